From an optimization exercise on the open Yosys and OpenROAD flow, aimed at small area, a short achievable clock period and few clock cycles; shortcuts taken in it are not production practice. At most, simulation tests tie the RTL to the original design; equivalence was not proved. The runs stand in the order in which they began. Some may have run side by side, so a run need not build on the results above it, and the first need not be the original design. The series may have gaps, and a smaller design here may also do less where the tests do not look. For runs 3 to 5, 13 and 15 to 17, only the layout was checked, not whether the RTL still works. Power and IR drop assume default switching activity.

==> design.v <==
module ALU(
    input [2:0] s,
    input [31:0] a,
    input [31:0] b,
    output reg [31:0] y,
    output reg zero
    );
    parameter ADD = 0, SUB = 1, AND = 2, OR = 3, XOR = 4, NOR = 5, SLT = 6;
    always @ (*)
    begin
      case (s)
        ADD:
        begin
            y = a + b;
            if (a + b == 0) 
                zero = 1;
            else
                zero = 0;
        end
        SUB:
        begin
            y = a + ~b + 32'd1;  
            if (a + ~b + 32'd1 == 0)
                zero = 1;  
            else
                zero = 0;  
        end
        AND:
        begin
            y = a & b;
            if (a & b == 0)
                zero = 1;
            else
                zero = 0;
        end
        OR:
        begin
            y = a | b;
            if (a | b == 0)
                zero = 1;
            else
                zero = 0;            
        end
        XOR:
        begin
            y = (~a & b) | (a & ~b);
            if (((a & b) | (~a & ~b)) == 0)
                zero = 1;
            else 
                zero = 0;
        end
        NOR:
        begin
            y = ~(a | b);
            if (~(a | b) == 0)
                zero = 1;
            else
                zero = 0;
        end
        SLT:
        begin
            if (a[31] == 0 && b[31] == 0) begin
                y = (a < b) ? 1 : 0;
                zero = (a < b) ? 0 : 1;
            end
            else if (a[31] == 1 && b[31] == 1) begin
                y = (a < b) ? 1 : 0;
                zero = (a < b) ? 0 : 1;
            end
            else if (a[31] == 0 && b[31] == 1) begin
                y = 0;
                zero = 1;
            end
            else begin
                y = 1;
                zero = 0;
            end
        end
        default: begin
            y = 0;
            zero = 0;
        end
      endcase
    end
endmodule
module ALUControl(
    input [1:0] ALUOp,
    input [5:0] OP,
    input [5:0] func,
    output reg [2:0] s
);
    always @ (*)
    begin
        if (ALUOp == 2'b00)
            s = 0;
        else if (ALUOp == 2'b01)
            s = 1;
        else if (ALUOp == 2'b10) begin
            if (func == 6'b100000)
                s = 0;
            else if (func == 6'b100010)
                s = 1;
            else if (func == 6'b100100)
                s = 2;
            else if (func == 6'b100101)
                s = 3;
            else if (func == 6'b100110)
                s = 4;
            else if (func == 6'b100111)
                s = 5;
            else if (func == 6'b101010)
                s = 6;
            else s = 0;
        end
        else begin
            if (OP == 6'b001000)
                s = 0;
            else if (OP == 6'b001100)
                s = 2;
            else if (OP == 6'b001101)
                s = 3;
            else if (OP == 6'b001110)
                s = 4;
            else if (OP == 6'b001010)
                s = 6;
            else s = 0;
        end
    end
endmodule  
module ControlUnit(
    input clk,
    input rst,
    input run,
    input [5:0] op,
    output reg PCWriteCond,
    output reg PCWrite,
    output reg IorD,
    output reg MemWrite,
    output reg MemtoReg,
    output reg IRWrite,
    output reg [1:0] PCSource,
    output reg [1:0] ALUOp,
    output reg [1:0] ALUSrcB,
    output reg ALUSrcA,
    output reg RegWrite,
    output reg RegDst,
    output reg EorN
);
    parameter Start = 0, InsFet = 1, InsDec = 2, MemAdrCom = 3, RExe = 4, IExe = 5, BeqCom = 6, 
    BneCom = 7, JumCom = 8, LwMemAcc = 9, SwMemAcc = 10, Rcom = 11, Icom = 12, WriBac = 13;
    reg [3:0] curr_state, next_state;
    always @ (posedge clk, posedge rst)
    begin
        if (rst)
            curr_state <= Start;
        else if (run)
            curr_state <= next_state;
        else curr_state <= curr_state;
    end
    always @ (*)
    begin
        case (curr_state)
            Start: begin
                next_state = InsFet;
            end
            InsFet: begin
                next_state = InsDec;
            end
            InsDec: begin
                if (op[5] == 1) begin
                        next_state = MemAdrCom;
                end
                else if (op == 6'b00_0000) begin
                        next_state = RExe;
                end
                else if (op[3] == 1) begin
                        next_state = IExe;
                end
                else if (op == 6'b00_0100) begin
                        next_state = BeqCom;
                end
                else if (op == 6'b00_0101) begin
                        next_state = BneCom;
                end
                else if (op == 6'b00_0010) begin
                        next_state = JumCom;
                end
                else next_state = InsFet;
            end
            MemAdrCom: begin
                if (op == 6'b10_0011) begin
                    next_state = LwMemAcc;
                end
                else if (op == 6'b10_1011) begin
                    next_state = SwMemAcc;
                end
                else next_state = InsFet;
            end
            RExe: begin
                next_state = Rcom;
            end
            IExe: begin
                next_state = Icom;
            end
            BeqCom: begin
                next_state = InsFet;
            end
            BneCom: begin
                next_state = InsFet;
            end
            JumCom: begin
                next_state = InsFet;
            end
            LwMemAcc: begin
                next_state = WriBac;
            end
            SwMemAcc: begin
                next_state = InsFet;
            end
            Rcom: begin
                next_state = InsFet;
            end
            Icom: begin
                next_state = InsFet;
            end
            WriBac: begin
                next_state = InsFet;
            end
            default: next_state = InsFet;
        endcase
    end
    always @ (curr_state)
    begin
        case (curr_state)
            Start: begin
                PCWriteCond = 1'b0;
                PCWrite = 1'b0;
                MemWrite = 1'b0;
                IRWrite = 1'b0;
                RegWrite = 1'b0;
                IorD = 1'b0;
                MemtoReg = 1'bx;
                PCSource = 2'bxx;
                ALUOp = 2'bxx;
                ALUSrcB = 2'bxx;
                ALUSrcA = 1'bx;
                RegDst = 1'bx;
                EorN = 1'bx;
            end
            InsFet: begin
                PCWriteCond = 1'b0;
                PCWrite = 1'b1;
                MemWrite = 1'b0;
                IRWrite = 1'b1;
                RegWrite = 1'b0;
                IorD = 1'b0;
                MemtoReg = 1'bx;
                PCSource = 2'b00;
                ALUOp = 2'b00;
                ALUSrcB = 2'b01;
                ALUSrcA = 1'b0;
                RegDst = 1'bx;
                EorN = 1'bx;
            end
            InsDec: begin
                PCWriteCond = 1'b0;
                PCWrite = 1'b0;
                MemWrite = 1'b0;
                IRWrite = 1'b0;
                RegWrite = 1'b0;
                IorD = 1'b0;
                MemtoReg = 1'bx;
                PCSource = 2'bxx;
                ALUOp = 2'b00;
                ALUSrcB = 2'b11;
                ALUSrcA = 1'b0;
                RegDst = 1'bx;
                EorN = 1'bx;
            end
            MemAdrCom: begin
                PCWriteCond = 1'b0;
                PCWrite = 1'b0;
                MemWrite = 1'b0;
                IRWrite = 1'b0;
                RegWrite = 1'b0;
                IorD = 1'b0;
                MemtoReg = 1'bx;
                PCSource = 2'bxx;
                ALUOp = 2'b00;
                ALUSrcB = 2'b10;
                ALUSrcA = 1'b1;
                RegDst = 1'bx;
                EorN = 1'bx;
            end 
            RExe: begin
                PCWriteCond = 1'b0;
                PCWrite = 1'b0;
                MemWrite = 1'b0;
                IRWrite = 1'b0;
                RegWrite = 1'b0;
                IorD = 1'b0;
                MemtoReg = 1'bx;
                PCSource = 2'bxx;
                ALUOp = 2'b10;
                ALUSrcB = 2'b00;
                ALUSrcA = 1'b1;
                RegDst = 1'bx;
                EorN = 1'bx;
            end
            IExe: begin
                PCWriteCond = 1'b0;
                PCWrite = 1'b0;
                MemWrite = 1'b0;
                IRWrite = 1'b0;
                RegWrite = 1'b0;
                IorD = 1'b0;
                MemtoReg = 1'bx;
                PCSource = 2'bxx;
                ALUOp = 2'b11;
                ALUSrcB = 2'b10;
                ALUSrcA = 1'b1;
                RegDst = 1'bx;
                EorN = 1'bx;
            end
            BeqCom: begin
                PCWriteCond = 1'b1;
                PCWrite = 1'b0;
                MemWrite = 1'b0;
                IRWrite = 1'b1;
                RegWrite = 1'b0;
                IorD = 1'b0;
                MemtoReg = 1'bx;
                PCSource = 2'b01;
                ALUOp = 2'b01;
                ALUSrcB = 2'b00;
                ALUSrcA = 1'b1;
                RegDst = 1'bX;
                EorN = 1'b1;
            end
            BneCom: begin
                PCWriteCond = 1'b1;
                PCWrite = 1'b0;
                MemWrite = 1'b0;
                IRWrite = 1'b0;
                RegWrite = 1'b0;
                IorD = 1'b0;
                MemtoReg = 1'bx;
                PCSource = 2'b01;
                ALUOp = 2'b01;
                ALUSrcB = 2'b00;
                ALUSrcA = 1'b1;
                RegDst = 1'bx;
                EorN = 1'b0;
            end
            JumCom: begin
                PCWriteCond = 1'b0;
                PCWrite = 1'b1;
                MemWrite = 1'b0;
                IRWrite = 1'b0;
                RegWrite = 1'b0;
                IorD = 1'b0;
                MemtoReg = 1'bx;
                PCSource = 2'b10;
                ALUOp = 2'bxx;
                ALUSrcB = 2'bxx;
                ALUSrcA = 1'bx;
                RegDst = 1'bx;
                EorN = 1'bx;
            end
            LwMemAcc: begin
                PCWriteCond = 1'b0;
                PCWrite = 1'b0;
                MemWrite = 1'b0;
                IRWrite = 1'b0;
                RegWrite = 1'b0;
                IorD = 1'b1;
                MemtoReg = 1'bx;
                PCSource = 2'bxx;
                ALUOp = 2'bxx;
                ALUSrcB = 2'bxx;
                ALUSrcA = 1'bx;
                RegDst = 1'bx;
                EorN = 1'bx;
            end
            SwMemAcc: begin
                PCWriteCond = 1'b0;
                PCWrite = 1'b0;
                MemWrite = 1'b1;
                IRWrite = 1'b0;
                RegWrite = 1'b0;
                IorD = 1'b1;
                MemtoReg = 1'bx;
                PCSource = 2'bxx;
                ALUOp = 2'bxx;
                ALUSrcB = 2'bxx;
                ALUSrcA = 1'bx;
                RegDst = 1'bx;
                EorN = 1'bx;
            end
            Rcom: begin
                PCWriteCond = 1'b0;
                PCWrite = 1'b0;
                MemWrite = 1'b0;
                IRWrite = 1'b0;
                RegWrite = 1'b1;
                IorD = 1'b0;
                MemtoReg = 1'b0;
                PCSource = 2'bxx;
                ALUOp = 2'bxx;
                ALUSrcB = 2'bxx;
                ALUSrcA = 1'bx;
                RegDst = 1'b1;
                EorN = 1'bx;
            end
            Icom: begin
                PCWriteCond = 1'b0;
                PCWrite = 1'b0;
                MemWrite = 1'b0;
                IRWrite = 1'b0;
                RegWrite = 1'b1;
                IorD = 1'b0;
                MemtoReg = 1'b0;
                PCSource = 2'bxx;
                ALUOp = 2'bxx;
                ALUSrcB = 2'bxx;
                ALUSrcA = 1'bx;
                RegDst = 1'b0;
                EorN = 1'bx;
            end
            WriBac: begin
                PCWriteCond = 1'b0;
                PCWrite = 1'b0;
                MemWrite = 1'b0;
                IRWrite = 1'b0;
                RegWrite = 1'b1;
                IorD = 1'b0;
                MemtoReg = 1'b1;
                PCSource = 2'bxx;
                ALUOp = 2'bxx;
                ALUSrcB = 2'bxx;
                ALUSrcA = 1'bx;
                RegDst = 1'b0;
                EorN = 1'bx;
            end
            default: begin
                PCWriteCond = 1'b0;
                PCWrite = 1'b0;
                MemWrite = 1'b0;
                IRWrite = 1'b0;
                RegWrite = 1'b0;
                IorD = 1'b0;
                MemtoReg = 1'bx;
                PCSource = 2'bxx;
                ALUOp = 2'bxx;
                ALUSrcB = 2'bxx;
                ALUSrcA = 1'bx;
                RegDst = 1'bx;
                EorN = 1'bx;
            end
        endcase
    end
endmodule  
module Registers #(parameter ADDR = 5, SIZE = 32, NUM = 1 << ADDR) (
    input [ADDR:1] ra1,
    input [ADDR:1] ra2,
    input [ADDR:1] wa,
    input [ADDR:1] addr,
    input [SIZE:1] wd,
    input we,
    input clk,
    input rst,
    output [SIZE:1] reg_data,
    output [SIZE:1] rd1,
    output [SIZE:1] rd2
);
    reg [SIZE:1] regs [NUM-1:0];
    integer i;
    always @ (posedge rst, posedge clk)
    begin
    if (rst)
        for (i = 0; i < NUM; i = i + 1) begin
            regs[i] <= 0;
        end
     else if (we) begin
        regs[wa] <= wd;
     end
    end
    assign reg_data = regs[addr];
    assign rd1 = regs[ra1];
    assign rd2 = regs[ra2];
endmodule 
module CPU(
    input clk,
    input rst,
    output [7:0] mem_addr,
    output [31:0] mem_wdata,
    output mem_we,
    input [31:0] mem_rdata
);
    wire run = 1'b1;
    wire [7:0] addr = 8'd0;
    wire [31:0] reg_data;
    reg [7:0] PC;
    reg [31:0] IR_q, A, B, ALUOut;
    reg IR_load;
    wire [31:0] IR, MDR;
    wire [1:0] PCSource, ALUOp, ALUSrcB;
    wire PCWriteCond, PCWrite, MemWrite, IRWrite, RegWrite;
    wire IorD, MemtoReg, ALUSrcA,  RegDst, EorN;
    wire zero, zero2, PCEnable;
    wire [7:0] AddrMux;
    wire [4:0] WriRegMux;
    wire [27:0] IRSL;
    wire [31:0] WriDatMux, AMux, BMux, MemData, SigExt, SigExtSL, PCMux, ALURes, rd1, rd2;
    wire [2:0] ALUChoice;
    assign mem_addr = AddrMux;
    assign mem_wdata = B;
    assign mem_we = run && MemWrite;
    assign MemData = mem_rdata;
    assign IR = IR_load ? MemData : IR_q;
    assign MDR = MemData;
    ALU ALU (.s(ALUChoice), .a(AMux), .b(BMux), .y(ALURes), .zero(zero));
    ControlUnit CU (.clk(clk), .rst(rst), .run(run), .op(IR[31:26]), .PCWriteCond(PCWriteCond), .PCWrite(PCWrite),
        .IorD(IorD), .MemWrite(MemWrite), .MemtoReg(MemtoReg), .IRWrite(IRWrite),
        .PCSource(PCSource), .ALUOp(ALUOp), .ALUSrcB(ALUSrcB), .ALUSrcA(ALUSrcA), .RegWrite(RegWrite),
        .RegDst(RegDst), .EorN(EorN));
    Registers Regs (.ra1(IR[25:21]), .ra2(IR[20:16]), .wa(WriRegMux), .addr(addr[4:0]),
        .wd(WriDatMux), .we(run && RegWrite), .clk(clk), .rst(rst), .reg_data(reg_data), .rd1(rd1), .rd2(rd2));               
    ALUControl ALUC (.ALUOp(ALUOp), .OP(IR[31:26]), .func(IR[5:0]), .s(ALUChoice));
    assign AddrMux = (IorD ? ALUOut : PC) / 4;
    assign WriRegMux = RegDst ? IR[15:11] : IR[20:16];
    assign WriDatMux = MemtoReg ? MDR : ALUOut;
    assign AMux = ALUSrcA ? A : PC;
    assign BMux = (ALUSrcB > 1) ? ((ALUSrcB == 2) ? SigExt : SigExtSL) : ((ALUSrcB == 0) ? B : 4);
    assign PCMux = (PCSource > 1) ? {4'b0000, IRSL} : ((PCSource == 0) ? ALURes : ALUOut);
    assign IRSL = {IR[25:0], 2'b00};
    assign SigExt = IR[15] ? {16'b1111_1111_1111_1111, IR[15:0]} : {16'b0000_0000_0000_0000, IR[15:0]};
    assign SigExtSL = SigExt << 2;
    assign PCEnable = PCWrite | (PCWriteCond & zero2);
    assign zero2 = EorN ? zero : ~zero;
    always @ (*)
    begin
        A = rd1;
        B = rd2;
    end
    always @ (posedge clk)
    begin
        if (run)
            ALUOut <= ALURes;
        else
            ALUOut <= ALUOut;
    end
    always @ (posedge clk, posedge rst)
    begin
        if (rst) begin
            PC <= 0;
        end
        else if (PCEnable && run) begin
            PC <= PCMux; 
        end      
        else PC <= PC; 
    end
    always @ (posedge clk, posedge rst)
    begin
        if (rst) begin
            IR_q <= 0;
            IR_load <= 0;
        end
        else begin
            IR_load <= IRWrite && run;
            if (IR_load)
                IR_q <= MemData;
        end
    end
endmodule  
==> run.sh <==
#!/bin/bash
# synth_recipe.tcl (not shown) runs the flow's synth.tcl, then flattens the netlist and writes it again
# the make line also repeats each setting of config.mk as NAME=value (left out here)
make -C /OpenROAD-flow-scripts/flow DESIGN_CONFIG=/design/flow/config.mk WORK_HOME=/design/flow/orfs CLKGATE_MAP_FILE= SYNTH_SCRIPT=/design/flow/synth_recipe.tcl finish
==> config.mk <==
export PLATFORM = sky130hd
export DESIGN_NAME = CPU
export DESIGN_NICKNAME = CPU
export VERILOG_FILES = /design/flow/design.v
export SDC_FILE = /design/flow/constraint.sdc
export NUM_CORES = 8
export LEC_CHECK = 0
export CAP_MARGIN = 20
export CORE_MARGIN = 2
export CORE_UTILIZATION = 30
export SLEW_MARGIN = 20
==> constraint.sdc <==
create_clock -name core_clock -period 12.0 [get_ports {clk}]
set_input_delay 2.4000 -clock core_clock [delete_from_list [all_inputs] [get_ports {clk}]]
set_output_delay 2.4000 -clock core_clock [all_outputs]
set_load 0.01 [all_outputs]
==> summary.md, run 1 <==
| Metric | Value |
|---|---|
| Status | `timing/DRC/antenna clean` |
| Pin count of the biggest net entering global routing | `173` |
| H-tree depth | `4` |
| DR vias | `71000` |
| HP Start | `IR_q[7]` |
| Leak | `31.4 nW` |
| Async set-reset flop share out of synthesis | `0.971` |
| Slew Viols, Final | `0` |
| First-pass GRT wire length | `576 mm` |
| Final worst-path cycle share | `0.961` |
| Routability cong. | `1.10` |
| Share of cells above drive strength 1 | `0.148` |
| Initial antenna violation count | `47` |
| R2R setup slack | `1880 ps` |
| Wire per inst | `42.8 µm` |
| R2r startpoint | `IR_load` |
| CTS root buf | `clkbuf_16` |
| Achievable Freq | `86.8 MHz` |
| Syn Nets | `7312` |
| Yosys warns | `6` |
| HP Class | `reg -> reg` |
| Rows | `167` |
| Post-cts repair resize count | `0` |
| CP max stage cell | `clkdlybuf4s50_1` |
| Port bufs | `74` |
| Worst clock skew | `46.6 ps` |
| Vias in the first global route | `64400` |
| Die Footprint | `211000 µm²` |
| Latest clock arrival within the worst-skew pair | `880 ps` |
| WHS | `494 ps` |
| Mapped cell area | `62100 µm²` |
| Max-cap violations | `0` |
| Least-Margin Pin Slew | `1320 ps` |
| Post-DP HPWL | `298 mm` |
| Clock slew at reported path FFs | `60 ps` |
| Sink Count | `1101` |
| Main flop type after synthesis | `dfrtp_1` |
| Post-CTS Hold Fix Bufs | `0` |
| I/O Pins | `75` |
| Synth Instances | `7173` |
| Synth Register Bits | `1101` |
| Final Util | `0.361` |
| Setup TNS | `0 ps` |
| Avg Cell Area, Syn | `8.66 µm²` |
| Synth top area cells | `dfrtp_1 (43%), a21oi_1 (9.7%), nor2_1 (7.7%)` |
| Arr. time, crit path | `12270 ps` |
| Top-count cell post-synth | `nor2_1` |
| Fill cells | `21100` |
| Core Area | `206000 µm²` |
| Final setup viols | `0` |
| Setup Buffers After CTS | `0` |
| Final nets | `7459` |
| Worst path top cell family by delay | `simple AND/OR/NAND/NOR gates` |
| Post-synth EDFFs | `0` |
| Critical Path Most Common Cell | `buf_4` |
| CP max stage delay | `870 ps` |
| Max IR drop VDD | `0.217 mV` |
| Top cells by count, synth | `nor2_1 (1271), a21oi_1 (1206), dfrtp_1 (1069)` |
| Die Ht | `459 µm` |
| Layout area overhead | `20.1%` |
| Worst endpoint required time | `12740 ps` |
| Setup CP Type | `in -> reg` |
| CTS tree | `done` |
| Final Critical Period | `11530 ps` |
| Drt pass-1 iters | `22` |
| Pwr Density | `324 nW/µm²` |
| RSZ-0062 raised after global routing | `no` |
| Chip width | `459 µm` |
| Detail Route Antenna Nets | `0` |
| Netlist cell types | `97` |
| Crit path max fanout | `14` |
| Starting DRT DRC Count | `13700` |
| Final Hold Viols | `0` |
| Initial Util | `0.301` |
| Top-area cell type share of the netlist area | `0.431` |
| Clock buffer depth | `3` |
| Total Wirelength | `435 mm` |
| WP buf/inv | `6` |
| # DRC | `0` |
| Sequential area share after synthesis | `0.441` |
| Total CTS buffers | `134` |
| Startpoint Class | `input pin` |
| Crit path launch | `mem_rdata[17]` |
| Total track usage | `0.399` |
| Via density | `6.98` |
| GRT Residual Overflow | `0` |
| Tot Pwr | `0.0241 W` |
| Area leader, netlist | `dfrtp_1` |
| Endpoint class of the critical path | `flop` |
| Rel. slew slack | `0.114` |
## stage by stage
stage	worst slack (ps)	cell area, µm²	std cells
3_3_place_gp	-60.3	69500	9874
2_1_floorplan	-5140	62100	7173
4_1_cts	852	74300	10100
5_1_grt	503	74500	10100
6_report	473	74600	10200
3_5_place_dp	14.5	69600	9879
## final timing paths
check | endpoint | depth (start not counted)
max reg2reg | PC[6] | 27
max | PC[6] | 27
min | IR_q[7] | 1
min reg2reg | IR_q[7] | 1
max in group asynchronous | Regs.regs[25][16] | 5
min in group asynchronous | Regs.regs[3][18] | 2
## sequential cells by signal, summed over array words and instances (netlist names)
| name | cells |
|---|---|
| Regs.regs | 1024 |
| IR_load | 1 |
| IR_q | 32 |
| CU.curr_state | 4 |
| ALUOut | 32 |
| PC | 8 |
## worst reg2reg max path: stages (launching register included)
cell and delay, ps:
dfrtp_4 730, buf_12 510, or3b_2 730, a22oi_2 1000
buf_4 520, a22oi_1 170, nand2_1 120, o32a_1 450
ha_1 330, inv_1 90, fa_1 570, nand2_1 70
a2111oi_0 800, o2111ai_1 300, nor2_1 260, nand4_1 140
nor4b_1 400, buf_4 200, nand4_1 160, nor4_1 500
buf_4 190, o2111ai_1 200, nor4_1 410, a211o_1 260
o31ai_2 100, nor3b_4 300, buf_12 170, mux2_2 330
## metal layers
| metal | GRT usage | routed length, µm | up-vias | part of all wire |
|---|---|---|---|---|
| met5 | 0.0218 | 1080 | - | 0.0025 |
| met4 | 0.321 | 46300 | 54 | 0.11 |
| met3 | 0.193 | 64500 | 2365 | 0.15 |
| met2 | 0.551 | 171000 | 6738 | 0.39 |
| met1 | 0.466 | 152000 | 34700 | 0.35 |
| li1 | - | - | 27200 | - |
## layout make-up
cell class	instances	area (µm²)	share of cell area
Timing Repair Buffer	658	5580	0.0748
Multi-Input combinational cell	5250	32800	0.439
Sequential cell	1101	27400	0.367
Clock buffer	189	3890	0.0522
Antenna cell	35	87.6	0.00117
Tap cell	2704	3380	0.0454
Clock inverter	57	807	0.0108
Inverter	175	661	0.00886
## logic make-up after synthesis
kind of cell / Yosys count / synth area share
AO/OA/AOI/OAI: 2852 / 0.302
XOR/XNOR: 39 / 0.00550
adder cells (fa/ha/maj): 105 / 0.0214
buffers and inverters: 822 / 0.0516
flip-flops: 1101 / 0.441
multiplexers: 102 / 0.0172
AND/OR/NAND/NOR: 2152 / 0.161
## cell usage in the layout, fill, tap and decap left out, drive strengths merged, types with 145 or more instances in the layout
| cell | instances |
|---|---|
| nor2 | 1272 |
| a21oi | 1206 |
| dfrtp | 1069 |
| buf | 582 |
| a22oi | 575 |
| nand2 | 261 |
| clkbuf | 191 |
| o21ai | 189 |
| inv | 176 |
| o221ai | 146 |
| a22o | 145 |
## report_power, final
group	internal [W]	total, W	leakage (nW)	switching [W]
registers	0.00502	0.00676	15.0	0.00174
logic	0.00399	0.0130	14.1	0.00899
clock network	0.00257	0.00441	2.29	0.00184
total	0.0116	0.0241	31.4	0.0126
Testbench counts, summed over its fixed seeds: cycles 71,110.
==> inputs of run 2 (changes only) <==
==> design.v (replaced) <==
module ALU(
    input [31:0] a,
    input [31:0] b,
    input sub,           
    input f_and,
    input f_or,
    input f_xor,
    input f_nor,
    input f_slt,
    output [31:0] y,
    output [31:0] sum
);
    wire [31:0] bx = sub ? ~b : b;
    assign sum = a + bx + {31'd0, sub};
    wire lt = (a[31] ^ b[31]) ? a[31] : sum[31];
    wire [31:0] lg = ({32{f_and}} & (a & b)) |
                     ({32{f_or}}  & (a | b)) |
                     ({32{f_xor}} & (a ^ b)) |
                     ({32{f_nor}} & ~(a | b));
    wire logic_op = f_and | f_or | f_xor | f_nor;
    assign y = f_slt ? {31'd0, lt} : (logic_op ? lg : sum);
endmodule
module Registers(
    input clk,
    input rst,
    input [4:0] ra1,
    input [4:0] ra2,
    input [4:0] wa,
    input [31:0] wd,
    input we,
    output reg [31:0] rd1,
    output reg [31:0] rd2
);
    reg [31:0] regs [0:31];
    reg [31:0] valid;
    integer k;
    genvar i;
    generate
        for (i = 0; i < 32; i = i + 1) begin : row
            always @(posedge clk)
                if (we && wa == i)
                    regs[i] <= wd;
        end
    endgenerate
    always @(posedge clk, posedge rst)
        if (rst)
            valid <= 32'd0;
        else if (we)
            valid[wa] <= 1'b1;
    wire [31:0] sel1 = valid & (32'd1 << ra1);
    wire [31:0] sel2 = valid & (32'd1 << ra2);
    always @(*) begin
        rd1 = 32'd0;
        rd2 = 32'd0;
        for (k = 0; k < 32; k = k + 1) begin
            rd1 = rd1 | ({32{sel1[k]}} & regs[k]);
            rd2 = rd2 | ({32{sel2[k]}} & regs[k]);
        end
    end
endmodule
module CPU(
    input clk,
    input rst,
    output [7:0] mem_addr,
    output [31:0] mem_wdata,
    output mem_we,
    input [31:0] mem_rdata
);
    reg  [5:0] nf_q;      
    reg        rv_q;      
    reg  [5:0] rpc_q;     
    reg        data_q;    
    reg  [7:0] daddr_q;   
    reg        dload_q;   
    reg  [4:0] lrd_d_q;   
    reg        lwb_q;     
    reg  [4:0] lrd_w_q;   
    reg        we_q;
    reg [31:0] wdata_q;
    reg        e_v;
    reg        e_wr;      
    reg        e_lw, e_sw, e_br, e_bne, e_j;
    reg  [4:0] e_rd, e_rs, e_rt;
    reg        e_urs, e_urt;
    reg        e_bimm, e_sub, e_and, e_or, e_xor, e_nor, e_slt;
    reg  [5:0] e_tgt;
    reg [15:0] e_imm;
    reg [31:0] e_a, e_b;
    wire [31:0] ins = mem_rdata;
    wire [5:0] op = ins[31:26];
    wire [5:0] fn = ins[5:0];
    wire [4:0] rs = ins[25:21];
    wire [4:0] rt = ins[20:16];
    wire d_r   = op == 6'b000000;
    wire d_i   = ~op[5] & op[3];
    wire d_lw  = op == 6'b100011;
    wire d_sw  = op == 6'b101011;
    wire d_beq = op == 6'b000100;
    wire d_bne = op == 6'b000101;
    wire d_j   = op == 6'b000010;
    wire d_br  = d_beq | d_bne;
    wire d_wr  = d_r | d_i;
    wire d_urs = d_r | d_i | d_lw | d_sw | d_br;
    wire d_urt = d_r | d_sw | d_br;
    wire [4:0] d_rd = d_r ? ins[15:11] : rt;
    wire d_sub = d_r & (fn == 6'b100010 || fn == 6'b101010) | (op == 6'b001010);
    wire d_and = d_r & (fn == 6'b100100) | (op == 6'b001100);
    wire d_or  = d_r & (fn == 6'b100101) | (op == 6'b001101);
    wire d_xor = d_r & (fn == 6'b100110) | (op == 6'b001110);
    wire d_nor = d_r & (fn == 6'b100111);
    wire d_slt = d_r & (fn == 6'b101010) | (op == 6'b001010);
    wire d_bimm = ~d_r;
    wire [5:0] d_tgt = d_j ? ins[5:0] : rpc_q + 6'd1 + ins[5:0];
    wire [31:0] res, sum;
    wire [31:0] bsel = e_bimm ? {{16{e_imm[15]}}, e_imm} : e_b;
    ALU alu (.a(e_a), .b(bsel), .sub(e_sub), .f_and(e_and), .f_or(e_or),
             .f_xor(e_xor), .f_nor(e_nor), .f_slt(e_slt), .y(res), .sum(sum));
    wire eq = e_a == e_b;
    wire lhaz = dload_q & ((e_urs & (e_rs == lrd_d_q)) |
                           (e_urt & (e_rt == lrd_d_q)) |
                           (e_wr  & (e_rd == lrd_d_q)));
    wire hold = lwb_q | (e_v & lhaz);
    wire ex = e_v & ~hold;
    wire redirect = ex & (e_j | (e_br & (eq ^ e_bne)));
    wire [5:0] fa = redirect ? e_tgt : nf_q;
    assign mem_addr  = data_q ? daddr_q : {2'b00, fa};
    assign mem_we    = we_q;
    assign mem_wdata = wdata_q;
    wire [31:0] rfa, rfb;
    wire        rf_we = lwb_q | (ex & e_wr);
    wire  [4:0] rf_wa = lwb_q ? lrd_w_q : e_rd;
    wire [31:0] rf_wd = lwb_q ? mem_rdata : res;
    Registers rf (.clk(clk), .rst(rst), .ra1(rs), .ra2(rt), .wa(rf_wa),
                  .wd(rf_wd), .we(rf_we), .rd1(rfa), .rd2(rfb));
    wire byp_a = e_v & e_wr & (e_rd == rs);
    wire byp_b = e_v & e_wr & (e_rd == rt);
    wire [31:0] d_a = byp_a ? res : rfa;
    wire [31:0] d_b = byp_b ? res : rfb;
    always @(posedge clk, posedge rst) begin
        if (rst) begin
            nf_q    <= 6'd0;
            rv_q    <= 1'b0;
            data_q  <= 1'b0;
            dload_q <= 1'b0;
            lwb_q   <= 1'b0;
            we_q    <= 1'b0;
            e_v     <= 1'b0;
        end else begin
            data_q  <= ex & (e_lw | e_sw);
            dload_q <= ex & e_lw;
            we_q    <= ex & e_sw;
            lwb_q   <= dload_q;
            rv_q    <= ~data_q;
            if (data_q)
                nf_q <= redirect ? e_tgt : ((rv_q & hold) ? rpc_q : nf_q);
            else
                nf_q <= fa + 6'd1;
            if (!hold)
                e_v <= rv_q & ~redirect;
        end
    end
    always @(posedge clk) begin
        rpc_q   <= fa;
        daddr_q <= sum[9:2];
        lrd_d_q <= e_rd;
        lrd_w_q <= lrd_d_q;
        wdata_q <= e_b;
        if (hold) begin
            if (lwb_q && e_rs == lrd_w_q) e_a <= mem_rdata;
            if (lwb_q && e_rt == lrd_w_q) e_b <= mem_rdata;
        end else begin
            e_a    <= d_a;
            e_b    <= d_b;
            e_imm  <= ins[15:0];
            e_rs   <= rs;
            e_rt   <= rt;
            e_rd   <= d_rd;
            e_urs  <= d_urs;
            e_urt  <= d_urt;
            e_wr   <= d_wr;
            e_lw   <= d_lw;
            e_sw   <= d_sw;
            e_br   <= d_br;
            e_bne  <= d_bne;
            e_j    <= d_j;
            e_bimm <= d_bimm;
            e_sub  <= d_sub;
            e_and  <= d_and;
            e_or   <= d_or;
            e_xor  <= d_xor;
            e_nor  <= d_nor;
            e_slt  <= d_slt;
            e_tgt  <= d_tgt;
        end
    end
endmodule
==> summary.md, run 2 <==
| Metric | Value |
|---|---|
| Detail Route Antenna Nets | `0` |
| Yosys warns | `3` |
| Final Util | `0.347` |
| Post-synthesis adder-cell area fraction | `0.0242` |
| Clock buffer depth | `3` |
| Top-count cell post-synth | `edfxtp_1` |
| Wire per inst | `38.9 µm` |
| Setup Buffers After CTS | `0` |
| Final Hold Viols | `0` |
| Final Critical Period | `7140 ps` |
| Pin count of the biggest net entering global routing | `49` |
| Main flop type after synthesis | `edfxtp_1` |
| Largest Register | `rf.regs` |
| Register share of total power | `0.449` |
| Avg Cell Area, Syn | `13.5 µm²` |
| Routability cong. | `0.981` |
| Syn Nets | `4311` |
| # DRC | `0` |
| Status | `timing/DRC/antenna clean` |
| Total CTS buffers | `132` |
| Clock slew at reported path FFs | `60 ps` |
| Least-Margin Pin Slew | `1340 ps` |
| Worst endpoint required time | `9600 ps` |
| Latest clock arrival within the worst-skew pair | `810 ps` |
| Endpoint class of the critical path | `output pin` |
| Die Ht | `438 µm` |
| Share of cells above drive strength 1 | `0.126` |
| Total track usage | `0.266` |
| Mux cell area share after synthesis | `0.0160` |
| Sink Count | `1240` |
| Most frequent cells in the layout | `edfxtp_1 (1140), a22oi_1 (549), a221oi_1 (186)` |
| CTS tree | `done` |
| Setup TNS | `0 ps` |
| Post-DP HPWL | `145 mm` |
| Synth Register Bits | `1240` |
| Arr. time, crit path | `4740 ps` |
| Top-area cell type share of the netlist area | `0.607` |
| Max reg flops | `1024` |
| Achievable Freq | `140 MHz` |
| Max IR drop VDD | `0.190 mV` |
| Gate power share | `0.292` |
| Crit path max fanout | `19` |
| Compound-Gate Fraction of Synth Area | `0.188` |
| Initial Util | `0.301` |
| Commonest non-fill, non-tap cell in the layout | `edfxtp_1` |
| P_sw | `0.00565 W` |
| Vias in the first global route | `43900` |
| Final nets | `4344` |
| Die Footprint | `192000 µm²` |
| Via density | `6.90` |
| Switching part of the total | `0.353` |
| Mapped cell area | `56400 µm²` |
| Rel. slew slack | `0.0988` |
| Chip width | `438 µm` |
| Worst clock skew | `48.8 ps` |
| Async set-reset flop share out of synthesis | `0.0355` |
| Synth Instances | `4169` |
| Netlist cell types | `81` |
| Slew Viols, Final | `0` |
| Rows | `159` |
| Layout area overhead | `15.4%` |
| Clock power share | `0.260` |
| Drt pass-1 iters | `17` |
| Final worst-path cycle share | `0.595` |
| Int Pwr | `0.0103 W` |
| Area leader, netlist | `edfxtp_1` |
| Final setup viols | `0` |
| First-pass GRT wire length | `358 mm` |
| Max-cap violations | `0` |
| Top cells by count, synth | `edfxtp_1 (1140), a22oi_1 (550), clkbuf_1 (275)` |
| Post-synthesis simple-gate area fraction | `0.0748` |
| Pwr Density | `246 nW/µm²` |
| Leak | `21.6 nW` |
| Post-CTS Hold Fix Bufs | `0` |
| Starting DRT DRC Count | `12400` |
| Initial antenna violation count | `11` |
| Main combinational cell family by area after synthesis | `compound AO/OA/AOI/OAI gates` |
| HP Class | `reg -> reg` |
| RSZ-0062 raised after global routing | `no` |
| Total Wirelength | `265 mm` |
| Synth Area in XOR/XNOR | `0.0209` |
| Core Area | `187000 µm²` |
| Port bufs | `74` |
| H-tree depth | `4` |
| Synth top area cells | `edfxtp_1 (61%), a22oi_1 (7.3%), a221oi_1 (2.9%)` |
| Post-cts repair resize count | `0` |
| Startpoint Class | `flop` |
| Setup CP Type | `reg -> out` |
| Post-synth EDFFs | `1140` |
| I/O Pins | `75` |
| CTS root buf | `clkbuf_16` |
| DR vias | `46900` |
| Sequential area share after synthesis | `0.646` |
| GRT Residual Overflow | `0` |
run 2: final cells by class:
| class | count | area (µm²) |
|---|---|---|
| Antenna cell | 8 | 20.0 |
| Clock buffer | 163 | 3560 |
| Clock inverter | 74 | 774 |
| Fill cell | 17900 | 122000 |
| Inverter | 100 | 378 |
| Multi-Input combinational cell | 2491 | 18800 |
| Sequential cell | 1240 | 36500 |
| Tap cell | 2495 | 3120 |
| Timing Repair Buffer | 237 | 1980 |
run 2: cells by family (layout without fill, tap and decap cells):
logic type,count (synthesis),in the layout
other cells,0,8
mux,85,85
fa+ha+maj,108,108
xor+xnor,134,134
flops,1240,1240
buf+inv,438,574
compound gates,1362,1362
simple gates,802,802
run 2: power by group through the flow:
stage                     clock network [W]  registers (W)  logic (W)
after detailed placement                  0        0.00725    0.00440
after CTS                           0.00415        0.00716    0.00440
after global routing                0.00433        0.00720    0.00488
after global placement                    0        0.00725    0.00430
after floorplan                           0        0.00712    0.00237
final                               0.00415        0.00718    0.00466
run 2: worst paths after layout:
kind                       slack [ps]  cells past startpoint  startpoint         endpoint
max in group asynchronous        9310                      2         rst            lwb_q
hold reg to reg                   420                      0  lrd_d_q[2]       lrd_w_q[2]
hold / removal                    420                      0  lrd_d_q[2]       lrd_w_q[2]
setup reg to reg                 6980                     13      e_bimm  rf.regs[19][28]
min in group asynchronous        2110                      2         rst          nf_q[5]
setup / recovery                 4860                      9     e_b[21]      mem_addr[0]
run 2: critical path: stages (launching register included):
cell and delay (ps):
edfxtp_1 520, xor2_1 220, nor4_1 650, nand4_1 170, nor2_1 290, and3b_1 200
o31a_1 680, mux2_2 470, mux2_2 280, clkdlybuf4s50_1 480
run 2: through the flow:
step	worst slack, ps	instance area, µm²	total power, W	hold WS, ps	instances
2_1_floorplan	6820	56400	0.00949	369	4169
3_5_place_dp	5520	60700	0.0116	409	6561
5_1_grt	4870	65100	0.0164	429	6803
3_3_place_gp	5390	60700	0.0115	396	6559
6_report	4860	65100	0.0160	416	6808
4_1_cts	4880	65000	0.0157	419	6798
run 2: per-layer routing:
layer / global-route usage / vias to the layer above / wire (µm)
li1: - / 17300 / -
met1: 0.312 / 22700 / 87100
met2: 0.380 / 5328 / 107000
met3: 0.146 / 1610 / 49100
met4: 0.152 / 24 / 21200
met5: 0.0202 / - / 594
Testbench counts for the RTL of run 2, summed over its fixed seeds: cycles 24,867.
==> inputs of run 3 (changes only) <==
--- a/design.v
+++ b/design.v
@@ -25,6 +25,8 @@
     input rst,
     input [4:0] ra1,
     input [4:0] ra2,
+    input en1,
+    input en2,
     input [4:0] wa,
     input [31:0] wd,
     input we,
@@ -47,14 +49,25 @@
             valid <= 32'd0;
         else if (we)
             valid[wa] <= 1'b1;
-    wire [31:0] sel1 = valid & (32'd1 << ra1);
-    wire [31:0] sel2 = valid & (32'd1 << ra2);
+    wire [3:0] h1 = 4'd1 << ra1[4:3];
+    wire [7:0] l1 = 8'd1 << ra1[2:0];
+    wire [3:0] h2 = 4'd1 << ra2[4:3];
+    wire [7:0] l2 = 8'd1 << ra2[2:0];
+    reg [31:0] g1 [0:3];
+    reg [31:0] g2 [0:3];
+    integer j;
     always @(*) begin
-        rd1 = 32'd0;
-        rd2 = 32'd0;
-        for (k = 0; k < 32; k = k + 1) begin
-            rd1 = rd1 | ({32{sel1[k]}} & regs[k]);
-            rd2 = rd2 | ({32{sel2[k]}} & regs[k]);
+        for (j = 0; j < 4; j = j + 1) begin
+            g1[j] = 32'd0; g2[j] = 32'd0;
+            for (k = 0; k < 8; k = k + 1) begin
+                g1[j] = g1[j] | ({32{l1[k] & valid[8*j+k]}} & regs[8*j+k]);
+                g2[j] = g2[j] | ({32{l2[k] & valid[8*j+k]}} & regs[8*j+k]);
+            end
+        end
+        rd1 = 32'd0; rd2 = 32'd0;
+        for (j = 0; j < 4; j = j + 1) begin
+            rd1 = rd1 | ({32{h1[j] & en1}} & g1[j]);
+            rd2 = rd2 | ({32{h2[j] & en2}} & g2[j]);
         end
     end
 endmodule
@@ -66,24 +79,32 @@
     output mem_we,
     input [31:0] mem_rdata
 );
-    reg  [5:0] nf_q;      
-    reg        rv_q;      
-    reg  [5:0] rpc_q;     
+    reg  [7:0] addr_q;    
     reg        data_q;    
-    reg  [7:0] daddr_q;   
     reg        dload_q;   
     reg  [4:0] lrd_d_q;   
     reg        lwb_q;     
     reg  [4:0] lrd_w_q;   
     reg        we_q;
     reg [31:0] wdata_q;
+    reg  [5:0] nf_q;      
+    reg        rv_q;      
+    reg  [5:0] rpc_q;     
+    reg        rpred_q;   
+    reg        btb_v;
+    reg  [5:0] btb_pc, btb_tgt;
     reg        e_v;
     reg        e_wr;      
-    reg        e_lw, e_sw, e_br, e_bne, e_j;
+    reg        e_lw, e_sw, e_br, e_bne;
     reg  [4:0] e_rd, e_rs, e_rt;
     reg        e_urs, e_urt;
     reg        e_bimm, e_sub, e_and, e_or, e_xor, e_nor, e_slt;
-    reg  [5:0] e_tgt;
+    reg  [5:0] e_tgt;     
+    reg  [5:0] e_btgt;    
+    reg  [5:0] e_pc;
+    reg        e_back;    
+    reg        e_mis;     
+    reg        e_ceq;     
     reg [15:0] e_imm;
     reg [31:0] e_a, e_b;
     wire [31:0] ins = mem_rdata;
@@ -110,7 +131,14 @@
     wire d_nor = d_r & (fn == 6'b100111);
     wire d_slt = d_r & (fn == 6'b101010) | (op == 6'b001010);
     wire d_bimm = ~d_r;
-    wire [5:0] d_tgt = d_j ? ins[5:0] : rpc_q + 6'd1 + ins[5:0];
+    wire [5:0] d_pc1 = rpc_q + 6'd1;
+    wire [5:0] d_btgt = d_j ? ins[5:0] : d_pc1 + ins[5:0];
+    wire d_back = d_br & ins[15] & ~rpred_q;
+    wire d_pred = rpred_q | d_back;
+    wire [5:0] d_tgt = d_pred ? d_pc1 : d_btgt;
+    wire d_mis = d_br ? 1'b0 : (d_j ? ~d_pred : d_pred);
+    wire d_ceq = d_bne ? d_pred : ~d_pred;
+    wire [5:0] fa = addr_q[5:0];
     wire [31:0] res, sum;
     wire [31:0] bsel = e_bimm ? {{16{e_imm[15]}}, e_imm} : e_b;
     ALU alu (.a(e_a), .b(bsel), .sub(e_sub), .f_and(e_and), .f_or(e_or),
@@ -121,56 +149,73 @@
                            (e_wr  & (e_rd == lrd_d_q)));
     wire hold = lwb_q | (e_v & lhaz);
     wire ex = e_v & ~hold;
-    wire redirect = ex & (e_j | (e_br & (eq ^ e_bne)));
-    wire [5:0] fa = redirect ? e_tgt : nf_q;
-    assign mem_addr  = data_q ? daddr_q : {2'b00, fa};
+    wire redirect = ex & (e_mis | (e_br & (eq == e_ceq)));
+    wire near = ~data_q & (e_tgt == fa);
+    wire refetch = redirect & ~near;
+    wire taken_back = ex & e_br & e_back & (eq ^ e_bne);
+    wire memop = ex & (e_lw | e_sw);
+    wire hit = btb_v & ~data_q & (fa == btb_pc);
+    wire [5:0] seq = data_q ? nf_q : (hit ? btb_tgt : fa + 6'd1);
+    wire d_redir = rv_q & d_back & ~hold & ~redirect;
+    wire [5:0] resume = refetch ? e_tgt :
+                        (rv_q & hold) ? rpc_q :
+                        d_redir ? d_btgt : seq;
+    assign mem_addr  = addr_q;
     assign mem_we    = we_q;
     assign mem_wdata = wdata_q;
     wire [31:0] rfa, rfb;
     wire        rf_we = lwb_q | (ex & e_wr);
     wire  [4:0] rf_wa = lwb_q ? lrd_w_q : e_rd;
     wire [31:0] rf_wd = lwb_q ? mem_rdata : res;
-    Registers rf (.clk(clk), .rst(rst), .ra1(rs), .ra2(rt), .wa(rf_wa),
-                  .wd(rf_wd), .we(rf_we), .rd1(rfa), .rd2(rfb));
     wire byp_a = e_v & e_wr & (e_rd == rs);
     wire byp_b = e_v & e_wr & (e_rd == rt);
-    wire [31:0] d_a = byp_a ? res : rfa;
-    wire [31:0] d_b = byp_b ? res : rfb;
+    wire en_a = ~hold & ~byp_a;
+    wire en_b = ~hold & ~byp_b;
+    wire fix_a = lwb_q & (e_rs == lrd_w_q);
+    wire fix_b = lwb_q & (e_rt == lrd_w_q);
+    wire [31:0] oth_a = hold ? (fix_a ? mem_rdata : e_a) : res;
+    wire [31:0] oth_b = hold ? (fix_b ? mem_rdata : e_b) : res;
+    Registers rf (.clk(clk), .rst(rst), .ra1(rs), .ra2(rt), .en1(en_a), .en2(en_b),
+                  .wa(rf_wa), .wd(rf_wd), .we(rf_we), .rd1(rfa), .rd2(rfb));
+    wire [31:0] a_next = rfa | (oth_a & {32{~en_a}});
+    wire [31:0] b_next = rfb | (oth_b & {32{~en_b}});
     always @(posedge clk, posedge rst) begin
         if (rst) begin
-            nf_q    <= 6'd0;
-            rv_q    <= 1'b0;
+            addr_q  <= 8'd0;
             data_q  <= 1'b0;
             dload_q <= 1'b0;
             lwb_q   <= 1'b0;
             we_q    <= 1'b0;
+            rv_q    <= 1'b0;
             e_v     <= 1'b0;
+            btb_v   <= 1'b0;
         end else begin
-            data_q  <= ex & (e_lw | e_sw);
+            addr_q  <= memop ? sum[9:2] : {2'b00, resume};
+            data_q  <= memop;
             dload_q <= ex & e_lw;
             we_q    <= ex & e_sw;
             lwb_q   <= dload_q;
-            rv_q    <= ~data_q;
-            if (data_q)
-                nf_q <= redirect ? e_tgt : ((rv_q & hold) ? rpc_q : nf_q);
-            else
-                nf_q <= fa + 6'd1;
+            rv_q    <= ~data_q & ~refetch & ~d_redir;
             if (!hold)
                 e_v <= rv_q & ~redirect;
+            if (taken_back)
+                btb_v <= 1'b1;
         end
     end
     always @(posedge clk) begin
+        nf_q    <= resume;
         rpc_q   <= fa;
-        daddr_q <= sum[9:2];
+        rpred_q <= hit;
         lrd_d_q <= e_rd;
         lrd_w_q <= lrd_d_q;
         wdata_q <= e_b;
-        if (hold) begin
-            if (lwb_q && e_rs == lrd_w_q) e_a <= mem_rdata;
-            if (lwb_q && e_rt == lrd_w_q) e_b <= mem_rdata;
-        end else begin
-            e_a    <= d_a;
-            e_b    <= d_b;
+        e_a     <= a_next;
+        e_b     <= b_next;
+        if (taken_back) begin
+            btb_pc  <= e_pc;
+            btb_tgt <= e_btgt;
+        end
+        if (!hold) begin
             e_imm  <= ins[15:0];
             e_rs   <= rs;
             e_rt   <= rt;
@@ -182,7 +227,6 @@
             e_sw   <= d_sw;
             e_br   <= d_br;
             e_bne  <= d_bne;
-            e_j    <= d_j;
             e_bimm <= d_bimm;
             e_sub  <= d_sub;
             e_and  <= d_and;
@@ -191,6 +235,11 @@
             e_nor  <= d_nor;
             e_slt  <= d_slt;
             e_tgt  <= d_tgt;
+            e_btgt <= d_btgt;
+            e_pc   <= rpc_q;
+            e_back <= ins[15];
+            e_mis  <= d_mis;
+            e_ceq  <= d_ceq;
         end
     end
 endmodule
==> flow/run.sh (new file) <==
#!/bin/bash
# Standard ORFS layout, with the timing repair steps aiming for 8 ns of
# setup slack at the design's 12 ns clock (the design's constraints are
# unchanged; only how hard the repair works).
set -euo pipefail
bash standard.sh SETUP_SLACK_MARGIN=8 finish > standard_finish.log 2>&1
==> standard.sh (new file) <==
#!/bin/bash
# synth_recipe.tcl (not shown) runs the flow's synth.tcl, then flattens the netlist and writes it again
# the make line also repeats each setting of config.mk as NAME=value (left out here)
make -C /OpenROAD-flow-scripts/flow DESIGN_CONFIG=/design/flow/config.mk WORK_HOME=/design/flow/orfs CLKGATE_MAP_FILE= SYNTH_SCRIPT=/design/flow/synth_recipe.tcl "${@:-finish}"
removed: run.sh
==> summary.md, run 3 <==
| Metric | Value |
|---|---|
| Achievable Freq | `217 MHz` |
| Main flop type after synthesis | `edfxtp_1` |
| Clock power share | `0.225` |
| Latest clock arrival within the worst-skew pair | `830 ps` |
| Main combinational cell family by area after synthesis | `compound AO/OA/AOI/OAI gates` |
| Sequential area share after synthesis | `0.624` |
| Synth Instances | `4469` |
| Initial antenna violation count | `21` |
| Hold Path Stages | `0` |
| Detail Route Antenna Nets | `0` |
| Leak | `25.7 nW` |
| CP max stage delay | `930 ps` |
| Setup TNS | `0 ps` |
| Vias in the first global route | `44000` |
| Total CTS buffers | `133` |
| Most frequent cells in the layout | `edfxtp_1 (1101), a22oi_1 (528), buf_4 (297)` |
| Max reg flops | `1024` |
| Clock slew at reported path FFs | `70 ps` |
| Metal-1 WL | `94.6 mm` |
| Placed Instances | `6948` |
| Post-synthesis adder-cell area fraction | `0.0245` |
| Area leader, netlist | `edfxtp_1` |
| Worst clock skew | `53.2 ps` |
| H-tree depth | `4` |
| Total track usage | `0.255` |
| Endpoint class of the critical path | `flop` |
| Uppermost layer routed | `met5` |
| First-pass GRT wire length | `359 mm` |
| Int Pwr | `0.0114 W` |
| Worst endpoint required time | `12700 ps` |
| Pin count of the biggest net entering global routing | `74` |
| Top cells by count, synth | `edfxtp_1 (1101), a22oi_1 (543), clkbuf_1 (301)` |
| Compound-Gate Fraction of Synth Area | `0.210` |
| Slew Viols, Final | `0` |
| Place WS | `5980 ps` |
| Least-Margin Pin Slew | `1400 ps` |
| Fill cells | `17800` |
| Drt pass-1 iters | `13` |
| Yosys warns | `5` |
| Arr. time, crit path | `5310 ps` |
| P_sw | `0.00750 W` |
| CTS tree | `done` |
| Critical Path Most Common Cell | `buf_16` |
| Die Ht | `446 µm` |
| Initial Util | `0.301` |
| Synth Register Bits | `1267` |
| Commonest non-fill, non-tap cell in the layout | `edfxtp_1` |
| Via density | `6.56` |
| Sink Count | `1267` |
| Setup CP Type | `in -> reg` |
| Tot Pwr | `0.0189 W` |
| Port bufs | `74` |
| Rel. slew slack | `0.0628` |
| Final Hold Viols | `0` |
| Post-CTS Hold Fix Bufs | `0` |
| R2r startpoint | `e_slt` |
| Pwr Density | `246 nW/µm²` |
| Netlist cell types | `83` |
| HP Start | `e_btgt[1]` |
| Mux cell area share after synthesis | `0.0224` |
| Share of cells above drive strength 1 | `0.279` |
| CP max stage cell | `o211ai_1` |
| Post-DP HPWL | `151 mm` |
| Final setup viols | `0` |
| DR vias | `49700` |
| Largest Register | `rf.regs` |
| Synth Area in XOR/XNOR | `0.0228` |
| Die Footprint | `199000 µm²` |
| Worst path cell trace | `buf_16, buf_16, and4b_2, buf_12, a22o_1, a221oi_2, nand3_1, o211ai_1, o21ai_2, a222oi_1, o21ai_1` |
| CTS root buf | `clkbuf_16` |
| Async set-reset flop share out of synthesis | `0.0371` |
| Core Area | `195000 µm²` |
| Final worst-path cycle share | `0.383` |
| # DRC | `0` |
| Gate power share | `0.404` |
| Total Wirelength | `276 mm` |
| Mapped cell area | `58700 µm²` |
| Final Critical Period | `4600 ps` |
| Met2 wire length | `112 mm` |
| Met3 WL | `43.5 mm` |
| Avg Cell Area, Syn | `13.1 µm²` |
| Layout area overhead | `30.6%` |
| Final nets | `4992` |
| Max-cap violations | `0` |
| Synth top area cells | `edfxtp_1 (56%), a22oi_1 (6.9%), dfxtp_1 (4.1%)` |
| Max IR drop VDD | `0.200 mV` |
| Wire per inst | `36.4 µm` |
| Syn Nets | `4617` |
| Final Non-Filler Cells | `7582` |
| Top-area cell type share of the netlist area | `0.563` |
| Switching part of the total | `0.398` |
| Crit path max fanout | `6` |
| Post-synth EDFFs | `1101` |
| Chip width | `446 µm` |
| HP Class | `reg -> reg` |
| R2R setup slack | `7490 ps` |
| Top-count cell post-synth | `edfxtp_1` |
| RSZ-0062 raised after global routing | `yes` |
| Worst r2r path cells | `6` |
| GRT Residual Overflow | `0` |
| I/O Pins | `75` |
| Routability cong. | `1.07` |
| Rows | `162` |
| Status | `timing/DRC/antenna clean` |
| Final worst slack | `7400 ps` |
| Reg2Reg Capture Point | `rf.regs[28][3]` |
| Starting DRT DRC Count | `10300` |
| Hold Path End | `btb_tgt[1]` |
| Final Util | `0.394` |
| Startpoint Class | `input pin` |
| Post-synthesis simple-gate area fraction | `0.0655` |
| Register share of total power | `0.371` |
| Clock buffer depth | `3` |
run 3: cell count changes after synthesis, moves of 57 or more:
cell      change
a31oi_1      +79
nand4_1      -94
dfxtp_1      +63
a22o_1       +95
and3_1       -57
a222oi_1    -104
a221oi_1     +83
run 3: area by class of cell:
| type | instances | area [µm²] | area share |
|---|---|---|---|
| diodes | 5 | 12.5 | 0.000163 |
| clock buffers | 161 | 3580 | 0.0467 |
| clock inverters | 83 | 847 | 0.0110 |
| inverters | 95 | 388 | 0.00506 |
| multi-input cells | 2748 | 24500 | 0.320 |
| flip-flops and latches | 1267 | 36600 | 0.478 |
| well taps | 2624 | 3280 | 0.0428 |
| repair buffers | 599 | 7420 | 0.0967 |
run 3: routing by layer:
layer,GRT usage,vias to the layer above
li1,-,19200
met1,0.319,24500
met2,0.361,4909
met3,0.0983,1136
met4,0.174,20
met5,0.00830,-
run 3: repair_timing:
item	4_1_cts	5_1_grt
pin swaps	123	246
endpoints found under the setup margin	938	1342
cloned	43	35
gates resized for setup	443	479
buffers inserted	118	189
run 3: power groups by stage:
stage,Sequential [W],Clock [W],Combinational [W]
floorplan,0.00684,0,0.00264
global placement,0.00704,0,0.00517
detailed placement,0.00705,0,0.00525
CTS,0.00693,0.00426,0.00600
global route,0.00698,0.00443,0.00758
finish,0.00699,0.00425,0.00762
run 3: logic make-up after synthesis:
| kind of cell | Yosys count |
|---|---|
| AOI/OAI and AO/OA | 1638 |
| xor gates and xnor gates | 153 |
| adders and majority gates | 114 |
| buffers and inverters | 468 |
| DFF | 1267 |
| muxes | 127 |
| and+or+nand+nor | 702 |
run 3: worst max-delay path: cells and delay by family:
kind	cells	cell delay, ps
AOI/OAI and AO/OA	6	2110
and+or+nand+nor	2	350
buffers and inverters	3	430
run 3: how the worst max path moves through the flow:
stage | start | endpoint | slack [ps]
floorplan | mem_rdata[18] | e_b[19] | 7760
global placement | mem_rdata[16] | e_b[19] | 5950
detailed placement | mem_rdata[16] | e_b[19] | 5980
CTS | mem_rdata[18] | e_b[30] | 7940
global route | mem_rdata[18] | e_b[30] | 7570
finish | mem_rdata[17] | e_b[30] | 7400
run 3: metrics by stage:
step / instance area, µm² / hold WS (ps)
after floorplan: 60800 / 372
after detailed placement: 63900 / 406
final: 76700 / 419
after global placement: 63900 / 401
after CTS: 72000 / 416
after global routing: 76700 / 424
==> inputs of run 4 (changes only) <==
==> run.sh (new file) <==
#!/bin/bash
# synth_recipe.tcl (not shown) runs the flow's synth.tcl, then flattens the netlist and writes it again
# the make line also repeats each setting of config.mk as NAME=value (left out here)
make -C /OpenROAD-flow-scripts/flow DESIGN_CONFIG=/design/flow/config.mk WORK_HOME=/design/flow/orfs CLKGATE_MAP_FILE= SYNTH_SCRIPT=/design/flow/synth_recipe.tcl finish
--- a/config.mk
+++ b/config.mk
@@ -8,4 +8,5 @@
 export CAP_MARGIN = 20
 export CORE_MARGIN = 2
 export CORE_UTILIZATION = 30
+export SETUP_SLACK_MARGIN = 5
 export SLEW_MARGIN = 20
removed: flow/run.sh
removed: standard.sh
==> summary.md, run 4 <==
| Metric | Value |
|---|---|
| Area leader, netlist | `edfxtp_1` |
| Core Area | `195000 µm²` |
| Final nets | `4621` |
| Synth Instances | `4469` |
| Compound-Gate Fraction of Synth Area | `0.210` |
| Worst path top cell family by delay | `simple AND/OR/NAND/NOR gates` |
| Clock slew at reported path FFs | `70 ps` |
| Worst endpoint required time | `12670 ps` |
| Netlist cell types | `83` |
| Mapped cell area | `58700 µm²` |
| Drt pass-1 iters | `11` |
| I/O Pins | `75` |
| Wire per inst | `33.4 µm` |
| Top-count cell post-synth | `edfxtp_1` |
| Largest Register | `rf.regs` |
| Setup CP Type | `in -> reg` |
| Mux cell area share after synthesis | `0.0224` |
| Endpoint class of the critical path | `flop` |
| DR vias | `45800` |
| H-tree depth | `4` |
| Max-cap violations | `0` |
| Most frequent cells in the layout | `edfxtp_1 (1101), a22oi_1 (543), a221oi_1 (270)` |
| Critical Path Most Common Cell | `or3_1` |
| Arr. time, crit path | `6290 ps` |
| CP max stage delay | `630 ps` |
| Least-Margin Pin Slew | `1220 ps` |
| Total track usage | `0.234` |
| Sequential area share after synthesis | `0.624` |
| GRT Residual Overflow | `0` |
| # DRC | `0` |
| Post-CTS Hold Fix Bufs | `0` |
| Latest clock arrival within the worst-skew pair | `830 ps` |
| Avg Cell Area, Syn | `13.1 µm²` |
| Post-cts repair resize count | `0` |
| Die Footprint | `199000 µm²` |
| Tot Pwr | `0.0166 W` |
| Detail Route Antenna Nets | `0` |
| Total Wirelength | `241 mm` |
| Rel. slew slack | `0.183` |
| Async set-reset flop share out of synthesis | `0.0371` |
| Top-area cell type share of the netlist area | `0.563` |
| Pwr Density | `246 nW/µm²` |
| Total CTS buffers | `135` |
| Post-synthesis simple-gate area fraction | `0.0655` |
| Final setup viols | `0` |
| Initial antenna violation count | `26` |
| Top cells by count, synth | `edfxtp_1 (1101), a22oi_1 (543), clkbuf_1 (301)` |
| Yosys warns | `5` |
| Final worst-path cycle share | `0.468` |
| Routability cong. | `1.00` |
| Die Ht | `446 µm` |
| Pin count of the biggest net entering global routing | `70` |
| CTS tree | `done` |
| Achievable Freq | `178 MHz` |
| CTS root buf | `clkbuf_16` |
| HP Class | `reg -> reg` |
| Chip width | `446 µm` |
| Via density | `6.35` |
| Rows | `162` |
| Starting DRT DRC Count | `8394` |
| Post-synth EDFFs | `1101` |
| Layout area overhead | `15.0%` |
| CP max stage cell | `or3_1` |
| Synth Register Bits | `1267` |
| Clock buffer depth | `3` |
| Synth top area cells | `edfxtp_1 (56%), a22oi_1 (6.9%), dfxtp_1 (4.1%)` |
| First-pass GRT wire length | `334 mm` |
| WP buf/inv | `2` |
| Sink Count | `1267` |
| Worst path cell trace | `clkdlybuf4s50_1, buf_4, xnor2_1, nand4_1, or3_1, nand2_2, or3_1, a31oi_1, a2111oi_0, o21ai_1` |
| Main flop type after synthesis | `edfxtp_1` |
| Final Critical Period | `5610 ps` |
| Vias in the first global route | `42700` |
| Crit path max fanout | `31` |
| Post-synthesis adder-cell area fraction | `0.0245` |
| Max IR drop VDD | `0.215 mV` |
| Setup Buffers After CTS | `0` |
| Share of cells above drive strength 1 | `0.108` |
| RSZ-0062 raised after global routing | `no` |
| Status | `timing/DRC/antenna clean` |
| Post-DP HPWL | `148 mm` |
| Slew Viols, Final | `0` |
| Commonest non-fill, non-tap cell in the layout | `edfxtp_1` |
| Setup TNS | `0 ps` |
| Synth Area in XOR/XNOR | `0.0228` |
| Initial Util | `0.301` |
| Final Hold Viols | `0` |
| Worst clock skew | `49.3 ps` |
| Leak | `21.8 nW` |
| Max reg flops | `1024` |
| Main combinational cell family by area after synthesis | `compound AO/OA/AOI/OAI gates` |
| Startpoint Class | `input pin` |
| Port bufs | `74` |
| Syn Nets | `4617` |
-- run 4: stage by stage --
step	hold slack [ps]	cells	worst slack [ps]	instance area, µm²	utilization
5_1_grt	423	7210	6250	67500	0.347
6_report	421	7217	6390	67500	0.347
2_1_floorplan	372	4469	6870	58700	-
4_1_cts	419	7207	6660	67500	0.346
3_5_place_dp	405	6960	5810	63000	0.323
3_3_place_gp	401	6960	5820	63000	0.323
-- run 4: kinds of logic after synthesis --
kind of cell | after synthesis
AOI/OAI and AO/OA | 1638
DFF | 1267
and+or+nand+nor | 702
buffers and inverters | 468
xor gates and xnor gates | 153
muxes | 127
adders and majority gates | 114
-- run 4: final timing paths --
path	from	to	slack [ps]	depth (start not counted)
worst max-delay path	mem_rdata[21]	e_a[19]	6390	10
worst min-delay path	e_pc[5]	btb_pc[5]	420	0
worst max register to register	e_bimm	rf.regs[11][21]	6450	14
worst min register to register	e_pc[5]	btb_pc[5]	420	0
max in group asynchronous	rst	rf.valid[9]	9260	3
min in group asynchronous	rst	addr_q[7]	2070	3
-- run 4: layer usage --
metal	wire length (µm)	GRT usage	vias to the layer above
li1	-	-	18400
met1	88200	0.298	22800
met2	101000	0.337	3930
met3	35100	0.0852	736
met4	16800	0.141	10
met5	76	0	-
-- run 4: area by class of cell --
type	count	area, µm²
diodes	10	25.0
multi-input cells	2734	20800
clock inverters	84	942
repair buffers	240	1950
well taps	2624	3280
clock buffers	163	3570
inverters	95	359
fillers	18700	127000
flip-flops and latches	1267	36600
-- run 4: where the power goes --
part	leakage (nW)	switching, W	total [W]	internal (W)
clock network	2.17	0.00187	0.00427	0.00240
registers	11.6	0.000446	0.00698	0.00653
logic	8.03	0.00408	0.00535	0.00126
==> inputs of run 5 (changes only) <==
==> flow/run.sh (new file) <==
#!/bin/bash
# Standard ORFS layout, with the timing repair steps aiming for 7 ns of
# setup slack at the design's 12 ns clock (the design's constraints are
# unchanged; only how hard the repair works).
set -euo pipefail
bash standard.sh SETUP_SLACK_MARGIN=7 finish > standard_finish.log 2>&1
==> standard.sh (new file) <==
#!/bin/bash
# synth_recipe.tcl (not shown) runs the flow's synth.tcl, then flattens the netlist and writes it again
# the make line also repeats each setting of config.mk as NAME=value (left out here)
make -C /OpenROAD-flow-scripts/flow DESIGN_CONFIG=/design/flow/config.mk WORK_HOME=/design/flow/orfs CLKGATE_MAP_FILE= SYNTH_SCRIPT=/design/flow/synth_recipe.tcl "${@:-finish}"
--- a/config.mk
+++ b/config.mk
@@ -8,5 +8,4 @@
 export CAP_MARGIN = 20
 export CORE_MARGIN = 2
 export CORE_UTILIZATION = 30
-export SETUP_SLACK_MARGIN = 5
 export SLEW_MARGIN = 20
removed: run.sh
==> summary.md, run 5 <==
| Metric | Value |
|---|---|
| Post-synth EDFFs | `1101` |
| Layout area overhead | `15.0%` |
| Metal-1 WL | `88.9 mm` |
| First-pass GRT wire length | `338 mm` |
| Drt pass-1 iters | `8` |
| Total CTS buffers | `138` |
| Initial Util | `0.301` |
| Sequential area share after synthesis | `0.624` |
| Sink Count | `1267` |
| Core Area | `195000 µm²` |
| Main flop type after synthesis | `edfxtp_1` |
| Synth top area cells | `edfxtp_1 (56%), a22oi_1 (6.9%), dfxtp_1 (4.1%)` |
| Setup TNS | `0 ps` |
| Pwr Density | `246 nW/µm²` |
| I/O Pins | `75` |
| Yosys warns | `5` |
| Total Wirelength | `245 mm` |
| Final worst slack | `6840 ps` |
| Die Footprint | `199000 µm²` |
| Avg Cell Area, Syn | `13.1 µm²` |
| Largest Register | `rf.regs` |
| Netlist cell types | `83` |
| CP max stage delay | `860 ps` |
| Startpoint Class | `input pin` |
| Max IR drop VDD | `0.220 mV` |
| Post-DP HPWL | `150 mm` |
| Worst clock skew | `49.0 ps` |
| Synth Register Bits | `1267` |
| Place WS | `5880 ps` |
| Status | `timing/DRC/antenna clean` |
| Share of cells above drive strength 1 | `0.113` |
| Final Critical Period | `5160 ps` |
| Post-CTS Hold Fix Bufs | `0` |
| Final Hold Viols | `0` |
| Most frequent cells in the layout | `edfxtp_1 (1101), a22oi_1 (543), a221oi_1 (270)` |
| Leak | `21.8 nW` |
| Crit path max fanout | `32` |
| DR vias | `46100` |
| Met3 WL | `36.8 mm` |
| Routability cong. | `1.03` |
| Top-count cell post-synth | `edfxtp_1` |
| CP max stage cell | `o211ai_1` |
| Hold Path Stages | `0` |
| Chip width | `446 µm` |
| H-tree depth | `4` |
| Commonest non-fill, non-tap cell in the layout | `edfxtp_1` |
| Total track usage | `0.237` |
| DP Area | `63000 µm²` |
| Latest clock arrival within the worst-skew pair | `840 ps` |
| Setup CP Type | `in -> reg` |
| Arr. time, crit path | `5820 ps` |
| CTS root buf | `clkbuf_16` |
| Synth Instances | `4469` |
| Syn Nets | `4617` |
| Final nets | `4627` |
| Worst endpoint required time | `12670 ps` |
| Max-cap violations | `0` |
| Vias in the first global route | `42500` |
| Via density | `6.39` |
| Setup Buffers After CTS | `0` |
| GRT Residual Overflow | `0` |
| RSZ-0062 raised after global routing | `yes` |
| HP Class | `reg -> reg` |
| Top-area cell type share of the netlist area | `0.563` |
| Rows | `162` |
| Placed Instances | `6963` |
| Worst r2r path cells | `14` |
| Worst path cell trace | `clkdlybuf4s50_1, buf_12, nor2_1, and3_1, buf_4, a22oi_1, nand3_1, o211ai_1, o21ai_0, nand2_1, o221ai_1` |
| Max reg flops | `1024` |
| Port bufs | `74` |
| Endpoint class of the critical path | `flop` |
| Starting DRT DRC Count | `8615` |
| Initial antenna violation count | `19` |
| Clock slew at reported path FFs | `60 ps` |
| Area leader, netlist | `edfxtp_1` |
| Mapped cell area | `58700 µm²` |
| Top cells by count, synth | `edfxtp_1 (1101), a22oi_1 (543), clkbuf_1 (301)` |
| Achievable Freq | `194 MHz` |
| Slew Viols, Final | `0` |
| Met2 wire length | `102 mm` |
| Final worst-path cycle share | `0.430` |
| Final Util | `0.347` |
| Final setup viols | `0` |
| Wire per inst | `34.0 µm` |
| Final Non-Filler Cells | `7215` |
| CTS tree | `done` |
| Clock buffer depth | `3` |
| Rel. slew slack | `0.238` |
| Pin count of the biggest net entering global routing | `76` |
| Fin area | `67500 µm²` |
| Uppermost layer routed | `met5` |
| Detail Route Antenna Nets | `0` |
| Die Ht | `446 µm` |
| Least-Margin Pin Slew | `1110 ps` |
| # DRC | `0` |
| Async set-reset flop share out of synthesis | `0.0371` |
run 5: worst paths after layout:
path,startpoint,endpoint,slack (ps)
worst max-delay path,mem_rdata[21],e_a[1],6840
worst max register to register,e_bimm,rf.regs[15][17],7220
worst min-delay path,e_btgt[5],btb_tgt[5],420
min in group asynchronous,rst,addr_q[6],2080
max in group asynchronous,rst,rf.valid[2],9290
worst min register to register,e_btgt[5],btb_tgt[5],420
run 5: routing by layer:
layer / up-vias / GRT usage
met5: - / 0
met4: 14 / 0.134
met3: 760 / 0.0915
met2: 4049 / 0.343
met1: 22900 / 0.303
li1: 18400 / -
run 5: final cells by class:
class | instances | area (µm²)
Inverter | 95 | 362
Antenna cell | 10 | 25.0
Timing Repair Buffer | 243 | 1990
Clock buffer | 171 | 3690
Sequential cell | 1267 | 36600
Clock inverter | 71 | 648
Multi-Input combinational cell | 2734 | 20900
Fill cell | 18700 | 127000
Tap cell | 2624 | 3280
run 5: critical path: cells and delay by family:
| kind | cells | cell delay [ps] |
|---|---|---|
| AOI/OAI and AO/OA | 4 | 1480 |
| and+or+nand+nor | 4 | 800 |
| buffers and inverters | 3 | 1030 |
run 5: stage by stage:
stage	hold WS [ps]	total power, W
after floorplan	372	0.00935
after global placement	400	0.0121
after detailed placement	405	0.0121
after CTS	418	0.0163
after global routing	427	0.0169
final	417	0.0166
run 5: kinds of logic (layout without fill, tap and decap cells):
logic type / Yosys count / after routing / share of synthesized area
simple gates: 702 / 702 / 0.0655
mux: 127 / 127 / 0.0224
other cells: 0 / 10 / 0
buf+inv: 468 / 580 / 0.0308
xor+xnor: 153 / 153 / 0.0228
compound gates: 1638 / 1638 / 0.210
flops: 1267 / 1267 / 0.624
fa+ha+maj: 114 / 114 / 0.0245
run 5: repair_timing:
action                     in CTS  in global routing
pin swaps                       0                  1
cloned                          0                  0
resized for setup              14                 28
setup endpoints to repair     159                196
run 5: power by group:
| group | internal (W) | leakage, nW | total, W | switching [W] |
|---|---|---|---|---|
| sequential | 0.00653 | 11.6 | 0.00698 | 0.000448 |
| combinational | 0.00128 | 8.08 | 0.00545 | 0.00416 |
| clock | 0.00233 | 2.11 | 0.00416 | 0.00183 |
| total | 0.0101 | 21.8 | 0.0166 | 0.00644 |
==> inputs of run 6 (changes only) <==
--- a/design.v
+++ b/design.v
@@ -1,24 +1,24 @@
 module ALU(
     input [31:0] a,
     input [31:0] b,
-    input sub,           
+    input sub,
+    input selL,
     input f_and,
     input f_or,
     input f_xor,
     input f_nor,
     input f_slt,
-    output [31:0] y,
-    output [31:0] sum
+    output [31:0] y
 );
-    wire [31:0] bx = sub ? ~b : b;
-    assign sum = a + bx + {31'd0, sub};
+    wire [31:0] bx = b ^ {32{sub}};
+    wire [31:0] sum = a + bx + {31'd0, sub};
     wire lt = (a[31] ^ b[31]) ? a[31] : sum[31];
     wire [31:0] lg = ({32{f_and}} & (a & b)) |
                      ({32{f_or}}  & (a | b)) |
                      ({32{f_xor}} & (a ^ b)) |
                      ({32{f_nor}} & ~(a | b));
-    wire logic_op = f_and | f_or | f_xor | f_nor;
-    assign y = f_slt ? {31'd0, lt} : (logic_op ? lg : sum);
+    assign y[31:1] = selL ? lg[31:1] : sum[31:1];
+    assign y[0] = f_slt ? lt : (selL ? lg[0] : sum[0]);
 endmodule
 module Registers(
     input clk,
@@ -98,15 +98,19 @@
     reg        e_lw, e_sw, e_br, e_bne;
     reg  [4:0] e_rd, e_rs, e_rt;
     reg        e_urs, e_urt;
-    reg        e_bimm, e_sub, e_and, e_or, e_xor, e_nor, e_slt;
+    reg        e_sub, e_selL, e_and, e_or, e_xor, e_nor, e_slt;
+    reg        e_fa, e_fb;    
     reg  [5:0] e_tgt;     
     reg  [5:0] e_btgt;    
     reg  [5:0] e_pc;
     reg        e_back;    
     reg        e_mis;     
     reg        e_ceq;     
-    reg [15:0] e_imm;
+    reg  [9:0] e_imm;     
     reg [31:0] e_a, e_b;
+    reg        w_v;
+    reg  [4:0] w_rd;
+    reg [31:0] r_q;
     wire [31:0] ins = mem_rdata;
     wire [5:0] op = ins[31:26];
     wire [5:0] fn = ins[5:0];
@@ -130,7 +134,7 @@
     wire d_xor = d_r & (fn == 6'b100110) | (op == 6'b001110);
     wire d_nor = d_r & (fn == 6'b100111);
     wire d_slt = d_r & (fn == 6'b101010) | (op == 6'b001010);
-    wire d_bimm = ~d_r;
+    wire d_selL = d_and | d_or | d_xor | d_nor | d_slt;
     wire [5:0] d_pc1 = rpc_q + 6'd1;
     wire [5:0] d_btgt = d_j ? ins[5:0] : d_pc1 + ins[5:0];
     wire d_back = d_br & ins[15] & ~rpred_q;
@@ -138,18 +142,20 @@
     wire [5:0] d_tgt = d_pred ? d_pc1 : d_btgt;
     wire d_mis = d_br ? 1'b0 : (d_j ? ~d_pred : d_pred);
     wire d_ceq = d_bne ? d_pred : ~d_pred;
-    wire [5:0] fa = addr_q[5:0];
-    wire [31:0] res, sum;
-    wire [31:0] bsel = e_bimm ? {{16{e_imm[15]}}, e_imm} : e_b;
-    ALU alu (.a(e_a), .b(bsel), .sub(e_sub), .f_and(e_and), .f_or(e_or),
-             .f_xor(e_xor), .f_nor(e_nor), .f_slt(e_slt), .y(res), .sum(sum));
-    wire eq = e_a == e_b;
+    wire [31:0] a = e_fa ? r_q : e_a;
+    wire [31:0] b = e_fb ? r_q : e_b;
+    wire [31:0] res;
+    ALU alu (.a(a), .b(b), .sub(e_sub), .selL(e_selL), .f_and(e_and), .f_or(e_or),
+             .f_xor(e_xor), .f_nor(e_nor), .f_slt(e_slt), .y(res));
+    wire eq = a == b;
+    wire [9:0] daddr = a[9:0] + e_imm;
     wire lhaz = dload_q & ((e_urs & (e_rs == lrd_d_q)) |
                            (e_urt & (e_rt == lrd_d_q)) |
                            (e_wr  & (e_rd == lrd_d_q)));
     wire hold = lwb_q | (e_v & lhaz);
     wire ex = e_v & ~hold;
     wire redirect = ex & (e_mis | (e_br & (eq == e_ceq)));
+    wire [5:0] fa = addr_q[5:0];
     wire near = ~data_q & (e_tgt == fa);
     wire refetch = redirect & ~near;
     wire taken_back = ex & e_br & e_back & (eq ^ e_bne);
@@ -164,19 +170,17 @@
     assign mem_we    = we_q;
     assign mem_wdata = wdata_q;
     wire [31:0] rfa, rfb;
-    wire        rf_we = lwb_q | (ex & e_wr);
-    wire  [4:0] rf_wa = lwb_q ? lrd_w_q : e_rd;
-    wire [31:0] rf_wd = lwb_q ? mem_rdata : res;
-    wire byp_a = e_v & e_wr & (e_rd == rs);
-    wire byp_b = e_v & e_wr & (e_rd == rt);
+    wire byp_a = w_v & (w_rd == rs);
+    wire byp_b = w_v & (w_rd == rt);
     wire en_a = ~hold & ~byp_a;
-    wire en_b = ~hold & ~byp_b;
-    wire fix_a = lwb_q & (e_rs == lrd_w_q);
-    wire fix_b = lwb_q & (e_rt == lrd_w_q);
-    wire [31:0] oth_a = hold ? (fix_a ? mem_rdata : e_a) : res;
-    wire [31:0] oth_b = hold ? (fix_b ? mem_rdata : e_b) : res;
+    wire en_b = ~hold & ~byp_b & ~d_i;
+    wire fix_a = lwb_q & e_urs & (e_rs == lrd_w_q);
+    wire fix_b = lwb_q & e_urt & (e_rt == lrd_w_q);
+    wire [31:0] se = {{16{ins[15]}}, ins[15:0]};
+    wire [31:0] oth_a = hold ? (fix_a ? mem_rdata : a) : r_q;
+    wire [31:0] oth_b = hold ? (fix_b ? mem_rdata : b) : (d_i ? se : r_q);
     Registers rf (.clk(clk), .rst(rst), .ra1(rs), .ra2(rt), .en1(en_a), .en2(en_b),
-                  .wa(rf_wa), .wd(rf_wd), .we(rf_we), .rd1(rfa), .rd2(rfb));
+                  .wa(w_rd), .wd(r_q), .we(w_v), .rd1(rfa), .rd2(rfb));
     wire [31:0] a_next = rfa | (oth_a & {32{~en_a}});
     wire [31:0] b_next = rfb | (oth_b & {32{~en_b}});
     always @(posedge clk, posedge rst) begin
@@ -188,14 +192,16 @@
             we_q    <= 1'b0;
             rv_q    <= 1'b0;
             e_v     <= 1'b0;
+            w_v     <= 1'b0;
             btb_v   <= 1'b0;
         end else begin
-            addr_q  <= memop ? sum[9:2] : {2'b00, resume};
+            addr_q  <= memop ? daddr[9:2] : {2'b00, resume};
             data_q  <= memop;
             dload_q <= ex & e_lw;
             we_q    <= ex & e_sw;
             lwb_q   <= dload_q;
             rv_q    <= ~data_q & ~refetch & ~d_redir;
+            w_v     <= lwb_q | (ex & e_wr);
             if (!hold)
                 e_v <= rv_q & ~redirect;
             if (taken_back)
@@ -208,15 +214,22 @@
         rpred_q <= hit;
         lrd_d_q <= e_rd;
         lrd_w_q <= lrd_d_q;
-        wdata_q <= e_b;
+        wdata_q <= b;
+        r_q     <= lwb_q ? mem_rdata : res;
+        w_rd    <= lwb_q ? lrd_w_q : e_rd;
         e_a     <= a_next;
         e_b     <= b_next;
         if (taken_back) begin
             btb_pc  <= e_pc;
             btb_tgt <= e_btgt;
         end
-        if (!hold) begin
-            e_imm  <= ins[15:0];
+        if (hold) begin
+            e_fa <= 1'b0;
+            e_fb <= 1'b0;
+        end else begin
+            e_fa   <= e_v & e_wr & (e_rd == rs);
+            e_fb   <= e_v & e_wr & (e_rd == rt) & ~d_i;
+            e_imm  <= ins[9:0];
             e_rs   <= rs;
             e_rt   <= rt;
             e_rd   <= d_rd;
@@ -227,8 +240,8 @@
             e_sw   <= d_sw;
             e_br   <= d_br;
             e_bne  <= d_bne;
-            e_bimm <= d_bimm;
             e_sub  <= d_sub;
+            e_selL <= d_selL;
             e_and  <= d_and;
             e_or   <= d_or;
             e_xor  <= d_xor;
==> flow/run.sh (replaced) <==
#!/bin/bash
# Standard ORFS layout, with the timing repair steps aiming for 8 ns of
# setup slack at the design's 12 ns clock (the design's constraints are
# unchanged; only how hard the repair works).
set -euo pipefail
bash standard.sh SETUP_SLACK_MARGIN=8 finish > standard_finish.log 2>&1
==> summary.md, run 6 <==
| Metric | Value |
|---|---|
| Status | `timing/DRC/antenna clean` |
| Hold Path Stages | `0` |
| Die Footprint | `203000 µm²` |
| Total track usage | `0.255` |
| Achievable Freq | `217 MHz` |
| Total CTS buffers | `142` |
| Final worst-path cycle share | `0.383` |
| Slew Viols, Final | `0` |
| Worst endpoint required time | `12670 ps` |
| Worst path top cell family by delay | `buffers and inverters` |
| Crit path max fanout | `36` |
| # DRC | `0` |
| Routability cong. | `0.975` |
| Detail Route Antenna Nets | `0` |
| HP Class | `reg -> reg` |
| Drt pass-1 iters | `7` |
| Initial Util | `0.302` |
| Endpoint class of the critical path | `flop` |
| Final nets | `4931` |
| Max-cap violations | `0` |
| Initial antenna violation count | `28` |
| Pin count of the biggest net entering global routing | `65` |
| Max reg flops | `1024` |
| Final setup viols | `0` |
| Most frequent cells in the layout | `edfxtp_1 (1096), a22oi_1 (502), a22o_1 (265)` |
| WP buf/inv | `4` |
| Avg Cell Area, Syn | `13.1 µm²` |
| Levels on crit path | `9` |
| Netlist cell types | `83` |
| Rows | `163` |
| I/O Pins | `75` |
| CP max stage delay | `680 ps` |
| Register area | `37300 µm²` |
| Rel. slew slack | `0.252` |
| Pwr Density | `204 nW/µm²` |
| Yosys warns | `5` |
| First-pass GRT wire length | `366 mm` |
| Area leader, netlist | `edfxtp_1` |
| Post-CTS Hold Fix Bufs | `0` |
| Least-Margin Pin Slew | `1120 ps` |
| Syn Nets | `4701` |
| Port bufs | `74` |
| Worst clock skew | `59.2 ps` |
| Place WS | `5520 ps` |
| Multi-input gate area | `23000 µm²` |
| Synth top area cells | `edfxtp_1 (55%), a22oi_1 (6.5%), dfxtp_1 (5.3%)` |
| Chip width | `450 µm` |
| CTS root buf | `clkbuf_16` |
| Leak | `25.8 nW` |
| Worst r2r path cells | `12` |
| Starting DRT DRC Count | `9867` |
| Main flop type after synthesis | `edfxtp_1` |
| Mapped cell area | `59700 µm²` |
| GRT Residual Overflow | `0` |
| Setup CP Type | `in -> reg` |
| Die Ht | `450 µm` |
| Fill cells | `18200` |
| Sink Count | `1302` |
| Clock slew at reported path FFs | `60 ps` |
| Startpoint Class | `input pin` |
| Post-synth EDFFs | `1096` |
| CP max stage cell | `o211ai_1` |
| Post-DP HPWL | `151 mm` |
| Layout area overhead | `25.1%` |
| Sequential area share after synthesis | `0.624` |
| Largest Register | `rf.regs` |
| Final Hold Viols | `0` |
| Setup TNS | `0 ps` |
| Max IR drop VDD | `0.154 mV` |
| Worst path cell trace | `buf_4, buf_6, buf_12, buf_12, nand4_1, o211ai_1, nand3_1, o21ai_2, o21ai_2` |
| Share of cells above drive strength 1 | `0.232` |
| Final worst slack | `7400 ps` |
| DR vias | `48900` |
| Core Area | `198000 µm²` |
| Top cells by count, synth | `edfxtp_1 (1096), a22oi_1 (515), clkbuf_1 (286)` |
| Via density | `6.48` |
| Synth Register Bits | `1302` |
| Latest clock arrival within the worst-skew pair | `840 ps` |
| Vias in the first global route | `45000` |
| Arr. time, crit path | `5270 ps` |
| Commonest non-fill, non-tap cell in the layout | `edfxtp_1` |
| RSZ-0062 raised after global routing | `yes` |
| H-tree depth | `4` |
| Wire per inst | `36.4 µm` |
| Total Wirelength | `275 mm` |
| Top-area cell type share of the netlist area | `0.551` |
| Top-count cell post-synth | `edfxtp_1` |
| CTS tree | `done` |
| Async set-reset flop share out of synthesis | `0.0369` |
| Synth Instances | `4550` |
| Final Critical Period | `4600 ps` |
| Clock buffer depth | `3` |
==> run 6: changes by cell type in the layout (fill, tap and decap cells not counted), sizes merged, moves of 39 or more <==
cell,previous run,this run
dfxtp,119,158
a31oi,95,55
buf,178,378
a21oi,95,152
clkdlybuf4s50,65,12
nand2,173,111
nand3,116,176
dlygate4sd2,0,43
nor2,120,169
==> run 6: final timing paths <==
| kind | from | to | slack [ps] |
|---|---|---|---|
| worst max-delay path | mem_rdata[24] | e_a[18] | 7400 |
| worst min-delay path | e_pc[0] | btb_pc[0] | 410 |
| worst max register to register | e_fb | addr_q[1] | 8000 |
| worst min register to register | e_pc[0] | btb_pc[0] | 410 |
| max in group asynchronous | rst | rf.valid[5] | 9320 |
| min in group asynchronous | rst | data_q | 2100 |
==> run 6: final cells by class <==
class	instances	share of cell area
antenna	17	0.000569
clock buffer	180	0.0511
clock inverter	80	0.0102
inverter	95	0.00479
multi-input combinational	2757	0.307
sequential	1302	0.499
tap	2640	0.0442
timing repair buffer	482	0.0828
==> run 6: per-stage QoR <==
step / hold WS (ps) / area, µm² / cells / utilization / total power, W
finish: 410 / 74700 / 7553 / 0.378 / 0.0152
global route: 419 / 74700 / 7537 / 0.378 / 0.0156
CTS: 412 / 72700 / 7462 / 0.368 / 0.0148
global placement: 374 / 64200 / 7035 / 0.325 / 0.0102
floorplan: 354 / 60900 / 4550 / - / 0.00839
detailed placement: 364 / 64200 / 7035 / 0.325 / 0.0102
==> run 6: kinds of logic after synthesis <==
family,count (synthesis),share of synthesized area
flip-flops,1302,0.624
adder cells (fa/ha/maj),117,0.0248
multiplexers,149,0.0294
buffers and inverters,493,0.0329
AND/OR/NAND/NOR,684,0.0581
XOR/XNOR,144,0.0211
AO/OA/AOI/OAI,1661,0.210
==> run 6: worst register-to-register path: stages, from the launching register on <==
cell and delay (ps):
dfxtp_4 450, clkbuf_16 300, mux2i_2 520, ha_1 350, nor4_1 260, nand4_1 130, buf_4 200, o21ai_1 240
a31oi_4 170, nor2_1 350, nand3_4 250, mux2_4 380, mux2_2 260
==> run 6: routing by layer <==
| layer | track usage | up-vias | wire length [µm] |
|---|---|---|---|
| met5 | 0 | - | 126 |
| met4 | 0.181 | 14 | 25400 |
| met3 | 0.102 | 1092 | 41100 |
| met2 | 0.367 | 4563 | 114000 |
| met1 | 0.309 | 24200 | 94800 |
| li1 | - | 19100 | - |
==> run 6: report_power, final <==
part | leakage, nW | internal [W] | total, W | switching [W]
clock | 2.22 | 0.00241 | 0.00435 | 0.00194
combinational | 11.6 | 0.00152 | 0.00474 | 0.00322
sequential | 12.0 | 0.00585 | 0.00613 | 0.000278
total | 25.8 | 0.00978 | 0.0152 | 0.00544
==> run 6: repair_timing <==
item / CTS / global route
resized for setup: 519 / 247
gates cloned: 42 / 18
setup endpoints to repair: 173 / 85
buffers inserted: 125 / 56
pin swaps: 97 / 127
Testbench counts for the RTL of run 6, summed over its fixed seeds: cycles 23,353.
==> inputs of run 7 (changes only) <==
--- a/config.mk
+++ b/config.mk
@@ -7,5 +7,6 @@
 export LEC_CHECK = 0
 export CAP_MARGIN = 20
 export CORE_MARGIN = 2
-export CORE_UTILIZATION = 30
+export CORE_UTILIZATION = 50
+export CTS_BUF_LIST = sky130_fd_sc_hd__clkbuf_8
 export SLEW_MARGIN = 20
==> summary.md, run 7 <==
| Metric | Value |
|---|---|
| Setup CP Type | `in -> reg` |
| RSZ-0062 raised after global routing | `yes` |
| I/O Pins | `75` |
| Crit path max fanout | `11` |
| Final setup viols | `0` |
| Via density | `7.41` |
| Multi-input gate area | `22400 µm²` |
| Most frequent cells in the layout | `edfxtp_1 (1096), a22oi_1 (509), a22o_1 (267)` |
| Worst setup path end | `e_b[23]` |
| Final Util | `0.601` |
| Max-cap violations | `0` |
| Final nets | `4936` |
| Commonest non-fill, non-tap cell in the layout | `edfxtp_1` |
| Routability cong. | `0.954` |
| Chip width | `350 µm` |
| Rel. slew slack | `0.170` |
| Max reg flops | `1024` |
| R2r startpoint | `e_fa` |
| # DRC | `0` |
| Register area | `37300 µm²` |
| H-tree depth | `4` |
| Startpoint Class | `input pin` |
| Mapped cell area | `59700 µm²` |
| Netlist cell types | `83` |
| Final Hold Viols | `0` |
| R2R setup slack | `8080 ps` |
| Die Footprint | `122000 µm²` |
| Synth Instances | `4550` |
| Syn Nets | `4701` |
| Reg2Reg Capture Point | `addr_q[2]` |
| Rows | `126` |
| Fill cells | `9276` |
| HP Class | `reg -> reg` |
| Tot Pwr | `0.0146 W` |
| DR vias | `48300` |
| Post-DP HPWL | `149 mm` |
| Main flop type after synthesis | `edfxtp_1` |
| Leak | `25.0 nW` |
| Yosys warns | `5` |
| Worst endpoint required time | `12800 ps` |
| Total Wirelength | `262 mm` |
| Layout area overhead | `19.0%` |
| Drt pass-1 iters | `9` |
| Port bufs | `74` |
| Area leader, netlist | `edfxtp_1` |
| Post-synth EDFFs | `1096` |
| Least-Margin Pin Slew | `1250 ps` |
| First-pass GRT wire length | `349 mm` |
| Setup TNS | `0 ps` |
| Max IR drop VDD | `0.182 mV` |
| Total CTS buffers | `213` |
| Status | `timing/DRC/antenna clean` |
| Vias in the first global route | `44300` |
| Initial Util | `0.505` |
| Share of cells above drive strength 1 | `0.217` |
| Pwr Density | `206 nW/µm²` |
| Place WS | `6000 ps` |
| Top cells by count, synth | `edfxtp_1 (1096), a22oi_1 (515), clkbuf_1 (286)` |
| Final worst slack | `7640 ps` |
| Final worst-path cycle share | `0.364` |
| Async set-reset flop share out of synthesis | `0.0369` |
| Synth top area cells | `edfxtp_1 (55%), a22oi_1 (6.5%), dfxtp_1 (5.3%)` |
| Initial antenna violation count | `15` |
| Worst r2r path cells | `13` |
| Top-count cell post-synth | `edfxtp_1` |
| Final Critical Period | `4360 ps` |
| Fin area | `71100 µm²` |
| Detail Route Antenna Nets | `0` |
| Core Area | `118000 µm²` |
| Arr. time, crit path | `5160 ps` |
| Avg Cell Area, Syn | `13.1 µm²` |
| Pin count of the biggest net entering global routing | `88` |
| Worst clock skew | `70.5 ps` |
| Largest Register | `rf.regs` |
| Clock buffer depth | `3` |
| Top-area cell type share of the netlist area | `0.551` |
| CTS tree | `done` |
| Die Ht | `350 µm` |
| Synth Register Bits | `1302` |
| Latest clock arrival within the worst-skew pair | `1000 ps` |
| Endpoint class of the critical path | `flop` |
| Slew Viols, Final | `0` |
| Wire per inst | `40.3 µm` |
| Sink Count | `1302` |
| GRT Residual Overflow | `0` |
| Clock slew at reported path FFs | `60 ps` |
| Crit path launch | `mem_rdata[17]` |
| DP Area | `62800 µm²` |
| Starting DRT DRC Count | `9036` |
| Achievable Freq | `229 MHz` |
| CTS root buf | `clkbuf_8` |
| Total track usage | `0.410` |
| Sequential area share after synthesis | `0.624` |
[run 7: cell counts after synthesis]
No cell type changed its count.
[run 7: critical path, stage by stage]
cell and delay (ps):
buf_6 130, buf_12 160, and3b_2 230, and2_4 150, buf_12 150, a221oi_2 260
nand4_1 860, o211ai_1 630, a31oi_1 150
[run 7: worst min-delay path by stage]
stage | slack, ps | to | start | cells past startpoint
6_report | 390 | lwb_q | dload_q | 0
5_1_grt | 400 | lwb_q | dload_q | 0
4_1_cts | 380 | lwb_q | dload_q | 0
3_5_place_dp | 370 | lwb_q | dload_q | 0
3_3_place_gp | 370 | lwb_q | dload_q | 0
2_1_floorplan | 350 | lwb_q | dload_q | 0
[run 7: layout make-up]
cell class                 count  area share
multi-input combinational   2757       0.314
inverter                      95     0.00509
tap                         1536      0.0270
clock inverter               168      0.0140
sequential                  1302       0.525
timing repair buffer         416      0.0701
clock buffer                 230      0.0445
antenna                        7    0.000246
[run 7: cell families (layout without fill, tap and decap cells)]
logic type	after synthesis	after routing	share of synthesized area
multiplexers	149	149	0.0294
buffers and inverters	493	909	0.0329
XOR/XNOR	144	144	0.0211
AO/OA/AOI/OAI	1661	1661	0.210
AND/OR/NAND/NOR	684	686	0.0581
flip-flops	1302	1302	0.624
adder cells (fa/ha/maj)	117	117	0.0248
other	0	7	0
[run 7: timing repair]
item                       4_1_cts  5_1_grt
setup endpoints to repair      156       82
setup buffers                   43       92
gates cloned                    22       20
hold buffers                     0        0
pin swaps                       65       78
gates resized for setup        477      204
[run 7: routing by layer]
metal	global-route usage	wire (µm)
met5	0	74
met4	0.273	20900
met3	0.177	42500
met2	0.567	108000
met1	0.521	91300
[run 7: where the power goes]
group | total [W] | internal, W | switching, W
clock network | 0.00387 | 0.00195 | 0.00192
logic | 0.00461 | 0.00146 | 0.00315
registers | 0.00614 | 0.00585 | 0.000286
total | 0.0146 | 0.00927 | 0.00536
[run 7: stage by stage]
step / hold slack (ps) / cells
2_1_floorplan: 354 / 4550
3_3_place_gp: 372 / 5928
3_5_place_dp: 366 / 5928
4_1_cts: 378 / 6391
5_1_grt: 396 / 6505
6_report: 387 / 6511
==> inputs of run 8 (changes only) <==
==> flow/run.sh (replaced) <==
#!/bin/bash
# Standard ORFS layout, with the timing repair steps aiming for 8.5 ns of
# setup slack at the design's 12 ns clock (the design's constraints are
# unchanged; only how hard the repair works).
set -euo pipefail
bash standard.sh SETUP_SLACK_MARGIN=8.5 finish > standard_finish.log 2>&1
==> summary.md, run 8 <==
| Metric | Value |
|---|---|
| Total Wirelength | `284 mm` |
| Pin count of the biggest net entering global routing | `93` |
| Setup CP Type | `in -> reg` |
| Port bufs | `74` |
| Latest clock arrival within the worst-skew pair | `1000 ps` |
| Rows | `126` |
| Vias in the first global route | `47000` |
| Pwr Density | `200 nW/µm²` |
| Worst clock skew | `79.0 ps` |
| # DRC | `0` |
| HP Start | `e_btgt[0]` |
| HP Class | `reg -> reg` |
| WHS | `409 ps` |
| CP max stage delay | `1070 ps` |
| Post-synthesis adder-cell area fraction | `0.0248` |
| Max-cap violations | `0` |
| Wire per inst | `41.9 µm` |
| R2R setup slack | `8140 ps` |
| Worst path top cell family by delay | `compound AO/OA/AOI/OAI gates` |
| I/O Pins | `75` |
| Final worst slack | `7720 ps` |
| Die Footprint | `122000 µm²` |
| Post-DP HPWL | `146 mm` |
| Mux cell area share after synthesis | `0.0294` |
| GRT Residual Overflow | `0` |
| Total track usage | `0.451` |
| Endpoint class of the critical path | `flop` |
| Main flop type after synthesis | `edfxtp_1` |
| Place WS | `5370 ps` |
| Top cells by count, synth | `edfxtp_1 (1096), a22oi_1 (515), clkbuf_1 (286)` |
| Final Hold Viols | `0` |
| Top-area cell type share of the netlist area | `0.551` |
| Die Ht | `350 µm` |
| Critical Path Most Common Cell | `buf_6` |
| Initial Util | `0.505` |
| Async set-reset flop share out of synthesis | `0.0369` |
| DP Area | `63000 µm²` |
| H-tree depth | `4` |
| Most frequent cells in the layout | `edfxtp_1 (1096), a22oi_1 (484), buf_4 (284)` |
| Status | `timing/DRC/antenna clean` |
| Largest Register | `rf.regs` |
| Initial antenna violation count | `29` |
| Clock buffer depth | `3` |
| Starting DRT DRC Count | `10600` |
| Synth Register Bits | `1302` |
| Total CTS buffers | `213` |
| Worst path cell trace | `buf_12, buf_6, buf_16, nor2_4, and2_1, buf_6, a221oi_2, nand3_1, o211ai_1, a31oi_1` |
| Routability cong. | `1.02` |
| Post-synthesis simple-gate area fraction | `0.0581` |
| Final Util | `0.656` |
| Leak | `27.8 nW` |
| Max reg flops | `1024` |
| Sink Count | `1302` |
| Chip width | `350 µm` |
| Yosys warns | `5` |
| Synth Instances | `4550` |
| Area leader, netlist | `edfxtp_1` |
| Least-Margin Pin Slew | `1330 ps` |
| Final setup viols | `0` |
| Setup TNS | `0 ps` |
| Rel. slew slack | `0.106` |
| DR vias | `51300` |
| Final Critical Period | `4280 ps` |
| Via density | `7.56` |
| Synth Area in XOR/XNOR | `0.0211` |
| Reg2Reg Capture Point | `addr_q[1]` |
| Synth top area cells | `edfxtp_1 (55%), a22oi_1 (6.5%), dfxtp_1 (5.3%)` |
| WP buf/inv | `4` |
| Top-count cell post-synth | `edfxtp_1` |
| Slew Viols, Final | `0` |
| Startpoint Class | `input pin` |
| CP max stage cell | `o211ai_1` |
| Syn Nets | `4701` |
| Main combinational cell family by area after synthesis | `compound AO/OA/AOI/OAI gates` |
| First-pass GRT wire length | `380 mm` |
| Mapped cell area | `59700 µm²` |
| Worst endpoint required time | `12810 ps` |
| Worst r2r path cells | `15` |
| Crit path max fanout | `32` |
| Drt pass-1 iters | `7` |
| Final nets | `5201` |
| Clock slew at reported path FFs | `70 ps` |
| Commonest non-fill, non-tap cell in the layout | `edfxtp_1` |
| Share of cells above drive strength 1 | `0.324` |
| Hold Path Stages | `0` |
| Max IR drop VDD | `0.167 mV` |
| Sequential area share after synthesis | `0.624` |
| Layout area overhead | `29.9%` |
| Compound-Gate Fraction of Synth Area | `0.210` |
| CTS tree | `done` |
| Achievable Freq | `234 MHz` |
| Arr. time, crit path | `5080 ps` |
| Fin area | `77600 µm²` |
| Avg Cell Area, Syn | `13.1 µm²` |
| RSZ-0062 raised after global routing | `yes` |
| Netlist cell types | `83` |
| Post-synth EDFFs | `1096` |
| Hold Path End | `btb_tgt[0]` |
| Core Area | `118000 µm²` |
| Final worst-path cycle share | `0.356` |
| Detail Route Antenna Nets | `0` |
| CTS root buf | `clkbuf_8` |
| R2r startpoint | `e_fb` |
run 8: cell counts after synthesis:
No cell type changed its count.
run 8: per-layer routing:
layer	vias up	track usage	routed length, µm
li1	19600	-	-
met1	25100	0.555	94300
met2	5297	0.613	113000
met3	1275	0.208	49000
met4	26	0.345	27300
met5	-	0.0130	700
run 8: how the worst max path moves through the flow:
stage                        from           to  slack [ps]  cells past startpoint
floorplan           mem_rdata[18]      e_b[11]        7790                     11
global placement    mem_rdata[18]      e_b[16]        5120                     12
detailed placement  mem_rdata[23]      e_a[30]        5370                      9
CTS                     addr_q[0]  mem_addr[0]        8050                      1
global route        mem_rdata[18]      e_b[31]        7880                     10
finish              mem_rdata[18]      e_b[26]        7720                     10
run 8: area by class of cell:
type                    count  area, µm²
diodes                     11       27.5
clock buffers             234       3220
clock inverters           167       1000
fillers                  8399      40700
inverters                  95        369
multi-input cells        2758      24700
flip-flops and latches   1302      37300
well taps                1536       1920
repair buffers            680       9060
run 8: repair_timing:
item,in CTS,in global routing
gates cloned,77,5
hold buffers,0,0
resized for setup,1165,245
setup buffers,248,101
endpoints found under the setup margin,174,146
pin swaps,323,259
run 8: logic make-up (layout without fill, tap and decap cells):
kind of cell / count (synthesis) / count (layout)
AO/OA/AOI/OAI: 1661 / 1662
XOR/XNOR: 144 / 144
adder cells (fa/ha/maj): 117 / 117
buffers and inverters: 493 / 1176
flip-flops: 1302 / 1302
multiplexers: 149 / 149
other: 0 / 11
AND/OR/NAND/NOR: 684 / 686
run 8: power breakdown:
part	total, W	internal [W]	switching, W	leakage (nW)
sequential	0.00620	0.00586	0.000341	12.0
combinational	0.00545	0.00196	0.00348	13.4
clock	0.00391	0.00198	0.00192	2.43
total	0.0156	0.00980	0.00575	27.8
run 8: per-stage QoR:
stage,std cells,total power (W)
5_1_grt,6776,0.0159
3_5_place_dp,5937,0.0102
6_report,6783,0.0156
3_3_place_gp,5936,0.0102
2_1_floorplan,4550,0.00841
4_1_cts,6663,0.0149
==> inputs of run 9 (changes only) <==
==> flow/run.sh (replaced) <==
#!/bin/bash
# Standard ORFS layout, with the timing repair steps aiming for 7.5 ns of
# setup slack at the design's 12 ns clock (the design's constraints are
# unchanged; only how hard the repair works).
set -euo pipefail
bash standard.sh SETUP_SLACK_MARGIN=7.5 finish > standard_finish.log 2>&1
==> summary.md, run 9 <==
| Metric | Value |
|---|---|
| Max reg flops | `1024` |
| Chip width | `350 µm` |
| Mux cell area share after synthesis | `0.0294` |
| Clock slew at reported path FFs | `70 ps` |
| CP max stage cell | `o211ai_1` |
| Worst r2r path cells | `12` |
| Top-area cell type share of the netlist area | `0.551` |
| Worst path cell trace | `clkbuf_4, buf_12, buf_4, and4b_2, buf_6, a22o_1, a221oi_1, nand4_1, o21ai_1, o211ai_1, o21ai_0, o21ai_1` |
| Final nets | `4775` |
| RSZ-0062 raised after global routing | `no` |
| Hold Path Stages | `0` |
| Mapped cell area | `59700 µm²` |
| Post-DP HPWL | `144 mm` |
| Largest Register | `rf.regs` |
| Final Util | `0.566` |
| Total CTS buffers | `209` |
| Slew Viols, Final | `0` |
| Yosys warns | `5` |
| Most frequent cells in the layout | `edfxtp_1 (1096), a22oi_1 (515), a221oi_1 (268), a22o_1 (268), clkbuf_8 (227)` |
| Post-CTS Hold Fix Bufs | `0` |
| Worst endpoint required time | `12880 ps` |
| Share of cells above drive strength 1 | `0.133` |
| Commonest non-fill, non-tap cell in the layout | `edfxtp_1` |
| Routability cong. | `1.01` |
| Final worst-path cycle share | `0.383` |
| CP max stage delay | `540 ps` |
| Detail Route Antenna Nets | `0` |
| Area leader, netlist | `edfxtp_1` |
| HP Start | `lrd_d_q[0]` |
| Worst clock skew | `59.9 ps` |
| Total Wirelength | `241 mm` |
| H-tree depth | `4` |
| Latest clock arrival within the worst-skew pair | `990 ps` |
| DR vias | `46100` |
| Total track usage | `0.386` |
| # DRC | `0` |
| Worst path top cell family by delay | `compound AO/OA/AOI/OAI gates` |
| Async set-reset flop share out of synthesis | `0.0369` |
| HP Class | `reg -> reg` |
| Wire per inst | `37.9 µm` |
| CTS root buf | `clkbuf_8` |
| Final Hold Viols | `0` |
| Synth Register Bits | `1302` |
| GRT Residual Overflow | `0` |
| Crit path launch | `mem_rdata[23]` |
| Post-synth EDFFs | `1096` |
| Register area | `37300 µm²` |
| Rows | `126` |
| Die Ht | `350 µm` |
| Starting DRT DRC Count | `9079` |
| Critical Path Most Common Cell | `o21ai_1` |
| Netlist cell types | `83` |
| Setup CP Type | `in -> reg` |
| Main combinational cell family by area after synthesis | `compound AO/OA/AOI/OAI gates` |
| CTS tree | `done` |
| Setup TNS | `0 ps` |
| Synth Instances | `4550` |
| Die Footprint | `122000 µm²` |
| Multi-input gate area | `20900 µm²` |
| Leak | `23.2 nW` |
| Achievable Freq | `218 MHz` |
| Arr. time, crit path | `5480 ps` |
| Vias in the first global route | `42600` |
| Status | `timing/DRC/antenna clean` |
| Fill cells | `9587` |
| Levels on crit path | `12` |
| Port bufs | `74` |
| Pwr Density | `209 nW/µm²` |
| Least-Margin Pin Slew | `1240 ps` |
| First-pass GRT wire length | `331 mm` |
| Pin count of the biggest net entering global routing | `65` |
| Synth Area in XOR/XNOR | `0.0211` |
| Post-synthesis simple-gate area fraction | `0.0581` |
| Compound-Gate Fraction of Synth Area | `0.210` |
| Clock buffer depth | `3` |
| Final Critical Period | `4600 ps` |
| Avg Cell Area, Syn | `13.1 µm²` |
| Top cells by count, synth | `edfxtp_1 (1096), a22oi_1 (515), clkbuf_1 (286)` |
| Sink Count | `1302` |
| Top-count cell post-synth | `edfxtp_1` |
| Core Area | `118000 µm²` |
| Max-cap violations | `0` |
| Sequential area share after synthesis | `0.624` |
| Startpoint Class | `input pin` |
| WP buf/inv | `4` |
| I/O Pins | `75` |
| Syn Nets | `4701` |
| Initial Util | `0.505` |
| Synth top area cells | `edfxtp_1 (55%), a22oi_1 (6.5%), dfxtp_1 (5.3%)` |
| Rel. slew slack | `0.172` |
| Layout area overhead | `12.1%` |
| Drt pass-1 iters | `9` |
| Via density | `7.27` |
| Post-synthesis adder-cell area fraction | `0.0248` |
| R2r startpoint | `e_fb` |
| Main flop type after synthesis | `edfxtp_1` |
| Endpoint class of the critical path | `flop` |
| Max IR drop VDD | `0.155 mV` |
| Crit path max fanout | `20` |
| Final setup viols | `0` |
| Initial antenna violation count | `21` |
run 9: cell counts after synthesis:
Identical to the previous run, type by type.
run 9: cells by family after synthesis:
family                     after synthesis
AOI/OAI and AO/OA                     1661
DFF                                   1302
and+or+nand+nor                        684
buffers and inverters                  493
muxes                                  149
xor gates and xnor gates               144
adders and majority gates              117
run 9: power by group:
| group | switching [W] | leakage (nW) | internal [W] | total, W |
|---|---|---|---|---|
| clock network | 0.00185 | 2.39 | 0.00188 | 0.00373 |
| registers | 0.000279 | 12.0 | 0.00585 | 0.00613 |
| logic | 0.00289 | 8.89 | 0.00124 | 0.00413 |
| total | 0.00502 | 23.2 | 0.00897 | 0.0140 |
run 9: what timing repair did:
item | 4_1_cts | 5_1_grt
buffers inserted | 2 | 11
gates resized for setup | 74 | 64
cloned | 3 | 1
setup endpoints to repair | 100 | 62
pin swaps | 20 | 20
run 9: per-layer routing:
| metal | GRT usage | up-vias | routed length, µm |
|---|---|---|---|
| met5 | 0.0200 | - | 487 |
| met4 | 0.205 | 26 | 14400 |
| met3 | 0.156 | 556 | 37600 |
| met2 | 0.532 | 3859 | 98400 |
| met1 | 0.518 | 23000 | 89600 |
| li1 | - | 18700 | - |
run 9: path summary, 6_finish.rpt:
check / to / slack [ps]
worst max-delay path: e_a[30] / 7400
worst min-delay path: lrd_w_q[0] / 420
worst max register to register: addr_q[3] / 7550
worst min register to register: lrd_w_q[0] / 420
max in group asynchronous: addr_q[0] / 9420
min in group asynchronous: w_v / 2000
run 9: worst reg2reg max path, cell delays in order (launching register included):
cell and delay [ps]:
dfxtp_2 320, buf_6 420, mux2i_1 660, ha_1 360, nor4_1 480, nand4_1 170
buf_4 220, or3_1 370, a31oi_4 280, nor2_1 140, nand3_2 240, mux2_2 400
mux2_2 260
run 9: final cells by class:
cell class              instances  share of cell area
clock buffers                 227              0.0467
well taps                    1536              0.0287
diodes                          9            0.000336
flip-flops and latches       1302               0.557
repair buffers                261              0.0360
multi-input cells            2755               0.313
clock inverters               160              0.0136
inverters                      95             0.00540
run 9: through the flow:
step	cell area, µm²	hold slack [ps]	setup slack [ps]	power [W]	std cells
2_1_floorplan	59700	354	7640	0.00831	4550
3_3_place_gp	62300	402	5590	0.0101	5932
3_5_place_dp	62300	405	5580	0.0101	5932
4_1_cts	66700	416	7450	0.0138	6324
5_1_grt	67000	425	7510	0.0144	6340
6_report	67000	415	7400	0.0140	6345
==> inputs of run 10 (changes only) <==
==> flow/run.sh (replaced) <==
#!/bin/bash
# Standard ORFS layout, with the timing repair steps aiming for 8 ns of
# setup slack at the design's 12 ns clock (the design's constraints are
# unchanged; only how hard the repair works).
set -euo pipefail
bash standard.sh SETUP_SLACK_MARGIN=8 finish > standard_finish.log 2>&1
--- a/config.mk
+++ b/config.mk
@@ -9,4 +9,5 @@
 export CORE_MARGIN = 2
 export CORE_UTILIZATION = 50
 export CTS_BUF_LIST = sky130_fd_sc_hd__clkbuf_8
+export PLACE_DENSITY = 0.8
 export SLEW_MARGIN = 20
==> summary.md, run 10 <==
| Metric | Value |
|---|---|
| Share of cells above drive strength 1 | `0.199` |
| Drt pass-1 iters | `19` |
| Mux cell area share after synthesis | `0.0294` |
| Synth Instances | `4550` |
| Sequential area share after synthesis | `0.624` |
| Final setup viols | `0` |
| Sink Count | `1302` |
| GRT Residual Overflow | `0` |
| Latest clock arrival within the worst-skew pair | `990 ps` |
| R2R setup slack | `8010 ps` |
| I/O Pins | `75` |
| Total CTS buffers | `200` |
| Max reg flops | `1024` |
| RSZ-0062 raised after global routing | `yes` |
| Crit path max fanout | `32` |
| Final Hold Viols | `0` |
| Total track usage | `0.381` |
| Initial Util | `0.505` |
| Setup CP Type | `in -> reg` |
| Achievable Freq | `231 MHz` |
| Commonest non-fill, non-tap cell in the layout | `edfxtp_1` |
| Top cells by count, synth | `edfxtp_1 (1096), a22oi_1 (515), clkbuf_1 (286)` |
| HP Class | `reg -> reg` |
| Avg Cell Area, Syn | `13.1 µm²` |
| Main flop type after synthesis | `edfxtp_1` |
| Final nets | `4826` |
| Hold Path End | `lwb_q` |
| Compound-Gate Fraction of Synth Area | `0.210` |
| Largest Register | `rf.regs` |
| Routability cong. | `1.09` |
| Least-Margin Pin Slew | `1240 ps` |
| Pin count of the biggest net entering global routing | `65` |
| Final Non-Filler Cells | `6396` |
| Post-DP HPWL | `139 mm` |
| Most frequent cells in the layout | `edfxtp_1 (1096), a22oi_1 (505), a22o_1 (268)` |
| Max-cap violations | `0` |
| Detail Route Antenna Nets | `0` |
| Post-synth EDFFs | `1096` |
| Arr. time, crit path | `5240 ps` |
| Core Area | `118000 µm²` |
| Placed Instances | `5921` |
| Async set-reset flop share out of synthesis | `0.0369` |
| CTS root buf | `clkbuf_8` |
| Vias in the first global route | `44900` |
| Status | `timing/DRC/antenna clean` |
| Post-synthesis adder-cell area fraction | `0.0248` |
| Worst r2r path cells | `12` |
| Post-synthesis simple-gate area fraction | `0.0581` |
| Main combinational cell family by area after synthesis | `compound AO/OA/AOI/OAI gates` |
| Die Ht | `350 µm` |
| HP Start | `dload_q` |
| Die Footprint | `122000 µm²` |
| Fill cells | `8709` |
| Max IR drop VDD | `0.138 mV` |
| H-tree depth | `4` |
| Leak | `24.5 nW` |
| Clock buffer depth | `3` |
| # DRC | `0` |
| Netlist cell types | `83` |
| Rel. slew slack | `0.168` |
| Top-count cell post-synth | `edfxtp_1` |
| Top-area cell type share of the netlist area | `0.551` |
| Pwr Density | `209 nW/µm²` |
| Starting DRT DRC Count | `11500` |
| Final worst slack | `7670 ps` |
| Rows | `126` |
| Startpoint Class | `input pin` |
| Setup TNS | `0 ps` |
| Initial antenna violation count | `22` |
| Layout area overhead | `17.6%` |
| Hold Path Stages | `0` |
| Slew Viols, Final | `0` |
| First-pass GRT wire length | `331 mm` |
| Worst endpoint required time | `12910 ps` |
| Chip width | `350 µm` |
| Reg2Reg Capture Point | `nf_q[4]` |
| Wire per inst | `38.0 µm` |
| Synth top area cells | `edfxtp_1 (55%), a22oi_1 (6.5%), dfxtp_1 (5.3%)` |
| Clock slew at reported path FFs | `70 ps` |
| Syn Nets | `4701` |
| Final Util | `0.594` |
| DR vias | `49000` |
| Synth Register Bits | `1302` |
| Via density | `7.66` |
| Endpoint class of the critical path | `flop` |
| Final worst-path cycle share | `0.361` |
| Final Critical Period | `4330 ps` |
| Mapped cell area | `59700 µm²` |
| Port bufs | `74` |
| CTS tree | `done` |
| Synth Area in XOR/XNOR | `0.0211` |
| Worst clock skew | `72.0 ps` |
| Total Wirelength | `243 mm` |
| Yosys warns | `5` |
| R2r startpoint | `e_fb` |
| Place WS | `5690 ps` |
| Area leader, netlist | `edfxtp_1` |
## run 10: cell counts after synthesis
No cell type changed its count.
## run 10: worst max-delay path by stage
stage | start | depth (start not counted) | endpoint | slack (ps)
after floorplan | mem_rdata[18] | 11 | e_b[11] | 7790
after global placement | mem_rdata[22] | 10 | e_a[28] | 5780
after detailed placement | mem_rdata[22] | 10 | e_a[28] | 5690
after CTS | mem_rdata[23] | 12 | e_a[28] | 7880
after global routing | mem_rdata[16] | 10 | e_b[30] | 7800
final | mem_rdata[16] | 10 | e_b[30] | 7670
## run 10: kinds of logic after synthesis
logic type,Yosys count
xor gates and xnor gates,144
and+or+nand+nor,684
DFF,1302
muxes,149
AOI/OAI and AO/OA,1661
adders and majority gates,117
buffers and inverters,493
## run 10: per-stage QoR
stage / hold slack (ps) / instance area [µm²] / total power [W]
after floorplan: 354 / 60900 / 0.00839
after global placement: 376 / 62700 / 0.0101
after detailed placement: 378 / 62700 / 0.0101
after CTS: 404 / 68800 / 0.0142
after global routing: 408 / 70200 / 0.0149
final: 410 / 70200 / 0.0147
## run 10: worst max-delay path: stages
cell	delay, ps
buf_6	240
nand2_2	90
nor2_2	300
and2_1	190
buf_4	510
a22oi_1	140
nand4_1	270
o211ai_1	560
o211ai_1	320
o21a_1	150
## run 10: cell type report
class,instances,area (µm²),share of cell area
Clock buffer,216,2970,0.0423
Multi-Input combinational cell,2755,22500,0.321
Inverter,95,358,0.00509
Timing Repair Buffer,321,3860,0.0550
Antenna cell,14,35.0,0.000499
Clock inverter,157,1280,0.0182
Tap cell,1536,1920,0.0274
Sequential cell,1302,37300,0.531
## run 10: power breakdown
part           total, W  internal [W]  switching (W)
Clock           0.00396       0.00211        0.00185
Combinational   0.00462       0.00141        0.00321
Sequential      0.00613       0.00585       0.000283
Total            0.0147       0.00937        0.00534
## run 10: repair_timing
action,4_1_cts,5_1_grt
cloned,13,12
gates resized for setup,395,219
pin swaps,54,70
buffers inserted,17,45
hold buffers,0,0
endpoints found under the setup margin,154,108
## run 10: metal layers
metal	track usage	part of all wire	vias up
met3	0.197	0.20	1371
met1	0.461	0.31	23200
met2	0.524	0.39	5560
li1	-	-	18800
met4	0.257	0.094	16
met5	0.0184	0.0012	-
==> inputs of run 11 (changes only) <==
==> flow/run.sh (replaced) <==
#!/bin/bash
# Standard ORFS layout. The timing repair steps aim for 8 ns of setup slack
# at the design's 12 ns clock up to clock tree synthesis, and for 9 ns in
# the repair after global routing (the design's constraints are unchanged;
# only how hard the repair works).
set -euo pipefail
bash standard.sh SETUP_SLACK_MARGIN=8 cts > standard_cts.log 2>&1
bash standard.sh SETUP_SLACK_MARGIN=9 finish > standard_finish.log 2>&1
--- a/config.mk
+++ b/config.mk
@@ -9,5 +9,4 @@
 export CORE_MARGIN = 2
 export CORE_UTILIZATION = 50
 export CTS_BUF_LIST = sky130_fd_sc_hd__clkbuf_8
-export PLACE_DENSITY = 0.8
 export SLEW_MARGIN = 20
==> summary.md, run 11 <==
| Metric | Value |
|---|---|
| Mapped cell area | `59700 µm²` |
| Hold Path End | `lwb_q` |
| Max IR drop VDD | `0.185 mV` |
| Final Hold Viols | `0` |
| Latest clock arrival within the worst-skew pair | `1010 ps` |
| Yosys warns | `5` |
| DR vias | `50100` |
| Total track usage | `0.410` |
| Arr. time, crit path | `5150 ps` |
| Top-count cell post-synth | `edfxtp_1` |
| Status | `timing/DRC/antenna clean` |
| # DRC | `0` |
| Commonest non-fill, non-tap cell in the layout | `edfxtp_1` |
| Chip width | `350 µm` |
| Mux cell area share after synthesis | `0.0294` |
| Layout area overhead | `26.5%` |
| Main flop type after synthesis | `edfxtp_1` |
| RSZ-0062 raised after global routing | `yes` |
| Pwr Density | `202 nW/µm²` |
| Final nets | `5124` |
| Synth Register Bits | `1302` |
| Synth Instances | `4550` |
| Post-synthesis simple-gate area fraction | `0.0581` |
| WHS | `392 ps` |
| Synth Area in XOR/XNOR | `0.0211` |
| Clock buffer depth | `3` |
| Slew Viols, Final | `0` |
| Core Area | `118000 µm²` |
| Port bufs | `74` |
| Async set-reset flop share out of synthesis | `0.0369` |
| Switching part of the total | `0.370` |
| Post-synth EDFFs | `1096` |
| Final worst-path cycle share | `0.362` |
| Tot Pwr | `0.0153 W` |
| HP Start | `dload_q` |
| I/O Pins | `75` |
| Max reg flops | `1024` |
| Die Footprint | `122000 µm²` |
| Netlist cell types | `83` |
| CTS tree | `done` |
| Clock power share | `0.254` |
| Avg Cell Area, Syn | `13.1 µm²` |
| Largest Register | `rf.regs` |
| Via density | `7.48` |
| Vias in the first global route | `44300` |
| Initial antenna violation count | `20` |
| Register share of total power | `0.405` |
| Endpoint class of the critical path | `flop` |
| First-pass GRT wire length | `349 mm` |
| Crit path max fanout | `11` |
| Gate power share | `0.341` |
| Total Wirelength | `276 mm` |
| Worst clock skew | `66.8 ps` |
| GRT Residual Overflow | `0` |
| Final Critical Period | `4340 ps` |
| Die Ht | `350 µm` |
| Detail Route Antenna Nets | `0` |
| R2r startpoint | `e_fa` |
| Sequential area share after synthesis | `0.624` |
| Clock slew at reported path FFs | `60 ps` |
| R2R setup slack | `8140 ps` |
| Area leader, netlist | `edfxtp_1` |
| Hold Path Stages | `0` |
| Syn Nets | `4701` |
| Initial Util | `0.505` |
| Final Util | `0.639` |
| Reg2Reg Capture Point | `addr_q[3]` |
| HP Class | `reg -> reg` |
| Achievable Freq | `230 MHz` |
| Sink Count | `1302` |
| Setup CP Type | `in -> reg` |
| Post-synthesis adder-cell area fraction | `0.0248` |
| Main combinational cell family by area after synthesis | `compound AO/OA/AOI/OAI gates` |
| Top cells by count, synth | `edfxtp_1 (1096), a22oi_1 (515), clkbuf_1 (286)` |
| Total CTS buffers | `213` |
| Routability cong. | `0.954` |
| Post-DP HPWL | `149 mm` |
| Final setup viols | `0` |
| Synth top area cells | `edfxtp_1 (55%), a22oi_1 (6.5%), dfxtp_1 (5.3%)` |
| Top-area cell type share of the netlist area | `0.551` |
| Worst r2r path cells | `16` |
| Leak | `26.8 nW` |
| Pin count of the biggest net entering global routing | `88` |
| Worst endpoint required time | `12800 ps` |
| CTS root buf | `clkbuf_8` |
| Starting DRT DRC Count | `10200` |
| Rel. slew slack | `0.188` |
| Most frequent cells in the layout | `edfxtp_1 (1096), a22oi_1 (495), buf_4 (269)` |
| Compound-Gate Fraction of Synth Area | `0.210` |
| H-tree depth | `4` |
| Least-Margin Pin Slew | `1220 ps` |
| Wire per inst | `41.2 µm` |
| Int Pwr | `0.00962 W` |
| Max-cap violations | `0` |
| Drt pass-1 iters | `7` |
| Rows | `126` |
| P_sw | `0.00564 W` |
| Share of cells above drive strength 1 | `0.295` |
| Setup TNS | `0 ps` |
| Startpoint Class | `input pin` |
[run 11: cell counts after synthesis]
Identical to the previous run, type by type.
[run 11: critical path: stages]
cell      delay (ps)
buf_12           120
buf_12           150
and3b_2          240
and2_4           150
buf_12           150
a221oi_2         270
nand4_1          850
o211ai_1         630
a31oi_1          150
[run 11: routing by layer]
layer,vias up,track usage,share of wire
li1,19500,-,-
met2,4941,0.567,0.41
met3,1181,0.177,0.16
met1,24500,0.521,0.34
met4,18,0.273,0.089
met5,-,0,0.00059
[run 11: metrics by stage]
stage | setup slack [ps] | area, µm² | cells
4_1_cts | 8000 | 69100 | 6391
3_5_place_dp | 6000 | 62800 | 5928
5_1_grt | 7860 | 75500 | 6693
6_report | 7660 | 75500 | 6697
3_3_place_gp | 5990 | 62800 | 5928
2_1_floorplan | 7790 | 60900 | 4550
[run 11: worst max path at each step]
| stage | from | to | slack, ps | cells after the start |
|---|---|---|---|---|
| 6_report | mem_rdata[16] | e_b[23] | 7660 | 9 |
| 2_1_floorplan | mem_rdata[18] | e_b[11] | 7790 | 11 |
| 3_3_place_gp | mem_rdata[23] | e_a[26] | 5990 | 12 |
| 3_5_place_dp | mem_rdata[23] | e_a[26] | 6000 | 12 |
| 4_1_cts | mem_rdata[18] | e_b[13] | 8000 | 11 |
| 5_1_grt | mem_rdata[16] | e_b[23] | 7860 | 9 |
[run 11: cell families (layout without fill, tap and decap cells)]
group,Yosys count,count (layout)
other,0,5
buffers and inverters,493,1095
XOR/XNOR,144,144
adder cells (fa/ha/maj),117,117
flip-flops,1302,1302
AO/OA/AOI/OAI,1661,1661
multiplexers,149,149
AND/OR/NAND/NOR,684,688
[run 11: area by class of cell]
class | instances | area, µm²
well taps | 1536 | 1920
flip-flops and latches | 1302 | 37300
clock inverters | 168 | 997
fillers | 8749 | 42700
diodes | 5 | 12.5
inverters | 95 | 370
repair buffers | 602 | 7570
clock buffers | 230 | 3170
multi-input cells | 2759 | 24200
[run 11: timing repair]
item                                    4_1_cts  5_1_grt
cloned                                       22       46
endpoints found under the setup margin      156      379
buffers inserted                             43      254
pin swaps                                    65      332
gates resized for setup                     477      841
hold buffers                                  0        0
[run 11: power by group through the flow]
| stage | clock network [W] | registers, W | logic [W] |
|---|---|---|---|
| after global routing | 0.00407 | 0.00619 | 0.00531 |
| after CTS | 0.00387 | 0.00610 | 0.00422 |
| after detailed placement | 0 | 0.00621 | 0.00399 |
| final | 0.00388 | 0.00618 | 0.00521 |
| after floorplan | 0 | 0.00639 | 0.00200 |
| after global placement | 0 | 0.00620 | 0.00396 |
==> inputs of run 12 (changes only) <==
--- a/design.v
+++ b/design.v
@@ -101,9 +101,6 @@
     reg        e_sub, e_selL, e_and, e_or, e_xor, e_nor, e_slt;
     reg        e_fa, e_fb;    
     reg  [5:0] e_tgt;     
-    reg  [5:0] e_btgt;    
-    reg  [5:0] e_pc;
-    reg        e_back;    
     reg        e_mis;     
     reg        e_ceq;     
     reg  [9:0] e_imm;     
@@ -158,7 +155,6 @@
     wire [5:0] fa = addr_q[5:0];
     wire near = ~data_q & (e_tgt == fa);
     wire refetch = redirect & ~near;
-    wire taken_back = ex & e_br & e_back & (eq ^ e_bne);
     wire memop = ex & (e_lw | e_sw);
     wire hit = btb_v & ~data_q & (fa == btb_pc);
     wire [5:0] seq = data_q ? nf_q : (hit ? btb_tgt : fa + 6'd1);
@@ -204,7 +200,7 @@
             w_v     <= lwb_q | (ex & e_wr);
             if (!hold)
                 e_v <= rv_q & ~redirect;
-            if (taken_back)
+            if (d_redir)
                 btb_v <= 1'b1;
         end
     end
@@ -219,9 +215,9 @@
         w_rd    <= lwb_q ? lrd_w_q : e_rd;
         e_a     <= a_next;
         e_b     <= b_next;
-        if (taken_back) begin
-            btb_pc  <= e_pc;
-            btb_tgt <= e_btgt;
+        if (d_redir) begin
+            btb_pc  <= rpc_q;
+            btb_tgt <= d_btgt;
         end
         if (hold) begin
             e_fa <= 1'b0;
@@ -248,9 +244,6 @@
             e_nor  <= d_nor;
             e_slt  <= d_slt;
             e_tgt  <= d_tgt;
-            e_btgt <= d_btgt;
-            e_pc   <= rpc_q;
-            e_back <= ins[15];
             e_mis  <= d_mis;
             e_ceq  <= d_ceq;
         end
==> flow/run.sh (replaced) <==
#!/bin/bash
# Standard ORFS layout, with the timing repair steps aiming for 8 ns of
# setup slack at the design's 12 ns clock (the design's constraints are
# unchanged; only how hard the repair works).
set -euo pipefail
bash standard.sh SETUP_SLACK_MARGIN=8 finish > standard_finish.log 2>&1
==> summary.md, run 12 <==
| Metric | Value |
|---|---|
| Register share of total power | `0.431` |
| Latest clock arrival within the worst-skew pair | `1000 ps` |
| Total track usage | `0.394` |
| Int Pwr | `0.00895 W` |
| RSZ-0062 raised after global routing | `yes` |
| Total Wirelength | `249 mm` |
| Main flop type after synthesis | `edfxtp_1` |
| Top cells by count, synth | `edfxtp_1 (1082), a22oi_1 (654), clkbuf_1 (298)` |
| Syn Nets | `4681` |
| Post-DP HPWL | `141 mm` |
| HP Class | `reg -> reg` |
| Avg Cell Area, Syn | `13.0 µm²` |
| Slew Viols, Final | `0` |
| Chip width | `347 µm` |
| Synth Instances | `4530` |
| Rel. slew slack | `0.207` |
| Endpoint class of the critical path | `flop` |
| Top-area cell type share of the netlist area | `0.551` |
| Status | `timing/DRC/antenna clean` |
| Initial antenna violation count | `16` |
| Max-cap violations | `0` |
| Yosys warns | `5` |
| CTS root buf | `clkbuf_8` |
| Final worst-path cycle share | `0.356` |
| Drt pass-1 iters | `8` |
| Switching part of the total | `0.361` |
| WHS | `405 ps` |
| # DRC | `0` |
| Startpoint Class | `input pin` |
| Netlist cell types | `90` |
| Worst endpoint required time | `12820 ps` |
| Vias in the first global route | `44000` |
| Core Area | `118000 µm²` |
| Die Ht | `347 µm` |
| Achievable Freq | `234 MHz` |
| H-tree depth | `4` |
| Top-count cell post-synth | `edfxtp_1` |
| Post-synth EDFFs | `1082` |
| Post-CTS Hold Fix Bufs | `0` |
| Layout area overhead | `16.6%` |
| Setup CP Type | `in -> reg` |
| Mapped cell area | `59000 µm²` |
| Max IR drop VDD | `0.142 mV` |
| CTS tree | `done` |
| Clock buffer depth | `3` |
| Area leader, netlist | `edfxtp_1` |
| Starting DRT DRC Count | `9056` |
| Pin count of the biggest net entering global routing | `88` |
| Placed Instances | `5912` |
| Initial Util | `0.502` |
| Arr. time, crit path | `5090 ps` |
| Crit path max fanout | `87` |
| DR vias | `47100` |
| Die Footprint | `121000 µm²` |
| Worst clock skew | `71.3 ps` |
| Share of cells above drive strength 1 | `0.186` |
| Sink Count | `1288` |
| Rows | `126` |
| GRT Residual Overflow | `0` |
| Clock power share | `0.265` |
| Detail Route Antenna Nets | `0` |
| Commonest non-fill, non-tap cell in the layout | `edfxtp_1` |
| I/O Pins | `75` |
| Final Hold Viols | `0` |
| First-pass GRT wire length | `336 mm` |
| Clock slew at reported path FFs | `60 ps` |
| Leak | `23.8 nW` |
| Routability cong. | `0.979` |
| Via density | `7.37` |
| Synth top area cells | `edfxtp_1 (55%), a22oi_1 (8.3%), dfxtp_1 (5.4%)` |
| Total CTS buffers | `208` |
| Most frequent cells in the layout | `edfxtp_1 (1082), a22oi_1 (621), clkbuf_8 (216)` |
| Pwr Density | `203 nW/µm²` |
| Final setup viols | `0` |
| Port bufs | `74` |
| Final nets | `4820` |
| Final Util | `0.585` |
| Final Non-Filler Cells | `6391` |
| Setup TNS | `0 ps` |
| Sequential area share after synthesis | `0.625` |
| P_sw | `0.00505 W` |
| Synth Register Bits | `1288` |
| Wire per inst | `38.9 µm` |
| Gate power share | `0.305` |
| Largest Register | `rf.regs` |
| Final Critical Period | `4270 ps` |
| Least-Margin Pin Slew | `1190 ps` |
| Max reg flops | `1024` |
| Fill cells | `9343` |
| Async set-reset flop share out of synthesis | `0.0373` |
[run 12: cell count changes in the layout (fill, tap and decap cells not counted), moves of 33 or more]
cell	before	now
nand4_1	61	180
buf_4	269	153
o21ai_0	38	91
o211ai_1	71	38
a21oi_1	133	80
buf_6	115	32
buf_12	92	35
a221oi_2	126	83
a22o_1	266	197
a22oi_1	495	621
[run 12: logic make-up after synthesis]
group           after synthesis  share of synthesized area
simple gates                770                     0.0686
xor+xnor                    138                     0.0205
buf+inv                     496                     0.0337
compound gates             1587                      0.201
flops                      1288                      0.625
fa+ha+maj                   117                     0.0251
mux                         134                     0.0260
[run 12: layout make-up]
type                            count  area (µm²)  area share
Inverter                           97         383     0.00557
Timing Repair Buffer              324        3670      0.0534
Sequential cell                  1288       36900       0.536
Tap cell                         1536        1920      0.0279
Clock inverter                    175        1030      0.0150
Antenna cell                        7        17.5    0.000255
Clock buffer                      214        2950      0.0428
Multi-Input combinational cell   2750       21900       0.319
[run 12: final timing paths]
kind	start	endpoint	slack [ps]	depth (start not counted)
hold reg to reg	dload_q	lwb_q	400	0
max in group asynchronous	rst	addr_q[1]	9400	3
min in group asynchronous	rst	addr_q[7]	1990	3
hold / removal	dload_q	lwb_q	400	0
setup reg to reg	e_fa	r_q[0]	8120	14
setup / recovery	mem_rdata[24]	e_a[19]	7730	9
[run 12: worst max-delay path, stage by stage]
cell and delay (ps):
buf_4 270, buf_16 280, inv_2 340, buf_4 510, a31oi_1 190, a21oi_2 280
nor2_1 130, a311oi_1 250, o21ai_1 110
[run 12: metrics by stage]
stage / total power [W] / cell area (µm²) / worst slack, ps
2_1_floorplan: 0.00825 / 60400 / 7870
3_3_place_gp: 0.00991 / 62300 / 5720
3_5_place_dp: 0.00995 / 62300 / 5790
4_1_cts: 0.0137 / 67500 / 7980
5_1_grt: 0.0144 / 68800 / 7980
6_report: 0.0140 / 68800 / 7730
[run 12: metal layers]
layer	up-vias	part of all wire	routed length [µm]	global-route usage
met5	-	0.00058	143	0.00760
met4	6	0.072	18000	0.250
met3	867	0.15	37700	0.148
met2	4178	0.42	105000	0.562
met1	23300	0.35	88100	0.505
li1	18800	-	-	-
[run 12: power groups by stage]
stage	combinational, W	clock (W)	sequential [W]
floorplan	0.00193	0	0.00632
global placement	0.00381	0	0.00610
detailed placement	0.00384	0	0.00610
CTS	0.00397	0.00371	0.00600
global route	0.00441	0.00390	0.00605
finish	0.00426	0.00370	0.00603
[run 12: timing repair]
action / in CTS / in global routing
setup buffers: 27 / 28
pin swaps: 22 / 46
endpoints found under the setup margin: 149 / 93
gates resized for setup: 293 / 187
cloned: 14 / 14
Testbench counts for the RTL of run 12, summed over its fixed seeds: cycles 23,353.
==> inputs of run 13 (changes only) <==
--- a/design.v
+++ b/design.v
@@ -49,26 +49,23 @@
             valid <= 32'd0;
         else if (we)
             valid[wa] <= 1'b1;
-    wire [3:0] h1 = 4'd1 << ra1[4:3];
-    wire [7:0] l1 = 8'd1 << ra1[2:0];
-    wire [3:0] h2 = 4'd1 << ra2[4:3];
-    wire [7:0] l2 = 8'd1 << ra2[2:0];
-    reg [31:0] g1 [0:3];
-    reg [31:0] g2 [0:3];
+    wire [1:0] h1 = 2'd1 << ra1[4];
+    wire [15:0] l1 = 16'd1 << ra1[3:0];
+    wire [1:0] h2 = 2'd1 << ra2[4];
+    wire [15:0] l2 = 16'd1 << ra2[3:0];
+    reg [31:0] g1 [0:1];
+    reg [31:0] g2 [0:1];
     integer j;
     always @(*) begin
-        for (j = 0; j < 4; j = j + 1) begin
+        for (j = 0; j < 2; j = j + 1) begin
             g1[j] = 32'd0; g2[j] = 32'd0;
-            for (k = 0; k < 8; k = k + 1) begin
-                g1[j] = g1[j] | ({32{l1[k] & valid[8*j+k]}} & regs[8*j+k]);
-                g2[j] = g2[j] | ({32{l2[k] & valid[8*j+k]}} & regs[8*j+k]);
+            for (k = 0; k < 16; k = k + 1) begin
+                g1[j] = g1[j] | ({32{l1[k] & valid[16*j+k]}} & regs[16*j+k]);
+                g2[j] = g2[j] | ({32{l2[k] & valid[16*j+k]}} & regs[16*j+k]);
             end
         end
-        rd1 = 32'd0; rd2 = 32'd0;
-        for (j = 0; j < 4; j = j + 1) begin
-            rd1 = rd1 | ({32{h1[j] & en1}} & g1[j]);
-            rd2 = rd2 | ({32{h2[j] & en2}} & g2[j]);
-        end
+        rd1 = ({32{h1[0] & en1}} & g1[0]) | ({32{h1[1] & en1}} & g1[1]);
+        rd2 = ({32{h2[0] & en2}} & g2[0]) | ({32{h2[1] & en2}} & g2[1]);
     end
 endmodule
 module CPU(
==> summary.md, run 13 <==
| Metric | Value |
|---|---|
| WP buf/inv | `2` |
| Main flop type after synthesis | `edfxtp_1` |
| Post-synth EDFFs | `1082` |
| Commonest non-fill, non-tap cell in the layout | `edfxtp_1` |
| Register share of total power | `0.435` |
| Final Non-Filler Cells | `6283` |
| Vias in the first global route | `44300` |
| Layout area overhead | `17.1%` |
| Slew Viols, Final | `0` |
| Post-synthesis simple-gate area fraction | `0.0626` |
| Yosys warns | `5` |
| Arr. time, crit path | `5110 ps` |
| Chip width | `346 µm` |
| Area leader, netlist | `edfxtp_1` |
| Least-Margin Pin Slew | `1140 ps` |
| Avg Cell Area, Syn | `13.2 µm²` |
| Compound-Gate Fraction of Synth Area | `0.204` |
| Achievable Freq | `232 MHz` |
| Top cells by count, synth | `edfxtp_1 (1082), a221oi_1 (358), a22o_1 (352)` |
| Syn Nets | `4570` |
| Crit path launch | `mem_rdata[20]` |
| Synth Instances | `4419` |
| Core Area | `116000 µm²` |
| Initial antenna violation count | `13` |
| Most frequent cells in the layout | `edfxtp_1 (1082), a22o_1 (352), a22oi_1 (344)` |
| Post-DP HPWL | `131 mm` |
| Setup CP Type | `in -> reg` |
| HP Start | `lrd_d_q[4]` |
| First-pass GRT wire length | `337 mm` |
| Die Ht | `346 µm` |
| Final nets | `4722` |
| Top-area cell type share of the netlist area | `0.557` |
| Rows | `125` |
| # DRC | `0` |
| CTS tree | `done` |
| Clock slew at reported path FFs | `60 ps` |
| Startpoint Class | `input pin` |
| Crit path max fanout | `44` |
| Worst endpoint required time | `12800 ps` |
| HP Class | `reg -> reg` |
| Rel. slew slack | `0.237` |
| Mux cell area share after synthesis | `0.0238` |
| Placed Instances | `5807` |
| DR vias | `47200` |
| R2R setup slack | `7880 ps` |
| Clock power share | `0.284` |
| Latest clock arrival within the worst-skew pair | `980 ps` |
| Leak | `24.0 nW` |
| Detail Route Antenna Nets | `0` |
| Largest Register | `rf.regs` |
| Critical Path Most Common Cell | `buf_4` |
| R2r startpoint | `e_fb` |
| Drt pass-1 iters | `9` |
| P_sw | `0.00480 W` |
| Sequential area share after synthesis | `0.632` |
| H-tree depth | `4` |
| Final worst-path cycle share | `0.359` |
| Via density | `7.52` |
| Final Hold Viols | `0` |
| Mapped cell area | `58300 µm²` |
| Post-synthesis adder-cell area fraction | `0.0254` |
| Total track usage | `0.399` |
| Gate power share | `0.281` |
| CP max stage cell | `buf_4` |
| Worst clock skew | `49.2 ps` |
| Worst path cell trace | `buf_4, buf_4, nand4_1, o211ai_1, o21ai_1` |
| Netlist cell types | `69` |
| Synth top area cells | `edfxtp_1 (56%), dfxtp_1 (5.4%), a221oi_1 (5.4%)` |
| Synth Register Bits | `1288` |
| Initial Util | `0.503` |
| Max-cap violations | `0` |
| GRT Residual Overflow | `0` |
| Max IR drop VDD | `0.135 mV` |
| Pwr Density | `205 nW/µm²` |
| Main combinational cell family by area after synthesis | `compound AO/OA/AOI/OAI gates` |
| Endpoint class of the critical path | `flop` |
| Sink Count | `1288` |
| RSZ-0062 raised after global routing | `yes` |
| Clock buffer depth | `3` |
| Total Wirelength | `245 mm` |
| I/O Pins | `75` |
| Share of cells above drive strength 1 | `0.201` |
| Port bufs | `74` |
| Top-count cell post-synth | `edfxtp_1` |
| Max reg flops | `1024` |
| Status | `timing/DRC/antenna clean` |
| Int Pwr | `0.00921 W` |
| CP max stage delay | `880 ps` |
| Async set-reset flop share out of synthesis | `0.0373` |
| Switching part of the total | `0.343` |
| Synth Area in XOR/XNOR | `0.0215` |
| CTS root buf | `clkbuf_8` |
| Routability cong. | `0.942` |
| Die Footprint | `119000 µm²` |
| Worst path top cell family by delay | `buffers and inverters` |
| Pin count of the biggest net entering global routing | `75` |
| Final Critical Period | `4300 ps` |
| Setup TNS | `0 ps` |
| Final setup viols | `0` |
| Total CTS buffers | `208` |
| Wire per inst | `39.0 µm` |
| Starting DRT DRC Count | `9117` |
[run 13: area by class of cell]
| type | instances | area [µm²] |
|---|---|---|
| Clock buffer | 229 | 3150 |
| Fill cell | 9015 | 47600 |
| Antenna cell | 5 | 12.5 |
| Timing Repair Buffer | 314 | 3070 |
| Clock inverter | 164 | 1210 |
| Tap cell | 1524 | 1910 |
| Multi-Input combinational cell | 2656 | 21700 |
| Inverter | 103 | 394 |
| Sequential cell | 1288 | 36900 |
[run 13: power groups by stage]
| stage | Combinational, W | Sequential, W | Clock [W] |
|---|---|---|---|
| final | 0.00394 | 0.00609 | 0.00399 |
| after CTS | 0.00365 | 0.00607 | 0.00401 |
| after floorplan | 0.00176 | 0.00631 | 0 |
| after global routing | 0.00410 | 0.00611 | 0.00420 |
| after global placement | 0.00335 | 0.00614 | 0 |
| after detailed placement | 0.00339 | 0.00614 | 0 |
[run 13: logic make-up (layout without fill, tap and decap cells)]
group,Yosys count,count (layout)
flip-flops,1288,1288
other,0,5
multiplexers,135,135
adder cells (fa/ha/maj),117,117
buffers and inverters,475,810
AND/OR/NAND/NOR,712,712
AO/OA/AOI/OAI,1549,1549
XOR/XNOR,143,143
[run 13: metrics by stage]
stage / total power (W) / hold WS, ps / util / instance area, µm² / setup WS (ps)
2_1_floorplan: 0.00808 / 395 / - / 59800 / 7340
3_3_place_gp: 0.00949 / 410 / 0.532 / 61700 / 6100
3_5_place_dp: 0.00953 / 408 / 0.532 / 61700 / 6090
4_1_cts: 0.0137 / 416 / 0.583 / 67600 / 7960
5_1_grt: 0.0144 / 431 / 0.589 / 68300 / 7840
6_report: 0.0140 / 415 / 0.590 / 68300 / 7700
[run 13: path summary, 6_finish.rpt]
kind	end	cells after the start
worst max-delay path	e_b[13]	5
worst min-delay path	lrd_w_q[4]	0
worst max register to register	addr_q[2]	14
worst min register to register	lrd_w_q[4]	0
max in group asynchronous	addr_q[5]	3
min in group asynchronous	rf.valid[1]	3
[run 13: what timing repair did]
item	4_1_cts	5_1_grt
gates cloned	6	1
hold buffers	0	0
pin swaps	14	37
buffers inserted	49	22
endpoints found under the setup margin	157	88
resized for setup	338	119
[run 13: routing by layer]
layer / wire length (µm) / vias to the layer above / track usage / share of wire
li1: - / 18400 / - / -
met1: 86500 / 23000 / 0.518 / 0.35
met2: 101000 / 4763 / 0.561 / 0.41
met3: 39700 / 1069 / 0.154 / 0.16
met4: 18000 / 18 / 0.249 / 0.073
met5: 218 / - / 0.00880 / 0.00089
==> inputs of run 14 (changes only) <==
--- a/design.v
+++ b/design.v
@@ -49,23 +49,26 @@
             valid <= 32'd0;
         else if (we)
             valid[wa] <= 1'b1;
-    wire [1:0] h1 = 2'd1 << ra1[4];
-    wire [15:0] l1 = 16'd1 << ra1[3:0];
-    wire [1:0] h2 = 2'd1 << ra2[4];
-    wire [15:0] l2 = 16'd1 << ra2[3:0];
-    reg [31:0] g1 [0:1];
-    reg [31:0] g2 [0:1];
+    wire [3:0] h1 = 4'd1 << ra1[4:3];
+    wire [7:0] l1 = 8'd1 << ra1[2:0];
+    wire [3:0] h2 = 4'd1 << ra2[4:3];
+    wire [7:0] l2 = 8'd1 << ra2[2:0];
+    reg [31:0] g1 [0:3];
+    reg [31:0] g2 [0:3];
     integer j;
     always @(*) begin
-        for (j = 0; j < 2; j = j + 1) begin
+        for (j = 0; j < 4; j = j + 1) begin
             g1[j] = 32'd0; g2[j] = 32'd0;
-            for (k = 0; k < 16; k = k + 1) begin
-                g1[j] = g1[j] | ({32{l1[k] & valid[16*j+k]}} & regs[16*j+k]);
-                g2[j] = g2[j] | ({32{l2[k] & valid[16*j+k]}} & regs[16*j+k]);
+            for (k = 0; k < 8; k = k + 1) begin
+                g1[j] = g1[j] | ({32{l1[k] & valid[8*j+k]}} & regs[8*j+k]);
+                g2[j] = g2[j] | ({32{l2[k] & valid[8*j+k]}} & regs[8*j+k]);
             end
         end
-        rd1 = ({32{h1[0] & en1}} & g1[0]) | ({32{h1[1] & en1}} & g1[1]);
-        rd2 = ({32{h2[0] & en2}} & g2[0]) | ({32{h2[1] & en2}} & g2[1]);
+        rd1 = 32'd0; rd2 = 32'd0;
+        for (j = 0; j < 4; j = j + 1) begin
+            rd1 = rd1 | ({32{h1[j] & en1}} & g1[j]);
+            rd2 = rd2 | ({32{h2[j] & en2}} & g2[j]);
+        end
     end
 endmodule
 module CPU(
--- a/config.mk
+++ b/config.mk
@@ -9,4 +9,6 @@
 export CORE_MARGIN = 2
 export CORE_UTILIZATION = 50
 export CTS_BUF_LIST = sky130_fd_sc_hd__clkbuf_8
+export CTS_CLUSTER_DIAMETER = 60
+export CTS_CLUSTER_SIZE = 16
 export SLEW_MARGIN = 20
==> summary.md, run 14 <==
| Metric | Value |
|---|---|
| CTS tree | `done` |
| Synth Instances | `4530` |
| Main combinational cell family by area after synthesis | `compound AO/OA/AOI/OAI gates` |
| Drt pass-1 iters | `7` |
| Top Usage Layer GRT | `met2` |
| Avg Cell Area, Syn | `13.0 µm²` |
| Vias in the first global route | `42700` |
| Reg2Reg Capture Point | `r_q[0]` |
| Top-area cell type share of the netlist area | `0.551` |
| Port bufs | `74` |
| HP Start | `dload_q` |
| Netlist cell types | `90` |
| Mux cell area share after synthesis | `0.0260` |
| Latest clock arrival within the worst-skew pair | `930 ps` |
| Final nets | `4746` |
| DP Area | `62300 µm²` |
| R2R setup slack | `8060 ps` |
| Top cells by count, synth | `edfxtp_1 (1082), a22oi_1 (654), clkbuf_1 (298)` |
| Slew Viols, Final | `0` |
| Startpoint Class | `input pin` |
| Top-count cell post-synth | `edfxtp_1` |
| Met2 Use GR | `0.569` |
| Max reg flops | `1024` |
| Wire per inst | `39.9 µm` |
| Area leader, netlist | `edfxtp_1` |
| Routability cong. | `0.979` |
| Total Wirelength | `249 mm` |
| Synth Area in XOR/XNOR | `0.0205` |
| Achievable Freq | `243 MHz` |
| Place WS | `5790 ps` |
| Worst clock skew | `57.7 ps` |
| Final Critical Period | `4110 ps` |
| Final Hold Viols | `0` |
| Main flop type after synthesis | `edfxtp_1` |
| Worst path cell trace | `buf_6, buf_16, nor2_1, and3_4, buf_12, a22o_1, a221oi_2, nand3_1, o211ai_1, a31oi_1` |
| First-pass GRT wire length | `333 mm` |
| Met1 Resource Use GR | `0.504` |
| Fill cells | `9380` |
| Final setup viols | `0` |
| Met3 Use GR | `0.142` |
| Post-synthesis adder-cell area fraction | `0.0251` |
| Hold Path End | `lwb_q` |
| GRT Residual Overflow | `0` |
| Die Ht | `347 µm` |
| CTS root buf | `clkbuf_8` |
| # DRC | `0` |
| Core Area | `118000 µm²` |
| Rel. slew slack | `0.223` |
| Fin area | `67500 µm²` |
| Setup TNS | `0 ps` |
| Worst r2r path cells | `13` |
| Placed Instances | `5912` |
| CP max stage cell | `o211ai_1` |
| Starting DRT DRC Count | `9257` |
| Largest Register | `rf.regs` |
| Leak | `22.9 nW` |
| Share of cells above drive strength 1 | `0.177` |
| Final worst-path cycle share | `0.342` |
| Die Footprint | `121000 µm²` |
| Most frequent cells in the layout | `edfxtp_1 (1082), a22oi_1 (618), a22o_1 (197)` |
| Clock buffer depth | `3` |
| Status | `timing/DRC/antenna clean` |
| Endpoint class of the critical path | `flop` |
| Arr. time, crit path | `4870 ps` |
| Pin count of the biggest net entering global routing | `88` |
| Pwr Density | `193 nW/µm²` |
| Final Non-Filler Cells | `6233` |
| Syn Nets | `4681` |
| Mapped cell area | `59000 µm²` |
| Detail Route Antenna Nets | `0` |
| Initial antenna violation count | `21` |
| Layout area overhead | `14.4%` |
| Hold Path Stages | `0` |
| Synth top area cells | `edfxtp_1 (55%), a22oi_1 (8.3%), dfxtp_1 (5.4%)` |
| Register area | `36900 µm²` |
| Sequential area share after synthesis | `0.625` |
| I/O Pins | `75` |
| HP Class | `reg -> reg` |
| Crit path max fanout | `8` |
| Async set-reset flop share out of synthesis | `0.0373` |
| Yosys warns | `5` |
| Post-synth EDFFs | `1082` |
| Synth Register Bits | `1288` |
| Initial Util | `0.502` |
| Post-DP HPWL | `141 mm` |
| CP max stage delay | `930 ps` |
| H-tree depth | `3` |
| Total CTS buffers | `112` |
| Total track usage | `0.391` |
| Least-Margin Pin Slew | `1150 ps` |
| R2r startpoint | `e_fa` |
| Max-cap violations | `0` |
| RSZ-0062 raised after global routing | `yes` |
| Compound-Gate Fraction of Synth Area | `0.201` |
| Max IR drop VDD | `0.113 mV` |
| Post-synthesis simple-gate area fraction | `0.0686` |
| Commonest non-fill, non-tap cell in the layout | `edfxtp_1` |
| DR vias | `46800` |
| Worst endpoint required time | `12770 ps` |
| Rows | `126` |
| Final worst slack | `7890 ps` |
| Via density | `7.51` |
| Multi-input gate area | `22000 µm²` |
| Chip width | `347 µm` |
| Sink Count | `1288` |
| Clock slew at reported path FFs | `110 ps` |
| Setup CP Type | `in -> reg` |
run 14: worst max-delay path, delay by kind of cell:
family	cells	cell delay, ps
simple gates	3	490
compound gates	4	1490
buf+inv	3	460
run 14: per-layer routing:
layer  share of wire  vias up
li1                -    18600
met1            0.35    23200
met2            0.42     4082
met3            0.15      877
met4           0.073       12
met5         0.00031        -
run 14: how the worst max path moves through the flow:
stage | end | depth (start not counted) | slack (ps) | startpoint
after floorplan | addr_q[4] | 10 | 7870 | mem_rdata[0]
after global placement | e_b[28] | 12 | 5720 | mem_rdata[16]
after detailed placement | e_b[28] | 12 | 5790 | mem_rdata[16]
after CTS | r_q[28] | 14 | 7940 | e_fa
after global routing | e_b[25] | 11 | 7950 | mem_rdata[18]
final | e_b[17] | 10 | 7890 | mem_rdata[16]
run 14: logic make-up after synthesis:
group | Yosys count
AO/OA/AOI/OAI | 1587
XOR/XNOR | 138
adder cells (fa/ha/maj) | 117
buffers and inverters | 496
flip-flops | 1288
multiplexers | 134
AND/OR/NAND/NOR | 770
run 14: per-stage QoR:
step,hold WS [ps],util,total power (W)
6_report,386,0.574,0.0130
3_5_place_dp,393,0.530,0.00995
5_1_grt,398,0.573,0.0133
4_1_cts,403,0.562,0.0127
2_1_floorplan,354,-,0.00825
3_3_place_gp,390,0.530,0.00991
run 14: report_power, final:
part	total, W	switching (W)	internal, W
registers	0.00602	0.000252	0.00577
clock network	0.00272	0.00163	0.00108
logic	0.00428	0.00297	0.00132
run 14: repair_timing:
item                                    4_1_cts  5_1_grt
endpoints found under the setup margin      150       98
cloned                                       15       19
gates resized for setup                     300      185
hold buffers                                  0        0
pin swaps                                    20       61
setup buffers                                35       36
run 14: final cells by class:
type / instances / area share
tap: 1536 / 0.0285
clock inverter: 83 / 0.00981
clock buffer: 121 / 0.0247
timing repair buffer: 346 / 0.0581
inverter: 97 / 0.00568
multi-input combinational: 2750 / 0.326
antenna: 12 / 0.000445
sequential: 1288 / 0.547
Testbench counts for the RTL of run 14, summed over its fixed seeds: cycles 23,353.
==> inputs of run 15 (changes only) <==
--- a/design.v
+++ b/design.v
@@ -49,26 +49,23 @@
             valid <= 32'd0;
         else if (we)
             valid[wa] <= 1'b1;
-    wire [3:0] h1 = 4'd1 << ra1[4:3];
-    wire [7:0] l1 = 8'd1 << ra1[2:0];
-    wire [3:0] h2 = 4'd1 << ra2[4:3];
-    wire [7:0] l2 = 8'd1 << ra2[2:0];
-    reg [31:0] g1 [0:3];
-    reg [31:0] g2 [0:3];
+    wire [1:0] h1 = 2'd1 << ra1[4];
+    wire [15:0] l1 = 16'd1 << ra1[3:0];
+    wire [1:0] h2 = 2'd1 << ra2[4];
+    wire [15:0] l2 = 16'd1 << ra2[3:0];
+    reg [31:0] g1 [0:1];
+    reg [31:0] g2 [0:1];
     integer j;
     always @(*) begin
-        for (j = 0; j < 4; j = j + 1) begin
+        for (j = 0; j < 2; j = j + 1) begin
             g1[j] = 32'd0; g2[j] = 32'd0;
-            for (k = 0; k < 8; k = k + 1) begin
-                g1[j] = g1[j] | ({32{l1[k] & valid[8*j+k]}} & regs[8*j+k]);
-                g2[j] = g2[j] | ({32{l2[k] & valid[8*j+k]}} & regs[8*j+k]);
+            for (k = 0; k < 16; k = k + 1) begin
+                g1[j] = g1[j] | ({32{l1[k] & valid[16*j+k]}} & regs[16*j+k]);
+                g2[j] = g2[j] | ({32{l2[k] & valid[16*j+k]}} & regs[16*j+k]);
             end
         end
-        rd1 = 32'd0; rd2 = 32'd0;
-        for (j = 0; j < 4; j = j + 1) begin
-            rd1 = rd1 | ({32{h1[j] & en1}} & g1[j]);
-            rd2 = rd2 | ({32{h2[j] & en2}} & g2[j]);
-        end
+        rd1 = ({32{h1[0] & en1}} & g1[0]) | ({32{h1[1] & en1}} & g1[1]);
+        rd2 = ({32{h2[0] & en2}} & g2[0]) | ({32{h2[1] & en2}} & g2[1]);
     end
 endmodule
 module CPU(
==> summary.md, run 15 <==
| Metric | Value |
|---|---|
| Final worst slack | `7750 ps` |
| Rows | `125` |
| Pin count of the biggest net entering global routing | `75` |
| Top Usage Layer GRT | `met2` |
| Top cells by count, synth | `edfxtp_1 (1082), a221oi_1 (358), a22o_1 (352)` |
| Final Critical Period | `4250 ps` |
| Routability cong. | `0.942` |
| Detail Route Antenna Nets | `0` |
| GRT Residual Overflow | `0` |
| Commonest non-fill, non-tap cell in the layout | `edfxtp_1` |
| Syn Nets | `4570` |
| Most frequent cells in the layout | `edfxtp_1 (1082), a22o_1 (352), a22oi_1 (344)` |
| Synth top area cells | `edfxtp_1 (56%), dfxtp_1 (5.4%), a221oi_1 (5.4%)` |
| Largest Register | `rf.regs` |
| Post-CTS Hold Fix Bufs | `0` |
| Leak | `23.0 nW` |
| Final setup viols | `0` |
| Total track usage | `0.396` |
| Main flop type after synthesis | `edfxtp_1` |
| Post-synth EDFFs | `1082` |
| Worst endpoint required time | `12740 ps` |
| Final nets | `4632` |
| Top-count cell post-synth | `edfxtp_1` |
| Drt pass-1 iters | `9` |
| Arr. time, crit path | `5000 ps` |
| CTS tree | `done` |
| Least-Margin Pin Slew | `1160 ps` |
| Post-DP HPWL | `131 mm` |
| Via density | `7.62` |
| Endpoint class of the critical path | `flop` |
| HP Class | `reg -> reg` |
| Wire per inst | `40.0 µm` |
| Vias in the first global route | `43600` |
| Starting DRT DRC Count | `8888` |
| # DRC | `0` |
| Status | `timing/DRC/antenna clean` |
| Startpoint Class | `input pin` |
| Place WS | `6090 ps` |
| Sink Count | `1288` |
| Crit path max fanout | `44` |
| Latest clock arrival within the worst-skew pair | `880 ps` |
| Total CTS buffers | `109` |
| Chip width | `346 µm` |
| Met2 Use GR | `0.563` |
| Final worst-path cycle share | `0.354` |
| DR vias | `46500` |
| Pwr Density | `193 nW/µm²` |
| H-tree depth | `3` |
| Clock buffer depth | `3` |
| Area leader, netlist | `edfxtp_1` |
| Netlist cell types | `69` |
| Initial Util | `0.503` |
| Total Wirelength | `244 mm` |
| Setup CP Type | `in -> reg` |
| Mapped cell area | `58300 µm²` |
| Achievable Freq | `235 MHz` |
| Die Ht | `346 µm` |
| Initial antenna violation count | `12` |
| Clock slew at reported path FFs | `110 ps` |
| Die Footprint | `119000 µm²` |
| I/O Pins | `75` |
| Max reg flops | `1024` |
| Async set-reset flop share out of synthesis | `0.0373` |
| Setup TNS | `0 ps` |
| Final Hold Viols | `0` |
| Avg Cell Area, Syn | `13.2 µm²` |
| Sequential area share after synthesis | `0.632` |
| CTS root buf | `clkbuf_8` |
| Max IR drop VDD | `0.0968 mV` |
| Top-area cell type share of the netlist area | `0.557` |
| Synth Register Bits | `1288` |
| Yosys warns | `5` |
| Synth Instances | `4419` |
| Max-cap violations | `0` |
| Rel. slew slack | `0.221` |
| Layout area overhead | `14.1%` |
| RSZ-0062 raised after global routing | `yes` |
| Port bufs | `74` |
| Core Area | `116000 µm²` |
| Share of cells above drive strength 1 | `0.181` |
| Met1 Resource Use GR | `0.522` |
| Met3 Use GR | `0.145` |
| Worst clock skew | `73.6 ps` |
| Slew Viols, Final | `0` |
| First-pass GRT wire length | `335 mm` |
[run 15: changes by cell type in the layout (fill, tap and decap cells not counted), sizes merged, moves of 26 or more]
cell | before | now
and3 | 39 | 109
nand4 | 181 | 74
a211oi | 38 | 3
nor2 | 181 | 102
a221oi | 205 | 358
nand3 | 128 | 199
a311oi | 32 | 4
a21oi | 85 | 111
a22o | 197 | 352
clkbuf | 142 | 116
o2111ai | 0 | 35
a22oi | 654 | 344
[run 15: layout make-up]
| type | count | area, µm² |
|---|---|---|
| Timing Repair Buffer | 323 | 3180 |
| Fill cell | 9150 | 49300 |
| Inverter | 103 | 392 |
| Sequential cell | 1288 | 36900 |
| Multi-Input combinational cell | 2656 | 21900 |
| Tap cell | 1524 | 1910 |
| Antenna cell | 6 | 15.0 |
| Clock inverter | 89 | 764 |
| Clock buffer | 112 | 1540 |
[run 15: what timing repair did]
item | in CTS | in global routing
gates resized for setup | 398 | 114
endpoints found under the hold margin | 0 | 0
buffers inserted | 62 | 17
gates cloned | 6 | 2
pin swaps | 25 | 25
setup endpoints to repair | 159 | 87
[run 15: metal layers]
layer / vias up / share of wire / wire length (µm)
li1: 18100 / - / -
met5: - / 0.00093 / 227
met1: 22700 / 0.36 / 86900
met4: 20 / 0.071 / 17200
met2: 4663 / 0.41 / 100000
met3: 1040 / 0.16 / 39100
[run 15: report_power, final]
group | internal (W) | switching [W] | leakage [nW]
Sequential | 0.00577 | 0.000322 | 11.8
Combinational | 0.00139 | 0.00265 | 9.95
Clock | 0.00109 | 0.00162 | 1.28
Total | 0.00825 | 0.00459 | 23.0
[run 15: path summary, 6_finish.rpt]
path                                from  depth (start not counted)          to  slack [ps]
setup / recovery           mem_rdata[20]                          5     e_b[13]        7750
max in group asynchronous            rst                          3   addr_q[5]        9350
hold reg to reg               lrd_d_q[4]                          0  lrd_w_q[4]         420
setup reg to reg                    e_fa                         14   addr_q[2]        7930
hold / removal                lrd_d_q[4]                          0  lrd_w_q[4]         420
min in group asynchronous            rst                          3     dload_q        2080
[run 15: critical path: stages]
cell	delay, ps
buf_4	490
buf_4	830
nand4_1	820
o211ai_1	300
o21ai_1	100
[run 15: logic make-up (layout without fill, tap and decap cells)]
kind of cell	Yosys count	count (layout)	synth area share
other cells	0	6	0
fa+ha+maj	117	117	0.0254
buf+inv	475	627	0.0306
mux	135	135	0.0238
flops	1288	1288	0.632
xor+xnor	143	143	0.0215
simple gates	712	712	0.0626
compound gates	1549	1549	0.204
[run 15: metrics by stage]
stage / cells / cell area [µm²] / hold slack (ps) / utilization / power, W
after floorplan: 4419 / 59800 / 395 / - / 0.00808
after global placement: 5807 / 61700 / 410 / 0.532 / 0.00949
after detailed placement: 5807 / 61700 / 408 / 0.532 / 0.00953
after CTS: 6076 / 66000 / 422 / 0.569 / 0.0126
after global routing: 6097 / 66500 / 438 / 0.574 / 0.0132
final: 6101 / 66600 / 420 / 0.574 / 0.0128
==> inputs of run 16 (changes only) <==
--- a/design.v
+++ b/design.v
@@ -7,6 +7,7 @@
     input f_or,
     input f_xor,
     input f_nor,
+    input f_pb,
     input f_slt,
     output [31:0] y
 );
@@ -16,7 +17,8 @@
     wire [31:0] lg = ({32{f_and}} & (a & b)) |
                      ({32{f_or}}  & (a | b)) |
                      ({32{f_xor}} & (a ^ b)) |
-                     ({32{f_nor}} & ~(a | b));
+                     ({32{f_nor}} & ~(a | b)) |
+                     ({32{f_pb}}  & b);
     assign y[31:1] = selL ? lg[31:1] : sum[31:1];
     assign y[0] = f_slt ? lt : (selL ? lg[0] : sum[0]);
 endmodule
@@ -49,23 +51,26 @@
             valid <= 32'd0;
         else if (we)
             valid[wa] <= 1'b1;
-    wire [1:0] h1 = 2'd1 << ra1[4];
-    wire [15:0] l1 = 16'd1 << ra1[3:0];
-    wire [1:0] h2 = 2'd1 << ra2[4];
-    wire [15:0] l2 = 16'd1 << ra2[3:0];
-    reg [31:0] g1 [0:1];
-    reg [31:0] g2 [0:1];
+    wire [3:0] h1 = 4'd1 << ra1[4:3];
+    wire [7:0] l1 = 8'd1 << ra1[2:0];
+    wire [3:0] h2 = 4'd1 << ra2[4:3];
+    wire [7:0] l2 = 8'd1 << ra2[2:0];
+    reg [31:0] g1 [0:3];
+    reg [31:0] g2 [0:3];
     integer j;
     always @(*) begin
-        for (j = 0; j < 2; j = j + 1) begin
+        for (j = 0; j < 4; j = j + 1) begin
             g1[j] = 32'd0; g2[j] = 32'd0;
-            for (k = 0; k < 16; k = k + 1) begin
-                g1[j] = g1[j] | ({32{l1[k] & valid[16*j+k]}} & regs[16*j+k]);
-                g2[j] = g2[j] | ({32{l2[k] & valid[16*j+k]}} & regs[16*j+k]);
+            for (k = 0; k < 8; k = k + 1) begin
+                g1[j] = g1[j] | ({32{l1[k] & valid[8*j+k]}} & regs[8*j+k]);
+                g2[j] = g2[j] | ({32{l2[k] & valid[8*j+k]}} & regs[8*j+k]);
             end
         end
-        rd1 = ({32{h1[0] & en1}} & g1[0]) | ({32{h1[1] & en1}} & g1[1]);
-        rd2 = ({32{h2[0] & en2}} & g2[0]) | ({32{h2[1] & en2}} & g2[1]);
+        rd1 = 32'd0; rd2 = 32'd0;
+        for (j = 0; j < 4; j = j + 1) begin
+            rd1 = rd1 | ({32{h1[j] & en1}} & g1[j]);
+            rd2 = rd2 | ({32{h2[j] & en2}} & g2[j]);
+        end
     end
 endmodule
 module CPU(
@@ -83,7 +88,6 @@
     reg        lwb_q;     
     reg  [4:0] lrd_w_q;   
     reg        we_q;
-    reg [31:0] wdata_q;
     reg  [5:0] nf_q;      
     reg        rv_q;      
     reg  [5:0] rpc_q;     
@@ -95,7 +99,7 @@
     reg        e_lw, e_sw, e_br, e_bne;
     reg  [4:0] e_rd, e_rs, e_rt;
     reg        e_urs, e_urt;
-    reg        e_sub, e_selL, e_and, e_or, e_xor, e_nor, e_slt;
+    reg        e_sub, e_selL, e_and, e_or, e_xor, e_nor, e_slt, e_pb;
     reg        e_fa, e_fb;    
     reg  [5:0] e_tgt;     
     reg        e_mis;     
@@ -128,7 +132,7 @@
     wire d_xor = d_r & (fn == 6'b100110) | (op == 6'b001110);
     wire d_nor = d_r & (fn == 6'b100111);
     wire d_slt = d_r & (fn == 6'b101010) | (op == 6'b001010);
-    wire d_selL = d_and | d_or | d_xor | d_nor | d_slt;
+    wire d_selL = d_and | d_or | d_xor | d_nor | d_slt | d_sw;
     wire [5:0] d_pc1 = rpc_q + 6'd1;
     wire [5:0] d_btgt = d_j ? ins[5:0] : d_pc1 + ins[5:0];
     wire d_back = d_br & ins[15] & ~rpred_q;
@@ -140,7 +144,7 @@
     wire [31:0] b = e_fb ? r_q : e_b;
     wire [31:0] res;
     ALU alu (.a(a), .b(b), .sub(e_sub), .selL(e_selL), .f_and(e_and), .f_or(e_or),
-             .f_xor(e_xor), .f_nor(e_nor), .f_slt(e_slt), .y(res));
+             .f_xor(e_xor), .f_nor(e_nor), .f_pb(e_pb), .f_slt(e_slt), .y(res));
     wire eq = a == b;
     wire [9:0] daddr = a[9:0] + e_imm;
     wire lhaz = dload_q & ((e_urs & (e_rs == lrd_d_q)) |
@@ -161,7 +165,7 @@
                         d_redir ? d_btgt : seq;
     assign mem_addr  = addr_q;
     assign mem_we    = we_q;
-    assign mem_wdata = wdata_q;
+    assign mem_wdata = r_q;
     wire [31:0] rfa, rfb;
     wire byp_a = w_v & (w_rd == rs);
     wire byp_b = w_v & (w_rd == rt);
@@ -207,7 +211,6 @@
         rpred_q <= hit;
         lrd_d_q <= e_rd;
         lrd_w_q <= lrd_d_q;
-        wdata_q <= b;
         r_q     <= lwb_q ? mem_rdata : res;
         w_rd    <= lwb_q ? lrd_w_q : e_rd;
         e_a     <= a_next;
@@ -240,6 +243,7 @@
             e_xor  <= d_xor;
             e_nor  <= d_nor;
             e_slt  <= d_slt;
+            e_pb   <= d_sw;
             e_tgt  <= d_tgt;
             e_mis  <= d_mis;
             e_ceq  <= d_ceq;
==> summary.md, run 16 <==
| Metric | Value |
|---|---|
| HP Class | `reg -> reg` |
| Final Critical Period | `4180 ps` |
| Final setup viols | `0` |
| Endpoint class of the critical path | `flop` |
| # DRC | `0` |
| Fill cells | `8911` |
| First-pass GRT wire length | `364 mm` |
| Core Area | `117000 µm²` |
| Post-DP HPWL | `147 mm` |
| Multi-input gate area | `23500 µm²` |
| Placed Instances | `5929` |
| Status | `timing/DRC/antenna clean` |
| Synth Instances | `4558` |
| Slew Viols, Final | `0` |
| Via density | `7.66` |
| Synth Register Bits | `1256` |
| Yosys warns | `5` |
| Largest Register | `rf.regs` |
| Chip width | `347 µm` |
| Netlist cell types | `81` |
| Commonest non-fill, non-tap cell in the layout | `edfxtp_1` |
| Area leader, netlist | `edfxtp_1` |
| Final Util | `0.608` |
| Port bufs | `74` |
| Most frequent cells in the layout | `edfxtp_1 (1082), a22oi_1 (629), buf_4 (210)` |
| CTS tree | `done` |
| I/O Pins | `75` |
| Total Wirelength | `277 mm` |
| Worst endpoint required time | `12790 ps` |
| Arr. time, crit path | `4970 ps` |
| Final nets | `4908` |
| Least-Margin Pin Slew | `1120 ps` |
| Initial antenna violation count | `45` |
| Wire per inst | `43.4 µm` |
| WHS | `438 ps` |
| Synth top area cells | `edfxtp_1 (55%), a22oi_1 (8.9%), dfxtp_1 (4.3%)` |
| Post-synth EDFFs | `1082` |
| Routability cong. | `1.05` |
| Pwr Density | `202 nW/µm²` |
| Register area | `36300 µm²` |
| Drt pass-1 iters | `10` |
| Post-CTS Hold Fix Bufs | `0` |
| Top cells by count, synth | `edfxtp_1 (1082), a22oi_1 (695), clkbuf_1 (321)` |
| Setup CP Type | `in -> reg` |
| Detail Route Antenna Nets | `0` |
| H-tree depth | `3` |
| Share of cells above drive strength 1 | `0.244` |
| GRT Residual Overflow | `0` |
| Total CTS buffers | `114` |
| Mapped cell area | `58900 µm²` |
| Total track usage | `0.437` |
| Sink Count | `1256` |
| Sequential area share after synthesis | `0.615` |
| Layout area overhead | `20.3%` |
| Startpoint Class | `input pin` |
| Die Ht | `347 µm` |
| Syn Nets | `4709` |
| Final Hold Viols | `0` |
| Final worst-path cycle share | `0.348` |
| Top-count cell post-synth | `edfxtp_1` |
| Tot Pwr | `0.0143 W` |
| Rel. slew slack | `0.245` |
| RSZ-0062 raised after global routing | `yes` |
| Async set-reset flop share out of synthesis | `0.0382` |
| Clock slew at reported path FFs | `90 ps` |
| Avg Cell Area, Syn | `12.9 µm²` |
| Setup TNS | `0 ps` |
| Initial Util | `0.505` |
| Achievable Freq | `239 MHz` |
| Vias in the first global route | `43400` |
| Latest clock arrival within the worst-skew pair | `890 ps` |
| Final Non-Filler Cells | `6392` |
| Pin count of the biggest net entering global routing | `65` |
| Leak | `25.1 nW` |
| Starting DRT DRC Count | `9421` |
| Max reg flops | `1024` |
| Max IR drop VDD | `0.161 mV` |
| DR vias | `49000` |
| Die Footprint | `121000 µm²` |
| Top-area cell type share of the netlist area | `0.552` |
| Crit path max fanout | `8` |
| Main flop type after synthesis | `edfxtp_1` |
| Max-cap violations | `0` |
| CTS root buf | `clkbuf_8` |
| Worst clock skew | `54.8 ps` |
| Rows | `125` |
| Clock buffer depth | `3` |
run 16: cell count changes in the layout (fill, tap and decap cells not counted), sizes merged, moves of 45 or more:
cell	previous run	this run
a22oi	344	696
a22o	352	179
buf	258	379
a211oi	3	48
o21ai	195	135
a221oi	358	186
and3	109	35
nand4	74	136
run 16: metal layers:
metal / track usage / part of all wire / vias up
li1: - / - / 19000
met4: 0.308 / 0.092 / 30
met1: 0.558 / 0.34 / 24300
met2: 0.600 / 0.40 / 4585
met5: 0.0108 / 0.0019 / -
met3: 0.180 / 0.16 / 1084
run 16: worst max-delay path, cell delays in order:
cell and delay (ps):
buf_6 70, buf_12 130, buf_12 150, nor2_4 50, and3_4 250, buf_12 180, a22o_1 240, a221oi_4 190
nand3_2 150, o211ai_1 670, o21ai_1 150, mux2_4 290
run 16: logic make-up after synthesis:
group | after synthesis | share of synthesized area
AO/OA/AOI/OAI | 1595 | 0.202
multiplexers | 149 | 0.0328
XOR/XNOR | 136 | 0.0202
flip-flops | 1256 | 0.615
buffers and inverters | 503 | 0.0331
adder cells (fa/ha/maj) | 117 | 0.0251
AND/OR/NAND/NOR | 802 | 0.0715
run 16: final timing paths:
check	startpoint	end	slack [ps]	depth (start not counted)
min	lrd_d_q[4]	lrd_w_q[4]	440	0
min reg2reg	lrd_d_q[4]	lrd_w_q[4]	440	0
max reg2reg	r_q[2]	addr_q[4]	7960	15
max	mem_rdata[16]	e_b[14]	7820	12
max in group asynchronous	rst	addr_q[4]	9290	3
min in group asynchronous	rst	lwb_q	2090	3
run 16: cell type report:
class	instances	share of cell area
diodes	26	0.000918
clock buffers	122	0.0237
clock inverters	79	0.0101
inverters	112	0.00600
multi-input cells	2799	0.332
flip-flops and latches	1256	0.513
well taps	1524	0.0269
repair buffers	474	0.0879
run 16: timing repair:
item / CTS / global route
endpoints found under the setup margin: 154 / 89
gates resized for setup: 604 / 227
buffers inserted: 138 / 32
pin swaps: 80 / 99
gates cloned: 40 / 26
run 16: where the power goes:
part	switching, W	total, W	internal, W
Combinational	0.00374	0.00567	0.00193
Sequential	0.000310	0.00592	0.00561
Clock	0.00166	0.00275	0.00109
Total	0.00571	0.0143	0.00862
run 16: through the flow:
step | instance area, µm² | setup WS, ps
after floorplan | 60500 | 7580
after global placement | 62300 | 5890
after detailed placement | 62300 | 5920
after CTS | 69000 | 7830
after global routing | 70800 | 7860
final | 70900 | 7820
==> inputs of run 17 (changes only) <==
==> design.v: back to that of run 13 <==
--- a/config.mk
+++ b/config.mk
@@ -7,7 +7,7 @@
 export LEC_CHECK = 0
 export CAP_MARGIN = 20
 export CORE_MARGIN = 2
-export CORE_UTILIZATION = 50
+export CORE_UTILIZATION = 60
 export CTS_BUF_LIST = sky130_fd_sc_hd__clkbuf_8
 export CTS_CLUSTER_DIAMETER = 60
 export CTS_CLUSTER_SIZE = 16
==> summary.md, run 17 <==
| Metric | Value |
|---|---|
| I/O Pins | `75` |
| DR vias | `46900` |
| Routability cong. | `0.948` |
| Worst path cell trace | `buf_12, buf_16, buf_12, mux2i_4, ha_4, nor4_4, nand4_1, buf_6, or3_4, a31oi_4, o2111ai_4, mux2_4, mux2_4, mux2_4, mux2_2` |
| Synth Register Bits | `1288` |
| DP Area | `61400 µm²` |
| Mux cell area share after synthesis | `0.0238` |
| Chip width | `316 µm` |
| Rows | `114` |
| Avg Cell Area, Syn | `13.2 µm²` |
| Pwr Density | `192 nW/µm²` |
| Setup TNS | `0 ps` |
| Endpoint class of the critical path | `flop` |
| Share of cells above drive strength 1 | `0.175` |
| Vias in the first global route | `43700` |
| Detail Route Antenna Nets | `0` |
| Post-synthesis simple-gate area fraction | `0.0626` |
| Latest clock arrival within the worst-skew pair | `870 ps` |
| Rel. slew slack | `0.217` |
| Arr. time, crit path | `5020 ps` |
| Initial antenna violation count | `13` |
| Synth Area in XOR/XNOR | `0.0215` |
| Main flop type after synthesis | `edfxtp_1` |
| Total track usage | `0.469` |
| Worst endpoint required time | `12710 ps` |
| Fill cells | `6749` |
| Largest Register | `rf.regs` |
| CTS root buf | `clkbuf_8` |
| Synth Instances | `4419` |
| Area leader, netlist | `edfxtp_1` |
| CP max stage cell | `dfxtp_4` |
| R2R setup slack | `7690 ps` |
| Crit path launch | `e_fa` |
| Wire per inst | `40.8 µm` |
| Final nets | `4625` |
| First-pass GRT wire length | `326 mm` |
| Fin area | `66100 µm²` |
| Pin count of the biggest net entering global routing | `75` |
| Total Wirelength | `239 mm` |
| Clock slew at reported path FFs | `110 ps` |
| Worst setup path end | `addr_q[2]` |
| Syn Nets | `4570` |
| Top-area cell type share of the netlist area | `0.557` |
| Achievable Freq | `232 MHz` |
| # DRC | `0` |
| Die Ht | `316 µm` |
| Final Critical Period | `4310 ps` |
| Worst r2r path cells | `15` |
| Main combinational cell family by area after synthesis | `compound AO/OA/AOI/OAI gates` |
| Setup CP Type | `reg -> reg` |
| GRT Residual Overflow | `0` |
| Sequential area share after synthesis | `0.632` |
| Top cells by count, synth | `edfxtp_1 (1082), a221oi_1 (358), a22o_1 (352)` |
| RSZ-0062 raised after global routing | `yes` |
| Max IR drop VDD | `0.134 mV` |
| Leak | `23.0 nW` |
| Worst clock skew | `55.0 ps` |
| Via density | `8.02` |
| Post-DP HPWL | `126 mm` |
| Least-Margin Pin Slew | `1160 ps` |
| Drt pass-1 iters | `11` |
| Die Footprint | `99700 µm²` |
| Compound-Gate Fraction of Synth Area | `0.204` |
| Async set-reset flop share out of synthesis | `0.0373` |
| Critical Path Most Common Cell | `mux2_4` |
| Crit path max fanout | `5` |
| Commonest non-fill, non-tap cell in the layout | `edfxtp_1` |
| R2r startpoint | `e_fa` |
| Final Util | `0.685` |
| Most frequent cells in the layout | `edfxtp_1 (1082), a22o_1 (352), a22oi_1 (343)` |
| Yosys warns | `5` |
| Slew Viols, Final | `0` |
| Initial Util | `0.604` |
| Netlist cell types | `69` |
| Final worst-path cycle share | `0.359` |
| Post-CTS Hold Fix Bufs | `0` |
| Sink Count | `1288` |
| Layout area overhead | `13.4%` |
| Top-count cell post-synth | `edfxtp_1` |
| CP max stage delay | `420 ps` |
| Startpoint Class | `flop` |
| Final Hold Viols | `0` |
| Placed Instances | `5563` |
| Max reg flops | `1024` |
| Mapped cell area | `58300 µm²` |
| Tot Pwr | `0.0127 W` |
| H-tree depth | `3` |
| Final Non-Filler Cells | `5854` |
| Total CTS buffers | `109` |
| Post-synth EDFFs | `1082` |
| Core Area | `96600 µm²` |
| Synth top area cells | `edfxtp_1 (56%), dfxtp_1 (5.4%), a221oi_1 (5.4%)` |
| Starting DRT DRC Count | `9700` |
| Status | `timing/DRC/antenna clean` |
| Final setup viols | `0` |
| Max-cap violations | `0` |
| Reg2Reg Capture Point | `addr_q[2]` |
| HP Class | `reg -> reg` |
| Clock buffer depth | `3` |
| CTS tree | `done` |
| Port bufs | `74` |
| Post-synthesis adder-cell area fraction | `0.0254` |
[run 17: cell count changes in the layout (fill, tap and decap cells not counted), moves of 62 or more]
cell,before,now
a221oi_1,69,288
a22oi_1,629,343
a22oi_2,67,1
a22o_1,176,352
nand3_1,120,197
nand4_1,136,74
[run 17: through the flow]
| step | setup slack, ps | hold WS, ps |
|---|---|---|
| after floorplan | 7340 | 395 |
| after global placement | 6020 | 421 |
| after detailed placement | 6010 | 415 |
| after CTS | 7900 | 430 |
| after global routing | 7660 | 439 |
| final | 7690 | 434 |
[run 17: worst min path at each step]
| stage | from | to | slack [ps] | cells after the start |
|---|---|---|---|---|
| after detailed placement | lrd_d_q[2] | lrd_w_q[2] | 420 | 0 |
| final | lrd_d_q[2] | lrd_w_q[2] | 430 | 0 |
| after CTS | lrd_d_q[2] | lrd_w_q[2] | 430 | 0 |
| after global routing | lrd_d_q[2] | lrd_w_q[2] | 440 | 0 |
| after floorplan | lrd_d_q[3] | lrd_w_q[3] | 400 | 0 |
| after global placement | lrd_d_q[2] | lrd_w_q[2] | 420 | 0 |
[run 17: cell type report]
cell class                      count  area [µm²]  share of cell area
Multi-Input combinational cell   2657       21500               0.325
Tap cell                         1276        1600              0.0241
Clock inverter                     87         811              0.0123
Antenna cell                        9        22.5            0.000340
Timing Repair Buffer              315        3290              0.0498
Inverter                          103         399             0.00603
Sequential cell                  1288       36900               0.557
Clock buffer                      119        1640              0.0248
[run 17: logic make-up (layout without fill, tap and decap cells)]
kind of cell    count (synthesis)  after routing
buf+inv                       475            624
simple gates                  712            713
compound gates               1549           1549
other cells                     0              9
flops                        1288           1288
mux                           135            135
xor+xnor                      143            143
fa+ha+maj                     117            117
[run 17: critical path, delay by kind of cell, from the launching register on]
kind,cells,cell delay (ps)
AO/OA/AOI/OAI,2,420
adder cells (fa/ha/maj),1,270
flip-flops,1,420
multiplexers,5,1520
buffers and inverters,4,640
AND/OR/NAND/NOR,3,890
[run 17: metal layers]
layer  up-vias  wire, µm  global-route usage
met1     22600     82000               0.615
met2      4974     95200               0.638
met4        20     18800               0.289
met5         -       420              0.0166
met3      1205     42400               0.207
li1      18100         -                   -
[run 17: what timing repair did]
| item | CTS | global route |
|---|---|---|
| setup buffers | 49 | 17 |
| cloned | 8 | 2 |
| setup endpoints to repair | 167 | 87 |
| pin swaps | 29 | 19 |
| gates resized for setup | 364 | 68 |
[run 17: where the power goes]
group | internal [W] | switching [W] | leakage, nW
logic | 0.00126 | 0.00258 | 9.89
registers | 0.00576 | 0.000289 | 11.8
clock network | 0.00118 | 0.00162 | 1.36
total | 0.00821 | 0.00449 | 23.0
==> inputs of run 18 (changes only) <==
--- a/design.v
+++ b/design.v
@@ -49,23 +49,26 @@
             valid <= 32'd0;
         else if (we)
             valid[wa] <= 1'b1;
-    wire [1:0] h1 = 2'd1 << ra1[4];
-    wire [15:0] l1 = 16'd1 << ra1[3:0];
-    wire [1:0] h2 = 2'd1 << ra2[4];
-    wire [15:0] l2 = 16'd1 << ra2[3:0];
-    reg [31:0] g1 [0:1];
-    reg [31:0] g2 [0:1];
+    wire [3:0] h1 = 4'd1 << ra1[4:3];
+    wire [7:0] l1 = 8'd1 << ra1[2:0];
+    wire [3:0] h2 = 4'd1 << ra2[4:3];
+    wire [7:0] l2 = 8'd1 << ra2[2:0];
+    reg [31:0] g1 [0:3];
+    reg [31:0] g2 [0:3];
     integer j;
     always @(*) begin
-        for (j = 0; j < 2; j = j + 1) begin
+        for (j = 0; j < 4; j = j + 1) begin
             g1[j] = 32'd0; g2[j] = 32'd0;
-            for (k = 0; k < 16; k = k + 1) begin
-                g1[j] = g1[j] | ({32{l1[k] & valid[16*j+k]}} & regs[16*j+k]);
-                g2[j] = g2[j] | ({32{l2[k] & valid[16*j+k]}} & regs[16*j+k]);
+            for (k = 0; k < 8; k = k + 1) begin
+                g1[j] = g1[j] | ({32{l1[k] & valid[8*j+k]}} & regs[8*j+k]);
+                g2[j] = g2[j] | ({32{l2[k] & valid[8*j+k]}} & regs[8*j+k]);
             end
         end
-        rd1 = ({32{h1[0] & en1}} & g1[0]) | ({32{h1[1] & en1}} & g1[1]);
-        rd2 = ({32{h2[0] & en2}} & g2[0]) | ({32{h2[1] & en2}} & g2[1]);
+        rd1 = 32'd0; rd2 = 32'd0;
+        for (j = 0; j < 4; j = j + 1) begin
+            rd1 = rd1 | ({32{h1[j] & en1}} & g1[j]);
+            rd2 = rd2 | ({32{h2[j] & en2}} & g2[j]);
+        end
     end
 endmodule
 module CPU(
==> summary.md, run 18 <==
| Metric | Value |
|---|---|
| Routability cong. | `1.02` |
| Register share of total power | `0.462` |
| GRT Residual Overflow | `0` |
| Detail Route Antenna Nets | `0` |
| Worst clock skew | `51.4 ps` |
| CP max stage cell | `and3_2` |
| Sequential area share after synthesis | `0.625` |
| Initial Util | `0.603` |
| Max reg flops | `1024` |
| Clock buffer depth | `3` |
| Via density | `7.82` |
| Final nets | `4711` |
| Starting DRT DRC Count | `9089` |
| Pin count of the biggest net entering global routing | `109` |
| Area leader, netlist | `edfxtp_1` |
| Final setup viols | `0` |
| Post-synth EDFFs | `1082` |
| Arr. time, crit path | `4920 ps` |
| Hold Path End | `lrd_w_q[2]` |
| Vias in the first global route | `42100` |
| HP Class | `reg -> reg` |
| Clock slew at reported path FFs | `100 ps` |
| WHS | `426 ps` |
| Netlist cell types | `90` |
| Final Hold Viols | `0` |
| Total CTS buffers | `106` |
| Total track usage | `0.456` |
| Die Ht | `318 µm` |
| R2r startpoint | `r_q[9]` |
| First-pass GRT wire length | `325 mm` |
| CTS tree | `done` |
| Synth top area cells | `edfxtp_1 (55%), a22oi_1 (8.3%), dfxtp_1 (5.4%)` |
| HP Start | `lrd_d_q[2]` |
| Rel. slew slack | `0.228` |
| R2R setup slack | `7980 ps` |
| Endpoint class of the critical path | `flop` |
| # DRC | `0` |
| Setup CP Type | `in -> reg` |
| Hold Path Stages | `0` |
| Post-DP HPWL | `135 mm` |
| Share of cells above drive strength 1 | `0.175` |
| Rows | `115` |
| Chip width | `318 µm` |
| Slew Viols, Final | `0` |
| Reg2Reg Capture Point | `addr_q[2]` |
| Wire per inst | `40.3 µm` |
| Critical Path Most Common Cell | `buf_12` |
| Leak | `22.9 nW` |
| Crit path max fanout | `16` |
| Worst path cell trace | `buf_12, buf_12, nor2_4, and3_2, a22oi_1, nand4_1, o21ai_2, nor2_1, a311oi_1, o21ai_1` |
| Worst r2r path cells | `12` |
| Worst endpoint required time | `12780 ps` |
| Clock power share | `0.207` |
| Achievable Freq | `242 MHz` |
| Die Footprint | `101000 µm²` |
| Top-count cell post-synth | `edfxtp_1` |
| Most frequent cells in the layout | `edfxtp_1 (1082), a22oi_1 (618), a22o_1 (197)` |
| Synth Instances | `4530` |
| CP max stage delay | `690 ps` |
| Top cells by count, synth | `edfxtp_1 (1082), a22oi_1 (654), clkbuf_1 (298)` |
| I/O Pins | `75` |
| Pwr Density | `195 nW/µm²` |
| Sink Count | `1288` |
| Port bufs | `74` |
| Mapped cell area | `59000 µm²` |
| Yosys warns | `5` |
| Top-area cell type share of the netlist area | `0.551` |
| Final worst-path cycle share | `0.345` |
| Layout area overhead | `14.0%` |
| Status | `timing/DRC/antenna clean` |
| Avg Cell Area, Syn | `13.0 µm²` |
| Total Wirelength | `240 mm` |
| Async set-reset flop share out of synthesis | `0.0373` |
| Commonest non-fill, non-tap cell in the layout | `edfxtp_1` |
| Switching part of the total | `0.373` |
| CTS root buf | `clkbuf_8` |
| Drt pass-1 iters | `10` |
| DR vias | `46500` |
| H-tree depth | `3` |
| Gate power share | `0.331` |
| Startpoint Class | `input pin` |
| P_sw | `0.00489 W` |
| Max-cap violations | `0` |
| Initial antenna violation count | `19` |
| Syn Nets | `4681` |
| Final Util | `0.687` |
| Final Critical Period | `4140 ps` |
| Core Area | `97800 µm²` |
| Latest clock arrival within the worst-skew pair | `890 ps` |
| Synth Register Bits | `1288` |
| Int Pwr | `0.00820 W` |
| Max IR drop VDD | `0.122 mV` |
| RSZ-0062 raised after global routing | `yes` |
| Largest Register | `rf.regs` |
| Main flop type after synthesis | `edfxtp_1` |
| Setup TNS | `0 ps` |
| Least-Margin Pin Slew | `1150 ps` |
-- run 18: cell types whose count changed after synthesis, moves of 70 or more --
cell,before,now
a22o_1,352,197
and3_1,109,39
nor2_1,102,181
nand3_1,199,128
nand4_1,74,180
a22oi_1,344,654
a221oi_1,358,204
-- run 18: worst max-delay path by stage --
stage / start / to / slack, ps / cells past startpoint
finish: mem_rdata[21] / e_a[8] / 7860 / 10
detailed placement: mem_rdata[17] / e_b[19] / 5710 / 7
global route: mem_rdata[16] / e_b[19] / 7870 / 10
CTS: mem_rdata[16] / e_b[19] / 7960 / 10
floorplan: mem_rdata[0] / addr_q[4] / 7870 / 10
global placement: mem_rdata[17] / e_b[19] / 5850 / 7
-- run 18: what timing repair did --
item | 4_1_cts | 5_1_grt
pin swaps | 64 | 46
gates resized for setup | 387 | 138
hold buffers | 0 | 0
endpoints found under the setup margin | 154 | 96
buffers inserted | 24 | 34
gates cloned | 22 | 10
endpoints found under the hold margin | 0 | 0
-- run 18: metal layers --
layer  wire length [µm]  global-route usage  up-vias
met1              82000               0.584    22900
met2              99200               0.638     4196
met4              18100               0.269       18
met5                241             0.00851        -
li1                   -                   -    18500
met3              40000               0.206      882
-- run 18: cell families (layout without fill, tap and decap cells) --
group / count (synthesis) / in the layout / share of synthesized area
XOR/XNOR: 138 / 138 / 0.0205
multiplexers: 134 / 134 / 0.0260
other: 0 / 12 / 0
buffers and inverters: 496 / 608 / 0.0337
AO/OA/AOI/OAI: 1587 / 1587 / 0.201
adder cells (fa/ha/maj): 117 / 117 / 0.0251
AND/OR/NAND/NOR: 770 / 774 / 0.0686
flip-flops: 1288 / 1288 / 0.625
-- run 18: worst max-delay path: cells and delay by family --
kind / cells / cell delay, ps
simple gates: 4 / 1520
compound gates: 4 / 700
buf+inv: 2 / 280
-- run 18: power by group through the flow --
stage	clock, W	combinational [W]	sequential [W]
after detailed placement	0	0.00385	0.00612
after CTS	0.00270	0.00403	0.00601
after global routing	0.00287	0.00444	0.00606
final	0.00271	0.00433	0.00604
after global placement	0	0.00381	0.00611
after floorplan	0	0.00193	0.00632
-- run 18: area by class of cell --
class	instances	area (µm²)
sequential	1288	36900
fill	6920	30600
multi-input combinational	2750	22200
timing repair buffer	317	3810
tap	1287	1610
clock buffer	112	1540
clock inverter	82	778
inverter	97	382
antenna	12	30.0
-- run 18: stage by stage --
stage	std cells	area, µm²	power (W)	setup WS (ps)
after floorplan	4530	60400	0.00825	7870
after global placement	5649	61900	0.00992	5850
after detailed placement	5649	61900	0.00996	5710
after CTS	5889	66200	0.0127	7960
after global routing	5937	67200	0.0134	7870
final	5945	67300	0.0131	7860
Testbench counts for the RTL of run 18, summed over its fixed seeds: cycles 23,353.
==> inputs of run 19 (changes only) <==
==> flow/run.sh (replaced) <==
#!/bin/bash
# Standard ORFS layout. The timing repair steps aim for 8 ns of setup slack
# at the design's 12 ns clock up to clock tree synthesis, and for 8.25 ns
# in the repair after global routing, which routing later erodes a little
# (the design's constraints are unchanged; only how hard the repair works).
set -euo pipefail
bash standard.sh SETUP_SLACK_MARGIN=8 cts > standard_cts.log 2>&1
bash standard.sh SETUP_SLACK_MARGIN=8.25 finish > standard_finish.log 2>&1
--- a/config.mk
+++ b/config.mk
@@ -7,7 +7,7 @@
 export LEC_CHECK = 0
 export CAP_MARGIN = 20
 export CORE_MARGIN = 2
-export CORE_UTILIZATION = 60
+export CORE_UTILIZATION = 50
 export CTS_BUF_LIST = sky130_fd_sc_hd__clkbuf_8
 export CTS_CLUSTER_DIAMETER = 60
 export CTS_CLUSTER_SIZE = 16
==> summary.md, run 19 <==
| Metric | Value |
|---|---|
| Met3 WL | `42.4 mm` |
| Total track usage | `0.391` |
| Max-cap violations | `0` |
| Detail Route Antenna Nets | `0` |
| Status | `timing/DRC/antenna clean` |
| Worst clock skew | `56.8 ps` |
| Syn Nets | `4681` |
| Largest Register | `rf.regs` |
| Max reg flops | `1024` |
| Final Critical Period | `4120 ps` |
| Hold Path End | `lwb_q` |
| Total CTS buffers | `112` |
| Share of cells above drive strength 1 | `0.247` |
| Synth Instances | `4530` |
| Most frequent cells in the layout | `edfxtp_1 (1082), a22oi_1 (605), buf_4 (243)` |
| First-pass GRT wire length | `333 mm` |
| Max IR drop VDD | `0.113 mV` |
| R2r startpoint | `e_fa` |
| Post-synth EDFFs | `1082` |
| Total Wirelength | `262 mm` |
| Slew Viols, Final | `0` |
| DR vias | `48500` |
| Routability cong. | `0.979` |
| Port bufs | `74` |
| Place WS | `5790 ps` |
| Latest clock arrival within the worst-skew pair | `930 ps` |
| RSZ-0062 raised after global routing | `yes` |
| Synth Register Bits | `1288` |
| Wire per inst | `41.1 µm` |
| Worst r2r path cells | `14` |
| H-tree depth | `3` |
| Hold Path Stages | `0` |
| CTS root buf | `clkbuf_8` |
| Netlist cell types | `90` |
| Final Hold Viols | `0` |
| Setup TNS | `0 ps` |
| Drt pass-1 iters | `7` |
| R2R setup slack | `8280 ps` |
| Commonest non-fill, non-tap cell in the layout | `edfxtp_1` |
| Arr. time, crit path | `4890 ps` |
| CTS tree | `done` |
| Reg2Reg Capture Point | `r_q[0]` |
| Initial antenna violation count | `19` |
| Post-CTS Hold Fix Bufs | `0` |
| Pin count of the biggest net entering global routing | `88` |
| Top-count cell post-synth | `edfxtp_1` |
| Core Area | `118000 µm²` |
| Fill cells | `9047` |
| Least-Margin Pin Slew | `1220 ps` |
| Initial Util | `0.502` |
| CP max stage delay | `920 ps` |
| Clock buffer depth | `3` |
| Sequential area share after synthesis | `0.625` |
| Die Footprint | `121000 µm²` |
| Leak | `24.2 nW` |
| Worst path cell trace | `buf_12, buf_12, buf_16, nand2_1, nor2_2, and2_1, buf_12, a221oi_2, nand3_1, o211ai_1, a31oi_1` |
| I/O Pins | `75` |
| Yosys warns | `5` |
| CP max stage cell | `o211ai_1` |
| Clock slew at reported path FFs | `110 ps` |
| Final worst-path cycle share | `0.344` |
| # DRC | `0` |
| Final worst slack | `7880 ps` |
| HP Class | `reg -> reg` |
| Starting DRT DRC Count | `9947` |
| Via density | `7.61` |
| Startpoint Class | `input pin` |
| Pwr Density | `190 nW/µm²` |
| Top cells by count, synth | `edfxtp_1 (1082), a22oi_1 (654), clkbuf_1 (298)` |
| Post-DP HPWL | `141 mm` |
| Achievable Freq | `242 MHz` |
| Uppermost layer routed | `met5` |
| Rows | `126` |
| Synth top area cells | `edfxtp_1 (55%), a22oi_1 (8.3%), dfxtp_1 (5.4%)` |
| Avg Cell Area, Syn | `13.0 µm²` |
| HP Start | `dload_q` |
| Main flop type after synthesis | `edfxtp_1` |
| Crit path max fanout | `32` |
| Met2 wire length | `108 mm` |
| Worst endpoint required time | `12770 ps` |
| Endpoint class of the critical path | `flop` |
| Top-area cell type share of the netlist area | `0.551` |
| Final Util | `0.602` |
| Area leader, netlist | `edfxtp_1` |
| Metal-1 WL | `90.3 mm` |
| Async set-reset flop share out of synthesis | `0.0373` |
| Critical Path Most Common Cell | `buf_12` |
| WHS | `384 ps` |
| Die Ht | `347 µm` |
| Vias in the first global route | `42700` |
| Final setup viols | `0` |
| Rel. slew slack | `0.183` |
| GRT Residual Overflow | `0` |
| Mapped cell area | `59000 µm²` |
| Chip width | `347 µm` |
| Sink Count | `1288` |
| Final nets | `4893` |
| Setup CP Type | `in -> reg` |
| Layout area overhead | `20.0%` |
run 19: cell counts after synthesis:
Identical to the previous run, type by type.
run 19: what timing repair did:
item,4_1_cts,5_1_grt
endpoints found under the setup margin,150,160
setup buffers,35,154
gates resized for setup,300,694
cloned,15,48
pin swaps,20,192
run 19: worst max-delay path by stage:
stage                      endpoint  slack, ps  cells after the start           from
final                       e_b[17]       7880                     11  mem_rdata[17]
after global routing        e_b[25]       7960                     11  mem_rdata[16]
after CTS                   r_q[28]       7940                     14           e_fa
after detailed placement    e_b[28]       5790                     12  mem_rdata[16]
after global placement      e_b[28]       5720                     12  mem_rdata[16]
after floorplan           addr_q[4]       7870                     10   mem_rdata[0]
run 19: final cells by class:
type / instances / area (µm²) / share of cell area
clock buffers: 121 / 1670 / 0.0235
diodes: 12 / 30.0 / 0.000424
flip-flops and latches: 1288 / 36900 / 0.521
well taps: 1536 / 1920 / 0.0272
repair buffers: 488 / 5910 / 0.0835
multi-input cells: 2755 / 23300 / 0.329
inverters: 97 / 389 / 0.00550
clock inverters: 83 / 662 / 0.00935
run 19: cell families after synthesis:
| logic type | count (synthesis) | share of synthesized area |
|---|---|---|
| buffers and inverters | 496 | 0.0337 |
| AO/OA/AOI/OAI | 1587 | 0.201 |
| multiplexers | 134 | 0.0260 |
| adder cells (fa/ha/maj) | 117 | 0.0251 |
| flip-flops | 1288 | 0.625 |
| XOR/XNOR | 138 | 0.0205 |
| AND/OR/NAND/NOR | 770 | 0.0686 |
run 19: routing by layer:
metal | up-vias | track usage
met3 | 1077 | 0.142
met2 | 4589 | 0.569
met1 | 24000 | 0.504
met5 | - | 0
li1 | 18900 | -
met4 | 10 | 0.225
run 19: report_power, final:
part | internal, W | switching [W] | total [W]
Sequential | 0.00577 | 0.000286 | 0.00606
Clock | 0.00108 | 0.00164 | 0.00272
Combinational | 0.00151 | 0.00313 | 0.00464
run 19: stage by stage:
step | instances | area, µm² | total power, W
after global placement | 5911 | 62300 | 0.00991
after CTS | 6166 | 66100 | 0.0127
after floorplan | 4530 | 60400 | 0.00825
final | 6380 | 70800 | 0.0134
after global routing | 6371 | 70800 | 0.0137
after detailed placement | 5912 | 62300 | 0.00995
run 19: critical path, delay by kind of cell:
kind,cells,cell delay [ps]
simple gates,4,540
compound gates,3,1330
buf+inv,4,570
==> inputs of run 20 (changes only) <==
==> flow/run.sh (replaced) <==
#!/bin/bash
# Standard ORFS layout, with the timing repair steps aiming for 8 ns of
# setup slack at the design's 12 ns clock (the design's constraints are
# unchanged; only how hard the repair works).
set -euo pipefail
bash standard.sh SETUP_SLACK_MARGIN=8 finish > standard_finish.log 2>&1
--- a/config.mk
+++ b/config.mk
@@ -8,7 +8,7 @@
 export CAP_MARGIN = 20
 export CORE_MARGIN = 2
 export CORE_UTILIZATION = 50
-export CTS_BUF_LIST = sky130_fd_sc_hd__clkbuf_8
+export CTS_BUF_LIST = sky130_fd_sc_hd__clkbuf_8 sky130_fd_sc_hd__clkbuf_16
 export CTS_CLUSTER_DIAMETER = 60
 export CTS_CLUSTER_SIZE = 16
 export SLEW_MARGIN = 20
==> summary.md, run 20 <==
| Metric | Value |
|---|---|
| Status | `timing/DRC/antenna clean` |
| Largest Register | `rf.regs` |
| # DRC | `0` |
| GRT Residual Overflow | `0` |
| Most frequent cells in the layout | `edfxtp_1 (1082), a22oi_1 (616), a22o_1 (197)` |
| Final Critical Period | `4320 ps` |
| Avg Cell Area, Syn | `13.0 µm²` |
| Worst clock skew | `35.8 ps` |
| Async set-reset flop share out of synthesis | `0.0373` |
| Clock slew at reported path FFs | `80 ps` |
| Die Ht | `347 µm` |
| Setup TNS | `0 ps` |
| Worst endpoint required time | `12590 ps` |
| Setup CP Type | `in -> reg` |
| Startpoint Class | `input pin` |
| Latest clock arrival within the worst-skew pair | `770 ps` |
| Main flop type after synthesis | `edfxtp_1` |
| Synth Instances | `4530` |
| Total Wirelength | `254 mm` |
| Layout area overhead | `19.7%` |
| Drt pass-1 iters | `9` |
| Slew Viols, Final | `0` |
| Hold Path End | `lwb_q` |
| I/O Pins | `75` |
| Sink Count | `1288` |
| Achievable Freq | `232 MHz` |
| First-pass GRT wire length | `340 mm` |
| CTS tree | `done` |
| Chip width | `347 µm` |
| Pwr Density | `199 nW/µm²` |
| Initial Util | `0.502` |
| Sequential area share after synthesis | `0.625` |
| Worst r2r path cells | `14` |
| Clock buffer depth | `3` |
| Wire per inst | `40.3 µm` |
| R2r startpoint | `e_fa` |
| DR vias | `47700` |
| Total CTS buffers | `112` |
| Least-Margin Pin Slew | `1160 ps` |
| Synth top area cells | `edfxtp_1 (55%), a22oi_1 (8.3%), dfxtp_1 (5.4%)` |
| Top-count cell post-synth | `edfxtp_1` |
| Syn Nets | `4681` |
| Mapped cell area | `59000 µm²` |
| Synth Register Bits | `1288` |
| Final Hold Viols | `0` |
| Max reg flops | `1024` |
| Crit path max fanout | `15` |
| Pin count of the biggest net entering global routing | `88` |
| Top-area cell type share of the netlist area | `0.551` |
| HP Class | `reg -> reg` |
| Post-CTS Hold Fix Bufs | `0` |
| Initial antenna violation count | `26` |
| Port bufs | `74` |
| Final setup viols | `0` |
| Starting DRT DRC Count | `9679` |
| Hold Path Stages | `0` |
| Total track usage | `0.401` |
| Arr. time, crit path | `4910 ps` |
| Leak | `24.3 nW` |
| Yosys warns | `5` |
| Via density | `7.57` |
| Rows | `126` |
| Netlist cell types | `90` |
| Post-DP HPWL | `141 mm` |
| Die Footprint | `121000 µm²` |
| Top cells by count, synth | `edfxtp_1 (1082), a22oi_1 (654), clkbuf_1 (298)` |
| Share of cells above drive strength 1 | `0.210` |
| RSZ-0062 raised after global routing | `yes` |
| R2R setup slack | `8020 ps` |
| Vias in the first global route | `43200` |
| Max IR drop VDD | `0.134 mV` |
| Routability cong. | `0.979` |
| Reg2Reg Capture Point | `r_q[0]` |
| Commonest non-fill, non-tap cell in the layout | `edfxtp_1` |
| Max-cap violations | `0` |
| Final worst-path cycle share | `0.360` |
| Detail Route Antenna Nets | `0` |
| H-tree depth | `3` |
| Final nets | `4816` |
| Area leader, netlist | `edfxtp_1` |
| HP Start | `dload_q` |
| Rel. slew slack | `0.222` |
| Final Util | `0.600` |
| CTS root buf | `clkbuf_16` |
| Post-synth EDFFs | `1082` |
| Endpoint class of the critical path | `flop` |
| Core Area | `118000 µm²` |
## run 20: layout make-up
cell class | count | area [µm²]
Multi-Input combinational cell | 2750 | 22700
Inverter | 97 | 385
Clock inverter | 79 | 569
Antenna cell | 8 | 20.0
Tap cell | 1536 | 1920
Clock buffer | 125 | 3040
Sequential cell | 1288 | 36900
Timing Repair Buffer | 416 | 5120
Fill cell | 9011 | 47000
## run 20: stage by stage
step	instance area [µm²]	hold slack (ps)	power, W	std cells	setup WS, ps
2_1_floorplan	60400	354	0.00825	4530	7870
3_3_place_gp	62300	390	0.00991	5911	5720
3_5_place_dp	62300	393	0.00995	5912	5790
4_1_cts	68600	404	0.0137	6207	7840
5_1_grt	70600	406	0.0144	6293	7810
6_report	70600	399	0.0141	6299	7680
## run 20: layer usage
layer | global-route usage | up-vias | wire [µm]
li1 | - | 18800 | -
met1 | 0.520 | 23600 | 88900
met2 | 0.574 | 4339 | 106000
met3 | 0.148 | 977 | 39000
met4 | 0.238 | 18 | 19900
met5 | 0 | - | 210
## run 20: how the worst max path moves through the flow
stage | start | to | cells after the start
2_1_floorplan | mem_rdata[0] | addr_q[4] | 10
3_3_place_gp | mem_rdata[16] | e_b[28] | 12
3_5_place_dp | mem_rdata[16] | e_b[28] | 12
4_1_cts | mem_rdata[21] | e_a[30] | 12
5_1_grt | mem_rdata[16] | e_b[17] | 11
6_report | mem_rdata[16] | e_b[17] | 9
## run 20: worst max-delay path, cell delays in order
cell      delay, ps
buf_12          120
buf_12          150
and3b_2         240
buf_12          140
and2_4          240
a221oi_4        320
nand3_2         130
o211ai_1        940
a31oi_1         190
## run 20: repair_timing
action | 4_1_cts | 5_1_grt
resized for setup | 450 | 245
gates cloned | 28 | 16
pin swaps | 85 | 130
buffers inserted | 63 | 68
endpoints found under the setup margin | 156 | 97
## run 20: logic make-up (layout without fill, tap and decap cells)
group / Yosys count / in the layout / share of synthesized area
AO/OA/AOI/OAI: 1587 / 1587 / 0.201
AND/OR/NAND/NOR: 770 / 774 / 0.0686
flip-flops: 1288 / 1288 / 0.625
adder cells (fa/ha/maj): 117 / 117 / 0.0251
other: 0 / 8 / 0
multiplexers: 134 / 134 / 0.0260
buffers and inverters: 496 / 717 / 0.0337
XOR/XNOR: 138 / 138 / 0.0205
## run 20: power by group
group          internal (W)  switching (W)  total [W]
clock               0.00186        0.00176    0.00362
sequential          0.00577       0.000252    0.00602
combinational       0.00140        0.00303    0.00443
==> inputs of run 21 (changes only) <==
--- a/config.mk
+++ b/config.mk
@@ -8,7 +8,7 @@
 export CAP_MARGIN = 20
 export CORE_MARGIN = 2
 export CORE_UTILIZATION = 50
-export CTS_BUF_LIST = sky130_fd_sc_hd__clkbuf_8 sky130_fd_sc_hd__clkbuf_16
-export CTS_CLUSTER_DIAMETER = 60
-export CTS_CLUSTER_SIZE = 16
+export CTS_BUF_LIST = sky130_fd_sc_hd__clkbuf_8
+export CTS_CLUSTER_DIAMETER = 45
+export CTS_CLUSTER_SIZE = 20
 export SLEW_MARGIN = 20
==> summary.md, run 21 <==
| Metric | Value |
|---|---|
| Latest clock arrival within the worst-skew pair | `970 ps` |
| Syn Nets | `4681` |
| # DRC | `0` |
| Detail Route Antenna Nets | `0` |
| Hold Path Stages | `0` |
| Largest Register | `rf.regs` |
| Rel. slew slack | `0.162` |
| HP Start | `dload_q` |
| Initial Util | `0.502` |
| First-pass GRT wire length | `334 mm` |
| Yosys warns | `5` |
| Layout area overhead | `15.9%` |
| Crit path max fanout | `32` |
| Fill cells | `9363` |
| Worst r2r path cells | `14` |
| Share of cells above drive strength 1 | `0.190` |
| Total Wirelength | `247 mm` |
| Endpoint class of the critical path | `flop` |
| Initial antenna violation count | `20` |
| Main flop type after synthesis | `edfxtp_1` |
| Mapped cell area | `59000 µm²` |
| Leak | `23.3 nW` |
| Netlist cell types | `90` |
| CTS tree | `done` |
| Sink Count | `1288` |
| Max reg flops | `1024` |
| Async set-reset flop share out of synthesis | `0.0373` |
| Final nets | `4761` |
| Max IR drop VDD | `0.151 mV` |
| Top-count cell post-synth | `edfxtp_1` |
| Total track usage | `0.392` |
| Pin count of the biggest net entering global routing | `88` |
| Via density | `7.44` |
| RSZ-0062 raised after global routing | `yes` |
| Final Hold Viols | `0` |
| Core Area | `118000 µm²` |
| Wire per inst | `39.3 µm` |
| Startpoint Class | `input pin` |
| Die Ht | `347 µm` |
| Post-synth EDFFs | `1082` |
| Post-DP HPWL | `141 mm` |
| Achievable Freq | `241 MHz` |
| Synth top area cells | `edfxtp_1 (55%), a22oi_1 (8.3%), dfxtp_1 (5.4%)` |
| Drt pass-1 iters | `8` |
| Routability cong. | `0.979` |
| Avg Cell Area, Syn | `13.0 µm²` |
| H-tree depth | `4` |
| Top cells by count, synth | `edfxtp_1 (1082), a22oi_1 (654), clkbuf_1 (298)` |
| Port bufs | `74` |
| Reg2Reg Capture Point | `r_q[0]` |
| Synth Instances | `4530` |
| Synth Register Bits | `1288` |
| Arr. time, crit path | `5000 ps` |
| Total CTS buffers | `152` |
| Top-area cell type share of the netlist area | `0.551` |
| Status | `timing/DRC/antenna clean` |
| Worst clock skew | `67.4 ps` |
| Slew Viols, Final | `0` |
| Worst endpoint required time | `12850 ps` |
| R2R setup slack | `8010 ps` |
| Clock slew at reported path FFs | `110 ps` |
| Vias in the first global route | `43200` |
| Clock buffer depth | `3` |
| Final setup viols | `0` |
| DR vias | `46700` |
| Final worst-path cycle share | `0.346` |
| Most frequent cells in the layout | `edfxtp_1 (1082), a22oi_1 (622), a22o_1 (197)` |
| Die Footprint | `121000 µm²` |
| Setup CP Type | `in -> reg` |
| Area leader, netlist | `edfxtp_1` |
| I/O Pins | `75` |
| Post-CTS Hold Fix Bufs | `0` |
| WHS | `393 ps` |
| Max-cap violations | `0` |
| Hold Path End | `lwb_q` |
| Final Critical Period | `4150 ps` |
| Starting DRT DRC Count | `9078` |
| R2r startpoint | `e_fa` |
| Commonest non-fill, non-tap cell in the layout | `edfxtp_1` |
| Setup TNS | `0 ps` |
| Chip width | `347 µm` |
| Rows | `126` |
| Least-Margin Pin Slew | `1240 ps` |
| HP Class | `reg -> reg` |
| Pwr Density | `203 nW/µm²` |
| CTS root buf | `clkbuf_8` |
| GRT Residual Overflow | `0` |
| Sequential area share after synthesis | `0.625` |
[run 21: kinds of logic after synthesis]
logic type               share of synthesized area
AO/OA/AOI/OAI                                0.201
flip-flops                                   0.625
AND/OR/NAND/NOR                             0.0686
buffers and inverters                       0.0337
XOR/XNOR                                    0.0205
multiplexers                                0.0260
adder cells (fa/ha/maj)                     0.0251
[run 21: critical path: stages]
cell and delay [ps]:
buf_4 180, buf_12 180, inv_2 110, and3_1 230, buf_12 190, a22o_1 230, a221oi_2 200, nand3_2 210
o211ai_1 620, o21ai_1 140, mux2i_1 160, o21ai_1 70
[run 21: power breakdown]
| group | total [W] | switching (W) | internal [W] |
|---|---|---|---|
| sequential | 0.00602 | 0.000248 | 0.00577 |
| clock | 0.00360 | 0.00191 | 0.00169 |
| combinational | 0.00425 | 0.00295 | 0.00131 |
[run 21: worst max path at each step]
stage | from | endpoint | slack, ps | cells after the start
6_report | mem_rdata[23] | e_a[30] | 7850 | 12
5_1_grt | mem_rdata[23] | e_a[30] | 7870 | 12
4_1_cts | e_fa | r_q[28] | 7950 | 14
3_3_place_gp | mem_rdata[16] | e_b[28] | 5720 | 12
3_5_place_dp | mem_rdata[16] | e_b[28] | 5790 | 12
2_1_floorplan | mem_rdata[0] | addr_q[4] | 7870 | 10
[run 21: area by class of cell]
cell class	instances	area, µm²	area share
flip-flops and latches	1288	36900	0.539
clock buffers	161	2220	0.0324
diodes	7	17.5	0.000256
clock inverters	125	1370	0.0201
inverters	97	380	0.00556
well taps	1536	1920	0.0281
multi-input cells	2750	21900	0.321
repair buffers	321	3650	0.0533
[run 21: repair_timing]
item	in CTS	in global routing
gates resized for setup	288	187
setup endpoints to repair	150	98
buffers inserted	24	29
gates cloned	14	13
pin swaps	20	63
[run 21: through the flow]
stage	setup slack, ps	instances	total power (W)	instance area, µm²	utilization
floorplan	7870	4530	0.00825	60400	-
global placement	5720	5911	0.00991	62300	0.530
detailed placement	5790	5912	0.00995	62300	0.530
CTS	7950	6236	0.0136	67100	0.571
global route	7870	6280	0.0142	68300	0.581
finish	7850	6285	0.0139	68400	0.581
[run 21: per-layer routing]
metal / share of wire / vias up / wire [µm] / global-route usage
met4: 0.075 / 8 / 18500 / 0.241
li1: - / 18600 / - / -
met3: 0.15 / 867 / 37600 / 0.148
met5: 0.00023 / - / 56 / 0
met1: 0.35 / 23100 / 87200 / 0.505
met2: 0.42 / 4123 / 104000 / 0.561
==> inputs of run 22 (changes only) <==
--- a/config.mk
+++ b/config.mk
@@ -7,8 +7,8 @@
 export LEC_CHECK = 0
 export CAP_MARGIN = 20
 export CORE_MARGIN = 2
-export CORE_UTILIZATION = 50
+export CORE_UTILIZATION = 45
 export CTS_BUF_LIST = sky130_fd_sc_hd__clkbuf_8
-export CTS_CLUSTER_DIAMETER = 45
-export CTS_CLUSTER_SIZE = 20
+export CTS_CLUSTER_DIAMETER = 60
+export CTS_CLUSTER_SIZE = 16
 export SLEW_MARGIN = 20
==> summary.md, run 22 <==
| Metric | Value |
|---|---|
| Status | `timing/DRC/antenna clean` |
| CTS root buf | `clkbuf_8` |
| Async set-reset flop share out of synthesis | `0.0373` |
| Mapped cell area | `59000 µm²` |
| Final Hold Viols | `0` |
| Fin area | `68200 µm²` |
| Endpoint class of the critical path | `flop` |
| Layout area overhead | `15.6%` |
| Yosys warns | `5` |
| Largest Register | `rf.regs` |
| Setup CP Type | `in -> reg` |
| H-tree depth | `3` |
| DP Area | `62500 µm²` |
| Main flop type after synthesis | `edfxtp_1` |
| Rel. slew slack | `0.232` |
| Worst path cell trace | `buf_6, buf_12, nor3b_4, and2_4, buf_12, a22o_1, a221oi_1, nand3_1, o211ai_1, a31oi_1` |
| Top cells by count, synth | `edfxtp_1 (1082), a22oi_1 (654), clkbuf_1 (298)` |
| Initial Util | `0.454` |
| Detail Route Antenna Nets | `0` |
| Netlist cell types | `90` |
| Arr. time, crit path | `4910 ps` |
| Least-Margin Pin Slew | `1150 ps` |
| Synth Instances | `4530` |
| Routability cong. | `1.03` |
| Rows | `132` |
| Total CTS buffers | `114` |
| Avg Cell Area, Syn | `13.0 µm²` |
| Multi-input gate area | `22100 µm²` |
| Final Non-Filler Cells | `6407` |
| RSZ-0062 raised after global routing | `yes` |
| DR vias | `46400` |
| Leak | `23.1 nW` |
| Place WS | `5850 ps` |
| Die Ht | `366 µm` |
| Synth top area cells | `edfxtp_1 (55%), a22oi_1 (8.3%), dfxtp_1 (5.4%)` |
| Synth Register Bits | `1288` |
| HP Class | `reg -> reg` |
| Top-count cell post-synth | `edfxtp_1` |
| Initial antenna violation count | `22` |
| Placed Instances | `6109` |
| Final setup viols | `0` |
| Final worst slack | `7830 ps` |
| Max-cap violations | `0` |
| First-pass GRT wire length | `332 mm` |
| Most frequent cells in the layout | `edfxtp_1 (1082), a22oi_1 (620), a22o_1 (197)` |
| Syn Nets | `4681` |
| Final Critical Period | `4170 ps` |
| Wire per inst | `38.3 µm` |
| Starting DRT DRC Count | `8383` |
| Sink Count | `1288` |
| Post-DP HPWL | `137 mm` |
| Post-synth EDFFs | `1082` |
| Fill cells | `11000` |
| Top-area cell type share of the netlist area | `0.551` |
| CP max stage delay | `880 ps` |
| Vias in the first global route | `42900` |
| Pin count of the biggest net entering global routing | `73` |
| # DRC | `0` |
| CTS tree | `done` |
| Chip width | `366 µm` |
| CP max stage cell | `o211ai_1` |
| Drt pass-1 iters | `7` |
| Via density | `7.24` |
| Core Area | `130000 µm²` |
| I/O Pins | `75` |
| Pwr Density | `194 nW/µm²` |
| Slew Viols, Final | `0` |
| Max IR drop VDD | `0.112 mV` |
| Sequential area share after synthesis | `0.625` |
| Max reg flops | `1024` |
| Clock slew at reported path FFs | `100 ps` |
| Commonest non-fill, non-tap cell in the layout | `edfxtp_1` |
| Setup TNS | `0 ps` |
| Total Wirelength | `246 mm` |
| Worst clock skew | `61.5 ps` |
| Critical Path Most Common Cell | `buf_12` |
| Total track usage | `0.347` |
| Worst endpoint required time | `12750 ps` |
| GRT Residual Overflow | `0` |
| Startpoint Class | `input pin` |
| Final worst-path cycle share | `0.347` |
| Port bufs | `74` |
| Share of cells above drive strength 1 | `0.182` |
| Die Footprint | `134000 µm²` |
| Area leader, netlist | `edfxtp_1` |
| Final nets | `4724` |
| Crit path max fanout | `15` |
| Achievable Freq | `240 MHz` |
| Clock buffer depth | `3` |
| Register area | `36900 µm²` |
| Latest clock arrival within the worst-skew pair | `920 ps` |
[run 22: per-layer routing]
| layer | GRT usage | vias to the layer above | wire length (µm) |
|---|---|---|---|
| met5 | 0 | - | 93 |
| met4 | 0.208 | 12 | 16800 |
| met3 | 0.109 | 708 | 35700 |
| met2 | 0.498 | 3860 | 104000 |
| met1 | 0.461 | 23300 | 89300 |
| li1 | - | 18500 | - |
[run 22: worst paths after layout]
path,startpoint,endpoint,slack (ps),depth (start not counted)
setup reg to reg,e_fa,addr_q[2],8090,13
hold / removal,lrd_d_q[0],lrd_w_q[0],420,0
min in group asynchronous,rst,rf.valid[18],2050,3
hold reg to reg,lrd_d_q[0],lrd_w_q[0],420,0
setup / recovery,mem_rdata[17],e_b[26],7830,10
max in group asynchronous,rst,addr_q[2],9390,3
[run 22: final cells by class]
cell class / count / share of cell area
flip-flops and latches: 1288 / 0.541
multi-input cells: 2747 / 0.324
repair buffers: 325 / 0.0600
well taps: 1742 / 0.0320
clock buffers: 117 / 0.0236
clock inverters: 85 / 0.0137
inverters: 97 / 0.00567
diodes: 6 / 0.000220
[run 22: kinds of logic after synthesis]
group,synth area share
DFF,0.625
xor gates and xnor gates,0.0205
and+or+nand+nor,0.0686
buffers and inverters,0.0337
muxes,0.0260
adders and majority gates,0.0251
AOI/OAI and AO/OA,0.201
[run 22: worst max-delay path, delay by kind of cell]
kind,cells,cell delay [ps]
buf+inv,3,420
simple gates,3,580
compound gates,4,1480
[run 22: power breakdown]
part | leakage, nW | total [W] | internal (W) | switching (W)
registers | 11.8 | 0.00602 | 0.00577 | 0.000257
clock network | 1.33 | 0.00292 | 0.00124 | 0.00167
logic | 9.95 | 0.00430 | 0.00134 | 0.00297
[run 22: per-stage QoR]
step                 util  hold slack (ps)  power (W)
finish              0.525              424     0.0132
global route        0.525              435     0.0136
CTS                 0.515              417     0.0129
global placement    0.481              403    0.00994
floorplan               -              354    0.00825
detailed placement  0.481              408    0.00997
[run 22: repair_timing]
action	CTS	global route
hold buffers	0	0
setup buffers	36	20
pin swaps	47	59
setup endpoints to repair	151	92
cloned	19	15
gates resized for setup	359	186
==> inputs of run 23 (changes only) <==
--- a/config.mk
+++ b/config.mk
@@ -7,7 +7,7 @@
 export LEC_CHECK = 0
 export CAP_MARGIN = 20
 export CORE_MARGIN = 2
-export CORE_UTILIZATION = 45
+export CORE_UTILIZATION = 55
 export CTS_BUF_LIST = sky130_fd_sc_hd__clkbuf_8
 export CTS_CLUSTER_DIAMETER = 60
 export CTS_CLUSTER_SIZE = 16
==> summary.md, run 23 <==
| Metric | Value |
|---|---|
| Total CTS buffers | `115` |
| Worst path cell trace | `buf_8, buf_6, nor3b_4, and2_4, buf_12, a22o_4, a221oi_4, nand3_2, o211ai_1, a31oi_1` |
| Leak | `23.4 nW` |
| Pwr Density | `194 nW/µm²` |
| Starting DRT DRC Count | `8434` |
| Total track usage | `0.433` |
| Rows | `120` |
| Final Util | `0.644` |
| Drt pass-1 iters | `8` |
| Final Non-Filler Cells | `6123` |
| Setup CP Type | `in -> reg` |
| H-tree depth | `3` |
| Initial Util | `0.553` |
| Routability cong. | `1.03` |
| Worst path top cell family by delay | `compound AO/OA/AOI/OAI gates` |
| Wire per inst | `40.5 µm` |
| Main flop type after synthesis | `edfxtp_1` |
| Final Critical Period | `4210 ps` |
| Syn Nets | `4681` |
| Async set-reset flop share out of synthesis | `0.0373` |
| CTS root buf | `clkbuf_8` |
| Mux cell area share after synthesis | `0.0260` |
| Sequential area share after synthesis | `0.625` |
| GRT Residual Overflow | `0` |
| Status | `timing/DRC/antenna clean` |
| Clock slew at reported path FFs | `110 ps` |
| Share of cells above drive strength 1 | `0.202` |
| Post-DP HPWL | `137 mm` |
| Yosys warns | `5` |
| Achievable Freq | `237 MHz` |
| WP buf/inv | `3` |
| Top-count cell post-synth | `edfxtp_1` |
| Crit path max fanout | `7` |
| Total Wirelength | `248 mm` |
| I/O Pins | `75` |
| Worst endpoint required time | `12730 ps` |
| Max-cap violations | `0` |
| Core Area | `107000 µm²` |
| Largest Register | `rf.regs` |
| Placed Instances | `5769` |
| Max reg flops | `1024` |
| Final nets | `4779` |
| Sink Count | `1288` |
| Avg Cell Area, Syn | `13.0 µm²` |
| Commonest non-fill, non-tap cell in the layout | `edfxtp_1` |
| Vias in the first global route | `42700` |
| DP Area | `62000 µm²` |
| Compound-Gate Fraction of Synth Area | `0.201` |
| Die Ht | `331 µm` |
| First-pass GRT wire length | `336 mm` |
| Least-Margin Pin Slew | `1070 ps` |
| Port bufs | `74` |
| Place WS | `5810 ps` |
| Max IR drop VDD | `0.140 mV` |
| Endpoint class of the critical path | `flop` |
| Final Hold Viols | `0` |
| Top-area cell type share of the netlist area | `0.551` |
| Final worst-path cycle share | `0.351` |
| Setup TNS | `0 ps` |
| Die Footprint | `110000 µm²` |
| Final setup viols | `0` |
| Detail Route Antenna Nets | `0` |
| Post-synth EDFFs | `1082` |
| Synth Register Bits | `1288` |
| Final worst slack | `7790 ps` |
| Chip width | `331 µm` |
| Main combinational cell family by area after synthesis | `compound AO/OA/AOI/OAI gates` |
| CP max stage cell | `o211ai_1` |
| Initial antenna violation count | `24` |
| Layout area overhead | `16.5%` |
| Latest clock arrival within the worst-skew pair | `880 ps` |
| Synth Area in XOR/XNOR | `0.0205` |
| Area leader, netlist | `edfxtp_1` |
| Post-synthesis simple-gate area fraction | `0.0686` |
| Via density | `7.57` |
| Mapped cell area | `59000 µm²` |
| HP Class | `reg -> reg` |
| Most frequent cells in the layout | `edfxtp_1 (1082), a22oi_1 (609), a22o_1 (192)` |
| Rel. slew slack | `0.278` |
| Worst clock skew | `45.2 ps` |
| Startpoint Class | `input pin` |
| RSZ-0062 raised after global routing | `yes` |
| Post-synthesis adder-cell area fraction | `0.0251` |
| Clock buffer depth | `3` |
| # DRC | `0` |
| CTS tree | `done` |
| Slew Viols, Final | `0` |
| Arr. time, crit path | `4950 ps` |
| Netlist cell types | `90` |
| DR vias | `46400` |
| Fin area | `68700 µm²` |
| Top cells by count, synth | `edfxtp_1 (1082), a22oi_1 (654), clkbuf_1 (298)` |
| Synth Instances | `4530` |
| CP max stage delay | `900 ps` |
| Synth top area cells | `edfxtp_1 (55%), a22oi_1 (8.3%), dfxtp_1 (5.4%)` |
| Pin count of the biggest net entering global routing | `98` |
==> run 23: per-layer routing <==
layer  up-vias  share of wire  wire, µm  global-route usage
met5         -         0.0015       361              0.0104
met4        30          0.076     18700               0.246
met3       790           0.15     36900               0.158
met2      3940           0.42    104000               0.623
met1     23000           0.35     87900               0.567
li1      18600              -         -                   -
==> run 23: cell type report <==
type,instances,area [µm²]
multi-input combinational,2753,22600
clock buffer,116,1600
sequential,1288,36900
inverter,97,389
timing repair buffer,373,4550
tap,1403,1760
fill,7959,38000
clock inverter,84,942
antenna,9,22.5
==> run 23: worst reg2reg max path, cell delays in order, from the launching register on <==
cell	delay, ps
dfxtp_1	320
buf_4	440
mux2i_1	300
xnor2_1	190
ha_1	380
and3_1	200
or4b_1	460
o2bb2ai_2	270
a21o_2	230
nand4_1	180
a2111o_1	440
a21oi_1	180
nand4bb_1	150
a2bb2oi_1	60
==> run 23: kinds of logic after synthesis <==
family | Yosys count
compound gates | 1587
flops | 1288
simple gates | 770
buf+inv | 496
xor+xnor | 138
mux | 134
fa+ha+maj | 117
==> run 23: through the flow <==
step | hold WS (ps) | total power [W]
floorplan | 354 | 0.00825
global placement | 379 | 0.00997
detailed placement | 378 | 0.0100
CTS | 405 | 0.0130
global route | 424 | 0.0137
finish | 406 | 0.0133
==> run 23: repair_timing <==
item                       in CTS  in global routing
buffers inserted               60                 44
setup endpoints to repair     156                 99
pin swaps                      77                123
hold buffers                    0                  0
cloned                         30                 11
resized for setup             412                224
==> run 23: path summary, 6_finish.rpt <==
check | start | cells after the start | slack (ps) | end
setup / recovery | mem_rdata[17] | 10 | 7790 | e_b[18]
hold reg to reg | dload_q | 0 | 410 | lwb_q
max in group asynchronous | rst | 3 | 9350 | rf.valid[9]
setup reg to reg | r_q[3] | 13 | 8080 | r_q[0]
min in group asynchronous | rst | 3 | 2060 | we_q
hold / removal | dload_q | 0 | 410 | lwb_q
==> run 23: report_power, final <==
group,total (W),internal [W],switching (W),leakage [nW]
Clock,0.00289,0.00122,0.00168,1.29
Sequential,0.00609,0.00577,0.000316,11.8
Combinational,0.00436,0.00137,0.00300,10.4
==> inputs of run 24 (changes only) <==
==> flow/run.sh (replaced) <==
#!/bin/bash
# Standard ORFS layout, with the timing repair steps aiming for 8.1 ns of
# setup slack at the design's 12 ns clock (the design's constraints are
# unchanged; only how hard the repair works).
set -euo pipefail
bash standard.sh SETUP_SLACK_MARGIN=8.1 finish > standard_finish.log 2>&1
--- a/config.mk
+++ b/config.mk
@@ -7,7 +7,7 @@
 export LEC_CHECK = 0
 export CAP_MARGIN = 20
 export CORE_MARGIN = 2
-export CORE_UTILIZATION = 55
+export CORE_UTILIZATION = 50
 export CTS_BUF_LIST = sky130_fd_sc_hd__clkbuf_8
 export CTS_CLUSTER_DIAMETER = 60
 export CTS_CLUSTER_SIZE = 16
==> summary.md, run 24 <==
| Metric | Value |
|---|---|
| Startpoint Class | `input pin` |
| Hold Path Stages | `0` |
| Worst path cell trace | `buf_12, buf_12, buf_12, nor2_4, and3_4, buf_12, a22o_1, a221oi_2, nand3_2, o211ai_1, o21ai_1, mux2i_2, o21ai_1` |
| Clock buffer depth | `3` |
| Status | `timing/DRC/antenna clean` |
| Placed Instances | `5902` |
| Area leader, netlist | `edfxtp_1` |
| First-pass GRT wire length | `353 mm` |
| Total CTS buffers | `114` |
| # DRC | `0` |
| Async set-reset flop share out of synthesis | `0.0373` |
| Fin area | `70300 µm²` |
| Core Area | `118000 µm²` |
| Synth Register Bits | `1288` |
| Post-DP HPWL | `141 mm` |
| Total track usage | `0.418` |
| Die Ht | `347 µm` |
| Max-cap violations | `0` |
| DP Area | `62500 µm²` |
| Netlist cell types | `90` |
| Post-synthesis adder-cell area fraction | `0.0251` |
| Initial antenna violation count | `22` |
| Detail Route Antenna Nets | `0` |
| Pin count of the biggest net entering global routing | `90` |
| Worst endpoint required time | `12780 ps` |
| Sequential area share after synthesis | `0.625` |
| Compound-Gate Fraction of Synth Area | `0.201` |
| Most frequent cells in the layout | `edfxtp_1 (1082), a22oi_1 (608), buf_4 (217)` |
| Top cells by count, synth | `edfxtp_1 (1082), a22oi_1 (654), clkbuf_1 (298)` |
| Leak | `24.1 nW` |
| Final worst-path cycle share | `0.349` |
| Reg2Reg Capture Point | `r_q[31]` |
| CTS root buf | `clkbuf_8` |
| Setup TNS | `0 ps` |
| Largest Register | `rf.regs` |
| HP Class | `reg -> reg` |
| Sink Count | `1288` |
| Main combinational cell family by area after synthesis | `compound AO/OA/AOI/OAI gates` |
| Layout area overhead | `19.3%` |
| Initial Util | `0.502` |
| RSZ-0062 raised after global routing | `yes` |
| Wire per inst | `41.9 µm` |
| Post-CTS Hold Fix Bufs | `0` |
| Port bufs | `74` |
| I/O Pins | `75` |
| Synth top area cells | `edfxtp_1 (55%), a22oi_1 (8.3%), dfxtp_1 (5.4%)` |
| Crit path max fanout | `6` |
| Critical Path Most Common Cell | `buf_12` |
| Worst clock skew | `52.1 ps` |
| CP max stage delay | `640 ps` |
| Synth Instances | `4530` |
| Setup CP Type | `in -> reg` |
| Post-synth EDFFs | `1082` |
| Rel. slew slack | `0.152` |
| Arr. time, crit path | `4960 ps` |
| Max reg flops | `1024` |
| Tot Pwr | `0.0136 W` |
| Yosys warns | `5` |
| R2r startpoint | `r_q[5]` |
| Starting DRT DRC Count | `9332` |
| HP Start | `lrd_d_q[3]` |
| Commonest non-fill, non-tap cell in the layout | `edfxtp_1` |
| H-tree depth | `3` |
| Least-Margin Pin Slew | `1270 ps` |
| Hold Path End | `lrd_w_q[3]` |
| Vias in the first global route | `44300` |
| Final setup viols | `0` |
| Pwr Density | `193 nW/µm²` |
| Drt pass-1 iters | `7` |
| Die Footprint | `121000 µm²` |
| Achievable Freq | `239 MHz` |
| Slew Viols, Final | `0` |
| Syn Nets | `4681` |
| Top-area cell type share of the netlist area | `0.551` |
| Clock slew at reported path FFs | `90 ps` |
| Final nets | `4859` |
| GRT Residual Overflow | `0` |
| Routability cong. | `1.05` |
| Main flop type after synthesis | `edfxtp_1` |
| Latest clock arrival within the worst-skew pair | `910 ps` |
| Total Wirelength | `266 mm` |
| Chip width | `347 µm` |
| R2R setup slack | `8050 ps` |
| DR vias | `48500` |
| Mapped cell area | `59000 µm²` |
| Endpoint class of the critical path | `flop` |
| CP max stage cell | `o211ai_1` |
| Final Critical Period | `4180 ps` |
| Post-synthesis simple-gate area fraction | `0.0686` |
| Worst r2r path cells | `13` |
| Via density | `7.65` |
| Final Non-Filler Cells | `6341` |
| Mux cell area share after synthesis | `0.0260` |
| Top-count cell post-synth | `edfxtp_1` |
| Share of cells above drive strength 1 | `0.236` |
| Rows | `126` |
| WHS | `427 ps` |
| CTS tree | `done` |
| Avg Cell Area, Syn | `13.0 µm²` |
| Max IR drop VDD | `0.120 mV` |
| Final Hold Viols | `0` |
| Synth Area in XOR/XNOR | `0.0205` |
run 24: changes by cell type in the layout (fill, tap and decap cells not counted), moves of 14 or more:
cell           change
a221oi_1          -25
buf_4             +56
o21ai_1           +14
dlygate4sd2_1     -35
buf_12            +26
o21ai_0           -16
a221oi_2          +29
run 24: routing by layer:
layer  wire [µm]  track usage  up-vias  share of wire
met5         448       0.0100        -         0.0017
met4       22200        0.274       30          0.084
met3       43100        0.169     1114           0.16
met2      110000        0.592     4545           0.41
met1       90300        0.528    24000           0.34
li1            -            -    18800              -
run 24: layout make-up:
type	count	area [µm²]
fill	9152	47300
sequential	1288	36900
multi-input combinational	2753	22800
timing repair buffer	454	5750
tap	1536	1920
clock buffer	120	1650
clock inverter	80	888
inverter	97	385
antenna	13	32.5
run 24: power breakdown:
group | internal, W | switching (W)
logic | 0.00144 | 0.00307
registers | 0.00577 | 0.000366
clock network | 0.00125 | 0.00167
run 24: critical path: cells and delay by family:
kind / cells / cell delay, ps
compound gates: 5 / 1310
buf+inv: 4 / 540
mux: 1 / 290
simple gates: 3 / 390
run 24: cells by family (layout without fill, tap and decap cells):
group | Yosys count | in the layout
compound gates | 1587 | 1587
xor+xnor | 138 | 138
fa+ha+maj | 117 | 117
buf+inv | 496 | 751
flops | 1288 | 1288
mux | 134 | 134
other cells | 0 | 13
simple gates | 770 | 777
run 24: metrics by stage:
step           worst slack (ps)  utilization
6_report                   7820        0.598
5_1_grt                    7850        0.598
4_1_cts                    8050        0.584
3_5_place_dp               5880        0.532
3_3_place_gp               5880        0.531
2_1_floorplan              7870            -
run 24: how the worst max path moves through the flow:
stage	end	cells past startpoint	startpoint	slack, ps
after global placement	e_b[7]	11	mem_rdata[17]	5880
after detailed placement	e_b[7]	11	mem_rdata[17]	5880
after floorplan	addr_q[4]	10	mem_rdata[0]	7870
final	e_a[30]	13	mem_rdata[21]	7820
after global routing	e_a[30]	13	mem_rdata[22]	7850
after CTS	mem_addr[6]	1	addr_q[6]	8050
run 24: what timing repair did:
action,in CTS,in global routing
hold endpoints to repair,0,0
cloned,40,18
pin swaps,67,76
endpoints found under the setup margin,161,127
resized for setup,559,229
buffers inserted,99,67
==> inputs of run 25 (changes only) <==
==> flow/run.sh (replaced) <==
#!/bin/bash
# Standard ORFS layout, with the timing repair steps aiming for 7.9 ns of
# setup slack at the design's 12 ns clock (the design's constraints are
# unchanged; only how hard the repair works).
set -euo pipefail
bash standard.sh SETUP_SLACK_MARGIN=7.9 finish > standard_finish.log 2>&1
==> summary.md, run 25 <==
| Metric | Value |
|---|---|
| Synth Instances | `4530` |
| Max reg flops | `1024` |
| Worst path top cell family by delay | `buffers and inverters` |
| Port bufs | `74` |
| Least-Margin Pin Slew | `1180 ps` |
| Top cells by count, synth | `edfxtp_1 (1082), a22oi_1 (654), clkbuf_1 (298)` |
| Placed Instances | `5906` |
| Worst r2r path cells | `13` |
| Worst clock skew | `70.2 ps` |
| Gate power share | `0.324` |
| HP Class | `reg -> reg` |
| Final setup viols | `0` |
| Final Non-Filler Cells | `6208` |
| R2R setup slack | `7920 ps` |
| Syn Nets | `4681` |
| Register share of total power | `0.451` |
| Avg Cell Area, Syn | `13.0 µm²` |
| Post-CTS Hold Fix Bufs | `0` |
| Async set-reset flop share out of synthesis | `0.0373` |
| Final nets | `4730` |
| Netlist cell types | `90` |
| Max IR drop VDD | `0.139 mV` |
| Synth top area cells | `edfxtp_1 (55%), a22oi_1 (8.3%), dfxtp_1 (5.4%)` |
| Most frequent cells in the layout | `edfxtp_1 (1082), a22oi_1 (649), a22o_1 (197)` |
| Switching part of the total | `0.368` |
| Detail Route Antenna Nets | `0` |
| Multi-input gate area | `21800 µm²` |
| P_sw | `0.00490 W` |
| DR vias | `45800` |
| CP max stage delay | `440 ps` |
| Yosys warns | `5` |
| Place WS | `5740 ps` |
| WP buf/inv | `3` |
| Rows | `126` |
| Initial Util | `0.502` |
| Worst path cell trace | `buf_8, buf_6, buf_6, nand4_1, o211ai_1, o21ai_1, mux2i_2, o21ai_1` |
| Tot Pwr | `0.0133 W` |
| Die Ht | `347 µm` |
| First-pass GRT wire length | `325 mm` |
| Main flop type after synthesis | `edfxtp_1` |
| Layout area overhead | `14.4%` |
| Reg2Reg Capture Point | `addr_q[2]` |
| Setup TNS | `0 ps` |
| Drt pass-1 iters | `6` |
| Final Critical Period | `4290 ps` |
| RSZ-0062 raised after global routing | `yes` |
| Clock slew at reported path FFs | `110 ps` |
| Post-synth EDFFs | `1082` |
| H-tree depth | `3` |
| Setup CP Type | `in -> reg` |
| CP max stage cell | `buf_6` |
| Slew Viols, Final | `0` |
| Core Area | `118000 µm²` |
| Int Pwr | `0.00840 W` |
| CTS root buf | `clkbuf_8` |
| Max-cap violations | `0` |
| Register area | `36900 µm²` |
| Worst endpoint required time | `12720 ps` |
| Final worst slack | `7710 ps` |
| Die Footprint | `121000 µm²` |
| Crit path max fanout | `45` |
| Leak | `23.0 nW` |
| Endpoint class of the critical path | `flop` |
| CTS tree | `done` |
| Largest Register | `rf.regs` |
| Final Hold Viols | `0` |
| Clock power share | `0.225` |
| Worst setup path end | `e_a[31]` |
| Startpoint Class | `input pin` |
| Total Wirelength | `240 mm` |
| Mapped cell area | `59000 µm²` |
| Levels on crit path | `8` |
| Total track usage | `0.381` |
| Vias in the first global route | `41500` |
| Share of cells above drive strength 1 | `0.168` |
| Synth Register Bits | `1288` |
| Chip width | `347 µm` |
| Via density | `7.37` |
| Top-count cell post-synth | `edfxtp_1` |
| Post-DP HPWL | `134 mm` |
| I/O Pins | `75` |
| # DRC | `0` |
| Sequential area share after synthesis | `0.625` |
| Top-area cell type share of the netlist area | `0.551` |
| Pwr Density | `197 nW/µm²` |
| Final Util | `0.574` |
| Rel. slew slack | `0.211` |
| Fill cells | `9388` |
| R2r startpoint | `e_fa` |
| Wire per inst | `38.6 µm` |
| Starting DRT DRC Count | `8795` |
| Achievable Freq | `233 MHz` |
| Area leader, netlist | `edfxtp_1` |
| Clock buffer depth | `3` |
| Initial antenna violation count | `16` |
| Pin count of the biggest net entering global routing | `64` |
| GRT Residual Overflow | `0` |
| Latest clock arrival within the worst-skew pair | `880 ps` |
| Sink Count | `1288` |
| Crit path launch | `mem_rdata[24]` |
| Commonest non-fill, non-tap cell in the layout | `edfxtp_1` |
| Arr. time, crit path | `5010 ps` |
| Final worst-path cycle share | `0.357` |
| Status | `timing/DRC/antenna clean` |
| Routability cong. | `1.04` |
| Total CTS buffers | `115` |
-- run 25: cell counts after synthesis --
No cell type changed its count.
-- run 25: per-layer routing --
metal / GRT usage / wire (µm) / up-vias
li1: - / - / 18500
met1: 0.515 / 87900 / 22800
met2: 0.541 / 100000 / 3752
met3: 0.133 / 35800 / 642
met4: 0.200 / 15400 / 12
met5: 0.0108 / 413 / -
-- run 25: how the worst min path moves through the flow --
stage,startpoint,endpoint,slack (ps),depth (start not counted)
4_1_cts,lrd_d_q[0],lrd_w_q[0],430,0
3_3_place_gp,lrd_d_q[4],lrd_w_q[4],410,0
3_5_place_dp,dload_q,lwb_q,410,0
5_1_grt,lrd_d_q[0],lrd_w_q[0],430,0
2_1_floorplan,dload_q,lwb_q,350,0
6_report,lrd_d_q[0],lrd_w_q[0],420,0
-- run 25: cells by family (layout without fill, tap and decap cells) --
| logic type | count (synthesis) | count (layout) | share of synthesized area |
|---|---|---|---|
| flops | 1288 | 1288 | 0.625 |
| fa+ha+maj | 117 | 117 | 0.0251 |
| mux | 134 | 134 | 0.0260 |
| xor+xnor | 138 | 138 | 0.0205 |
| other cells | 0 | 7 | 0 |
| buf+inv | 496 | 630 | 0.0337 |
| simple gates | 770 | 770 | 0.0686 |
| compound gates | 1587 | 1588 | 0.201 |
-- run 25: area by class of cell --
class / count / area share
diodes: 7 / 0.000260
clock buffers: 119 / 0.0243
clock inverters: 84 / 0.0150
inverters: 97 / 0.00566
multi-input cells: 2747 / 0.323
flip-flops and latches: 1288 / 0.547
well taps: 1536 / 0.0285
repair buffers: 330 / 0.0564
-- run 25: power groups by stage --
stage,combinational (W),clock [W],sequential (W)
2_1_floorplan,0.00191,0,0.00631
3_3_place_gp,0.00384,0,0.00608
3_5_place_dp,0.00387,0,0.00609
4_1_cts,0.00402,0.00300,0.00598
5_1_grt,0.00445,0.00316,0.00603
6_report,0.00431,0.00299,0.00600
-- run 25: repair_timing --
item / 4_1_cts / 5_1_grt
pin swaps: 39 / 50
cloned: 19 / 7
endpoints found under the setup margin: 147 / 95
buffers inserted: 31 / 35
gates resized for setup: 332 / 177
-- run 25: per-stage QoR --
stage          hold slack (ps)  area, µm²
6_report                   416      67500
3_5_place_dp               413      61900
5_1_grt                    433      67500
3_3_place_gp               415      61900
4_1_cts                    425      66300
2_1_floorplan              354      59900
==> inputs of run 26 (changes only) <==
==> flow/run.sh (replaced) <==
#!/bin/bash
# Standard ORFS layout, with the timing repair steps aiming for 8 ns of
# setup slack at the design's 12 ns clock (the design's constraints are
# unchanged; only how hard the repair works).
set -euo pipefail
bash standard.sh SETUP_SLACK_MARGIN=8 finish > standard_finish.log 2>&1
--- a/config.mk
+++ b/config.mk
@@ -12,3 +12,4 @@
 export CTS_CLUSTER_DIAMETER = 60
 export CTS_CLUSTER_SIZE = 16
 export SLEW_MARGIN = 20
+export TNS_END_PERCENT = 5
==> summary.md, run 26 <==
| Metric | Value |
|---|---|
| Core Area | `118000 µm²` |
| Final setup viols | `0` |
| Status | `timing/DRC/antenna clean` |
| Netlist cell types | `90` |
| Top Usage Layer GRT | `met2` |
| Detail Route Antenna Nets | `0` |
| Setup CP Type | `in -> reg` |
| Mapped cell area | `59000 µm²` |
| Met1 Resource Use GR | `0.513` |
| Post-synth EDFFs | `1082` |
| Final Non-Filler Cells | `6179` |
| Achievable Freq | `231 MHz` |
| Rows | `126` |
| CTS root buf | `clkbuf_8` |
| Int Pwr | `0.00829 W` |
| Latest clock arrival within the worst-skew pair | `870 ps` |
| H-tree depth | `3` |
| Worst clock skew | `63.4 ps` |
| Top-area cell type share of the netlist area | `0.551` |
| Synth Instances | `4530` |
| GRT Residual Overflow | `0` |
| Synth Register Bits | `1288` |
| Reg2Reg Capture Point | `r_q[0]` |
| Max reg flops | `1024` |
| Total track usage | `0.386` |
| Placed Instances | `5907` |
| Wire per inst | `38.9 µm` |
| Worst path cell trace | `buf_2, buf_4, buf_4, nand4_1, a31oi_4, a21oi_1` |
| Chip width | `347 µm` |
| Via density | `7.42` |
| Vias in the first global route | `42100` |
| Hold Path End | `lwb_q` |
| Routability cong. | `1.01` |
| Post-DP HPWL | `135 mm` |
| CP max stage cell | `nand4_1` |
| R2r startpoint | `e_fa` |
| Most frequent cells in the layout | `edfxtp_1 (1082), a22oi_1 (644), a22o_1 (197)` |
| I/O Pins | `75` |
| Worst endpoint required time | `12700 ps` |
| HP Class | `reg -> reg` |
| Crit path max fanout | `45` |
| Post-CTS Hold Fix Bufs | `0` |
| RSZ-0062 raised after global routing | `yes` |
| P_sw | `0.00486 W` |
| Pin count of the biggest net entering global routing | `65` |
| Fill cells | `9333` |
| Gate power share | `0.326` |
| Setup TNS | `0 ps` |
| Die Ht | `347 µm` |
| Avg Cell Area, Syn | `13.0 µm²` |
| CTS tree | `done` |
| Commonest non-fill, non-tap cell in the layout | `edfxtp_1` |
| Yosys warns | `5` |
| Sequential area share after synthesis | `0.625` |
| Starting DRT DRC Count | `8205` |
| Initial antenna violation count | `17` |
| Least-Margin Pin Slew | `1140 ps` |
| Endpoint class of the critical path | `flop` |
| Sink Count | `1288` |
| Critical Path Most Common Cell | `buf_4` |
| Tot Pwr | `0.0131 W` |
| Clock buffer depth | `3` |
| Clock power share | `0.214` |
| Top-count cell post-synth | `edfxtp_1` |
| Rel. slew slack | `0.231` |
| Register share of total power | `0.460` |
| Slew Viols, Final | `0` |
| Arr. time, crit path | `5030 ps` |
| # DRC | `0` |
| Die Footprint | `121000 µm²` |
| Max-cap violations | `0` |
| Area leader, netlist | `edfxtp_1` |
| Pwr Density | `196 nW/µm²` |
| Final Critical Period | `4330 ps` |
| Share of cells above drive strength 1 | `0.164` |
| Port bufs | `74` |
| Met2 Use GR | `0.549` |
| Leak | `22.7 nW` |
| Synth top area cells | `edfxtp_1 (55%), a22oi_1 (8.3%), dfxtp_1 (5.4%)` |
| Final nets | `4711` |
| Levels on crit path | `6` |
| Startpoint Class | `input pin` |
| Final Hold Viols | `0` |
| Switching part of the total | `0.369` |
| Worst r2r path cells | `13` |
| Initial Util | `0.502` |
| Total CTS buffers | `112` |
| DR vias | `45800` |
| HP Start | `dload_q` |
| CP max stage delay | `740 ps` |
| Final worst-path cycle share | `0.361` |
| Total Wirelength | `241 mm` |
| Drt pass-1 iters | `6` |
| Max IR drop VDD | `0.116 mV` |
| Largest Register | `rf.regs` |
| R2R setup slack | `7910 ps` |
| Async set-reset flop share out of synthesis | `0.0373` |
| Met3 Use GR | `0.139` |
| Syn Nets | `4681` |
| First-pass GRT wire length | `330 mm` |
| Hold Path Stages | `0` |
| Worst path top cell family by delay | `buffers and inverters` |
| WP buf/inv | `3` |
| Layout area overhead | `13.8%` |
| Clock slew at reported path FFs | `100 ps` |
| Top cells by count, synth | `edfxtp_1 (1082), a22oi_1 (654), clkbuf_1 (298)` |
| Main flop type after synthesis | `edfxtp_1` |
[run 26: worst max path at each step]
stage                      endpoint           from  slack [ps]
after floorplan           addr_q[4]   mem_rdata[0]        7870
after global placement      e_a[30]  mem_rdata[23]        5520
after detailed placement    e_b[27]  mem_rdata[17]        5620
after CTS                   r_q[28]           e_fa        7800
after global routing        r_q[28]           e_fa        7790
final                       e_b[28]  mem_rdata[19]        7670
[run 26: metrics by stage]
stage	util	instance area [µm²]	setup WS, ps	hold slack [ps]
final	0.571	67100	7670	421
after global routing	0.571	67100	7790	444
after CTS	0.564	66300	7800	434
after detailed placement	0.527	61900	5620	414
after global placement	0.526	61900	5520	416
after floorplan	-	59900	7870	354
[run 26: power by group through the flow]
| stage | logic, W | clock network [W] | registers (W) |
|---|---|---|---|
| after floorplan | 0.00191 | 0 | 0.00631 |
| after global placement | 0.00381 | 0 | 0.00613 |
| after detailed placement | 0.00384 | 0 | 0.00613 |
| after CTS | 0.00402 | 0.00282 | 0.00602 |
| after global routing | 0.00442 | 0.00298 | 0.00608 |
| final | 0.00428 | 0.00281 | 0.00605 |
[run 26: cells by family (layout without fill, tap and decap cells)]
| kind of cell | after synthesis | count (layout) | share of synthesized area |
|---|---|---|---|
| AOI/OAI and AO/OA | 1587 | 1587 | 0.201 |
| xor gates and xnor gates | 138 | 138 | 0.0205 |
| adders and majority gates | 117 | 117 | 0.0251 |
| buffers and inverters | 496 | 601 | 0.0337 |
| DFF | 1288 | 1288 | 0.625 |
| muxes | 134 | 134 | 0.0260 |
| other | 0 | 7 | 0 |
| and+or+nand+nor | 770 | 771 | 0.0686 |
[run 26: worst register-to-register path: stages (launching register included)]
cell,delay [ps]
dfxtp_2,410
buf_12,230
mux2i_2,510
inv_1,210
ha_1,490
nand2_1,80
or4b_1,520
o2bb2ai_2,260
a21o_2,240
nand4_1,200
a2111o_1,440
a21oi_1,180
nand4bb_1,150
a2bb2oi_1,60
[run 26: timing repair]
item / CTS / global route
endpoints found under the setup margin: 154 / 144
pin swaps: 53 / 37
resized for setup: 306 / 155
cloned: 26 / 2
buffers inserted: 25 / 21
[run 26: metal layers]
layer	routed length, µm	vias to the layer above	part of all wire
li1	-	18500	-
met1	87500	22900	0.36
met2	101000	3772	0.42
met3	35300	693	0.15
met4	17100	14	0.071
met5	90	-	0.00037
[run 26: cell type report]
| class | instances | area, µm² | area share |
|---|---|---|---|
| inverters | 97 | 384 | 0.00572 |
| well taps | 1536 | 1920 | 0.0286 |
| diodes | 7 | 17.5 | 0.000261 |
| flip-flops and latches | 1288 | 36900 | 0.549 |
| clock inverters | 73 | 816 | 0.0122 |
| repair buffers | 314 | 3780 | 0.0563 |
| multi-input cells | 2747 | 21700 | 0.324 |
| clock buffers | 117 | 1610 | 0.0240 |
==> inputs of run 27 (changes only) <==
--- a/config.mk
+++ b/config.mk
@@ -12,4 +12,4 @@
 export CTS_CLUSTER_DIAMETER = 60
 export CTS_CLUSTER_SIZE = 16
 export SLEW_MARGIN = 20
-export TNS_END_PERCENT = 5
+export TNS_END_PERCENT = 25
==> summary.md, run 27 <==
| Metric | Value |
|---|---|
| Worst clock skew | `78.0 ps` |
| Core Area | `118000 µm²` |
| Synth Instances | `4530` |
| Final Critical Period | `4230 ps` |
| Area leader, netlist | `edfxtp_1` |
| Largest Register | `rf.regs` |
| CTS tree | `done` |
| Leak | `23.3 nW` |
| Drt pass-1 iters | `12` |
| Final setup viols | `0` |
| Avg Cell Area, Syn | `13.0 µm²` |
| Chip width | `347 µm` |
| Synth Register Bits | `1288` |
| Syn Nets | `4681` |
| Latest clock arrival within the worst-skew pair | `890 ps` |
| Max-cap violations | `0` |
| Least-Margin Pin Slew | `1190 ps` |
| Final worst slack | `7770 ps` |
| Pin count of the biggest net entering global routing | `64` |
| Pwr Density | `194 nW/µm²` |
| GRT Residual Overflow | `0` |
| Routability cong. | `1.03` |
| Arr. time, crit path | `4970 ps` |
| Commonest non-fill, non-tap cell in the layout | `edfxtp_1` |
| Post-synth EDFFs | `1082` |
| Port bufs | `74` |
| H-tree depth | `3` |
| Initial antenna violation count | `18` |
| Mapped cell area | `59000 µm²` |
| Async set-reset flop share out of synthesis | `0.0373` |
| WP buf/inv | `3` |
| # DRC | `0` |
| Hold Path Stages | `0` |
| RSZ-0062 raised after global routing | `yes` |
| Setup TNS | `0 ps` |
| CP max stage delay | `760 ps` |
| Final nets | `4772` |
| Main flop type after synthesis | `edfxtp_1` |
| Total Wirelength | `248 mm` |
| CTS root buf | `clkbuf_8` |
| Synth top area cells | `edfxtp_1 (55%), a22oi_1 (8.3%), dfxtp_1 (5.4%)` |
| Placed Instances | `5912` |
| Yosys warns | `5` |
| Rel. slew slack | `0.200` |
| Starting DRT DRC Count | `8256` |
| Share of cells above drive strength 1 | `0.181` |
| Rows | `126` |
| Final Non-Filler Cells | `6251` |
| Die Ht | `347 µm` |
| Achievable Freq | `236 MHz` |
| Max reg flops | `1024` |
| Setup CP Type | `in -> reg` |
| Clock buffer depth | `3` |
| WHS | `424 ps` |
| Layout area overhead | `15.6%` |
| Clock slew at reported path FFs | `100 ps` |
| Top cells by count, synth | `edfxtp_1 (1082), a22oi_1 (654), clkbuf_1 (298)` |
| Worst endpoint required time | `12740 ps` |
| Final worst-path cycle share | `0.353` |
| Startpoint Class | `input pin` |
| Post-DP HPWL | `139 mm` |
| First-pass GRT wire length | `333 mm` |
| Netlist cell types | `90` |
| Slew Viols, Final | `0` |
| Worst path top cell family by delay | `compound AO/OA/AOI/OAI gates` |
| Levels on crit path | `10` |
| Sink Count | `1288` |
| I/O Pins | `75` |
| Die Footprint | `121000 µm²` |
| HP Class | `reg -> reg` |
| Top-count cell post-synth | `edfxtp_1` |
| Endpoint class of the critical path | `flop` |
| CP max stage cell | `o211ai_1` |
| Total track usage | `0.391` |
| Most frequent cells in the layout | `edfxtp_1 (1082), a22oi_1 (627), a22o_1 (197)` |
| DR vias | `46500` |
| Final Hold Viols | `0` |
| Initial Util | `0.502` |
| Detail Route Antenna Nets | `0` |
| Worst r2r path cells | `13` |
| Worst path cell trace | `buf_6, buf_6, and3b_2, and2_1, buf_12, a22o_1, a221oi_2, nand3_2, o211ai_1, a31oi_1` |
| Max IR drop VDD | `0.123 mV` |
| Via density | `7.44` |
| Wire per inst | `39.6 µm` |
| Tot Pwr | `0.0133 W` |
| Total CTS buffers | `115` |
| Sequential area share after synthesis | `0.625` |
| Place WS | `5430 ps` |
| Crit path max fanout | `32` |
| Status | `timing/DRC/antenna clean` |
| Top-area cell type share of the netlist area | `0.551` |
| Vias in the first global route | `42300` |
| Critical Path Most Common Cell | `buf_6` |
## run 27: cell count changes in the layout (fill, tap and decap cells not counted), sizes merged
cell / before / now
inv: 126 / 137
buf: 225 / 277
bufbuf: 20 / 17
clkbuf: 125 / 135
diode: 7 / 6
dlymetal6s2s: 3 / 14
bufinv: 11 / 8
clkdlybuf4s50: 50 / 42
dlygate4sd2: 8 / 5
clkinv: 25 / 31
## run 27: power by group
part | leakage [nW] | switching [W] | internal, W
clock | 1.29 | 0.00165 | 0.00115
combinational | 10.2 | 0.00305 | 0.00137
sequential | 11.8 | 0.000272 | 0.00577
## run 27: logic make-up (layout without fill, tap and decap cells)
kind of cell	Yosys count	in the layout	synth area share
AO/OA/AOI/OAI	1587	1587	0.201
XOR/XNOR	138	138	0.0205
adder cells (fa/ha/maj)	117	117	0.0251
buffers and inverters	496	674	0.0337
flip-flops	1288	1288	0.625
multiplexers	134	134	0.0260
other	0	6	0
AND/OR/NAND/NOR	770	771	0.0686
## run 27: routing by layer
layer / share of wire / GRT usage
met5: 0.00050 / 0
met4: 0.078 / 0.223
met3: 0.15 / 0.137
met2: 0.41 / 0.558
met1: 0.36 / 0.518
## run 27: area by class of cell
class | instances | area [µm²]
clock buffers | 118 | 1620
multi-input cells | 2747 | 22000
inverters | 97 | 383
well taps | 1536 | 1920
fillers | 9354 | 49400
flip-flops and latches | 1288 | 36900
repair buffers | 372 | 4580
diodes | 6 | 15.0
clock inverters | 87 | 822
## run 27: path summary, 6_finish.rpt
path	from	end	slack, ps
max	mem_rdata[17]	e_b[19]	7770
min	lrd_d_q[3]	lrd_w_q[3]	420
max reg2reg	e_rd[3]	e_b[25]	7980
min reg2reg	lrd_d_q[3]	lrd_w_q[3]	420
max in group asynchronous	rst	rf.valid[18]	9320
min in group asynchronous	rst	rf.valid[2]	2090
## run 27: repair_timing
action	4_1_cts	5_1_grt
setup buffers	36	52
gates cloned	25	14
pin swaps	49	41
hold endpoints to repair	0	0
resized for setup	326	181
hold buffers	0	0
endpoints found under the setup margin	155	152
## run 27: through the flow
step	instance area (µm²)	utilization
floorplan	60100	-
global placement	62100	0.528
detailed placement	62100	0.528
CTS	66800	0.568
global route	68200	0.580
finish	68200	0.580
## run 27: worst reg2reg max path: stages (launching register included)
cell      delay, ps
edfxtp_1        500
xor2_1          210
nor4_1          340
and3_1          220
o311a_1         280
or2_2           140
buf_4           490
inv_8           290
nand2_4         420
a31oi_4          60
buf_4           270
buf_16          200
nor2_1          390
a31oi_1          70

## what the ideal ports hide
How much do the figures lean on ideal ports? The routed layouts below were timed once more, with nothing changed but the port constraints.
Step 1 (the two cells are an assumption about what drives the block):
set clk [get_ports {clk}]
set_driving_cell -lib_cell sky130_fd_sc_hd__clkbuf_16 $clk
set_driving_cell -lib_cell sky130_fd_sc_hd__buf_2 [delete_from_list [all_inputs] $clk]
Step 2 times the ports against the registers' clock, not the clock port: input delays grow and output delays shrink by t, the midpoint of the rising clock arrivals with the driver on.
Slacks: ideal ports / drivers / drivers and shift; pairs: ideal ports / drivers.
run | t, ns | slack for setup (ns) | hold slack, ns | worst setup path after step 2 | latest minus earliest clock arrival (ns)
run 1 | 0.950 | 0.473 / 0.540 / -0.410 | 0.494 / 0.494 / 0.494 | input to register | 0.047 / 0.047
run 2 | 0.856 | 4.856 / 4.780 / 4.986 | 0.416 / 0.416 / 0.416 | input to register | 0.055 / 0.054
run 3 | 0.897 | 7.398 / 7.246 / 6.349 | 0.419 / 0.419 / 0.419 | input to register | 0.054 / 0.053
run 4 | 0.895 | 6.388 / 6.451 / 5.556 | 0.421 / 0.421 / 0.421 | input to register | 0.050 / 0.050
run 5 | 0.901 | 6.842 / 6.870 / 5.969 | 0.417 / 0.417 / 0.417 | input to register | 0.050 / 0.049
run 6 | 0.893 | 7.399 / 7.452 / 6.560 | 0.410 / 0.410 / 0.410 | input to register | 0.060 / 0.059
run 7 | 1.040 | 7.637 / 7.660 / 6.620 | 0.387 / 0.387 / 0.387 | input to register | 0.072 / 0.072
run 8 | 1.033 | 7.723 / 7.734 / 6.701 | 0.409 / 0.409 / 0.409 | input to register | 0.083 / 0.082
run 9 | 1.031 | 7.403 / 7.418 / 6.387 | 0.415 / 0.415 / 0.415 | input to register | 0.068 / 0.068
run 10 | 1.028 | 7.670 / 7.637 / 6.609 | 0.410 / 0.410 / 0.410 | input to register | 0.079 / 0.078
run 11 | 1.050 | 7.658 / 7.670 / 6.620 | 0.392 / 0.392 / 0.392 | input to register | 0.067 / 0.067
run 12 | 1.038 | 7.729 / 7.773 / 6.735 | 0.405 / 0.405 / 0.405 | input to register | 0.075 / 0.075
run 13 | 1.020 | 7.698 / 7.740 / 6.719 | 0.415 / 0.415 / 0.415 | input to register | 0.053 / 0.053
run 14 | 0.975 | 7.893 / 7.919 / 6.944 | 0.386 / 0.386 / 0.386 | input to register | 0.060 / 0.060
run 15 | 0.918 | 7.747 / 7.791 / 6.873 | 0.420 / 0.420 / 0.420 | input to register | 0.080 / 0.081
run 16 | 0.949 | 7.822 / 7.848 / 6.899 | 0.438 / 0.438 / 0.438 | input to register | 0.065 / 0.065
run 17 | 0.909 | 7.695 / 7.695 / 6.958 | 0.434 / 0.434 / 0.434 | input to register | 0.057 / 0.058
run 18 | 0.942 | 7.864 / 7.892 / 6.950 | 0.426 / 0.426 / 0.426 | input to register | 0.052 / 0.052
run 19 | 0.990 | 7.875 / 7.908 / 6.917 | 0.384 / 0.384 / 0.384 | input to register | 0.067 / 0.067
run 20 | 0.829 | 7.681 / 7.708 / 6.879 | 0.399 / 0.399 / 0.399 | input to register | 0.036 / 0.035
run 21 | 1.016 | 7.846 / 7.887 / 6.871 | 0.393 / 0.393 / 0.393 | input to register | 0.067 / 0.068
run 22 | 0.960 | 7.834 / 7.868 / 6.908 | 0.424 / 0.424 / 0.424 | input to register | 0.064 / 0.064
run 23 | 0.924 | 7.788 / 7.811 / 6.887 | 0.406 / 0.406 / 0.406 | input to register | 0.052 / 0.052
run 24 | 0.978 | 7.816 / 7.819 / 6.841 | 0.427 / 0.427 / 0.427 | input to register | 0.065 / 0.066
run 25 | 0.920 | 7.714 / 7.734 / 6.814 | 0.416 / 0.416 / 0.416 | input to register | 0.084 / 0.084
run 26 | 0.918 | 7.674 / 7.715 / 6.797 | 0.421 / 0.421 / 0.421 | input to register | 0.067 / 0.066
run 27 | 0.927 | 7.768 / 7.803 / 6.876 | 0.424 / 0.424 / 0.424 | input to register | 0.082 / 0.083
With both steps, setup timing fails in run 1, where it was met with ideal ports. The setup slack of run 10, which loses most, moves by -0.033 ns with the drivers and by -1.061 ns with both steps.
